This design comes from an exercise in tuning for small area on the open sky130 flow, not from production work.
The RTL was checked by simulation tests, not by an equivalence proof against the original design.
The runs stand in the order in which they began. Some may have run side by side, so a run need not build on the results above it, and the first need not be the original design.
Some runs may be left out. An edit can pass the tests and still lose a function that they never use.
Power figures rest on the tool's default switching activity, not on a simulated workload.

--- flow/config.mk ---
export PLATFORM = sky130hd
export DESIGN_NAME = vga_stats_display
export DESIGN_NICKNAME = vga_stats_display
export VERILOG_FILES = /design/flow/design.v
export SDC_FILE = /design/flow/constraint.sdc
export NUM_CORES = 4
export LEC_CHECK = 0
export CAP_MARGIN = 20
export CORE_MARGIN = 2
export CORE_UTILIZATION = 40
export CTS_CLUSTER_DIAMETER = 50
export CTS_CLUSTER_SIZE = 10
export SLEW_MARGIN = 30
--- flow/constraint.sdc ---
create_clock -name core_clock -period 40.0 [get_ports {clk}]
set_input_delay 8.0000 -clock core_clock [delete_from_list [all_inputs] [get_ports {clk}]]
set_output_delay 8.0000 -clock core_clock [all_outputs]
set_load 0.01 [all_outputs]
--- flow/design.v ---
module Vga(
	input pixelClock,
	input reset,
	input [23:0] activePixel,
	output reg [7:0]RED,
	output reg [7:0]GREEN,
	output reg [7:0]BLUE,
	output reg HSYNC,
	output reg VSYNC,
	output reg visibleArea,
	output reg [10:0] screenX,
	output reg [10:0] screenY
);
reg [15:0] hPos;
reg [15:0] vPos;
parameter [15:0] hVisiblePixels = 640;
localparam [7:0] hBackPorchPixels = 48;
localparam [7:0] hSyncPixels = 96;
localparam [7:0] hFrontPorchPixels = 16;
localparam [15:0] hTotalPixels = hVisiblePixels + hFrontPorchPixels + hSyncPixels + hBackPorchPixels;
parameter [15:0] vVisibleLines = 480;
localparam [7:0] vBackPorchLines = 33;
localparam [7:0] vSyncLines = 2;
localparam [7:0] vFrontPorchLines = 10;
localparam [15:0] vTotalLines = vVisibleLines + vFrontPorchLines + vSyncLines + vBackPorchLines;
    parameter HA_END = 639;            
    parameter HS_STA = HA_END + 16;    
    parameter HS_END = HS_STA + 96;    
    parameter LINE   = 799;            
    parameter VA_END = 479;            
    parameter VS_STA = VA_END + 10;    
    parameter VS_END = VS_STA + 2;     
    parameter SCREEN = 524;            
always @(posedge pixelClock)
begin
	hPos <= hPos + 1'b1;
	if (hPos >= hTotalPixels)
	begin
		hPos <= 0;
		vPos <= vPos + 1'b1;
		if (vPos >= vTotalLines)
			vPos <= 0;
	end
	if (reset)
	begin
		hPos <= 0;
		vPos <= 0;
	end
	if ((vPos >= vBackPorchLines)
		& (vPos < vBackPorchLines + vVisibleLines)
		& (hPos >= hBackPorchPixels)
		& (hPos < hBackPorchPixels + hVisiblePixels))
		begin
			visibleArea <= 1;
			RED <= activePixel[23:16];
			GREEN <= activePixel[15:8];
			BLUE <= activePixel[7:0];
		end
	else
		begin
			visibleArea <= 0;
			RED <= 8'h00;
			GREEN <= 8'h00;
			BLUE <= 8'h00;
		end
	HSYNC <= ~(hPos >= HS_STA && hPos < HS_END);   
	VSYNC <= ~(vPos >= VS_STA && vPos < VS_END);
	if(hPos<hBackPorchPixels) screenX<=0;
	else screenX <= hPos - hBackPorchPixels;
	if (vPos<vBackPorchLines) screenY<=0;
	else screenY <= vPos - vBackPorchLines;
end
endmodule
module Renderer(
	input pixelClock,
	input visibleArea,
	input [10:0] screenX,
	input [10:0] screenY,
	input [3:0] data_trans,
	input [3:0] data_recev,
	input [15:0] received1,
	input [15:0] received2,
	input [15:0] received3,
	input [15:0] received4,
	input [15:0] transmitted1,
	input [15:0] transmitted2,
	input [15:0] transmitted3,
	input [15:0] transmitted4,
	input [10:0] drop1,
	input [10:0] drop2,
	input [10:0] drop3,
	input [10:0] drop4,
	input [2:0] count1,
	input [2:0] count2,
	input [2:0] count3,
	input [2:0] count4,
	input [11:0] buffer1,
	input [11:0] buffer2,
	input [11:0] buffer3,
	input [11:0] buffer4,
	output reg [23:0] screenPixel
);
localparam
	black = 24'h000000,
	blue = 24'h0000FF,
	green = 24'h00FF00,
	red = 24'hFF0000,
	yellow = 24'hFFFF00,
	white = 24'hFFFFFF;
localparam [799:0] digits = {	
	80'b01111100110001101100011011001110110111101111011011100110110001101100011001111100,
	80'b00011000001110000111100000011000000110000001100000011000000110000001100001111110,
	80'b01111100110001100000011000001100000110000011000001100000110000001100011011111110,
	80'b01111100110001100000011000000110001111000000011000000110000001101100011001111100,
	80'b00001100000111000011110001101100110011001111111000001100000011000000110000011110,
	80'b11111110110000001100000011000000111111000000011000000110000001101100011001111100,
	80'b00111000011000001100000011000000111111001100011011000110110001101100011001111100,
	80'b11111110110001100000011000000110000011000001100000110000001100000011000000110000,
	80'b01111100110001101100011011000110011111001100011011000110110001101100011001111100,
	80'b01111100110001101100011011000110011111100000011000000110000001100000110001111000
};
function digit_bit;
	input [31:0] idx;
	begin
		digit_bit = (idx[9:0] < 800) ? digits[idx[9:0]] : 1'b0;
	end
endfunction
function [15:0] bcd_d0;
	input [15:0] v;
	reg [4:0] r;
	integer i;
	begin
		r = 5'd0;
		for (i = 15; i >= 0; i = i - 1) begin
			r = {r[3:0], v[i]};
			if (r >= 5'd10) r = r - 5'd10;
		end
		bcd_d0 = {11'd0, r};
	end
endfunction
function [15:0] bcd_q1;
	input [15:0] v;
	reg [4:0] r;
	reg [15:0] q;
	integer i;
	begin
		r = 5'd0;
		q = 16'd0;
		for (i = 15; i >= 0; i = i - 1) begin
			r = {r[3:0], v[i]};
			q = {q[14:0], (r >= 5'd10)};
			if (r >= 5'd10) r = r - 5'd10;
		end
		bcd_q1 = q;
	end
endfunction
localparam
	v_box_start=129,
	v_box_end=249,
	h_box_start=53,
	h_box_end=75,
	box_distance=42,
	h_num=8,
	v_num=10;
reg [15:0] transmitted_data; 
reg [15:0] received_data;
reg [15:0] drop_data;
reg [23:0] box_pixel;
reg [23:0] box_pixel1;
reg [23:0] box_pixel2;
reg [23:0] box_pixel3;
reg [23:0] box_pixel4;
reg [23:0] color_box_pixel_1;
reg [23:0] color_box_pixel_2;
reg [23:0] color_box_pixel_3;
reg [23:0] color_box_pixel_4;
reg [23:0] color_box_pixel;
reg [23:0] input_num_pixel_1;
reg [23:0] input_num_pixel_2;
reg [23:0] input_num_pixel_3;
reg [23:0] input_num_pixel_4;
reg [23:0] input_num_pixel;
reg [23:0] output_num_pixel_1;
reg [23:0] output_num_pixel_2;
reg [23:0] output_num_pixel_3;
reg [23:0] output_num_pixel_4;
reg [23:0] output_num_pixel;
reg [23:0] tnum_pixel_1;
reg [23:0] tnum_pixel_2;
reg [23:0] tnum_pixel_3;
reg [23:0] tnum_pixel_4;
reg [23:0] tnum_pixel_5;
reg [23:0] tnum_pixel;
reg [23:0] rnum_pixel_1;
reg [23:0] rnum_pixel_2;
reg [23:0] rnum_pixel_3;
reg [23:0] rnum_pixel_4;
reg [23:0] rnum_pixel_5;
reg [23:0] rnum_pixel;
reg [23:0] num_pixel_1;
reg [23:0] num_pixel_2;
reg [23:0] num_pixel_3;
reg [23:0] num_pixel_4;
reg [23:0] num_pixel_5;
reg [23:0] num_pixel;
reg [23:0] computedPixel;
wire [15:0] bcd_d0_transmitted1 = bcd_d0(transmitted1);
wire [15:0] bcd_q1_transmitted1 = bcd_q1(transmitted1);
wire [15:0] bcd_d1_transmitted1 = bcd_d0(bcd_q1_transmitted1);
wire [15:0] bcd_d2_transmitted1 = bcd_q1(bcd_q1_transmitted1);
wire [15:0] bcd_d0_transmitted2 = bcd_d0(transmitted2);
wire [15:0] bcd_q1_transmitted2 = bcd_q1(transmitted2);
wire [15:0] bcd_d1_transmitted2 = bcd_d0(bcd_q1_transmitted2);
wire [15:0] bcd_d2_transmitted2 = bcd_q1(bcd_q1_transmitted2);
wire [15:0] bcd_d0_transmitted3 = bcd_d0(transmitted3);
wire [15:0] bcd_q1_transmitted3 = bcd_q1(transmitted3);
wire [15:0] bcd_d1_transmitted3 = bcd_d0(bcd_q1_transmitted3);
wire [15:0] bcd_d2_transmitted3 = bcd_q1(bcd_q1_transmitted3);
wire [15:0] bcd_d0_transmitted4 = bcd_d0(transmitted4);
wire [15:0] bcd_q1_transmitted4 = bcd_q1(transmitted4);
wire [15:0] bcd_d1_transmitted4 = bcd_d0(bcd_q1_transmitted4);
wire [15:0] bcd_d2_transmitted4 = bcd_q1(bcd_q1_transmitted4);
wire [15:0] bcd_d0_transmitted_data = bcd_d0(transmitted_data);
wire [15:0] bcd_q1_transmitted_data = bcd_q1(transmitted_data);
wire [15:0] bcd_d1_transmitted_data = bcd_d0(bcd_q1_transmitted_data);
wire [15:0] bcd_d2_transmitted_data = bcd_q1(bcd_q1_transmitted_data);
wire [15:0] bcd_d0_received1 = bcd_d0(received1);
wire [15:0] bcd_q1_received1 = bcd_q1(received1);
wire [15:0] bcd_d1_received1 = bcd_d0(bcd_q1_received1);
wire [15:0] bcd_d2_received1 = bcd_q1(bcd_q1_received1);
wire [15:0] bcd_d0_received2 = bcd_d0(received2);
wire [15:0] bcd_q1_received2 = bcd_q1(received2);
wire [15:0] bcd_d1_received2 = bcd_d0(bcd_q1_received2);
wire [15:0] bcd_d2_received2 = bcd_q1(bcd_q1_received2);
wire [15:0] bcd_d0_received3 = bcd_d0(received3);
wire [15:0] bcd_q1_received3 = bcd_q1(received3);
wire [15:0] bcd_d1_received3 = bcd_d0(bcd_q1_received3);
wire [15:0] bcd_d2_received3 = bcd_q1(bcd_q1_received3);
wire [15:0] bcd_d0_received4 = bcd_d0(received4);
wire [15:0] bcd_q1_received4 = bcd_q1(received4);
wire [15:0] bcd_d1_received4 = bcd_d0(bcd_q1_received4);
wire [15:0] bcd_d2_received4 = bcd_q1(bcd_q1_received4);
wire [15:0] bcd_d0_received_data = bcd_d0(received_data);
wire [15:0] bcd_q1_received_data = bcd_q1(received_data);
wire [15:0] bcd_d1_received_data = bcd_d0(bcd_q1_received_data);
wire [15:0] bcd_d2_received_data = bcd_q1(bcd_q1_received_data);
wire [15:0] bcd_d0_drop1 = bcd_d0(drop1);
wire [15:0] bcd_q1_drop1 = bcd_q1(drop1);
wire [15:0] bcd_d1_drop1 = bcd_d0(bcd_q1_drop1);
wire [15:0] bcd_d2_drop1 = bcd_q1(bcd_q1_drop1);
wire [15:0] bcd_d0_drop2 = bcd_d0(drop2);
wire [15:0] bcd_q1_drop2 = bcd_q1(drop2);
wire [15:0] bcd_d1_drop2 = bcd_d0(bcd_q1_drop2);
wire [15:0] bcd_d2_drop2 = bcd_q1(bcd_q1_drop2);
wire [15:0] bcd_d0_drop3 = bcd_d0(drop3);
wire [15:0] bcd_q1_drop3 = bcd_q1(drop3);
wire [15:0] bcd_d1_drop3 = bcd_d0(bcd_q1_drop3);
wire [15:0] bcd_d2_drop3 = bcd_q1(bcd_q1_drop3);
wire [15:0] bcd_d0_drop4 = bcd_d0(drop4);
wire [15:0] bcd_q1_drop4 = bcd_q1(drop4);
wire [15:0] bcd_d1_drop4 = bcd_d0(bcd_q1_drop4);
wire [15:0] bcd_d2_drop4 = bcd_q1(bcd_q1_drop4);
wire [15:0] bcd_d0_drop_data = bcd_d0(drop_data);
wire [15:0] bcd_q1_drop_data = bcd_q1(drop_data);
wire [15:0] bcd_d1_drop_data = bcd_d0(bcd_q1_drop_data);
wire [15:0] bcd_d2_drop_data = bcd_q1(bcd_q1_drop_data);
always @(posedge pixelClock)
begin
	if (visibleArea)
	begin
		if ((((screenX >= h_box_start & screenX < h_box_start+1)|(screenX >= h_box_end-1 & screenX < h_box_end))
			& screenY >= v_box_start
			& screenY < v_box_end)
			|(screenX>=h_box_start & screenX<h_box_end 
			&((screenY>=v_box_start & screenY<v_box_start+1)|(screenY>=v_box_end-1 & screenY<v_box_end))))
			box_pixel1 <= black;
		else
			box_pixel1 <= white;
		if ((((screenX >= h_box_start+box_distance & screenX < h_box_start+box_distance+1)|(screenX >= h_box_end+box_distance-1 & screenX < h_box_end+box_distance))
			& screenY >= v_box_start
			& screenY <v_box_end)
			|(screenX>=h_box_start+box_distance & screenX<h_box_end+box_distance
			&((screenY>=v_box_start & screenY<v_box_start+1)|(screenY>=v_box_end-1 & screenY<v_box_end))))
			box_pixel2 <= black;
		else
			box_pixel2 <= white;
		if ((((screenX >= h_box_start+2*box_distance & screenX < h_box_start+2*box_distance+1)|(screenX >= h_box_end+2*box_distance-1 & screenX < h_box_end+2*box_distance))
			& screenY >= v_box_start
			& screenY < v_box_end)
			|(screenX>=h_box_start+2*box_distance & screenX<h_box_end+2*box_distance
			&((screenY>=v_box_start & screenY<v_box_start+1)|(screenY>=v_box_end-1 & screenY<v_box_end))))
			box_pixel3 <= black;
		else
			box_pixel3 <= white;
		if ((((screenX >= h_box_start+3*box_distance & screenX < h_box_start+3*box_distance+1)|(screenX >= h_box_end+3*box_distance-1 & screenX < h_box_end+3*box_distance))
			& screenY >= v_box_start
			& screenY < v_box_end)
			|(screenX>=h_box_start+3*box_distance & screenX<h_box_end+3*box_distance
			&((screenY>=v_box_start & screenY<v_box_start+1)|(screenY>=v_box_end-1 & screenY<v_box_end))))
			box_pixel4 <= black;
		else
			box_pixel4 <= white;
		box_pixel<=box_pixel1&box_pixel2&box_pixel3&box_pixel4;
		if (screenX>=h_box_start+7 & screenX<h_box_end-7 & screenY>=v_box_end-v_num-6 & screenY<v_box_end-6 & count1>=1 & digit_bit(799-(screenY-v_box_end+v_num+6+1)*(screenX-h_box_start-7+1)-1-80*buffer1[11:10]))
			color_box_pixel_1<=black;
		else if (screenX>=h_box_start+1 & screenX<h_box_end-1 & screenY>=v_box_end-21 & screenY<v_box_end-1 & count1>=1)
			color_box_pixel_1<=red;
		else if (screenX>=h_box_start+7 & screenX<h_box_end-7 & screenY>=v_box_end-v_num-6-21 & screenY<v_box_end-6-21 & count1>=2 &  digit_bit(799-(screenY-v_box_end+v_num+6+21+1)*(screenX-h_box_start-7+1)-1-80*buffer1[9:8]))
			color_box_pixel_1<=black;
		else if (screenX>=h_box_start+1 & screenX<h_box_end-1 & screenY>=v_box_end-21-21 & screenY<v_box_end-1-21 & count1>=2)
			color_box_pixel_1<=red;
		else if (screenX>=h_box_start+7 & screenX<h_box_end-7 & screenY>=v_box_end-v_num-6-2*21 & screenY<v_box_end-6-2*21 & count1>=3 &  digit_bit(799-(screenY-v_box_end+v_num+6+2*21+1)*(screenX-h_box_start-7+1)-1-80*buffer1[7:6]))
			color_box_pixel_1<=black;
		else if (screenX>=h_box_start+1 & screenX<h_box_end-1 & screenY>=v_box_end-21-2*21 & screenY<v_box_end-1-2*21 & count1>=3)
			color_box_pixel_1<=red;
		else if (screenX>=h_box_start+7 & screenX<h_box_end-7 & screenY>=v_box_end-v_num-6-3*21 & screenY<v_box_end-6-3*21 & count1>=4 &  digit_bit(799-(screenY-v_box_end+v_num+6+3*21+1)*(screenX-h_box_start-7+1)-1-80*buffer1[5:4]))
			color_box_pixel_1<=black;
		else if (screenX>=h_box_start+1 & screenX<h_box_end-1 & screenY>=v_box_end-21-3*21 & screenY<v_box_end-1-3*21 & count1>=4)
			color_box_pixel_1<=red;
		else if (screenX>=h_box_start+7 & screenX<h_box_end-7 & screenY>=v_box_end-v_num-6-4*21 & screenY<v_box_end-6-4*21 & count1>=5 &  digit_bit(799-(screenY-v_box_end+v_num+6+4*21+1)*(screenX-h_box_start-7+1)-1-80*buffer1[3:2]))
			color_box_pixel_1<=black;
		else if (screenX>=h_box_start+1 & screenX<h_box_end-1 & screenY>=v_box_end-21-4*21 & screenY<v_box_end-1-4*21 & count1>=5)
			color_box_pixel_1<=red;
		else if (screenX>=h_box_start+7 & screenX<h_box_end-7 & screenY>=v_box_end-v_num-6-5*21 & screenY<v_box_end-6-5*21 & count1==6 &  digit_bit(799-(screenY-v_box_end+v_num+6+5*21+1)*(screenX-h_box_start-7+1)-1-80*buffer1[1:0]))
			color_box_pixel_1<=black;
		else if (screenX>=h_box_start+1 & screenX<h_box_end-1 & screenY>=v_box_end-21-5*21 & screenY<v_box_end-1-5*21 & count1==6)
			color_box_pixel_1<=red;
		else color_box_pixel_1<=white;
		if (screenX>=h_box_start+7+box_distance & screenX<h_box_end-7+box_distance & screenY>=v_box_end-v_num-6 & screenY<v_box_end-6 & count2>=1 & digit_bit(799-(screenY-v_box_end+v_num+6+1)*(screenX-h_box_start-7-box_distance+1)-1-80*buffer2[11:10]))
			color_box_pixel_2<=black;
		else if (screenX>=h_box_start+1+box_distance & screenX<h_box_end-1+box_distance & screenY>=v_box_end-21 & screenY<v_box_end-1 & count2>=1)
			color_box_pixel_2<=blue;
		else if (screenX>=h_box_start+7+box_distance & screenX<h_box_end-7+box_distance & screenY>=v_box_end-v_num-6-21 & screenY<v_box_end-6-21 & count2>=2 &  digit_bit(799-(screenY-v_box_end+v_num+21+6+1)*(screenX-h_box_start-7-box_distance+1)-1-80*buffer2[9:8]))
			color_box_pixel_2<=black;
		else if (screenX>=h_box_start+1+box_distance & screenX<h_box_end-1+box_distance & screenY>=v_box_end-21-21 & screenY<v_box_end-1-21 & count2>=2)
			color_box_pixel_2<=blue;
		else if (screenX>=h_box_start+7+box_distance & screenX<h_box_end-7+box_distance & screenY>=v_box_end-v_num-6-2*21 & screenY<v_box_end-6-2*21 & count2>=3 &  digit_bit(799-(screenY-v_box_end+v_num+2*21+6+1)*(screenX-h_box_start-7-box_distance+1)-1-80*buffer2[7:6]))
			color_box_pixel_2<=black;
		else if (screenX>=h_box_start+1+box_distance & screenX<h_box_end-1+box_distance & screenY>=v_box_end-21-2*21 & screenY<v_box_end-1-2*21 & count2>=3)
			color_box_pixel_2<=blue;
		else if (screenX>=h_box_start+7+box_distance & screenX<h_box_end-7+box_distance & screenY>=v_box_end-v_num-6-3*21 & screenY<v_box_end-6-3*21 & count2>=4 &  digit_bit(799-(screenY-v_box_end+v_num+3*21+6+1)*(screenX-h_box_start-7-box_distance+1)-1-80*buffer2[5:4]))
			color_box_pixel_2<=black;
		else if (screenX>=h_box_start+1+box_distance & screenX<h_box_end-1+box_distance & screenY>=v_box_end-21-3*21 & screenY<v_box_end-1-3*21 & count2>=4)
			color_box_pixel_2<=blue;
		else if (screenX>=h_box_start+7+box_distance & screenX<h_box_end-7+box_distance & screenY>=v_box_end-v_num-6-4*21 & screenY<v_box_end-6-4*21 & count2>=5 &  digit_bit(799-(screenY-v_box_end+v_num+4*21+6+1)*(screenX-h_box_start-7-box_distance+1)-1-80*buffer2[3:2]))
			color_box_pixel_2<=black;
		else if (screenX>=h_box_start+1+box_distance & screenX<h_box_end-1+box_distance & screenY>=v_box_end-21-4*21 & screenY<v_box_end-1-4*21 & count2>=5)
			color_box_pixel_2<=blue;
		else if (screenX>=h_box_start+7+box_distance & screenX<h_box_end-7+box_distance & screenY>=v_box_end-v_num-6-5*21 & screenY<v_box_end-6-5*21 & count2==6 & digit_bit(799-(screenY-v_box_end+v_num+5*21+6+1)*(screenX-h_box_start-7-box_distance+1)-1-80*buffer2[1:0]))
			color_box_pixel_2<=black;
		else if (screenX>=h_box_start+1+box_distance & screenX<h_box_end-1+box_distance & screenY>=v_box_end-21-5*21 & screenY<v_box_end-1-5*21 & count2==6)
			color_box_pixel_2<=blue;
		else color_box_pixel_2<=white;
		if (screenX>=h_box_start+7+2*box_distance & screenX<h_box_end-7+2*box_distance & screenY>=v_box_end-v_num-6 & screenY<v_box_end-6 & count3>=1 & digit_bit(799-(screenY-v_box_end+v_num+6+1)*(screenX-h_box_start-7-2*box_distance+1)-1-80*buffer3[11:10]))
			color_box_pixel_3<=black;
		else if (screenX>=h_box_start+1+2*box_distance & screenX<h_box_end-1+2*box_distance & screenY>=v_box_end-21 & screenY<v_box_end-1 & count3>=1)
			color_box_pixel_3<=yellow;
		else if (screenX>=h_box_start+7+2*box_distance & screenX<h_box_end-7+2*box_distance & screenY>=v_box_end-v_num-6-21 & screenY<v_box_end-6-21 & count3>=2 & digit_bit(799-(screenY-v_box_end+v_num+21+6+1)*(screenX-h_box_start-7-2*box_distance+1)-1-80*buffer3[9:8]))
			color_box_pixel_3<=black;
		else if (screenX>=h_box_start+1+2*box_distance & screenX<h_box_end-1+2*box_distance & screenY>=v_box_end-21-21 & screenY<v_box_end-1-21 & count3>=2)
			color_box_pixel_3<=yellow;
		else if (screenX>=h_box_start+7+2*box_distance & screenX<h_box_end-7+2*box_distance & screenY>=v_box_end-v_num-6-2*21 & screenY<v_box_end-6-2*21 & count3>=3 &  digit_bit(799-(screenY-v_box_end+v_num+2*21+6+1)*(screenX-h_box_start-7-2*box_distance+1)-1-80*buffer3[7:6]))
			color_box_pixel_3<=black;
		else if (screenX>=h_box_start+1+2*box_distance & screenX<h_box_end-1+2*box_distance & screenY>=v_box_end-21-2*21 & screenY<v_box_end-1-2*21 & count3>=3)
			color_box_pixel_3<=yellow;
		else if (screenX>=h_box_start+7+2*box_distance & screenX<h_box_end-7+2*box_distance & screenY>=v_box_end-v_num-6-3*21 & screenY<v_box_end-6-3*21 & count3>=4 &  digit_bit(799-(screenY-v_box_end+v_num+3*21+6+1)*(screenX-h_box_start-7-2*box_distance+1)-1-80*buffer3[5:4]))
			color_box_pixel_3<=black;
		else if (screenX>=h_box_start+1+2*box_distance & screenX<h_box_end-1+2*box_distance & screenY>=v_box_end-21-2*21 & screenY<v_box_end-1-2*21 & count3>=4)
			color_box_pixel_3<=yellow;
		else if (screenX>=h_box_start+7+2*box_distance & screenX<h_box_end-7+2*box_distance & screenY>=v_box_end-v_num-6-4*21 & screenY<v_box_end-6-4*21 & count3>=5 &  digit_bit(799-(screenY-v_box_end+v_num+4*21+6+1)*(screenX-h_box_start-7-2*box_distance+1)-1-80*buffer3[3:2]))
			color_box_pixel_3<=black;
		else if (screenX>=h_box_start+1+2*box_distance & screenX<h_box_end-1+2*box_distance & screenY>=v_box_end-21-4*21 & screenY<v_box_end-1-4*21 & count3>=5)
			color_box_pixel_3<=yellow;
		else if (screenX>=h_box_start+7+2*box_distance & screenX<h_box_end-7+2*box_distance & screenY>=v_box_end-v_num-6-5*21 & screenY<v_box_end-6-5*21 & count3==6 & digit_bit(799-(screenY-v_box_end+v_num+5*21+6+1)*(screenX-h_box_start-7-2*box_distance+1)-1-80*buffer3[1:0]))
			color_box_pixel_3<=black;
		else if (screenX>=h_box_start+1+2*box_distance & screenX<h_box_end-1+2*box_distance & screenY>=v_box_end-21-5*21 & screenY<v_box_end-1-5*21 & count3==6)
			color_box_pixel_3<=yellow;
		else color_box_pixel_3<=white;
		if (screenX>=h_box_start+7+3*box_distance & screenX<h_box_end-7+3*box_distance & screenY>=v_box_end-v_num-6 & screenY<v_box_end-6 & count4>=1 & digit_bit(799-(screenY-v_box_end+v_num+6+1)*(screenX-h_box_start-7-3*box_distance+1)-1-80*buffer4[11:10]))
			color_box_pixel_4<=black;
		else if (screenX>=h_box_start+1+3*box_distance & screenX<h_box_end-1+3*box_distance & screenY>=v_box_end-21 & screenY<v_box_end-1 & count4>=1)
			color_box_pixel_4<=green;
		else if (screenX>=h_box_start+7+3*box_distance & screenX<h_box_end-7+3*box_distance & screenY>=v_box_end-v_num-6-21 & screenY<v_box_end-6-21 & count4>=2 &  digit_bit(799-(screenY-v_box_end+v_num+21+6+1)*(screenX-h_box_start-7-3*box_distance+1)-1-80*buffer4[9:8]))
			color_box_pixel_4<=black;
		else if (screenX>=h_box_start+1+3*box_distance & screenX<h_box_end-1+3*box_distance & screenY>=v_box_end-21-21 & screenY<v_box_end-1-21 & count4>=2)
			color_box_pixel_4<=green;
		else if (screenX>=h_box_start+7+3*box_distance & screenX<h_box_end-7+3*box_distance & screenY>=v_box_end-v_num-6-2*21 & screenY<v_box_end-6-2*21 & count4>=3 &  digit_bit(799-(screenY-v_box_end+v_num+2*21+6+1)*(screenX-h_box_start-7-3*box_distance+1)-1-80*buffer4[7:6]))
			color_box_pixel_4<=black;
		else if (screenX>=h_box_start+1+3*box_distance & screenX<h_box_end-1+3*box_distance & screenY>=v_box_end-21-2*21 & screenY<v_box_end-1-2*21 & count4>=3)
			color_box_pixel_4<=green;
		else if (screenX>=h_box_start+7+3*box_distance & screenX<h_box_end-7+3*box_distance & screenY>=v_box_end-v_num-6-3*21 & screenY<v_box_end-6-3*21 & count4>=4 &  digit_bit(799-(screenY-v_box_end+v_num+3*21+6+1)*(screenX-h_box_start-7-3*box_distance+1)-1-80*buffer4[5:4]))
			color_box_pixel_4<=black;
		else if (screenX>=h_box_start+1+3*box_distance & screenX<h_box_end-1+3*box_distance & screenY>=v_box_end-21-3*21 & screenY<v_box_end-1-3*21 & count4>=4)
			color_box_pixel_4<=green;
		else if (screenX>=h_box_start+7+3*box_distance & screenX<h_box_end-7+3*box_distance & screenY>=v_box_end-v_num-6-4*21 & screenY<v_box_end-6-4*21 & count4>=5 &  digit_bit(799-(screenY-v_box_end+v_num+4*21+6+1)*(screenX-h_box_start-7-3*box_distance+1)-1-80*buffer4[3:2]))
			color_box_pixel_4<=black;
		else if (screenX>=h_box_start+1+3*box_distance & screenX<h_box_end-1+3*box_distance & screenY>=v_box_end-21-4*21 & screenY<v_box_end-1-4*21 & count4>=5)
			color_box_pixel_4<=green;
		else if (screenX>=h_box_start+7+3*box_distance & screenX<h_box_end-7+3*box_distance & screenY>=v_box_end-v_num-6-5*21 & screenY<v_box_end-6-5*21 & count4==6 &  digit_bit(799-(screenY-v_box_end+v_num+5*21+6+1)*(screenX-h_box_start-7-3*box_distance+1)-1-80*buffer4[1:0]))
			color_box_pixel_4<=black;
		else if (screenX>=h_box_start+1+3*box_distance & screenX<h_box_end-1+3*box_distance & screenY>=v_box_end-21-5*21 & screenY<v_box_end-1-5*21 & count4==6)
			color_box_pixel_4<=green;
		else color_box_pixel_4<=white;
		color_box_pixel<=color_box_pixel_4&color_box_pixel_3&color_box_pixel_2&color_box_pixel_1;
		if (screenX>=106 & screenX<114 & screenY>=389 & screenY<399 & digit_bit(799-(screenX-106)-80*data_trans[3]))
			input_num_pixel_4<=black;
		else
			input_num_pixel_4<=white;
		if (screenX>=114 & screenX<122 & screenY>=389 & screenY<399 & digit_bit(799-(screenX-114)-80*data_trans[2]))
			input_num_pixel_3<=black;
		else
			input_num_pixel_3<=white;
		if (screenX>=122 & screenX<130 & screenY>=389 & screenY<399 & digit_bit(799-(screenX-122)-80*data_trans[1]))
			input_num_pixel_2<=black;
		else
			input_num_pixel_2<=white;
		if (screenX>=130 & screenX<138 & screenY>=389 & screenY<399 & digit_bit(799-(screenX-130)-80*data_trans[0]))
			input_num_pixel_1<=black;
		else
			input_num_pixel_1<=white;
		if (screenX>=106 & screenX<114 & screenY>=99 & screenY<109 & digit_bit(799-(screenX-106)-80*data_recev[3]))
			output_num_pixel_4<=black;
		else
			output_num_pixel_4<=white;
		if (screenX>=114 & screenX<122 & screenY>=99 & screenY<109 & digit_bit(799-(screenX-114)-80*data_recev[2]))
			output_num_pixel_3<=black;
		else
			output_num_pixel_3<=white;
		if (screenX>=122 & screenX<130 & screenY>=99 & screenY<109 & digit_bit(799-(screenX-122)-80*data_recev[1]))
			output_num_pixel_2<=black;
		else
			output_num_pixel_2<=white;
		if (screenX>=130 & screenX<138 & screenY>=99 & screenY<109 & digit_bit(799-(screenX-130)-80*data_recev[0]))
			output_num_pixel_1<=black;
		else
			output_num_pixel_1<=white;
		input_num_pixel<=input_num_pixel_1&input_num_pixel_2&input_num_pixel_3&input_num_pixel_4;
		output_num_pixel<=output_num_pixel_1&output_num_pixel_2&output_num_pixel_3&output_num_pixel_4;
		if (screenX>=281 & screenX<289 & screenY>=139 & screenY<149 & transmitted1<10 & digit_bit(799-(screenX-281+1)*(screenY-139+1)-1-80*transmitted1))
			tnum_pixel_1<=black;
		else if ((screenX>=281 & screenX<289 & screenY>=139 & screenY<149  & digit_bit(799-(screenX-281+1)*(screenY-139+1)-1-80*bcd_d0_transmitted1))
		| (screenX>=273 & screenX<281 & screenY>=139 & screenY<149  & digit_bit(799-(screenX-273+1)*(screenY-139+1)-1-80*bcd_q1_transmitted1))
		& transmitted1<100)
			tnum_pixel_1<=black;
		else if ((screenX>=281 & screenX<289 & screenY>=139 & screenY<149  & digit_bit(799-(screenX-281+1)*(screenY-139+1)-1-80*bcd_d0_transmitted1))
		| (screenX>=273 & screenX<281 & screenY>=139 & screenY<149  & digit_bit(799-(screenX-273+1)*(screenY-139+1)-1-80*bcd_d1_transmitted1))
		| (screenX>=265 & screenX<273 & screenY>=139 & screenY<149  & digit_bit(799-(screenX-265+1)*(screenY-139+1)-1-80*bcd_d2_transmitted1))
		& transmitted1<1000)
			tnum_pixel_1<=black;
		else 
			tnum_pixel_1<=white;
		if (screenX>=361 & screenX<369 & screenY>=139 & screenY<149 & transmitted2<10 & digit_bit(799-(screenX-361+1)*(screenY-139+1)-1-80*transmitted2))
			tnum_pixel_2<=black;
		else if ((screenX>=361 & screenX<369 & screenY>=139 & screenY<149  & digit_bit(799-(screenX-361+1)*(screenY-139+1)-1-80*bcd_d0_transmitted2))
		| (screenX>=353 & screenX<361 & screenY>=139 & screenY<149  & digit_bit(799-(screenX-353+1)*(screenY-139+1)-1-80*bcd_q1_transmitted2))
		& transmitted2<100)
			tnum_pixel_2<=black;
		else if ((screenX>=361 & screenX<369 & screenY>=139 & screenY<149  & digit_bit(799-(screenX-361+1)*(screenY-139+1)-1-80*bcd_d0_transmitted2))
		| (screenX>=353 & screenX<361 & screenY>=139 & screenY<149  & digit_bit(799-(screenX-353+1)*(screenY-139+1)-1-80*bcd_d1_transmitted2))
		| (screenX>=345 & screenX<353 & screenY>=139 & screenY<149  & digit_bit(799-(screenX-345+1)*(screenY-139+1)-1-80*bcd_d2_transmitted2))
		& transmitted2<1000)
			tnum_pixel_2<=black;
		else 
			tnum_pixel_2<=white;
		if (screenX>=441 & screenX<449 & screenY>=139 & screenY<149 & transmitted3<10 & digit_bit(799-(screenX-441+1)*(screenY-139+1)-1-80*transmitted3))
			tnum_pixel_3<=black;
		else if ((screenX>=441 & screenX<449 & screenY>=139 & screenY<149  & digit_bit(799-(screenX-441+1)*(screenY-139+1)-1-80*bcd_d0_transmitted3))
		| (screenX>=433 & screenX<441 & screenY>=139 & screenY<149  & digit_bit(799-(screenX-433+1)*(screenY-139+1)-1-80*bcd_q1_transmitted3))
		& transmitted3<100)
			tnum_pixel_3<=black;
		else if ((screenX>=441 & screenX<449 & screenY>=139 & screenY<149  & digit_bit(799-(screenX-441+1)*(screenY-139+1)-1-80*bcd_d0_transmitted3))
		| (screenX>=433 & screenX<441 & screenY>=139 & screenY<149  & digit_bit(799-(screenX-433+1)*(screenY-139+1)-1-80*bcd_d1_transmitted3))
		| (screenX>=425 & screenX<433 & screenY>=139 & screenY<149  & digit_bit(799-(screenX-425+1)*(screenY-139+1)-1-80*bcd_d2_transmitted3))
		& transmitted3<1000)
			tnum_pixel_3<=black;
		else 
			tnum_pixel_3<=white;
		if (screenX>=521 & screenX<529 & screenY>=139 & screenY<149 & transmitted4<10 & digit_bit(799-(screenX-521+1)*(screenY-139+1)-1-80*transmitted4))
			tnum_pixel_4<=black;
		else if ((screenX>=521 & screenX<529 & screenY>=139 & screenY<149  & digit_bit(799-(screenX-521+1)*(screenY-139+1)-1-80*bcd_d0_transmitted4))
		| (screenX>=513 & screenX<521 & screenY>=139 & screenY<149  & digit_bit(799-(screenX-513+1)*(screenY-139+1)-1-80*bcd_q1_transmitted4))
		& transmitted4<100)
			tnum_pixel_4<=black;
		else if ((screenX>=521 & screenX<529 & screenY>=139 & screenY<149  & digit_bit(799-(screenX-521+1)*(screenY-139+1)-1-80*bcd_d0_transmitted4))
		| (screenX>=513 & screenX<521 & screenY>=139 & screenY<149  & digit_bit(799-(screenX-513+1)*(screenY-139+1)-1-80*bcd_d1_transmitted4))
		| (screenX>=505 & screenX<513 & screenY>=139 & screenY<149  & digit_bit(799-(screenX-505+1)*(screenY-139+1)-1-80*bcd_d2_transmitted4))
		& transmitted4<1000)
			tnum_pixel_4<=black;
		else 
			tnum_pixel_4<=white;
		transmitted_data<=transmitted1+transmitted2+transmitted3+transmitted4;
		if (screenX>=566 & screenX<574 & screenY>=139 & screenY<149 & transmitted_data<10 & digit_bit(799-(screenX-566+1)*(screenY-139+1)-1-80*transmitted_data))
			tnum_pixel_5<=black;
		else if ((screenX>=566 & screenX<574 & screenY>=139 & screenY<149  & digit_bit(799-(screenX-566+1)*(screenY-139+1)-1-80*bcd_d0_transmitted_data))
		| (screenX>=558 & screenX<566 & screenY>=139 & screenY<149  & digit_bit(799-(screenX-558+1)*(screenY-139+1)-1-80*bcd_q1_transmitted_data))
		& transmitted_data<100)
			tnum_pixel_5<=black;
		else if ((screenX>=566 & screenX<574 & screenY>=139 & screenY<149  & digit_bit(799-(screenX-566+1)*(screenY-139+1)-1-80*bcd_d0_transmitted_data))
		| (screenX>=558 & screenX<566 & screenY>=139 & screenY<149  & digit_bit(799-(screenX-558+1)*(screenY-139+1)-1-80*bcd_d1_transmitted_data))
		| (screenX>=550 & screenX<558 & screenY>=139 & screenY<149  & digit_bit(799-(screenX-550+1)*(screenY-139+1)-1-80*bcd_d2_transmitted_data))
		& transmitted_data<1000)
			tnum_pixel_5<=black;
		else 
			tnum_pixel_5<=white;
		if (screenX>=281 & screenX<289 & screenY>=239 & screenY<249 & received1<10 & digit_bit(799-(screenX-281+1)*(screenY-239+1)-1-80*received1))
			rnum_pixel_1<=black;
		else if ((screenX>=281 & screenX<289 & screenY>=239 & screenY<249  & digit_bit(799-(screenX-281+1)*(screenY-239+1)-1-80*bcd_d0_received1))
		| (screenX>=273 & screenX<281 & screenY>=239 & screenY<249  & digit_bit(799-(screenX-273+1)*(screenY-239+1)-1-80*bcd_q1_received1))
		& received1<100)
			rnum_pixel_1<=black;
		else if ((screenX>=281 & screenX<289 & screenY>=239 & screenY<249  & digit_bit(799-(screenX-281+1)*(screenY-239+1)-1-80*bcd_d0_received1))
		| (screenX>=273 & screenX<281 & screenY>=239 & screenY<249  & digit_bit(799-(screenX-273+1)*(screenY-239+1)-1-80*bcd_d1_received1))
		| (screenX>=265 & screenX<273 & screenY>=239 & screenY<249  & digit_bit(799-(screenX-265+1)*(screenY-239+1)-1-80*bcd_d2_received1))
		& received1<1000)
			rnum_pixel_1<=black;
		else 
			rnum_pixel_1<=white;
		if (screenX>=361 & screenX<369 & screenY>=239 & screenY<249 & received2<10 & digit_bit(799-(screenX-361+1)*(screenY-239+1)-1-80*received2))
			rnum_pixel_2<=black;
		else if ((screenX>=361 & screenX<369 & screenY>=239 & screenY<249  & digit_bit(799-(screenX-361+1)*(screenY-239+1)-1-80*bcd_d0_received2))
		| (screenX>=353 & screenX<361 & screenY>=139 & screenY<249  & digit_bit(799-(screenX-353+1)*(screenY-239+1)-1-80*bcd_q1_received2))
		& received2<100)
			rnum_pixel_2<=black;
		else if ((screenX>=361 & screenX<369 & screenY>=239 & screenY<249  & digit_bit(799-(screenX-361+1)*(screenY-239+1)-1-80*bcd_d0_received2))
		| (screenX>=353 & screenX<361 & screenY>=239 & screenY<249  & digit_bit(799-(screenX-353+1)*(screenY-239+1)-1-80*bcd_d1_received2))
		| (screenX>=345 & screenX<353 & screenY>=239 & screenY<249  & digit_bit(799-(screenX-345+1)*(screenY-239+1)-1-80*bcd_d2_received2))
		& received2<1000)
			rnum_pixel_2<=black;
		else 
			rnum_pixel_2<=white;
		if (screenX>=441 & screenX<449 & screenY>=239 & screenY<249 & received3<10 & digit_bit(799-(screenX-441+1)*(screenY-239+1)-1-80*received3))
			rnum_pixel_3<=black;
		else if ((screenX>=441 & screenX<449 & screenY>=239 & screenY<249  & digit_bit(799-(screenX-441+1)*(screenY-239+1)-1-80*bcd_d0_received3))
		| (screenX>=433 & screenX<441 & screenY>=239 & screenY<249  & digit_bit(799-(screenX-433+1)*(screenY-239+1)-1-80*bcd_q1_received3))
		& received3<100)
			rnum_pixel_3<=black;
		else if ((screenX>=441 & screenX<449 & screenY>=239 & screenY<249  & digit_bit(799-(screenX-441+1)*(screenY-239+1)-1-80*bcd_d0_received3))
		| (screenX>=433 & screenX<441 & screenY>=239 & screenY<249  & digit_bit(799-(screenX-433+1)*(screenY-239+1)-1-80*bcd_d1_received3))
		| (screenX>=425 & screenX<433 & screenY>=239 & screenY<249  & digit_bit(799-(screenX-425+1)*(screenY-239+1)-1-80*bcd_d2_received3))
		& received3<1000)
			rnum_pixel_3<=black;
		else 
			rnum_pixel_3<=white;
		if (screenX>=521 & screenX<529 & screenY>=239 & screenY<249 & received4<10 & digit_bit(799-(screenX-521+1)*(screenY-239+1)-1-80*received4))
			rnum_pixel_4<=black;
		else if ((screenX>=521 & screenX<529 & screenY>=239 & screenY<249  & digit_bit(799-(screenX-521+1)*(screenY-239+1)-1-80*bcd_d0_received4))
		| (screenX>=513 & screenX<521 & screenY>=239 & screenY<249  & digit_bit(799-(screenX-513+1)*(screenY-239+1)-1-80*bcd_q1_received4))
		& received4<100)
			rnum_pixel_4<=black;
		else if ((screenX>=521 & screenX<529 & screenY>=239 & screenY<249  & digit_bit(799-(screenX-521+1)*(screenY-239+1)-1-80*bcd_d0_received4))
		| (screenX>=513 & screenX<521 & screenY>=239 & screenY<249  & digit_bit(799-(screenX-513+1)*(screenY-239+1)-1-80*bcd_d1_received4))
		| (screenX>=505 & screenX<513 & screenY>=239 & screenY<249  & digit_bit(799-(screenX-505+1)*(screenY-239+1)-1-80*bcd_d2_received4))
		& received4<1000)
			rnum_pixel_4<=black;
		else 
			rnum_pixel_4<=white;
		received_data<=received1+received2+received3+received4;
		if (screenX>=566 & screenX<574 & screenY>=239 & screenY<249 & received_data<10 & digit_bit(799-(screenX-566+1)*(screenY-239+1)-1-80*received_data))
			rnum_pixel_5<=black;
		else if ((screenX>=566 & screenX<574 & screenY>=239 & screenY<249  & digit_bit(799-(screenX-566+1)*(screenY-239+1)-1-80*bcd_d0_received_data))
		| (screenX>=558 & screenX<566 & screenY>=239 & screenY<249  & digit_bit(799-(screenX-558+1)*(screenY-239+1)-1-80*bcd_q1_received_data))
		& received_data<100)
			rnum_pixel_5<=black;
		else if ((screenX>=566 & screenX<574 & screenY>=239 & screenY<249  & digit_bit(799-(screenX-566+1)*(screenY-239+1)-1-80*bcd_d0_received_data))
		| (screenX>=558 & screenX<566 & screenY>=239 & screenY<249  & digit_bit(799-(screenX-558+1)*(screenY-239+1)-1-80*bcd_d1_received_data))
		| (screenX>=550 & screenX<558 & screenY>=239 & screenY<249  & digit_bit(799-(screenX-550+1)*(screenY-239+1)-1-80*bcd_d2_received_data))
		& received_data<1000)
			rnum_pixel_5<=black;
		else 
			rnum_pixel_5<=white;
		if (screenX>=281 & screenX<289 & screenY>=329 & screenY<339 & drop1<10 & digit_bit(799-(screenX-281+1)*(screenY-329+1)-1-80*drop1))
			num_pixel_1<=black;
		else if ((screenX>=281 & screenX<289 & screenY>=329 & screenY<339  & digit_bit(799-(screenX-281+1)*(screenY-329+1)-1-80*bcd_d0_drop1))
		| (screenX>=273 & screenX<281 & screenY>=329 & screenY<339  & digit_bit(799-(screenX-273+1)*(screenY-329+1)-1-80*bcd_q1_drop1))
		& drop1<100)
			num_pixel_1<=black;
		else if ((screenX>=281 & screenX<289 & screenY>=329 & screenY<339  & digit_bit(799-(screenX-281+1)*(screenY-329+1)-1-80*bcd_d0_drop1))
		| (screenX>=273 & screenX<281 & screenY>=329 & screenY<339  & digit_bit(799-(screenX-273+1)*(screenY-329+1)-1-80*bcd_d1_drop1))
		| (screenX>=265 & screenX<273 & screenY>=329 & screenY<339  & digit_bit(799-(screenX-265+1)*(screenY-329+1)-1-80*bcd_d2_drop1))
		& drop1<1000)
			num_pixel_1<=black;
		else 
			num_pixel_1<=white;
		if (screenX>=361 & screenX<369 & screenY>=329 & screenY<339 & drop2<10 & digit_bit(799-(screenX-361+1)*(screenY-329+1)-1-80*drop2))
			num_pixel_2<=black;
		else if ((screenX>=361 & screenX<369 & screenY>=329 & screenY<339  & digit_bit(799-(screenX-361+1)*(screenY-329+1)-1-80*bcd_d0_drop2))
		| (screenX>=353 & screenX<361 & screenY>=329 & screenY<339  & digit_bit(799-(screenX-353+1)*(screenY-329+1)-1-80*bcd_q1_drop2))
		& drop2<100)
			num_pixel_2<=black;
		else if ((screenX>=361 & screenX<369 & screenY>=329 & screenY<339  & digit_bit(799-(screenX-361+1)*(screenY-329+1)-1-80*bcd_d0_drop2))
		| (screenX>=353 & screenX<361 & screenY>=329 & screenY<339  & digit_bit(799-(screenX-353+1)*(screenY-329+1)-1-80*bcd_d1_drop2))
		| (screenX>=345 & screenX<353 & screenY>=329 & screenY<339  & digit_bit(799-(screenX-345+1)*(screenY-329+1)-1-80*bcd_d2_drop2))
		& drop2<1000)
			num_pixel_2<=black;
		else 
			num_pixel_2<=white;
		if (screenX>=441 & screenX<449 & screenY>=329 & screenY<339 & drop3<10 & digit_bit(799-(screenX-441+1)*(screenY-329+1)-1-80*drop3))
			num_pixel_3<=black;
		else if ((screenX>=441 & screenX<449 & screenY>=329 & screenY<339  & digit_bit(799-(screenX-441+1)*(screenY-329+1)-1-80*bcd_d0_drop3))
		| (screenX>=433 & screenX<441 & screenY>=329 & screenY<339  & digit_bit(799-(screenX-433+1)*(screenY-329+1)-1-80*bcd_q1_drop3))
		& drop3<100)
			num_pixel_3<=black;
		else if ((screenX>=441 & screenX<449 & screenY>=329 & screenY<339  & digit_bit(799-(screenX-441+1)*(screenY-329+1)-1-80*bcd_d0_drop3))
		| (screenX>=433 & screenX<441 & screenY>=329 & screenY<339  & digit_bit(799-(screenX-433+1)*(screenY-329+1)-1-80*bcd_d1_drop3))
		| (screenX>=425 & screenX<433 & screenY>=329 & screenY<339  & digit_bit(799-(screenX-425+1)*(screenY-329+1)-1-80*bcd_d2_drop3))
		& drop3<1000)
			num_pixel_3<=black;
		else 
			num_pixel_3<=white;
		if (screenX>=521 & screenX<529 & screenY>=329 & screenY<339 & drop4<10 & digit_bit(799-(screenX-521+1)*(screenY-329+1)-1-80*drop4))
			num_pixel_4<=black;
		else if ((screenX>=521 & screenX<529 & screenY>=329 & screenY<339  & digit_bit(799-(screenX-521+1)*(screenY-329+1)-1-80*bcd_d0_drop4))
		| (screenX>=513 & screenX<521 & screenY>=329 & screenY<339  & digit_bit(799-(screenX-513+1)*(screenY-329+1)-1-80*bcd_q1_drop4))
		& drop4<100)
			num_pixel_4<=black;
		else if ((screenX>=521 & screenX<529 & screenY>=329 & screenY<339  & digit_bit(799-(screenX-521+1)*(screenY-329+1)-1-80*bcd_d0_drop4))
		| (screenX>=513 & screenX<521 & screenY>=329 & screenY<339  & digit_bit(799-(screenX-513+1)*(screenY-329+1)-1-80*bcd_d1_drop4))
		| (screenX>=505 & screenX<513 & screenY>=329 & screenY<339  & digit_bit(799-(screenX-505+1)*(screenY-329+1)-1-80*bcd_d2_drop4))
		& drop4<1000)
			num_pixel_4<=black;
		else 
			num_pixel_4<=white;
		drop_data<=drop1+drop2+drop3+drop4;
		if (screenX>=566 & screenX<574 & screenY>=329 & screenY<339 & drop_data<10 & digit_bit(799-(screenX-566+1)*(screenY-329+1)-1-80*drop_data))
			num_pixel_5<=black;
		else if ((screenX>=566 & screenX<574 & screenY>=329 & screenY<339  & digit_bit(799-(screenX-566+1)*(screenY-329+1)-1-80*bcd_d0_drop_data))
		| (screenX>=558 & screenX<566 & screenY>=329 & screenY<339  & digit_bit(799-(screenX-558+1)*(screenY-329+1)-1-80*bcd_q1_drop_data))
		& drop_data>=100)
			num_pixel_5<=black;
		else if ((screenX>=566 & screenX<574 & screenY>=329 & screenY<339  & digit_bit(799-(screenX-566+1)*(screenY-329+1)-1-80*bcd_d0_drop_data))
		| (screenX>=558 & screenX<566 & screenY>=329 & screenY<339  & digit_bit(799-(screenX-558+1)*(screenY-329+1)-1-80*bcd_d1_drop_data))
		| (screenX>=550 & screenX<558 & screenY>=329 & screenY<339  & digit_bit(799-(screenX-550+1)*(screenY-329+1)-1-80*bcd_d2_drop_data))
		& drop_data<1000)
			num_pixel_5<=black;
		else 
			num_pixel_5<=white;
		num_pixel<=num_pixel_1&num_pixel_2&num_pixel_3&num_pixel_4&num_pixel_5;
		tnum_pixel<=tnum_pixel_1&tnum_pixel_2&tnum_pixel_3&tnum_pixel_4&tnum_pixel_5;
		rnum_pixel<=rnum_pixel_1&rnum_pixel_2&rnum_pixel_3&rnum_pixel_4&rnum_pixel_5;
		computedPixel <= box_pixel & color_box_pixel & input_num_pixel&num_pixel&output_num_pixel&tnum_pixel&rnum_pixel;
		screenPixel <= computedPixel;
	end
end
endmodule
module vga_stats_display(
	input clk,
	input rst,
	input [3:0] data_trans,
	input [3:0] data_recev,
	input [15:0] received1,
	input [15:0] received2,
	input [15:0] received3,
	input [15:0] received4,
	input [15:0] transmitted1,
	input [15:0] transmitted2,
	input [15:0] transmitted3,
	input [15:0] transmitted4,
	input [10:0] drop1,
	input [10:0] drop2,
	input [10:0] drop3,
	input [10:0] drop4,
	input [2:0] count1,
	input [2:0] count2,
	input [2:0] count3,
	input [2:0] count4,
	input [11:0] buffer1,
	input [11:0] buffer2,
	input [11:0] buffer3,
	input [11:0] buffer4,
	output [7:0] RED,
	output [7:0] GREEN,
	output [7:0] BLUE,
	output HSYNC,
	output VSYNC
);
	wire [10:0] screenx;
	wire [10:0] screeny;
	wire visible;
	wire [23:0] pixel;
	Renderer rend(.pixelClock(clk),.visibleArea(visible),.screenX(screenx),.screenY(screeny),.data_trans(data_trans),.data_recev(data_recev),
	.received1(received1),.received2(received2),.received3(received3),.received4(received4),
	.transmitted1(transmitted1),.transmitted2(transmitted2),.transmitted3(transmitted3),.transmitted4(transmitted4),
	.drop1(drop1),.drop2(drop2),.drop3(drop3),.drop4(drop4),
	.count1(count1),.count2(count2),.count3(count3),.count4(count4),
	.buffer1(buffer1),.buffer2(buffer2),.buffer3(buffer3),.buffer4(buffer4),
	.screenPixel(pixel));
	Vga vg(.pixelClock(clk),.reset(rst),.activePixel(pixel),
	.RED(RED),.GREEN(GREEN),.BLUE(BLUE),.HSYNC(HSYNC),.VSYNC(VSYNC),.visibleArea(visible),.screenX(screenx),.screenY(screeny));
endmodule
--- flow/run.sh ---
#!/bin/bash
# synth_recipe.tcl (not shown) runs the flow's synth.tcl, then flattens the netlist and writes it again
# the make line also repeats each setting of config.mk as NAME=value (left out here)
make -C /OpenROAD-flow-scripts/flow DESIGN_CONFIG=/design/flow/config.mk WORK_HOME=/design/flow/orfs CLKGATE_MAP_FILE= SYNTH_SCRIPT=/design/flow/synth_recipe.tcl finish
==> results by group, run 1 <==
Run status
  – Status: complete, no violations

Yosys
  – Part of the Yosys area used for sequential elements: 1.83%
  – Number of register bits inferred by synthesis: 155
  – Share of the synthesized area in the top cell type: 16.5%
  – Number of enable flip-flop cells after synthesis: 95
  – Netlist Area Pre-Place: 222000 um2
  – Average cell area after synthesis: 7.64 um2
  – Syn Inst Count: 29000
  – Count of warnings emitted by yosys: 2
  – Cell taking the most area after synthesis: sky130_fd_sc_hd__fa_1
  – Cells taking the most area after synthesis: sky130_fd_sc_hd__fa_1, sky130_fd_sc_hd__ha_1, sky130_fd_sc_hd__xnor2_1, sky130_fd_sc_hd__inv_1, sky130_fd_sc_hd__mux4_2
  – Async set-or-reset flop fraction in the synthesized netlist: 0%
  – Ys flop type: sky130_fd_sc_hd__edfxtp_1
  – Count of unique library cells instantiated by Yosys: 162

Clocking
  – Hold buffer count at CTS: 0
  – Number of buffers on the longest clock path: 3
  – Total clock buffers created by CTS: 25
  – TritonCTS clock tree: done
  – Clock sink total: 155
  – Root buffer selected by CTS: sky130_fd_sc_hd__clkbuf_16
  – Clock-pin transition on the worst setup and hold timing paths: 90 ps
  – CTS-repair resized insts: 0
  – Clock Latency Late Sink: 620 ps
  – Setup bufs post-CTS: 0
  – Count of H-tree levels built during CTS: 4

Global route
  – Pin count of the biggest net entering global routing: 80
  – Vias in the first global route: 204000
  – Wire length of the first global-routing pass: 1260 mm
  – GR Util All Layers: 28.7%
  – GRT Residual Overflow: 0
  – Initial antenna violation count: 64

Timing
  – Max-slew violation count: 0
  – Summed negative setup slack over all endpoints: 0 ps
  – Setup Skew: 42.2 ps
  – Max Fclk: 0.0333 GHz
  – Clock period minus worst slack: 30050 ps
  – Setup Viol. Count Final: 0
  – Transition time at the pin with the least slew margin: 1180 ps
  – Remaining max-slew budget at the tightest pin: 21.3%
  – Ratio of final minimum period to clock period: 75.1%
  – Unrepaired setup endpoints after global routing: false
  – Final hold viol count: 0

Setup path
  – Required @ worst endpoint: 40410 ps
  – Critical path's slowest cell: sky130_fd_sc_hd__o21bai_1
  – Largest incremental delay on the critical path: 780 ps
  – Critical path class: input port to flip-flop
  – Critical path's most frequent cell: sky130_fd_sc_hd__xnor2_1
  – Max Fanout on Critical Path: 11
  – Crit path launch type: input port
  – Arrival time reported for the critical path endpoint: 30460 ps
  – Capturing element type of the critical path: flip-flop

Finish
  – Final core utilization: 42.5%
  – Ratio of cells with drive above 1 in the final layout: 7.23%
  – Area added between synthesis and finish: 5.80%
  – Leading cell type in the layout, fill and taps excluded: sky130_fd_sc_hd__inv_1
  – Final nets: 33200
  – Most frequent cells in the layout: sky130_fd_sc_hd__inv_1, sky130_fd_sc_hd__nor2_1, sky130_fd_sc_hd__ha_1, sky130_fd_sc_hd__nand2_1, sky130_fd_sc_hd__a21oi_1

Worst hold path
  – Type of the worst min-delay path: flip-flop to flip-flop

Routing
  – Number of nets with antenna violations after detailed routing: 0
  – First-iteration detailed-routing DRC count: 22500
  – Detail Route met2 WL: 361 mm
  – Vias: 215000
  – Total Routed Length: 836 mm
  – First-pass iteration count of the detailed router: 9
  – Metal3 WL: 77.6 mm
  – Number of remaining DRC errors: 0
  – Total routed wire length on the met1 layer: 356 mm
  – Post-detailed-route wirelength per cell: 23.4 um
  – Detail-routed via count per cell: 6.01
  – Top routing layer used: met5

Place
  – Routability congestion estimate: 1.01
  – Buffers added on ports: 267
  – HPWL reported at the end of detailed placement: 676 mm

Die
  – Count of pins on the block boundary: 268
  – Core footprint: 553000 um2
  – Die Footprint: 560000 um2
  – Die X: 749 um
  – Initial cell density of the core: 40.1%
  – Site Rows: 273
  – Height of the chip: 749 um

Run
  – Max cap viols: 0
-- synth_stat cells, types with 59 or more instances --
cell type                   count
sky130_fd_sc_hd__inv_1       3208
sky130_fd_sc_hd__nor2_1      2895
sky130_fd_sc_hd__ha_1        2755
sky130_fd_sc_hd__nand2_1     2453
sky130_fd_sc_hd__a21oi_1     2261
sky130_fd_sc_hd__xnor2_1     2240
sky130_fd_sc_hd__fa_1        1831
sky130_fd_sc_hd__o21ai_0     1754
sky130_fd_sc_hd__clkbuf_1    1254
sky130_fd_sc_hd__mux2i_1      587
sky130_fd_sc_hd__mux4_2       534
sky130_fd_sc_hd__xor2_1       482
sky130_fd_sc_hd__a211oi_1     460
sky130_fd_sc_hd__a21o_1       446
sky130_fd_sc_hd__nand3_1      405
sky130_fd_sc_hd__o211ai_1     405
sky130_fd_sc_hd__nor3_1       370
sky130_fd_sc_hd__a31oi_1      298
sky130_fd_sc_hd__nand2b_1     269
sky130_fd_sc_hd__o21bai_1     253
sky130_fd_sc_hd__buf_1        203
sky130_fd_sc_hd__nor2b_1      194
sky130_fd_sc_hd__o22ai_1      188
sky130_fd_sc_hd__mux2_2       178
sky130_fd_sc_hd__and2_1       170
sky130_fd_sc_hd__o21a_1       163
sky130_fd_sc_hd__or2_2        144
sky130_fd_sc_hd__nor4_1       122
sky130_fd_sc_hd__o31ai_1      117
sky130_fd_sc_hd__a21boi_0     100
sky130_fd_sc_hd__edfxtp_1      95
sky130_fd_sc_hd__and3_1        92
sky130_fd_sc_hd__or3_1         91
sky130_fd_sc_hd__o21ai_1       87
sky130_fd_sc_hd__a311oi_1      81
sky130_fd_sc_hd__nand4_1       79
sky130_fd_sc_hd__o311ai_0      76
sky130_fd_sc_hd__a211o_1       72
sky130_fd_sc_hd__o221ai_1      62
sky130_fd_sc_hd__dfxtp_1       60
sky130_fd_sc_hd__o2111ai_1     59
-- layer usage --
| metal | up-vias | global-route usage [%] |
|---|---|---|
| li1 | 100000 | - |
| met2 | 9243 | 44.4 |
| met5 | - | 0 |
| met1 | 104000 | 39.3 |
| met4 | 48 | 11.8 |
| met3 | 1448 | 5.33 |
-- sequential cells by signal, indices dropped and copies added, names as in the netlist, 2 cells and up --
register                cells
rend.drop_data             13
rend.transmitted_data      16
rend.color_box_pixel_2      2
vg.screenY                 11
rend.received_data         16
vg.screenX                 11
rend.screenPixel            3
rend.computedPixel          3
vg.hPos                    16
rend.color_box_pixel_4      2
rend.color_box_pixel        3
vg.vPos                    16
rend.color_box_pixel_3      2
rend.color_box_pixel_1      2
-- logic make-up after synthesis --
logic type,synth area share (%)
other cells,0.00169
simple gates,15.3
xor+xnor,10.8
mux,9.10
fa+ha+maj,32.1
buf+inv,8.25
flops,1.83
compound gates,22.6
-- metrics by stage --
step | std cells | cell area [um2] | hold slack, ps | setup slack (ps)
finish | 35800 | 235000 | 425 | 9950
global route | 35700 | 235000 | 444 | 8010
CTS | 35700 | 234000 | 432 | 10280
detailed placement | 35700 | 234000 | 410 | 9810
global placement | 35700 | 233000 | 406 | 9850
floorplan | 29000 | 222000 | 400 | 13320
-- path summary, 6_finish.rpt --
path	slack, ps	end	cells after the start	start
hold reg to reg	430	rend.screenPixel[22]	0	rend.computedPixel[22]
setup reg to reg	15730	rend.tnum_pixel_5[22]	96	rend.transmitted_data[13]
setup / recovery	9950	rend.tnum_pixel_3[22]	95	transmitted3[13]
hold / removal	430	rend.screenPixel[22]	0	rend.computedPixel[22]
-- critical path, delay by kind of cell --
| family | cells | cell delay, ps |
|---|---|---|
| multiplexers | 2 | 670 |
| XOR/XNOR | 18 | 3590 |
| AO/OA/AOI/OAI | 31 | 7700 |
| adder cells (fa/ha/maj) | 21 | 6460 |
| buffers and inverters | 17 | 2690 |
| AND/OR/NAND/NOR | 6 | 1340 |
-- area by class of cell --
type / instances / area [um2]
diodes: 59 / 148
clock buffers: 27 / 654
clock inverters: 5 / 50.0
fillers: 56300 / 318000
inverters: 3299 / 12400
multi-input cells: 24000 / 201000
flip-flops and latches: 155 / 4080
well taps: 7287 / 9120
repair buffers: 892 / 7400
Power of run 1 is not shown: default switching activity piles up to over one toggle a cycle in this logic, so the estimate is an artifact.
==> run 2: changes to the inputs <==
==> flow/design.v (replaced) <==
module Vga(
	input pixelClock,
	input reset,
	output reg HSYNC,
	output reg VSYNC,
	output [9:0] x,
	output [9:0] y,
	output show           
);
function [9:0] inc;
	input [9:0] a;
	reg c;
	integer i;
	begin
		c = 1'b1;
		for (i = 0; i < 10; i = i + 1) begin
			inc[i] = a[i] ^ c;
			c = a[i] & c;
		end
	end
endfunction
function ge;
	input [9:0] a;
	input [9:0] k;
	reg r;
	integer i;
	begin
		r = 1'b1;
		for (i = 0; i < 10; i = i + 1)
			r = k[i] ? (a[i] & r) : (a[i] | r);
		ge = r;
	end
endfunction
reg [9:0] cx;	 
reg [9:0] cy;	 
wire line_end = (cx == 10'd751);	 
wire frame_end = (cy == 10'd492);	 
always @(posedge pixelClock) begin
	if (reset) begin
		cx <= 10'd975;	 
		cy <= 10'd991;	 
	end else if (line_end) begin
		cx <= 10'd975;
		cy <= frame_end ? 10'd991 : inc(cy);
	end else
		cx <= inc(cx);
	HSYNC <= ~(ge(cx, 10'd606) & ~ge(cx, 10'd702));	 
	VSYNC <= ~((cy == 10'd456) | (cy == 10'd457));	 
end
assign x = cx;
assign y = cy;
assign show = (ge(cx, 10'd1019) | ~ge(cx, 10'd635)) & ~ge(cy, 10'd480);
endmodule
module Renderer(
	input clk,
	input [9:0] x,           
	input [9:0] y,           
	input [3:0] data_trans,
	input [3:0] data_recev,
	input [15:0] received1,
	input [15:0] received2,
	input [15:0] received3,
	input [15:0] received4,
	input [15:0] transmitted1,
	input [15:0] transmitted2,
	input [15:0] transmitted3,
	input [15:0] transmitted4,
	input [10:0] drop1,
	input [10:0] drop2,
	input [10:0] drop3,
	input [10:0] drop4,
	input [2:0] count1,
	input [2:0] count2,
	input [2:0] count3,
	input [2:0] count4,
	input [11:0] buffer1,
	input [11:0] buffer2,
	input [11:0] buffer3,
	input [11:0] buffer4,
	output [2:0] pixel       
);
localparam [2:0] BLACK = 3'b000, WHITE = 3'b111, RED = 3'b100, BLUE = 3'b001,
	YELLOW = 3'b110, GREEN = 3'b010;
function [15:0] add;
	input [15:0] a;
	input [15:0] b;
	input ci;
	reg c;
	integer i;
	begin
		c = ci;
		for (i = 0; i < 16; i = i + 1) begin
			add[i] = a[i] ^ b[i] ^ c;
			c = (a[i] & b[i]) | (c & (a[i] ^ b[i]));
		end
	end
endfunction
function ge;
	input [15:0] a;
	input [15:0] k;
	reg r;
	integer i;
	begin
		r = 1'b1;
		for (i = 0; i < 16; i = i + 1)
			r = k[i] ? (a[i] & r) : (a[i] | r);
		ge = r;
	end
endfunction
function in;
	input [15:0] a;
	input [15:0] lo;
	input [15:0] hi;
	begin
		in = ge(a, lo) & ~ge(a, hi);
	end
endfunction
function [0:0] glyph_tab;
	input [10:0] i;
	begin
		case (i)
			11'd0: glyph_tab = 1'd1;
			11'd1: glyph_tab = 1'd1;
			11'd2: glyph_tab = 1'd1;
			11'd3: glyph_tab = 1'd1;
			11'd6: glyph_tab = 1'd1;
			11'd7: glyph_tab = 1'd1;
			11'd16: glyph_tab = 1'd1;
			11'd17: glyph_tab = 1'd1;
			11'd19: glyph_tab = 1'd1;
			11'd21: glyph_tab = 1'd1;
			11'd23: glyph_tab = 1'd1;
			11'd25: glyph_tab = 1'd1;
			11'd32: glyph_tab = 1'd1;
			11'd35: glyph_tab = 1'd1;
			11'd36: glyph_tab = 1'd1;
			11'd38: glyph_tab = 1'd1;
			11'd39: glyph_tab = 1'd1;
			11'd40: glyph_tab = 1'd1;
			11'd48: glyph_tab = 1'd1;
			11'd49: glyph_tab = 1'd1;
			11'd50: glyph_tab = 1'd1;
			11'd51: glyph_tab = 1'd1;
			11'd52: glyph_tab = 1'd1;
			11'd53: glyph_tab = 1'd1;
			11'd54: glyph_tab = 1'd1;
			11'd55: glyph_tab = 1'd1;
			11'd56: glyph_tab = 1'd1;
			11'd57: glyph_tab = 1'd1;
			11'd66: glyph_tab = 1'd1;
			11'd67: glyph_tab = 1'd1;
			11'd70: glyph_tab = 1'd1;
			11'd71: glyph_tab = 1'd1;
			11'd72: glyph_tab = 1'd1;
			11'd81: glyph_tab = 1'd1;
			11'd83: glyph_tab = 1'd1;
			11'd85: glyph_tab = 1'd1;
			11'd86: glyph_tab = 1'd1;
			11'd87: glyph_tab = 1'd1;
			11'd89: glyph_tab = 1'd1;
			11'd96: glyph_tab = 1'd1;
			11'd98: glyph_tab = 1'd1;
			11'd99: glyph_tab = 1'd1;
			11'd100: glyph_tab = 1'd1;
			11'd101: glyph_tab = 1'd1;
			11'd102: glyph_tab = 1'd1;
			11'd103: glyph_tab = 1'd1;
			11'd104: glyph_tab = 1'd1;
			11'd112: glyph_tab = 1'd1;
			11'd113: glyph_tab = 1'd1;
			11'd114: glyph_tab = 1'd1;
			11'd115: glyph_tab = 1'd1;
			11'd116: glyph_tab = 1'd1;
			11'd117: glyph_tab = 1'd1;
			11'd118: glyph_tab = 1'd1;
			11'd119: glyph_tab = 1'd1;
			11'd120: glyph_tab = 1'd1;
			11'd129: glyph_tab = 1'd1;
			11'd130: glyph_tab = 1'd1;
			11'd136: glyph_tab = 1'd1;
			11'd137: glyph_tab = 1'd1;
			11'd144: glyph_tab = 1'd1;
			11'd148: glyph_tab = 1'd1;
			11'd151: glyph_tab = 1'd1;
			11'd152: glyph_tab = 1'd1;
			11'd160: glyph_tab = 1'd1;
			11'd162: glyph_tab = 1'd1;
			11'd165: glyph_tab = 1'd1;
			11'd168: glyph_tab = 1'd1;
			11'd179: glyph_tab = 1'd1;
			11'd193: glyph_tab = 1'd1;
			11'd198: glyph_tab = 1'd1;
			11'd201: glyph_tab = 1'd1;
			11'd210: glyph_tab = 1'd1;
			11'd214: glyph_tab = 1'd1;
			11'd228: glyph_tab = 1'd1;
			11'd229: glyph_tab = 1'd1;
			11'd241: glyph_tab = 1'd1;
			11'd248: glyph_tab = 1'd1;
			11'd249: glyph_tab = 1'd1;
			11'd256: glyph_tab = 1'd1;
			11'd257: glyph_tab = 1'd1;
			11'd258: glyph_tab = 1'd1;
			11'd259: glyph_tab = 1'd1;
			11'd262: glyph_tab = 1'd1;
			11'd263: glyph_tab = 1'd1;
			11'd272: glyph_tab = 1'd1;
			11'd273: glyph_tab = 1'd1;
			11'd275: glyph_tab = 1'd1;
			11'd277: glyph_tab = 1'd1;
			11'd281: glyph_tab = 1'd1;
			11'd288: glyph_tab = 1'd1;
			11'd291: glyph_tab = 1'd1;
			11'd294: glyph_tab = 1'd1;
			11'd296: glyph_tab = 1'd1;
			11'd304: glyph_tab = 1'd1;
			11'd305: glyph_tab = 1'd1;
			11'd306: glyph_tab = 1'd1;
			11'd308: glyph_tab = 1'd1;
			11'd310: glyph_tab = 1'd1;
			11'd323: glyph_tab = 1'd1;
			11'd326: glyph_tab = 1'd1;
			11'd337: glyph_tab = 1'd1;
			11'd342: glyph_tab = 1'd1;
			11'd343: glyph_tab = 1'd1;
			11'd352: glyph_tab = 1'd1;
			11'd354: glyph_tab = 1'd1;
			11'd355: glyph_tab = 1'd1;
			11'd356: glyph_tab = 1'd1;
			11'd357: glyph_tab = 1'd1;
			11'd358: glyph_tab = 1'd1;
			11'd359: glyph_tab = 1'd1;
			11'd360: glyph_tab = 1'd1;
			11'd368: glyph_tab = 1'd1;
			11'd373: glyph_tab = 1'd1;
			11'd374: glyph_tab = 1'd1;
			11'd375: glyph_tab = 1'd1;
			11'd376: glyph_tab = 1'd1;
			11'd377: glyph_tab = 1'd1;
			11'd384: glyph_tab = 1'd1;
			11'd385: glyph_tab = 1'd1;
			11'd386: glyph_tab = 1'd1;
			11'd387: glyph_tab = 1'd1;
			11'd390: glyph_tab = 1'd1;
			11'd391: glyph_tab = 1'd1;
			11'd400: glyph_tab = 1'd1;
			11'd401: glyph_tab = 1'd1;
			11'd403: glyph_tab = 1'd1;
			11'd405: glyph_tab = 1'd1;
			11'd409: glyph_tab = 1'd1;
			11'd416: glyph_tab = 1'd1;
			11'd419: glyph_tab = 1'd1;
			11'd422: glyph_tab = 1'd1;
			11'd432: glyph_tab = 1'd1;
			11'd433: glyph_tab = 1'd1;
			11'd434: glyph_tab = 1'd1;
			11'd436: glyph_tab = 1'd1;
			11'd438: glyph_tab = 1'd1;
			11'd440: glyph_tab = 1'd1;
			11'd451: glyph_tab = 1'd1;
			11'd454: glyph_tab = 1'd1;
			11'd456: glyph_tab = 1'd1;
			11'd465: glyph_tab = 1'd1;
			11'd469: glyph_tab = 1'd1;
			11'd473: glyph_tab = 1'd1;
			11'd480: glyph_tab = 1'd1;
			11'd482: glyph_tab = 1'd1;
			11'd483: glyph_tab = 1'd1;
			11'd484: glyph_tab = 1'd1;
			11'd488: glyph_tab = 1'd1;
			11'd496: glyph_tab = 1'd1;
			11'd503: glyph_tab = 1'd1;
			11'd504: glyph_tab = 1'd1;
			11'd514: glyph_tab = 1'd1;
			11'd515: glyph_tab = 1'd1;
			11'd521: glyph_tab = 1'd1;
			11'd529: glyph_tab = 1'd1;
			11'd532: glyph_tab = 1'd1;
			11'd533: glyph_tab = 1'd1;
			11'd536: glyph_tab = 1'd1;
			11'd537: glyph_tab = 1'd1;
			11'd544: glyph_tab = 1'd1;
			11'd547: glyph_tab = 1'd1;
			11'd549: glyph_tab = 1'd1;
			11'd551: glyph_tab = 1'd1;
			11'd552: glyph_tab = 1'd1;
			11'd560: glyph_tab = 1'd1;
			11'd562: glyph_tab = 1'd1;
			11'd564: glyph_tab = 1'd1;
			11'd565: glyph_tab = 1'd1;
			11'd566: glyph_tab = 1'd1;
			11'd567: glyph_tab = 1'd1;
			11'd568: glyph_tab = 1'd1;
			11'd569: glyph_tab = 1'd1;
			11'd577: glyph_tab = 1'd1;
			11'd579: glyph_tab = 1'd1;
			11'd580: glyph_tab = 1'd1;
			11'd582: glyph_tab = 1'd1;
			11'd583: glyph_tab = 1'd1;
			11'd584: glyph_tab = 1'd1;
			11'd593: glyph_tab = 1'd1;
			11'd594: glyph_tab = 1'd1;
			11'd595: glyph_tab = 1'd1;
			11'd597: glyph_tab = 1'd1;
			11'd598: glyph_tab = 1'd1;
			11'd601: glyph_tab = 1'd1;
			11'd611: glyph_tab = 1'd1;
			11'd612: glyph_tab = 1'd1;
			11'd613: glyph_tab = 1'd1;
			11'd626: glyph_tab = 1'd1;
			11'd627: glyph_tab = 1'd1;
			11'd628: glyph_tab = 1'd1;
			11'd633: glyph_tab = 1'd1;
			11'd640: glyph_tab = 1'd1;
			11'd641: glyph_tab = 1'd1;
			11'd642: glyph_tab = 1'd1;
			11'd643: glyph_tab = 1'd1;
			11'd644: glyph_tab = 1'd1;
			11'd646: glyph_tab = 1'd1;
			11'd647: glyph_tab = 1'd1;
			11'd656: glyph_tab = 1'd1;
			11'd657: glyph_tab = 1'd1;
			11'd659: glyph_tab = 1'd1;
			11'd663: glyph_tab = 1'd1;
			11'd672: glyph_tab = 1'd1;
			11'd676: glyph_tab = 1'd1;
			11'd679: glyph_tab = 1'd1;
			11'd688: glyph_tab = 1'd1;
			11'd689: glyph_tab = 1'd1;
			11'd691: glyph_tab = 1'd1;
			11'd693: glyph_tab = 1'd1;
			11'd695: glyph_tab = 1'd1;
			11'd696: glyph_tab = 1'd1;
			11'd704: glyph_tab = 1'd1;
			11'd706: glyph_tab = 1'd1;
			11'd710: glyph_tab = 1'd1;
			11'd712: glyph_tab = 1'd1;
			11'd723: glyph_tab = 1'd1;
			11'd725: glyph_tab = 1'd1;
			11'd729: glyph_tab = 1'd1;
			11'd736: glyph_tab = 1'd1;
			11'd740: glyph_tab = 1'd1;
			11'd744: glyph_tab = 1'd1;
			11'd752: glyph_tab = 1'd1;
			11'd753: glyph_tab = 1'd1;
			11'd754: glyph_tab = 1'd1;
			11'd755: glyph_tab = 1'd1;
			11'd759: glyph_tab = 1'd1;
			11'd760: glyph_tab = 1'd1;
			11'd768: glyph_tab = 1'd1;
			11'd769: glyph_tab = 1'd1;
			11'd770: glyph_tab = 1'd1;
			11'd775: glyph_tab = 1'd1;
			11'd776: glyph_tab = 1'd1;
			11'd784: glyph_tab = 1'd1;
			11'd787: glyph_tab = 1'd1;
			11'd791: glyph_tab = 1'd1;
			11'd800: glyph_tab = 1'd1;
			11'd802: glyph_tab = 1'd1;
			11'd804: glyph_tab = 1'd1;
			11'd807: glyph_tab = 1'd1;
			11'd817: glyph_tab = 1'd1;
			11'd819: glyph_tab = 1'd1;
			11'd821: glyph_tab = 1'd1;
			11'd823: glyph_tab = 1'd1;
			11'd824: glyph_tab = 1'd1;
			11'd825: glyph_tab = 1'd1;
			11'd834: glyph_tab = 1'd1;
			11'd838: glyph_tab = 1'd1;
			11'd839: glyph_tab = 1'd1;
			11'd840: glyph_tab = 1'd1;
			11'd851: glyph_tab = 1'd1;
			11'd853: glyph_tab = 1'd1;
			11'd855: glyph_tab = 1'd1;
			11'd857: glyph_tab = 1'd1;
			11'd868: glyph_tab = 1'd1;
			11'd871: glyph_tab = 1'd1;
			11'd872: glyph_tab = 1'd1;
			11'd880: glyph_tab = 1'd1;
			11'd881: glyph_tab = 1'd1;
			11'd882: glyph_tab = 1'd1;
			11'd883: glyph_tab = 1'd1;
			11'd884: glyph_tab = 1'd1;
			11'd885: glyph_tab = 1'd1;
			11'd886: glyph_tab = 1'd1;
			11'd887: glyph_tab = 1'd1;
			11'd888: glyph_tab = 1'd1;
			11'd889: glyph_tab = 1'd1;
			11'd896: glyph_tab = 1'd1;
			11'd897: glyph_tab = 1'd1;
			11'd898: glyph_tab = 1'd1;
			11'd899: glyph_tab = 1'd1;
			11'd900: glyph_tab = 1'd1;
			11'd902: glyph_tab = 1'd1;
			11'd903: glyph_tab = 1'd1;
			11'd912: glyph_tab = 1'd1;
			11'd913: glyph_tab = 1'd1;
			11'd915: glyph_tab = 1'd1;
			11'd917: glyph_tab = 1'd1;
			11'd921: glyph_tab = 1'd1;
			11'd928: glyph_tab = 1'd1;
			11'd931: glyph_tab = 1'd1;
			11'd934: glyph_tab = 1'd1;
			11'd944: glyph_tab = 1'd1;
			11'd945: glyph_tab = 1'd1;
			11'd946: glyph_tab = 1'd1;
			11'd948: glyph_tab = 1'd1;
			11'd950: glyph_tab = 1'd1;
			11'd952: glyph_tab = 1'd1;
			11'd960: glyph_tab = 1'd1;
			11'd963: glyph_tab = 1'd1;
			11'd966: glyph_tab = 1'd1;
			11'd969: glyph_tab = 1'd1;
			11'd977: glyph_tab = 1'd1;
			11'd981: glyph_tab = 1'd1;
			11'd982: glyph_tab = 1'd1;
			11'd992: glyph_tab = 1'd1;
			11'd994: glyph_tab = 1'd1;
			11'd995: glyph_tab = 1'd1;
			11'd996: glyph_tab = 1'd1;
			11'd997: glyph_tab = 1'd1;
			11'd998: glyph_tab = 1'd1;
			11'd1008: glyph_tab = 1'd1;
			11'd1017: glyph_tab = 1'd1;
			11'd1024: glyph_tab = 1'd1;
			11'd1025: glyph_tab = 1'd1;
			11'd1026: glyph_tab = 1'd1;
			11'd1027: glyph_tab = 1'd1;
			11'd1030: glyph_tab = 1'd1;
			11'd1031: glyph_tab = 1'd1;
			11'd1040: glyph_tab = 1'd1;
			11'd1041: glyph_tab = 1'd1;
			11'd1043: glyph_tab = 1'd1;
			11'd1045: glyph_tab = 1'd1;
			11'd1047: glyph_tab = 1'd1;
			11'd1049: glyph_tab = 1'd1;
			11'd1056: glyph_tab = 1'd1;
			11'd1059: glyph_tab = 1'd1;
			11'd1060: glyph_tab = 1'd1;
			11'd1062: glyph_tab = 1'd1;
			11'd1063: glyph_tab = 1'd1;
			11'd1072: glyph_tab = 1'd1;
			11'd1073: glyph_tab = 1'd1;
			11'd1074: glyph_tab = 1'd1;
			11'd1075: glyph_tab = 1'd1;
			11'd1076: glyph_tab = 1'd1;
			11'd1077: glyph_tab = 1'd1;
			11'd1078: glyph_tab = 1'd1;
			11'd1079: glyph_tab = 1'd1;
			11'd1080: glyph_tab = 1'd1;
			11'd1081: glyph_tab = 1'd1;
			11'd1090: glyph_tab = 1'd1;
			11'd1091: glyph_tab = 1'd1;
			11'd1094: glyph_tab = 1'd1;
			11'd1095: glyph_tab = 1'd1;
			11'd1096: glyph_tab = 1'd1;
			11'd1105: glyph_tab = 1'd1;
			11'd1107: glyph_tab = 1'd1;
			11'd1109: glyph_tab = 1'd1;
			11'd1111: glyph_tab = 1'd1;
			11'd1113: glyph_tab = 1'd1;
			11'd1120: glyph_tab = 1'd1;
			11'd1122: glyph_tab = 1'd1;
			11'd1123: glyph_tab = 1'd1;
			11'd1124: glyph_tab = 1'd1;
			11'd1127: glyph_tab = 1'd1;
			11'd1128: glyph_tab = 1'd1;
			11'd1136: glyph_tab = 1'd1;
			11'd1137: glyph_tab = 1'd1;
			11'd1138: glyph_tab = 1'd1;
			11'd1139: glyph_tab = 1'd1;
			11'd1140: glyph_tab = 1'd1;
			11'd1141: glyph_tab = 1'd1;
			11'd1142: glyph_tab = 1'd1;
			11'd1143: glyph_tab = 1'd1;
			11'd1144: glyph_tab = 1'd1;
			11'd1145: glyph_tab = 1'd1;
			11'd1152: glyph_tab = 1'd1;
			11'd1153: glyph_tab = 1'd1;
			11'd1154: glyph_tab = 1'd1;
			11'd1155: glyph_tab = 1'd1;
			11'd1158: glyph_tab = 1'd1;
			11'd1159: glyph_tab = 1'd1;
			11'd1168: glyph_tab = 1'd1;
			11'd1169: glyph_tab = 1'd1;
			11'd1171: glyph_tab = 1'd1;
			11'd1173: glyph_tab = 1'd1;
			11'd1175: glyph_tab = 1'd1;
			11'd1177: glyph_tab = 1'd1;
			11'd1184: glyph_tab = 1'd1;
			11'd1187: glyph_tab = 1'd1;
			11'd1188: glyph_tab = 1'd1;
			11'd1190: glyph_tab = 1'd1;
			11'd1191: glyph_tab = 1'd1;
			11'd1200: glyph_tab = 1'd1;
			11'd1201: glyph_tab = 1'd1;
			11'd1202: glyph_tab = 1'd1;
			11'd1203: glyph_tab = 1'd1;
			11'd1204: glyph_tab = 1'd1;
			11'd1205: glyph_tab = 1'd1;
			11'd1206: glyph_tab = 1'd1;
			11'd1207: glyph_tab = 1'd1;
			11'd1208: glyph_tab = 1'd1;
			11'd1218: glyph_tab = 1'd1;
			11'd1219: glyph_tab = 1'd1;
			11'd1222: glyph_tab = 1'd1;
			11'd1224: glyph_tab = 1'd1;
			11'd1233: glyph_tab = 1'd1;
			11'd1235: glyph_tab = 1'd1;
			11'd1237: glyph_tab = 1'd1;
			11'd1241: glyph_tab = 1'd1;
			11'd1248: glyph_tab = 1'd1;
			11'd1250: glyph_tab = 1'd1;
			11'd1251: glyph_tab = 1'd1;
			11'd1252: glyph_tab = 1'd1;
			11'd1264: glyph_tab = 1'd1;
			11'd1265: glyph_tab = 1'd1;
			11'd1266: glyph_tab = 1'd1;
			11'd1267: glyph_tab = 1'd1;
			11'd1272: glyph_tab = 1'd1;
			default: glyph_tab = 1'd0;
		endcase
	end
endfunction
function [0:0] font_rom;
	input [9:0] i;
	begin
		case (i)
			10'd3: font_rom = 1'd1;
			10'd4: font_rom = 1'd1;
			10'd5: font_rom = 1'd1;
			10'd6: font_rom = 1'd1;
			10'd10: font_rom = 1'd1;
			10'd11: font_rom = 1'd1;
			10'd17: font_rom = 1'd1;
			10'd18: font_rom = 1'd1;
			10'd25: font_rom = 1'd1;
			10'd26: font_rom = 1'd1;
			10'd33: font_rom = 1'd1;
			10'd34: font_rom = 1'd1;
			10'd41: font_rom = 1'd1;
			10'd42: font_rom = 1'd1;
			10'd43: font_rom = 1'd1;
			10'd44: font_rom = 1'd1;
			10'd45: font_rom = 1'd1;
			10'd46: font_rom = 1'd1;
			10'd49: font_rom = 1'd1;
			10'd50: font_rom = 1'd1;
			10'd54: font_rom = 1'd1;
			10'd55: font_rom = 1'd1;
			10'd57: font_rom = 1'd1;
			10'd58: font_rom = 1'd1;
			10'd62: font_rom = 1'd1;
			10'd63: font_rom = 1'd1;
			10'd65: font_rom = 1'd1;
			10'd66: font_rom = 1'd1;
			10'd70: font_rom = 1'd1;
			10'd71: font_rom = 1'd1;
			10'd74: font_rom = 1'd1;
			10'd75: font_rom = 1'd1;
			10'd76: font_rom = 1'd1;
			10'd77: font_rom = 1'd1;
			10'd78: font_rom = 1'd1;
			10'd82: font_rom = 1'd1;
			10'd83: font_rom = 1'd1;
			10'd84: font_rom = 1'd1;
			10'd85: font_rom = 1'd1;
			10'd86: font_rom = 1'd1;
			10'd89: font_rom = 1'd1;
			10'd90: font_rom = 1'd1;
			10'd94: font_rom = 1'd1;
			10'd95: font_rom = 1'd1;
			10'd97: font_rom = 1'd1;
			10'd98: font_rom = 1'd1;
			10'd102: font_rom = 1'd1;
			10'd103: font_rom = 1'd1;
			10'd105: font_rom = 1'd1;
			10'd106: font_rom = 1'd1;
			10'd110: font_rom = 1'd1;
			10'd111: font_rom = 1'd1;
			10'd113: font_rom = 1'd1;
			10'd114: font_rom = 1'd1;
			10'd118: font_rom = 1'd1;
			10'd119: font_rom = 1'd1;
			10'd122: font_rom = 1'd1;
			10'd123: font_rom = 1'd1;
			10'd124: font_rom = 1'd1;
			10'd125: font_rom = 1'd1;
			10'd126: font_rom = 1'd1;
			10'd129: font_rom = 1'd1;
			10'd130: font_rom = 1'd1;
			10'd134: font_rom = 1'd1;
			10'd135: font_rom = 1'd1;
			10'd137: font_rom = 1'd1;
			10'd138: font_rom = 1'd1;
			10'd142: font_rom = 1'd1;
			10'd143: font_rom = 1'd1;
			10'd145: font_rom = 1'd1;
			10'd146: font_rom = 1'd1;
			10'd150: font_rom = 1'd1;
			10'd151: font_rom = 1'd1;
			10'd154: font_rom = 1'd1;
			10'd155: font_rom = 1'd1;
			10'd156: font_rom = 1'd1;
			10'd157: font_rom = 1'd1;
			10'd158: font_rom = 1'd1;
			10'd164: font_rom = 1'd1;
			10'd165: font_rom = 1'd1;
			10'd172: font_rom = 1'd1;
			10'd173: font_rom = 1'd1;
			10'd180: font_rom = 1'd1;
			10'd181: font_rom = 1'd1;
			10'd188: font_rom = 1'd1;
			10'd189: font_rom = 1'd1;
			10'd195: font_rom = 1'd1;
			10'd196: font_rom = 1'd1;
			10'd202: font_rom = 1'd1;
			10'd203: font_rom = 1'd1;
			10'd209: font_rom = 1'd1;
			10'd210: font_rom = 1'd1;
			10'd217: font_rom = 1'd1;
			10'd218: font_rom = 1'd1;
			10'd225: font_rom = 1'd1;
			10'd226: font_rom = 1'd1;
			10'd230: font_rom = 1'd1;
			10'd231: font_rom = 1'd1;
			10'd233: font_rom = 1'd1;
			10'd234: font_rom = 1'd1;
			10'd235: font_rom = 1'd1;
			10'd236: font_rom = 1'd1;
			10'd237: font_rom = 1'd1;
			10'd238: font_rom = 1'd1;
			10'd239: font_rom = 1'd1;
			10'd242: font_rom = 1'd1;
			10'd243: font_rom = 1'd1;
			10'd244: font_rom = 1'd1;
			10'd245: font_rom = 1'd1;
			10'd246: font_rom = 1'd1;
			10'd249: font_rom = 1'd1;
			10'd250: font_rom = 1'd1;
			10'd254: font_rom = 1'd1;
			10'd255: font_rom = 1'd1;
			10'd257: font_rom = 1'd1;
			10'd258: font_rom = 1'd1;
			10'd262: font_rom = 1'd1;
			10'd263: font_rom = 1'd1;
			10'd265: font_rom = 1'd1;
			10'd266: font_rom = 1'd1;
			10'd270: font_rom = 1'd1;
			10'd271: font_rom = 1'd1;
			10'd273: font_rom = 1'd1;
			10'd274: font_rom = 1'd1;
			10'd278: font_rom = 1'd1;
			10'd279: font_rom = 1'd1;
			10'd282: font_rom = 1'd1;
			10'd283: font_rom = 1'd1;
			10'd284: font_rom = 1'd1;
			10'd285: font_rom = 1'd1;
			10'd286: font_rom = 1'd1;
			10'd287: font_rom = 1'd1;
			10'd294: font_rom = 1'd1;
			10'd295: font_rom = 1'd1;
			10'd302: font_rom = 1'd1;
			10'd303: font_rom = 1'd1;
			10'd309: font_rom = 1'd1;
			10'd310: font_rom = 1'd1;
			10'd315: font_rom = 1'd1;
			10'd316: font_rom = 1'd1;
			10'd317: font_rom = 1'd1;
			10'd322: font_rom = 1'd1;
			10'd323: font_rom = 1'd1;
			10'd324: font_rom = 1'd1;
			10'd325: font_rom = 1'd1;
			10'd326: font_rom = 1'd1;
			10'd329: font_rom = 1'd1;
			10'd330: font_rom = 1'd1;
			10'd334: font_rom = 1'd1;
			10'd335: font_rom = 1'd1;
			10'd337: font_rom = 1'd1;
			10'd338: font_rom = 1'd1;
			10'd345: font_rom = 1'd1;
			10'd346: font_rom = 1'd1;
			10'd353: font_rom = 1'd1;
			10'd354: font_rom = 1'd1;
			10'd362: font_rom = 1'd1;
			10'd363: font_rom = 1'd1;
			10'd364: font_rom = 1'd1;
			10'd365: font_rom = 1'd1;
			10'd366: font_rom = 1'd1;
			10'd367: font_rom = 1'd1;
			10'd374: font_rom = 1'd1;
			10'd375: font_rom = 1'd1;
			10'd382: font_rom = 1'd1;
			10'd383: font_rom = 1'd1;
			10'd390: font_rom = 1'd1;
			10'd391: font_rom = 1'd1;
			10'd393: font_rom = 1'd1;
			10'd394: font_rom = 1'd1;
			10'd395: font_rom = 1'd1;
			10'd396: font_rom = 1'd1;
			10'd397: font_rom = 1'd1;
			10'd398: font_rom = 1'd1;
			10'd399: font_rom = 1'd1;
			10'd401: font_rom = 1'd1;
			10'd402: font_rom = 1'd1;
			10'd403: font_rom = 1'd1;
			10'd404: font_rom = 1'd1;
			10'd410: font_rom = 1'd1;
			10'd411: font_rom = 1'd1;
			10'd418: font_rom = 1'd1;
			10'd419: font_rom = 1'd1;
			10'd426: font_rom = 1'd1;
			10'd427: font_rom = 1'd1;
			10'd433: font_rom = 1'd1;
			10'd434: font_rom = 1'd1;
			10'd435: font_rom = 1'd1;
			10'd436: font_rom = 1'd1;
			10'd437: font_rom = 1'd1;
			10'd438: font_rom = 1'd1;
			10'd439: font_rom = 1'd1;
			10'd442: font_rom = 1'd1;
			10'd443: font_rom = 1'd1;
			10'd446: font_rom = 1'd1;
			10'd447: font_rom = 1'd1;
			10'd450: font_rom = 1'd1;
			10'd451: font_rom = 1'd1;
			10'd453: font_rom = 1'd1;
			10'd454: font_rom = 1'd1;
			10'd458: font_rom = 1'd1;
			10'd459: font_rom = 1'd1;
			10'd460: font_rom = 1'd1;
			10'd461: font_rom = 1'd1;
			10'd466: font_rom = 1'd1;
			10'd467: font_rom = 1'd1;
			10'd468: font_rom = 1'd1;
			10'd474: font_rom = 1'd1;
			10'd475: font_rom = 1'd1;
			10'd482: font_rom = 1'd1;
			10'd483: font_rom = 1'd1;
			10'd484: font_rom = 1'd1;
			10'd485: font_rom = 1'd1;
			10'd486: font_rom = 1'd1;
			10'd489: font_rom = 1'd1;
			10'd490: font_rom = 1'd1;
			10'd494: font_rom = 1'd1;
			10'd495: font_rom = 1'd1;
			10'd497: font_rom = 1'd1;
			10'd498: font_rom = 1'd1;
			10'd505: font_rom = 1'd1;
			10'd506: font_rom = 1'd1;
			10'd513: font_rom = 1'd1;
			10'd514: font_rom = 1'd1;
			10'd522: font_rom = 1'd1;
			10'd523: font_rom = 1'd1;
			10'd524: font_rom = 1'd1;
			10'd525: font_rom = 1'd1;
			10'd529: font_rom = 1'd1;
			10'd530: font_rom = 1'd1;
			10'd537: font_rom = 1'd1;
			10'd538: font_rom = 1'd1;
			10'd545: font_rom = 1'd1;
			10'd546: font_rom = 1'd1;
			10'd550: font_rom = 1'd1;
			10'd551: font_rom = 1'd1;
			10'd554: font_rom = 1'd1;
			10'd555: font_rom = 1'd1;
			10'd556: font_rom = 1'd1;
			10'd557: font_rom = 1'd1;
			10'd558: font_rom = 1'd1;
			10'd561: font_rom = 1'd1;
			10'd562: font_rom = 1'd1;
			10'd563: font_rom = 1'd1;
			10'd564: font_rom = 1'd1;
			10'd565: font_rom = 1'd1;
			10'd566: font_rom = 1'd1;
			10'd567: font_rom = 1'd1;
			10'd569: font_rom = 1'd1;
			10'd570: font_rom = 1'd1;
			10'd574: font_rom = 1'd1;
			10'd575: font_rom = 1'd1;
			10'd582: font_rom = 1'd1;
			10'd583: font_rom = 1'd1;
			10'd589: font_rom = 1'd1;
			10'd590: font_rom = 1'd1;
			10'd596: font_rom = 1'd1;
			10'd597: font_rom = 1'd1;
			10'd603: font_rom = 1'd1;
			10'd604: font_rom = 1'd1;
			10'd610: font_rom = 1'd1;
			10'd611: font_rom = 1'd1;
			10'd617: font_rom = 1'd1;
			10'd618: font_rom = 1'd1;
			10'd625: font_rom = 1'd1;
			10'd626: font_rom = 1'd1;
			10'd630: font_rom = 1'd1;
			10'd631: font_rom = 1'd1;
			10'd634: font_rom = 1'd1;
			10'd635: font_rom = 1'd1;
			10'd636: font_rom = 1'd1;
			10'd637: font_rom = 1'd1;
			10'd638: font_rom = 1'd1;
			10'd641: font_rom = 1'd1;
			10'd642: font_rom = 1'd1;
			10'd643: font_rom = 1'd1;
			10'd644: font_rom = 1'd1;
			10'd645: font_rom = 1'd1;
			10'd646: font_rom = 1'd1;
			10'd651: font_rom = 1'd1;
			10'd652: font_rom = 1'd1;
			10'd659: font_rom = 1'd1;
			10'd660: font_rom = 1'd1;
			10'd667: font_rom = 1'd1;
			10'd668: font_rom = 1'd1;
			10'd675: font_rom = 1'd1;
			10'd676: font_rom = 1'd1;
			10'd683: font_rom = 1'd1;
			10'd684: font_rom = 1'd1;
			10'd691: font_rom = 1'd1;
			10'd692: font_rom = 1'd1;
			10'd699: font_rom = 1'd1;
			10'd700: font_rom = 1'd1;
			10'd701: font_rom = 1'd1;
			10'd702: font_rom = 1'd1;
			10'd707: font_rom = 1'd1;
			10'd708: font_rom = 1'd1;
			10'd709: font_rom = 1'd1;
			10'd715: font_rom = 1'd1;
			10'd716: font_rom = 1'd1;
			10'd722: font_rom = 1'd1;
			10'd723: font_rom = 1'd1;
			10'd724: font_rom = 1'd1;
			10'd725: font_rom = 1'd1;
			10'd726: font_rom = 1'd1;
			10'd729: font_rom = 1'd1;
			10'd730: font_rom = 1'd1;
			10'd734: font_rom = 1'd1;
			10'd735: font_rom = 1'd1;
			10'd737: font_rom = 1'd1;
			10'd738: font_rom = 1'd1;
			10'd742: font_rom = 1'd1;
			10'd743: font_rom = 1'd1;
			10'd745: font_rom = 1'd1;
			10'd746: font_rom = 1'd1;
			10'd749: font_rom = 1'd1;
			10'd750: font_rom = 1'd1;
			10'd751: font_rom = 1'd1;
			10'd753: font_rom = 1'd1;
			10'd754: font_rom = 1'd1;
			10'd756: font_rom = 1'd1;
			10'd757: font_rom = 1'd1;
			10'd758: font_rom = 1'd1;
			10'd759: font_rom = 1'd1;
			10'd761: font_rom = 1'd1;
			10'd762: font_rom = 1'd1;
			10'd763: font_rom = 1'd1;
			10'd764: font_rom = 1'd1;
			10'd766: font_rom = 1'd1;
			10'd767: font_rom = 1'd1;
			10'd769: font_rom = 1'd1;
			10'd770: font_rom = 1'd1;
			10'd771: font_rom = 1'd1;
			10'd774: font_rom = 1'd1;
			10'd775: font_rom = 1'd1;
			10'd777: font_rom = 1'd1;
			10'd778: font_rom = 1'd1;
			10'd782: font_rom = 1'd1;
			10'd783: font_rom = 1'd1;
			10'd785: font_rom = 1'd1;
			10'd786: font_rom = 1'd1;
			10'd790: font_rom = 1'd1;
			10'd791: font_rom = 1'd1;
			10'd794: font_rom = 1'd1;
			10'd795: font_rom = 1'd1;
			10'd796: font_rom = 1'd1;
			10'd797: font_rom = 1'd1;
			10'd798: font_rom = 1'd1;
			default: font_rom = 1'd0;
		endcase
	end
endfunction
function [7:0] digits_tab;
	input [6:0] i;
	begin
		case (i)
			7'd0: digits_tab = 8'd0;
			7'd1: digits_tab = 8'd1;
			7'd2: digits_tab = 8'd2;
			7'd3: digits_tab = 8'd3;
			7'd4: digits_tab = 8'd4;
			7'd5: digits_tab = 8'd5;
			7'd6: digits_tab = 8'd6;
			7'd7: digits_tab = 8'd7;
			7'd8: digits_tab = 8'd8;
			7'd9: digits_tab = 8'd9;
			7'd10: digits_tab = 8'd16;
			7'd11: digits_tab = 8'd17;
			7'd12: digits_tab = 8'd18;
			7'd13: digits_tab = 8'd19;
			7'd14: digits_tab = 8'd20;
			7'd15: digits_tab = 8'd21;
			7'd16: digits_tab = 8'd22;
			7'd17: digits_tab = 8'd23;
			7'd18: digits_tab = 8'd24;
			7'd19: digits_tab = 8'd25;
			7'd20: digits_tab = 8'd32;
			7'd21: digits_tab = 8'd33;
			7'd22: digits_tab = 8'd34;
			7'd23: digits_tab = 8'd35;
			7'd24: digits_tab = 8'd36;
			7'd25: digits_tab = 8'd37;
			7'd26: digits_tab = 8'd38;
			7'd27: digits_tab = 8'd39;
			7'd28: digits_tab = 8'd40;
			7'd29: digits_tab = 8'd41;
			7'd30: digits_tab = 8'd48;
			7'd31: digits_tab = 8'd49;
			7'd32: digits_tab = 8'd50;
			7'd33: digits_tab = 8'd51;
			7'd34: digits_tab = 8'd52;
			7'd35: digits_tab = 8'd53;
			7'd36: digits_tab = 8'd54;
			7'd37: digits_tab = 8'd55;
			7'd38: digits_tab = 8'd56;
			7'd39: digits_tab = 8'd57;
			7'd40: digits_tab = 8'd64;
			7'd41: digits_tab = 8'd65;
			7'd42: digits_tab = 8'd66;
			7'd43: digits_tab = 8'd67;
			7'd44: digits_tab = 8'd68;
			7'd45: digits_tab = 8'd69;
			7'd46: digits_tab = 8'd70;
			7'd47: digits_tab = 8'd71;
			7'd48: digits_tab = 8'd72;
			7'd49: digits_tab = 8'd73;
			7'd50: digits_tab = 8'd80;
			7'd51: digits_tab = 8'd81;
			7'd52: digits_tab = 8'd82;
			7'd53: digits_tab = 8'd83;
			7'd54: digits_tab = 8'd84;
			7'd55: digits_tab = 8'd85;
			7'd56: digits_tab = 8'd86;
			7'd57: digits_tab = 8'd87;
			7'd58: digits_tab = 8'd88;
			7'd59: digits_tab = 8'd89;
			7'd60: digits_tab = 8'd96;
			7'd61: digits_tab = 8'd97;
			7'd62: digits_tab = 8'd98;
			7'd63: digits_tab = 8'd99;
			7'd64: digits_tab = 8'd100;
			7'd65: digits_tab = 8'd101;
			7'd66: digits_tab = 8'd102;
			7'd67: digits_tab = 8'd103;
			7'd68: digits_tab = 8'd104;
			7'd69: digits_tab = 8'd105;
			7'd70: digits_tab = 8'd112;
			7'd71: digits_tab = 8'd113;
			7'd72: digits_tab = 8'd114;
			7'd73: digits_tab = 8'd115;
			7'd74: digits_tab = 8'd116;
			7'd75: digits_tab = 8'd117;
			7'd76: digits_tab = 8'd118;
			7'd77: digits_tab = 8'd119;
			7'd78: digits_tab = 8'd120;
			7'd79: digits_tab = 8'd121;
			7'd80: digits_tab = 8'd128;
			7'd81: digits_tab = 8'd129;
			7'd82: digits_tab = 8'd130;
			7'd83: digits_tab = 8'd131;
			7'd84: digits_tab = 8'd132;
			7'd85: digits_tab = 8'd133;
			7'd86: digits_tab = 8'd134;
			7'd87: digits_tab = 8'd135;
			7'd88: digits_tab = 8'd136;
			7'd89: digits_tab = 8'd137;
			7'd90: digits_tab = 8'd144;
			7'd91: digits_tab = 8'd145;
			7'd92: digits_tab = 8'd146;
			7'd93: digits_tab = 8'd147;
			7'd94: digits_tab = 8'd148;
			7'd95: digits_tab = 8'd149;
			7'd96: digits_tab = 8'd150;
			7'd97: digits_tab = 8'd151;
			7'd98: digits_tab = 8'd152;
			7'd99: digits_tab = 8'd153;
			default: digits_tab = 8'd0;
		endcase
	end
endfunction
function [7:0] mod25_tab;
	input [7:0] i;
	begin
		case (i)
			8'd0: mod25_tab = 8'd0;
			8'd1: mod25_tab = 8'd1;
			8'd2: mod25_tab = 8'd2;
			8'd3: mod25_tab = 8'd3;
			8'd4: mod25_tab = 8'd4;
			8'd5: mod25_tab = 8'd5;
			8'd6: mod25_tab = 8'd6;
			8'd7: mod25_tab = 8'd7;
			8'd8: mod25_tab = 8'd8;
			8'd9: mod25_tab = 8'd9;
			8'd10: mod25_tab = 8'd10;
			8'd11: mod25_tab = 8'd11;
			8'd12: mod25_tab = 8'd12;
			8'd13: mod25_tab = 8'd13;
			8'd14: mod25_tab = 8'd14;
			8'd15: mod25_tab = 8'd15;
			8'd16: mod25_tab = 8'd16;
			8'd17: mod25_tab = 8'd17;
			8'd18: mod25_tab = 8'd18;
			8'd19: mod25_tab = 8'd19;
			8'd20: mod25_tab = 8'd20;
			8'd21: mod25_tab = 8'd21;
			8'd22: mod25_tab = 8'd22;
			8'd23: mod25_tab = 8'd23;
			8'd24: mod25_tab = 8'd24;
			8'd25: mod25_tab = 8'd32;
			8'd26: mod25_tab = 8'd33;
			8'd27: mod25_tab = 8'd34;
			8'd28: mod25_tab = 8'd35;
			8'd29: mod25_tab = 8'd36;
			8'd30: mod25_tab = 8'd37;
			8'd31: mod25_tab = 8'd38;
			8'd32: mod25_tab = 8'd39;
			8'd33: mod25_tab = 8'd40;
			8'd34: mod25_tab = 8'd41;
			8'd35: mod25_tab = 8'd42;
			8'd36: mod25_tab = 8'd43;
			8'd37: mod25_tab = 8'd44;
			8'd38: mod25_tab = 8'd45;
			8'd39: mod25_tab = 8'd46;
			8'd40: mod25_tab = 8'd47;
			8'd41: mod25_tab = 8'd48;
			8'd42: mod25_tab = 8'd49;
			8'd43: mod25_tab = 8'd50;
			8'd44: mod25_tab = 8'd51;
			8'd45: mod25_tab = 8'd52;
			8'd46: mod25_tab = 8'd53;
			8'd47: mod25_tab = 8'd54;
			8'd48: mod25_tab = 8'd55;
			8'd49: mod25_tab = 8'd56;
			8'd50: mod25_tab = 8'd64;
			8'd51: mod25_tab = 8'd65;
			8'd52: mod25_tab = 8'd66;
			8'd53: mod25_tab = 8'd67;
			8'd54: mod25_tab = 8'd68;
			8'd55: mod25_tab = 8'd69;
			8'd56: mod25_tab = 8'd70;
			8'd57: mod25_tab = 8'd71;
			8'd58: mod25_tab = 8'd72;
			8'd59: mod25_tab = 8'd73;
			8'd60: mod25_tab = 8'd74;
			8'd61: mod25_tab = 8'd75;
			8'd62: mod25_tab = 8'd76;
			8'd63: mod25_tab = 8'd77;
			8'd64: mod25_tab = 8'd78;
			8'd65: mod25_tab = 8'd79;
			8'd66: mod25_tab = 8'd80;
			8'd67: mod25_tab = 8'd81;
			8'd68: mod25_tab = 8'd82;
			8'd69: mod25_tab = 8'd83;
			8'd70: mod25_tab = 8'd84;
			8'd71: mod25_tab = 8'd85;
			8'd72: mod25_tab = 8'd86;
			8'd73: mod25_tab = 8'd87;
			8'd74: mod25_tab = 8'd88;
			8'd75: mod25_tab = 8'd96;
			8'd76: mod25_tab = 8'd97;
			8'd77: mod25_tab = 8'd98;
			8'd78: mod25_tab = 8'd99;
			8'd79: mod25_tab = 8'd100;
			8'd80: mod25_tab = 8'd101;
			8'd81: mod25_tab = 8'd102;
			8'd82: mod25_tab = 8'd103;
			8'd83: mod25_tab = 8'd104;
			8'd84: mod25_tab = 8'd105;
			8'd85: mod25_tab = 8'd106;
			8'd86: mod25_tab = 8'd107;
			8'd87: mod25_tab = 8'd108;
			8'd88: mod25_tab = 8'd109;
			8'd89: mod25_tab = 8'd110;
			8'd90: mod25_tab = 8'd111;
			8'd91: mod25_tab = 8'd112;
			8'd92: mod25_tab = 8'd113;
			8'd93: mod25_tab = 8'd114;
			8'd94: mod25_tab = 8'd115;
			8'd95: mod25_tab = 8'd116;
			8'd96: mod25_tab = 8'd117;
			8'd97: mod25_tab = 8'd118;
			8'd98: mod25_tab = 8'd119;
			8'd99: mod25_tab = 8'd120;
			8'd100: mod25_tab = 8'd128;
			8'd101: mod25_tab = 8'd129;
			8'd102: mod25_tab = 8'd130;
			8'd103: mod25_tab = 8'd131;
			8'd104: mod25_tab = 8'd132;
			8'd105: mod25_tab = 8'd133;
			8'd106: mod25_tab = 8'd134;
			8'd107: mod25_tab = 8'd135;
			8'd108: mod25_tab = 8'd136;
			8'd109: mod25_tab = 8'd137;
			8'd110: mod25_tab = 8'd138;
			8'd111: mod25_tab = 8'd139;
			8'd112: mod25_tab = 8'd140;
			8'd113: mod25_tab = 8'd141;
			8'd114: mod25_tab = 8'd142;
			8'd115: mod25_tab = 8'd143;
			8'd116: mod25_tab = 8'd144;
			8'd117: mod25_tab = 8'd145;
			8'd118: mod25_tab = 8'd146;
			8'd119: mod25_tab = 8'd147;
			8'd120: mod25_tab = 8'd148;
			8'd121: mod25_tab = 8'd149;
			8'd122: mod25_tab = 8'd150;
			8'd123: mod25_tab = 8'd151;
			8'd124: mod25_tab = 8'd152;
			8'd125: mod25_tab = 8'd160;
			8'd126: mod25_tab = 8'd161;
			8'd127: mod25_tab = 8'd162;
			8'd128: mod25_tab = 8'd163;
			8'd129: mod25_tab = 8'd164;
			8'd130: mod25_tab = 8'd165;
			8'd131: mod25_tab = 8'd166;
			8'd132: mod25_tab = 8'd167;
			8'd133: mod25_tab = 8'd168;
			8'd134: mod25_tab = 8'd169;
			8'd135: mod25_tab = 8'd170;
			8'd136: mod25_tab = 8'd171;
			8'd137: mod25_tab = 8'd172;
			8'd138: mod25_tab = 8'd173;
			8'd139: mod25_tab = 8'd174;
			8'd140: mod25_tab = 8'd175;
			8'd141: mod25_tab = 8'd176;
			8'd142: mod25_tab = 8'd177;
			8'd143: mod25_tab = 8'd178;
			8'd144: mod25_tab = 8'd179;
			8'd145: mod25_tab = 8'd180;
			8'd146: mod25_tab = 8'd181;
			8'd147: mod25_tab = 8'd182;
			8'd148: mod25_tab = 8'd183;
			8'd149: mod25_tab = 8'd184;
			8'd150: mod25_tab = 8'd192;
			8'd151: mod25_tab = 8'd193;
			8'd152: mod25_tab = 8'd194;
			8'd153: mod25_tab = 8'd195;
			8'd154: mod25_tab = 8'd196;
			8'd155: mod25_tab = 8'd197;
			8'd156: mod25_tab = 8'd198;
			8'd157: mod25_tab = 8'd199;
			8'd158: mod25_tab = 8'd200;
			default: mod25_tab = 8'd0;
		endcase
	end
endfunction
function [6:0] tens_tab;
	input [6:0] i;
	begin
		case (i)
			7'd0: tens_tab = 7'd0;
			7'd1: tens_tab = 7'd0;
			7'd2: tens_tab = 7'd0;
			7'd3: tens_tab = 7'd0;
			7'd4: tens_tab = 7'd0;
			7'd5: tens_tab = 7'd0;
			7'd6: tens_tab = 7'd0;
			7'd7: tens_tab = 7'd0;
			7'd8: tens_tab = 7'd0;
			7'd9: tens_tab = 7'd0;
			7'd10: tens_tab = 7'd10;
			7'd11: tens_tab = 7'd10;
			7'd12: tens_tab = 7'd10;
			7'd13: tens_tab = 7'd10;
			7'd14: tens_tab = 7'd10;
			7'd15: tens_tab = 7'd10;
			7'd16: tens_tab = 7'd10;
			7'd17: tens_tab = 7'd10;
			7'd18: tens_tab = 7'd10;
			7'd19: tens_tab = 7'd10;
			7'd20: tens_tab = 7'd20;
			7'd21: tens_tab = 7'd20;
			7'd22: tens_tab = 7'd20;
			7'd23: tens_tab = 7'd20;
			7'd24: tens_tab = 7'd20;
			7'd25: tens_tab = 7'd20;
			7'd26: tens_tab = 7'd20;
			7'd27: tens_tab = 7'd20;
			7'd28: tens_tab = 7'd20;
			7'd29: tens_tab = 7'd20;
			7'd30: tens_tab = 7'd30;
			7'd31: tens_tab = 7'd30;
			7'd32: tens_tab = 7'd30;
			7'd33: tens_tab = 7'd30;
			7'd34: tens_tab = 7'd30;
			7'd35: tens_tab = 7'd30;
			7'd36: tens_tab = 7'd30;
			7'd37: tens_tab = 7'd30;
			7'd38: tens_tab = 7'd30;
			7'd39: tens_tab = 7'd30;
			7'd40: tens_tab = 7'd40;
			7'd41: tens_tab = 7'd40;
			7'd42: tens_tab = 7'd40;
			7'd43: tens_tab = 7'd40;
			7'd44: tens_tab = 7'd40;
			7'd45: tens_tab = 7'd40;
			7'd46: tens_tab = 7'd40;
			7'd47: tens_tab = 7'd40;
			7'd48: tens_tab = 7'd40;
			7'd49: tens_tab = 7'd40;
			7'd50: tens_tab = 7'd50;
			7'd51: tens_tab = 7'd50;
			7'd52: tens_tab = 7'd50;
			7'd53: tens_tab = 7'd50;
			7'd54: tens_tab = 7'd50;
			7'd55: tens_tab = 7'd50;
			7'd56: tens_tab = 7'd50;
			7'd57: tens_tab = 7'd50;
			7'd58: tens_tab = 7'd50;
			7'd59: tens_tab = 7'd50;
			7'd60: tens_tab = 7'd60;
			7'd61: tens_tab = 7'd60;
			7'd62: tens_tab = 7'd60;
			7'd63: tens_tab = 7'd60;
			7'd64: tens_tab = 7'd60;
			7'd65: tens_tab = 7'd60;
			7'd66: tens_tab = 7'd60;
			7'd67: tens_tab = 7'd60;
			7'd68: tens_tab = 7'd60;
			7'd69: tens_tab = 7'd60;
			7'd70: tens_tab = 7'd70;
			7'd71: tens_tab = 7'd70;
			7'd72: tens_tab = 7'd70;
			7'd73: tens_tab = 7'd70;
			7'd74: tens_tab = 7'd70;
			7'd75: tens_tab = 7'd70;
			7'd76: tens_tab = 7'd70;
			7'd77: tens_tab = 7'd70;
			7'd78: tens_tab = 7'd70;
			7'd79: tens_tab = 7'd70;
			7'd80: tens_tab = 7'd80;
			7'd81: tens_tab = 7'd80;
			7'd82: tens_tab = 7'd80;
			7'd83: tens_tab = 7'd80;
			7'd84: tens_tab = 7'd80;
			7'd85: tens_tab = 7'd80;
			7'd86: tens_tab = 7'd80;
			7'd87: tens_tab = 7'd80;
			7'd88: tens_tab = 7'd80;
			7'd89: tens_tab = 7'd80;
			7'd90: tens_tab = 7'd90;
			7'd91: tens_tab = 7'd90;
			7'd92: tens_tab = 7'd90;
			7'd93: tens_tab = 7'd90;
			7'd94: tens_tab = 7'd90;
			7'd95: tens_tab = 7'd90;
			7'd96: tens_tab = 7'd90;
			7'd97: tens_tab = 7'd90;
			7'd98: tens_tab = 7'd90;
			7'd99: tens_tab = 7'd90;
			default: tens_tab = 7'd0;
		endcase
	end
endfunction
wire [15:0] X = {6'd0, x};
wire [15:0] Y = {6'd0, y};
wire row_t = in(Y, 139, 149);
wire row_r = in(Y, 239, 249);
wire row_d = in(Y, 329, 339);
wire row_any = row_t | row_r | row_d;
wire [3:0] cb_k;
assign cb_k[0] = in(X, 265, 289);
assign cb_k[1] = in(X, 345, 369);
assign cb_k[2] = in(X, 425, 449);
assign cb_k[3] = in(X, 505, 529);
wire cb_in = |cb_k;
wire cb_h = in(X, 265, 273) | in(X, 345, 353) | in(X, 425, 433) | in(X, 505, 513);
wire cb_t = in(X, 273, 281) | in(X, 353, 361) | in(X, 433, 441) | in(X, 513, 521);
wire tot_in = in(X, 549, 573);
wire tot_h = in(X, 549, 557);
wire tot_t = in(X, 557, 565);
wire pos_h = tot_in ? tot_h : cb_h;	 
wire pos_t = tot_in ? tot_t : cb_t;	 
wire [3:0] en = cb_k | {4{tot_in}};
wire [15:0] a1 = ({16{row_t}} & transmitted1 | {16{row_r}} & received1 | {16{row_d}} & {5'd0, drop1}) & {16{en[0]}};
wire [15:0] a2 = ({16{row_t}} & transmitted2 | {16{row_r}} & received2 | {16{row_d}} & {5'd0, drop2}) & {16{en[1]}};
wire [15:0] a3 = ({16{row_t}} & transmitted3 | {16{row_r}} & received3 | {16{row_d}} & {5'd0, drop3}) & {16{en[2]}};
wire [15:0] a4 = ({16{row_t}} & transmitted4 | {16{row_r}} & received4 | {16{row_d}} & {5'd0, drop4}) & {16{en[3]}};
wire [15:0] s1 = a1 ^ a2 ^ a3;
wire [15:0] c1 = {(a1[14:0] & a2[14:0]) | (a1[14:0] & a3[14:0]) | (a2[14:0] & a3[14:0]), 1'b0};
wire [15:0] s2 = s1 ^ c1 ^ a4;
wire [15:0] c2 = {(s1[14:0] & c1[14:0]) | (s1[14:0] & a4[14:0]) | (c1[14:0] & a4[14:0]), 1'b0};
wire [15:0] V = add(s2, c2, 1'b0);
wire [15:0] r25_0 = add({11'd0, V[6:2]}, {8'd0, V[7] ? 8'd7 : 8'd0}, 1'b0);
wire [15:0] r25_1 = add({8'd0, V[8] ? 8'd14 : 8'd0}, {8'd0, V[9] ? 8'd3 : 8'd0}, 1'b0);
wire [15:0] r25_2 = add({8'd0, V[10] ? 8'd6 : 8'd0}, {8'd0, V[11] ? 8'd12 : 8'd0}, 1'b0);
wire [15:0] r25_3 = add({8'd0, V[12] ? 8'd24 : 8'd0}, {8'd0, V[13] ? 8'd23 : 8'd0}, 1'b0);
wire [15:0] r25_4 = add({8'd0, V[14] ? 8'd21 : 8'd0}, {8'd0, V[15] ? 8'd17 : 8'd0}, 1'b0);
wire [15:0] S25 = add(add(add(r25_0, r25_1, 1'b0), add(r25_2, r25_3, 1'b0), 1'b0), r25_4, 1'b0);
wire [7:0] m25 = mod25_tab(S25[7:0]);	 
wire [7:0] dd = digits_tab({m25[4:0], V[1:0]});
wire [3:0] d1 = dd[7:4];
wire [3:0] d0 = dd[3:0];
wire [15:0] d2w = add(add({15'd0, V[7]}, {14'd0, V[8], 1'b0}, 1'b0), {13'd0, V[9], 1'b0, V[9]}, 1'b0);
wire [15:0] d2x = add(d2w, {13'd0, m25[7:5]}, 1'b0);
wire [3:0] d2 = d2x[3:0];
wire lt1000 = ~ge(V, 1000);
wire ge100 = ge(V, 100);
wire [3:0] cdigit = pos_h ? d2 : pos_t ? d1 : d0;
wire cnt_show = ~pos_h | lt1000;
wire [3:0] bcol, dcol, bside, bspan;
genvar gb, gj;
generate
	for (gb = 0; gb < 4; gb = gb + 1) begin : g_box
		assign bcol[gb] = in(X, 54 + 42*gb, 74 + 42*gb);
		assign dcol[gb] = in(X, 60 + 42*gb, 68 + 42*gb);
		assign bside[gb] = (x == 53 + 42*gb) | (x == 74 + 42*gb);
		assign bspan[gb] = in(X, 53 + 42*gb, 75 + 42*gb);
	end
endgenerate
wire [5:0] brow, drow;
generate
	for (gj = 0; gj < 6; gj = gj + 1) begin : g_row
		assign brow[gj] = in(Y, 228 - 21*gj, 248 - 21*gj);
		assign drow[gj] = in(Y, 233 - 21*gj, 243 - 21*gj);
	end
endgenerate
wire box_line = (|bside & in(Y, 129, 249)) | (|bspan & ((y == 129) | (y == 248)));
wire [2:0] cnt = ({3{bcol[0]}} & count1) | ({3{bcol[1]}} & count2) | ({3{bcol[2]}} & count3) | ({3{bcol[3]}} & count4);
wire [11:0] bw = ({12{bcol[0]}} & buffer1) | ({12{bcol[1]}} & buffer2) | ({12{bcol[2]}} & buffer3) | ({12{bcol[3]}} & buffer4);
wire [5:0] filled = {cnt == 3'd6, cnt >= 3'd5, cnt >= 3'd4, cnt >= 3'd3, cnt >= 3'd2, cnt >= 3'd1};
wire cell_on = |(brow & filled);
wire cell_in = |bcol & |brow & ~(bcol[2] & brow[3]);
wire [2:0] cell_col = bcol[0] ? RED : bcol[1] ? BLUE : bcol[2] ? YELLOW : GREEN;
wire dig_in = |dcol & |drow;
wire [1:0] dig_w = ({2{drow[0]}} & bw[11:10]) | ({2{drow[1]}} & bw[9:8]) | ({2{drow[2]}} & bw[7:6])
	| ({2{drow[3]}} & bw[5:4]) | ({2{drow[4]}} & bw[3:2]) | ({2{drow[5]}} & bw[1:0]);
wire [2:0] xo = dig_in ? (dcol[0] ? 3'd4 : dcol[1] ? 3'd2 : dcol[2] ? 3'd0 : 3'd6)
	: tot_in ? 3'd3 : 3'd7;
wire [3:0] yo = dig_in ? (drow[0] ? 4'd7 : drow[1] ? 4'd12 : drow[2] ? 4'd1 : drow[3] ? 4'd6
		: drow[4] ? 4'd11 : 4'd0)
	: row_t ? 4'd5 : row_r ? 4'd1 : 4'd7;
wire [15:0] g_dx = add({13'd0, x[2:0]}, {13'd0, xo}, 1'b0);
wire [15:0] g_dy = add({12'd0, y[3:0]}, {12'd0, yo}, 1'b0);
wire [3:0] g_d = dig_in ? {2'b00, dig_w} : cdigit;
wire gbit = glyph_tab({g_d, g_dx[2:0], g_dy[3:0]});
wire r2_rows = in(Y, 139, 239);
wire r2_in = in(X, 353, 361) & r2_rows & ~ge(received2, 100);
wire dq_in = tot_t & row_d & ge100;
wire [15:0] n = add(r2_rows ? 16'd239 : 16'd329, ~Y, 1'b0);	 
reg [9:0] w;
wire [15:0] w_next = add(((x == 10'd352) || (x == 10'd556)) ? 16'd798 : {6'd0, w}, n, 1'b0);
always @(posedge clk)
	w <= w_next[9:0];
wire [15:0] vq = add({9'd0, V[6:0]}, ~{12'd0, d0}, 1'b1);
wire [6:0] m10 = r2_rows ? tens_tab(received2[6:0]) : vq[6:0];
wire [15:0] q_hi = add({9'd0, w[9:3]}, ~{9'd0, m10}, 1'b1);
wire qbit = font_rom({q_hi[6:0], w[2:0]});
wire bin_t = in(Y, 389, 399);
wire bin_r = in(Y, 99, 109);
wire [3:0] bword = bin_t ? data_trans : data_recev;
wire bbit = (in(X, 106, 114) & bword[3]) | (in(X, 114, 122) & bword[2])
	| (in(X, 122, 130) & bword[1]) | (in(X, 130, 138) & bword[0]);
wire bblack = (bin_t | bin_r) & in(X, 106, 138) & (bbit ? (x[2:0] == 3'd5 || x[2:0] == 3'd6)
	: (x[2:0] == 3'd3 || x[2:0] == 3'd4 || x[2:0] == 3'd5 || x[2:0] == 3'd6 || x[2:0] == 3'd7));
wire cnt_black = row_any & cb_in & cnt_show & gbit;
wire dig_black = dig_in & cell_on & gbit;
reg tot_black;
always @(posedge clk)
	tot_black <= row_any & tot_in & ((cnt_show & gbit) | (dq_in & qbit));
wire black = box_line | dig_black | cnt_black | bblack | (r2_in & qbit)
	| (in(X, 550, 574) & tot_black);
assign pixel = black ? BLACK : (cell_in & cell_on) ? cell_col : WHITE;
endmodule
module vga_stats_display(
	input clk,
	input rst,
	input [3:0] data_trans,
	input [3:0] data_recev,
	input [15:0] received1,
	input [15:0] received2,
	input [15:0] received3,
	input [15:0] received4,
	input [15:0] transmitted1,
	input [15:0] transmitted2,
	input [15:0] transmitted3,
	input [15:0] transmitted4,
	input [10:0] drop1,
	input [10:0] drop2,
	input [10:0] drop3,
	input [10:0] drop4,
	input [2:0] count1,
	input [2:0] count2,
	input [2:0] count3,
	input [2:0] count4,
	input [11:0] buffer1,
	input [11:0] buffer2,
	input [11:0] buffer3,
	input [11:0] buffer4,
	output [7:0] RED,
	output [7:0] GREEN,
	output [7:0] BLUE,
	output HSYNC,
	output VSYNC
);
	wire [9:0] x, y;
	wire show;
	wire [2:0] pixel;
	Vga vg(.pixelClock(clk), .reset(rst), .HSYNC(HSYNC), .VSYNC(VSYNC),
		.x(x), .y(y), .show(show));
	Renderer rend(.clk(clk), .x(x), .y(y), .data_trans(data_trans), .data_recev(data_recev),
		.received1(received1), .received2(received2), .received3(received3), .received4(received4),
		.transmitted1(transmitted1), .transmitted2(transmitted2), .transmitted3(transmitted3), .transmitted4(transmitted4),
		.drop1(drop1), .drop2(drop2), .drop3(drop3), .drop4(drop4),
		.count1(count1), .count2(count2), .count3(count3), .count4(count4),
		.buffer1(buffer1), .buffer2(buffer2), .buffer3(buffer3), .buffer4(buffer4),
		.pixel(pixel));
	reg [2:0] p1, p2, p3, p4, rgb;
	always @(posedge clk) begin
		p1 <= show ? pixel : 3'b000;
		p2 <= p1;
		p3 <= p2;
		p4 <= p3;
		rgb <= p4;
	end
	assign RED = {8{rgb[2]}};
	assign GREEN = {8{rgb[1]}};
	assign BLUE = {8{rgb[0]}};
endmodule
--- a/flow/config.mk
+++ b/flow/config.mk
@@ -7,2 +7,3 @@
 export LEC_CHECK = 0
+export ABC_AREA = 1
 export CAP_MARGIN = 20
==> results by group, run 2 <==
Run status
  – Status: complete, no violations

Yosys
  – Average cell area after synthesis: 5.97 um2
  – Count of warnings emitted by yosys: 3
  – Number of enable flip-flop cells after synthesis: 0
  – Ys flop type: sky130_fd_sc_hd__dfxtp_1
  – Library cell with the highest instance count after synthesis: sky130_fd_sc_hd__nand2_1
  – Cells taking the most area after synthesis: sky130_fd_sc_hd__nand2_1, sky130_fd_sc_hd__fa_1, sky130_fd_sc_hd__inv_1, sky130_fd_sc_hd__ha_1, sky130_fd_sc_hd__dfxtp_1
  – Share of the synthesized area in the top cell type: 18.6%
  – Syn Inst Count: 2158
  – Leading cell types by count after synthesis: sky130_fd_sc_hd__nand2_1, sky130_fd_sc_hd__inv_1, sky130_fd_sc_hd__nor2_1
  – Netlist Area Pre-Place: 12900 um2
  – Number of register bits inferred by synthesis: 48
  – Count of unique library cells instantiated by Yosys: 67
  – Cell taking the most area after synthesis: sky130_fd_sc_hd__nand2_1
  – Part of the Yosys area used for sequential elements: 7.45%
  – Async set-or-reset flop fraction in the synthesized netlist: 0%

Setup path
  – Capturing element type of the critical path: flip-flop
  – Critical path's most frequent cell: sky130_fd_sc_hd__fa_1
  – Critical path class: input port to flip-flop
  – Cell count along the critical path: 66
  – Max Fanout on Critical Path: 12
  – Crit path buffers/inverters: 14
  – Required @ worst endpoint: 40180 ps
  – Largest incremental delay on the critical path: 810 ps
  – R2r startpoint: vg.cy[0]
  – Beginning of the critical path: received2[1]
  – Endpoint of the lowest-slack register-to-register path: p1[2]
  – Critical path's slowest cell: sky130_fd_sc_hd__fa_1
  – Crit path launch type: input port
  – Reg-to-reg setup timing slack: 20780 ps
  – Arrival time reported for the critical path endpoint: 24790 ps
  – Worst reg-to-reg path cell count: 74
  – Family of cells with the greatest summed delay on the critical path: adder cells

Routing
  – Total Routed Length: 49.3 mm
  – Number of remaining DRC errors: 0
  – First-iteration detailed-routing DRC count: 1436
  – Post-detailed-route wirelength per cell: 18.0 um
  – Number of nets with antenna violations after detailed routing: 0
  – Vias: 15400
  – First-pass iteration count of the detailed router: 6
  – Detail-routed via count per cell: 5.60

Global route
  – Wire length of the first global-routing pass: 78.5 mm
  – GR Util All Layers: 28.8%
  – Fraction of met2 tracks used by global routing: 50.7%
  – Vias in the first global route: 14600
  – Global routing usage on met1: 38.1%
  – Layer carrying the most global-route usage: met2
  – Pin count of the biggest net entering global routing: 67
  – GRT Residual Overflow: 0
  – M3 GR Usage: 3.27%
  – Initial antenna violation count: 0

Finish
  – Fillers: 3317
  – Total inserted antenna cells: 0
  – Area added between synthesis and finish: 22.0%
  – Largest registers in the final layout: rend.w: 10 flops, vg.cx: 10 flops, vg.cy: 10 flops
  – Ratio of cells with drive above 1 in the final layout: 4.70%
  – Post-route standard cell area excluding fillers: 15700 um2
  – Most frequent cells in the layout: sky130_fd_sc_hd__nand2_1, sky130_fd_sc_hd__inv_1, sky130_fd_sc_hd__clkdlybuf4s50_1, sky130_fd_sc_hd__nor2_1, sky130_fd_sc_hd__nand3_1
  – Final nets: 2750
  – Leading cell type in the layout, fill and taps excluded: sky130_fd_sc_hd__nand2_1

Timing
  – Setup Viol. Count Final: 0
  – Max-slew violation count: 0
  – Unrepaired setup endpoints after global routing: false
  – Final hold viol count: 0
  – Summed negative setup slack over all endpoints: 0 ps
  – Clock period minus worst slack: 24610 ps
  – Final hold slack: 325 ps
  – Setup Skew: 7.26 ps
  – Ratio of final minimum period to clock period: 61.5%
  – Transition time at the pin with the least slew margin: 736 ps
  – Max Fclk: 0.0406 GHz
  – Remaining max-slew budget at the tightest pin: 50.7%

Clocking
  – Clock sink total: 48
  – TritonCTS clock tree: done
  – Hold buffer count at CTS: 0
  – Number of buffers on the longest clock path: 2
  – CTS-repair resized insts: 0
  – Clock-pin transition on the worst setup and hold timing paths: 80 ps
  – Count of H-tree levels built during CTS: 2
  – Setup bufs post-CTS: 0
  – Clock Latency Late Sink: 300 ps
  – Total clock buffers created by CTS: 5
  – Root buffer selected by CTS: sky130_fd_sc_hd__clkbuf_16

Die
  – Count of pins on the block boundary: 268
  – Die Footprint: 33700 um2
  – Die X: 184 um
  – Site Rows: 65
  – Height of the chip: 184 um
  – Core footprint: 31600 um2
  – Initial cell density of the core: 40.8%

Power and ir drop
  – Power after layout: 279 uW
  – Power Dens Cells: 17.8 nW/um2
  – Maximum ir drop on the vdd rail: 0.0000217 V
  – Static Leakage: 0.00750 uW

Worst hold path
  – Min-Delay Path Depth: 0
  – Type of the worst min-delay path: flip-flop to flip-flop
  – Startpoint of the tightest hold check path: p3[2]
  – Sink of the worst hold path: p4[2]

Place
  – Cell Area, Placed: 15500 um2
  – HPWL reported at the end of detailed placement: 40.6 mm
  – Buffers added on ports: 267
  – Routability congestion estimate: 0.983

Run
  – Max cap viols: 0
run 2: cell count changes in the layout (fill, tap and decap cells not counted), moves of 617 or more:
cell and delta:
sky130_fd_sc_hd__inv_1 -2921, sky130_fd_sc_hd__nand2_1 -1809, sky130_fd_sc_hd__nor2_1 -2666, sky130_fd_sc_hd__fa_1 -1736, sky130_fd_sc_hd__a21oi_1 -2175, sky130_fd_sc_hd__xnor2_1 -2132
sky130_fd_sc_hd__buf_4 -617, sky130_fd_sc_hd__ha_1 -2661, sky130_fd_sc_hd__o21ai_0 -1678
run 2: per-stage QoR:
step | worst slack (ps) | util, % | std cells
after floorplan | 17270 | - | 2158
after global placement | 15460 | 49.1 | 2734
after detailed placement | 15190 | 49.1 | 2734
after CTS | 15480 | 49.7 | 2742
after global routing | 14340 | 49.7 | 2742
final | 15390 | 49.7 | 2742
run 2: worst max path at each step:
stage	endpoint	slack [ps]
3_3_place_gp	p1[2]	15460
4_1_cts	p1[2]	15480
3_5_place_dp	p1[2]	15190
2_1_floorplan	p1[0]	17270
6_report	p1[2]	15390
5_1_grt	p1[0]	14340
run 2: metal layers:
metal	up-vias	part of all wire (%)
li1	7363	-
met1	7163	43
met2	755	48
met3	83	7.0
met4	0	2.0
met5	-	0
run 2: layout make-up:
cell class | count | area (um2) | share of cell area, %
well taps | 402 | 503 | 3.20
clock buffers | 5 | 125 | 0.796
inverters | 323 | 1220 | 7.74
multi-input cells | 1688 | 10100 | 64.4
clock inverters | 3 | 68.8 | 0.438
repair buffers | 273 | 2720 | 17.3
flip-flops and latches | 48 | 961 | 6.11
run 2: kinds of logic after synthesis:
family	share of synthesized area [%]
flip-flops	7.45
adder cells (fa/ha/maj)	21.5
AO/OA/AOI/OAI	15.1
XOR/XNOR	1.23
buffers and inverters	14.1
AND/OR/NAND/NOR	40.7
run 2: power breakdown:
part / total [uW] / internal (uW) / switching [uW]
Combinational: 161 / 62.6 / 97.9
Clock: 57.8 / 36.1 / 21.7
Sequential: 61.1 / 53.7 / 7.38
==> run 3: changes to the inputs <==
--- a/flow/design.v
+++ b/flow/design.v
@@ -988,166 +988,146 @@
 endfunction
-function [7:0] mod25_tab;
-	input [7:0] i;
+function [6:0] mod25_tab;
+	input [6:0] i;
+	begin
+		case (i)
+			7'd0: mod25_tab = 7'd0;
+			7'd1: mod25_tab = 7'd1;
+			7'd2: mod25_tab = 7'd2;
+			7'd3: mod25_tab = 7'd3;
+			7'd4: mod25_tab = 7'd4;
+			7'd5: mod25_tab = 7'd5;
+			7'd6: mod25_tab = 7'd6;
+			7'd7: mod25_tab = 7'd7;
+			7'd8: mod25_tab = 7'd8;
+			7'd9: mod25_tab = 7'd9;
+			7'd10: mod25_tab = 7'd10;
+			7'd11: mod25_tab = 7'd11;
+			7'd12: mod25_tab = 7'd12;
+			7'd13: mod25_tab = 7'd13;
+			7'd14: mod25_tab = 7'd14;
+			7'd15: mod25_tab = 7'd15;
+			7'd16: mod25_tab = 7'd16;
+			7'd17: mod25_tab = 7'd17;
+			7'd18: mod25_tab = 7'd18;
+			7'd19: mod25_tab = 7'd19;
+			7'd20: mod25_tab = 7'd20;
+			7'd21: mod25_tab = 7'd21;
+			7'd22: mod25_tab = 7'd22;
+			7'd23: mod25_tab = 7'd23;
+			7'd24: mod25_tab = 7'd24;
+			7'd25: mod25_tab = 7'd32;
+			7'd26: mod25_tab = 7'd33;
+			7'd27: mod25_tab = 7'd34;
+			7'd28: mod25_tab = 7'd35;
+			7'd29: mod25_tab = 7'd36;
+			7'd30: mod25_tab = 7'd37;
+			7'd31: mod25_tab = 7'd38;
+			7'd32: mod25_tab = 7'd39;
+			7'd33: mod25_tab = 7'd40;
+			7'd34: mod25_tab = 7'd41;
+			7'd35: mod25_tab = 7'd42;
+			7'd36: mod25_tab = 7'd43;
+			7'd37: mod25_tab = 7'd44;
+			7'd38: mod25_tab = 7'd45;
+			7'd39: mod25_tab = 7'd46;
+			7'd40: mod25_tab = 7'd47;
+			7'd41: mod25_tab = 7'd48;
+			7'd42: mod25_tab = 7'd49;
+			7'd43: mod25_tab = 7'd50;
+			7'd44: mod25_tab = 7'd51;
+			7'd45: mod25_tab = 7'd52;
+			7'd46: mod25_tab = 7'd53;
+			7'd47: mod25_tab = 7'd54;
+			7'd48: mod25_tab = 7'd55;
+			7'd49: mod25_tab = 7'd56;
+			7'd50: mod25_tab = 7'd64;
+			7'd51: mod25_tab = 7'd65;
+			7'd52: mod25_tab = 7'd66;
+			7'd53: mod25_tab = 7'd67;
+			7'd54: mod25_tab = 7'd68;
+			7'd55: mod25_tab = 7'd69;
+			7'd56: mod25_tab = 7'd70;
+			7'd57: mod25_tab = 7'd71;
+			7'd58: mod25_tab = 7'd72;
+			7'd59: mod25_tab = 7'd73;
+			7'd60: mod25_tab = 7'd74;
+			7'd61: mod25_tab = 7'd75;
+			7'd62: mod25_tab = 7'd76;
+			7'd63: mod25_tab = 7'd77;
+			7'd64: mod25_tab = 7'd78;
+			7'd65: mod25_tab = 7'd79;
+			7'd66: mod25_tab = 7'd80;
+			7'd67: mod25_tab = 7'd81;
+			7'd68: mod25_tab = 7'd82;
+			7'd69: mod25_tab = 7'd83;
+			7'd70: mod25_tab = 7'd84;
+			7'd71: mod25_tab = 7'd85;
+			7'd72: mod25_tab = 7'd86;
+			7'd73: mod25_tab = 7'd87;
+			7'd74: mod25_tab = 7'd88;
+			7'd75: mod25_tab = 7'd96;
+			7'd76: mod25_tab = 7'd97;
+			7'd77: mod25_tab = 7'd98;
+			7'd78: mod25_tab = 7'd99;
+			7'd79: mod25_tab = 7'd100;
+			7'd80: mod25_tab = 7'd101;
+			7'd81: mod25_tab = 7'd102;
+			7'd82: mod25_tab = 7'd103;
+			7'd83: mod25_tab = 7'd104;
+			7'd84: mod25_tab = 7'd105;
+			7'd85: mod25_tab = 7'd106;
+			7'd86: mod25_tab = 7'd107;
+			7'd87: mod25_tab = 7'd108;
+			7'd88: mod25_tab = 7'd109;
+			7'd89: mod25_tab = 7'd110;
+			7'd90: mod25_tab = 7'd111;
+			7'd91: mod25_tab = 7'd112;
+			7'd92: mod25_tab = 7'd113;
+			7'd93: mod25_tab = 7'd114;
+			7'd94: mod25_tab = 7'd115;
+			7'd95: mod25_tab = 7'd116;
+			7'd96: mod25_tab = 7'd117;
+			7'd97: mod25_tab = 7'd118;
+			7'd98: mod25_tab = 7'd119;
+			7'd99: mod25_tab = 7'd120;
+			default: mod25_tab = 7'd0;
+		endcase
+	end
+endfunction
+function [3:0] hund_tab;
+	input [4:0] i;
 	begin
 		case (i)
-			8'd0: mod25_tab = 8'd0;
-			8'd1: mod25_tab = 8'd1;
-			8'd2: mod25_tab = 8'd2;
-			8'd3: mod25_tab = 8'd3;
-			8'd4: mod25_tab = 8'd4;
-			8'd5: mod25_tab = 8'd5;
-			8'd6: mod25_tab = 8'd6;
-			8'd7: mod25_tab = 8'd7;
-			8'd8: mod25_tab = 8'd8;
-			8'd9: mod25_tab = 8'd9;
-			8'd10: mod25_tab = 8'd10;
-			8'd11: mod25_tab = 8'd11;
-			8'd12: mod25_tab = 8'd12;
-			8'd13: mod25_tab = 8'd13;
-			8'd14: mod25_tab = 8'd14;
-			8'd15: mod25_tab = 8'd15;
-			8'd16: mod25_tab = 8'd16;
-			8'd17: mod25_tab = 8'd17;
-			8'd18: mod25_tab = 8'd18;
-			8'd19: mod25_tab = 8'd19;
-			8'd20: mod25_tab = 8'd20;
-			8'd21: mod25_tab = 8'd21;
-			8'd22: mod25_tab = 8'd22;
-			8'd23: mod25_tab = 8'd23;
-			8'd24: mod25_tab = 8'd24;
-			8'd25: mod25_tab = 8'd32;
-			8'd26: mod25_tab = 8'd33;
-			8'd27: mod25_tab = 8'd34;
-			8'd28: mod25_tab = 8'd35;
-			8'd29: mod25_tab = 8'd36;
-			8'd30: mod25_tab = 8'd37;
-			8'd31: mod25_tab = 8'd38;
-			8'd32: mod25_tab = 8'd39;
-			8'd33: mod25_tab = 8'd40;
-			8'd34: mod25_tab = 8'd41;
-			8'd35: mod25_tab = 8'd42;
-			8'd36: mod25_tab = 8'd43;
-			8'd37: mod25_tab = 8'd44;
-			8'd38: mod25_tab = 8'd45;
-			8'd39: mod25_tab = 8'd46;
-			8'd40: mod25_tab = 8'd47;
-			8'd41: mod25_tab = 8'd48;
-			8'd42: mod25_tab = 8'd49;
-			8'd43: mod25_tab = 8'd50;
-			8'd44: mod25_tab = 8'd51;
-			8'd45: mod25_tab = 8'd52;
-			8'd46: mod25_tab = 8'd53;
-			8'd47: mod25_tab = 8'd54;
-			8'd48: mod25_tab = 8'd55;
-			8'd49: mod25_tab = 8'd56;
-			8'd50: mod25_tab = 8'd64;
-			8'd51: mod25_tab = 8'd65;
-			8'd52: mod25_tab = 8'd66;
-			8'd53: mod25_tab = 8'd67;
-			8'd54: mod25_tab = 8'd68;
-			8'd55: mod25_tab = 8'd69;
-			8'd56: mod25_tab = 8'd70;
-			8'd57: mod25_tab = 8'd71;
-			8'd58: mod25_tab = 8'd72;
-			8'd59: mod25_tab = 8'd73;
-			8'd60: mod25_tab = 8'd74;
-			8'd61: mod25_tab = 8'd75;
-			8'd62: mod25_tab = 8'd76;
-			8'd63: mod25_tab = 8'd77;
-			8'd64: mod25_tab = 8'd78;
-			8'd65: mod25_tab = 8'd79;
-			8'd66: mod25_tab = 8'd80;
-			8'd67: mod25_tab = 8'd81;
-			8'd68: mod25_tab = 8'd82;
-			8'd69: mod25_tab = 8'd83;
-			8'd70: mod25_tab = 8'd84;
-			8'd71: mod25_tab = 8'd85;
-			8'd72: mod25_tab = 8'd86;
-			8'd73: mod25_tab = 8'd87;
-			8'd74: mod25_tab = 8'd88;
-			8'd75: mod25_tab = 8'd96;
-			8'd76: mod25_tab = 8'd97;
-			8'd77: mod25_tab = 8'd98;
-			8'd78: mod25_tab = 8'd99;
-			8'd79: mod25_tab = 8'd100;
-			8'd80: mod25_tab = 8'd101;
-			8'd81: mod25_tab = 8'd102;
-			8'd82: mod25_tab = 8'd103;
-			8'd83: mod25_tab = 8'd104;
-			8'd84: mod25_tab = 8'd105;
-			8'd85: mod25_tab = 8'd106;
-			8'd86: mod25_tab = 8'd107;
-			8'd87: mod25_tab = 8'd108;
-			8'd88: mod25_tab = 8'd109;
-			8'd89: mod25_tab = 8'd110;
-			8'd90: mod25_tab = 8'd111;
-			8'd91: mod25_tab = 8'd112;
-			8'd92: mod25_tab = 8'd113;
-			8'd93: mod25_tab = 8'd114;
-			8'd94: mod25_tab = 8'd115;
-			8'd95: mod25_tab = 8'd116;
-			8'd96: mod25_tab = 8'd117;
-			8'd97: mod25_tab = 8'd118;
-			8'd98: mod25_tab = 8'd119;
-			8'd99: mod25_tab = 8'd120;
-			8'd100: mod25_tab = 8'd128;
-			8'd101: mod25_tab = 8'd129;
-			8'd102: mod25_tab = 8'd130;
-			8'd103: mod25_tab = 8'd131;
-			8'd104: mod25_tab = 8'd132;
-			8'd105: mod25_tab = 8'd133;
-			8'd106: mod25_tab = 8'd134;
-			8'd107: mod25_tab = 8'd135;
-			8'd108: mod25_tab = 8'd136;
-			8'd109: mod25_tab = 8'd137;
-			8'd110: mod25_tab = 8'd138;
-			8'd111: mod25_tab = 8'd139;
-			8'd112: mod25_tab = 8'd140;
-			8'd113: mod25_tab = 8'd141;
-			8'd114: mod25_tab = 8'd142;
-			8'd115: mod25_tab = 8'd143;
-			8'd116: mod25_tab = 8'd144;
-			8'd117: mod25_tab = 8'd145;
-			8'd118: mod25_tab = 8'd146;
-			8'd119: mod25_tab = 8'd147;
-			8'd120: mod25_tab = 8'd148;
-			8'd121: mod25_tab = 8'd149;
-			8'd122: mod25_tab = 8'd150;
-			8'd123: mod25_tab = 8'd151;
-			8'd124: mod25_tab = 8'd152;
-			8'd125: mod25_tab = 8'd160;
-			8'd126: mod25_tab = 8'd161;
-			8'd127: mod25_tab = 8'd162;
-			8'd128: mod25_tab = 8'd163;
-			8'd129: mod25_tab = 8'd164;
-			8'd130: mod25_tab = 8'd165;
-			8'd131: mod25_tab = 8'd166;
-			8'd132: mod25_tab = 8'd167;
-			8'd133: mod25_tab = 8'd168;
-			8'd134: mod25_tab = 8'd169;
-			8'd135: mod25_tab = 8'd170;
-			8'd136: mod25_tab = 8'd171;
-			8'd137: mod25_tab = 8'd172;
-			8'd138: mod25_tab = 8'd173;
-			8'd139: mod25_tab = 8'd174;
-			8'd140: mod25_tab = 8'd175;
-			8'd141: mod25_tab = 8'd176;
-			8'd142: mod25_tab = 8'd177;
-			8'd143: mod25_tab = 8'd178;
-			8'd144: mod25_tab = 8'd179;
-			8'd145: mod25_tab = 8'd180;
-			8'd146: mod25_tab = 8'd181;
-			8'd147: mod25_tab = 8'd182;
-			8'd148: mod25_tab = 8'd183;
-			8'd149: mod25_tab = 8'd184;
-			8'd150: mod25_tab = 8'd192;
-			8'd151: mod25_tab = 8'd193;
-			8'd152: mod25_tab = 8'd194;
-			8'd153: mod25_tab = 8'd195;
-			8'd154: mod25_tab = 8'd196;
-			8'd155: mod25_tab = 8'd197;
-			8'd156: mod25_tab = 8'd198;
-			8'd157: mod25_tab = 8'd199;
-			8'd158: mod25_tab = 8'd200;
-			default: mod25_tab = 8'd0;
+			5'd1: hund_tab = 4'd0;
+			5'd2: hund_tab = 4'd1;
+			5'd3: hund_tab = 4'd2;
+			5'd4: hund_tab = 4'd0;
+			5'd5: hund_tab = 4'd1;
+			5'd6: hund_tab = 4'd2;
+			5'd7: hund_tab = 4'd3;
+			5'd8: hund_tab = 4'd1;
+			5'd9: hund_tab = 4'd2;
+			5'd10: hund_tab = 4'd3;
+			5'd11: hund_tab = 4'd4;
+			5'd12: hund_tab = 4'd2;
+			5'd13: hund_tab = 4'd3;
+			5'd14: hund_tab = 4'd4;
+			5'd15: hund_tab = 4'd5;
+			5'd16: hund_tab = 4'd4;
+			5'd17: hund_tab = 4'd5;
+			5'd18: hund_tab = 4'd6;
+			5'd19: hund_tab = 4'd7;
+			5'd20: hund_tab = 4'd5;
+			5'd21: hund_tab = 4'd6;
+			5'd22: hund_tab = 4'd7;
+			5'd23: hund_tab = 4'd8;
+			5'd24: hund_tab = 4'd6;
+			5'd25: hund_tab = 4'd7;
+			5'd26: hund_tab = 4'd8;
+			5'd27: hund_tab = 4'd9;
+			5'd28: hund_tab = 4'd7;
+			5'd29: hund_tab = 4'd8;
+			5'd30: hund_tab = 4'd9;
+			5'd31: hund_tab = 4'd10;
+			default: hund_tab = 4'd0;
 		endcase
@@ -1292,9 +1272,8 @@
 wire [15:0] V = add(s2, c2, 1'b0);
-wire [15:0] r25_0 = add({11'd0, V[6:2]}, {8'd0, V[7] ? 8'd7 : 8'd0}, 1'b0);
-wire [15:0] r25_1 = add({8'd0, V[8] ? 8'd14 : 8'd0}, {8'd0, V[9] ? 8'd3 : 8'd0}, 1'b0);
-wire [15:0] r25_2 = add({8'd0, V[10] ? 8'd6 : 8'd0}, {8'd0, V[11] ? 8'd12 : 8'd0}, 1'b0);
-wire [15:0] r25_3 = add({8'd0, V[12] ? 8'd24 : 8'd0}, {8'd0, V[13] ? 8'd23 : 8'd0}, 1'b0);
-wire [15:0] r25_4 = add({8'd0, V[14] ? 8'd21 : 8'd0}, {8'd0, V[15] ? 8'd17 : 8'd0}, 1'b0);
-wire [15:0] S25 = add(add(add(r25_0, r25_1, 1'b0), add(r25_2, r25_3, 1'b0), 1'b0), r25_4, 1'b0);
-wire [7:0] m25 = mod25_tab(S25[7:0]);	 
+wire [15:0] ra = add({11'd0, V[6:2]}, {13'd0, {3{V[7]}}}, 1'b0);			 
+wire [15:0] rb = add({12'd0, {3{V[8]}}, 1'b0}, {14'd0, {2{V[9]}}}, 1'b0);		 
+wire [15:0] rc = add({13'd0, {2{V[10]}}, 1'b0}, {12'd0, {2{V[11]}}, 2'b0}, 1'b0);	 
+wire [15:0] rd = add({12'd0, ~V[15:12]}, 16'd10, 1'b0);				 
+wire [15:0] sp = add(add(ra, rb, 1'b0), add(rc, rd, 1'b0), 1'b0);
+wire [6:0] m25 = mod25_tab(sp[6:0]);	 
 wire [7:0] dd = digits_tab({m25[4:0], V[1:0]});
@@ -1302,5 +1281,3 @@
 wire [3:0] d0 = dd[3:0];
-wire [15:0] d2w = add(add({15'd0, V[7]}, {14'd0, V[8], 1'b0}, 1'b0), {13'd0, V[9], 1'b0, V[9]}, 1'b0);
-wire [15:0] d2x = add(d2w, {13'd0, m25[7:5]}, 1'b0);
-wire [3:0] d2 = d2x[3:0];
+wire [3:0] d2 = hund_tab({V[9:7], m25[6:5]});
 wire lt1000 = ~ge(V, 1000);
@@ -1329,3 +1306,4 @@
 wire [11:0] bw = ({12{bcol[0]}} & buffer1) | ({12{bcol[1]}} & buffer2) | ({12{bcol[2]}} & buffer3) | ({12{bcol[3]}} & buffer4);
-wire [5:0] filled = {cnt == 3'd6, cnt >= 3'd5, cnt >= 3'd4, cnt >= 3'd3, cnt >= 3'd2, cnt >= 3'd1};
+wire [5:0] filled = {cnt == 3'd6, cnt[2] & (cnt[1] | cnt[0]), cnt[2], cnt[2] | (cnt[1] & cnt[0]),
+	cnt[2] | cnt[1], |cnt};
 wire cell_on = |(brow & filled);
==> flow/flow/run.sh (new file) <==
#!/bin/bash
# Own layout flow: the standard flow, except that
#  - the combinational logic of the standard synthesis is re-optimised by ABC
#    (flow/reopt.tcl); the flip-flops keep their cells and names;
#  - the port buffers are sky130_fd_sc_hd__buf_1 (every port still gets one).
# Each tool's output goes to a log file of its own in this folder.
set -euo pipefail
W=$(pwd)
R=$W/orfs/results/$FLOW_PLATFORM/vga_stats_display/base

bash standard.sh synth > $W/flow_synth.log 2>&1
cp $R/1_2_yosys.v $W/standard_netlist.v

IN=$W/standard_netlist.v OUT=$W/reopt_netlist.v ABC_T=${ABC_T:-120} \
LIB=$FLOW_HOME/platforms/$FLOW_PLATFORM/lib/sky130_fd_sc_hd__tt_025C_1v80.lib \
	yosys -c $W/flow/reopt.tcl > $W/reopt.log 2>&1

# the flip-flops must come through unchanged
diff <(grep -o 'sky130_fd_sc_hd__df[a-z0-9_]* [^ ]*' $W/standard_netlist.v | sort) \
     <(grep -o 'sky130_fd_sc_hd__df[a-z0-9_]* [^ ]*' $W/reopt_netlist.v | sort) > $W/flops_diff.log

cp $W/reopt_netlist.v $R/1_2_yosys.v
rm -f $R/1_synth.odb
bash standard.sh "BUFFER_PORTS_ARGS=-buffer_cell sky130_fd_sc_hd__buf_1" finish > $W/flow_finish.log 2>&1
==> flow/flow/reopt.tcl (new file) <==
# Re-optimises the combinational logic of the standard synthesis's netlist
# with ABC. The flip-flops stay as they are (same cells, same names: they are
# black boxes here); every other cell is read as its logic function from the liberty file and mapped
# again. Environment: IN (netlist), OUT (netlist written), LIB (liberty),
# ABC_T (seconds for ABC's deepsyn).
yosys read_liberty -ignore_miss_func $::env(LIB)
yosys read_verilog $::env(IN)
yosys hierarchy -top vga_stats_display
yosys setattr -mod -set blackbox 1 sky130_fd_sc_hd__df*
yosys stat -liberty $::env(LIB)
yosys flatten
yosys opt -purge
yosys abc -liberty $::env(LIB) -dont_use sky130_fd_sc_hd__probe_p_8 -dont_use sky130_fd_sc_hd__probec_p_8 -dont_use sky130_fd_sc_hd__lpflow_bleeder_1 -dont_use sky130_fd_sc_hd__lpflow_clkbufkapwr_1 -dont_use sky130_fd_sc_hd__lpflow_clkbufkapwr_16 -dont_use sky130_fd_sc_hd__lpflow_clkbufkapwr_2 -dont_use sky130_fd_sc_hd__lpflow_clkbufkapwr_4 -dont_use sky130_fd_sc_hd__lpflow_clkbufkapwr_8 -dont_use sky130_fd_sc_hd__lpflow_clkinvkapwr_1 -dont_use sky130_fd_sc_hd__lpflow_clkinvkapwr_16 -dont_use sky130_fd_sc_hd__lpflow_clkinvkapwr_2 -dont_use sky130_fd_sc_hd__lpflow_clkinvkapwr_4 -dont_use sky130_fd_sc_hd__lpflow_clkinvkapwr_8 -dont_use sky130_fd_sc_hd__lpflow_decapkapwr_12 -dont_use sky130_fd_sc_hd__lpflow_decapkapwr_3 -dont_use sky130_fd_sc_hd__lpflow_decapkapwr_4 -dont_use sky130_fd_sc_hd__lpflow_decapkapwr_6 -dont_use sky130_fd_sc_hd__lpflow_decapkapwr_8 -dont_use sky130_fd_sc_hd__lpflow_inputiso0n_1 -dont_use sky130_fd_sc_hd__lpflow_inputiso0p_1 -dont_use sky130_fd_sc_hd__lpflow_inputiso1n_1 -dont_use sky130_fd_sc_hd__lpflow_inputiso1p_1 -dont_use sky130_fd_sc_hd__lpflow_inputisolatch_1 -dont_use sky130_fd_sc_hd__lpflow_isobufsrc_1 -dont_use sky130_fd_sc_hd__lpflow_isobufsrc_16 -dont_use sky130_fd_sc_hd__lpflow_isobufsrc_2 -dont_use sky130_fd_sc_hd__lpflow_isobufsrc_4 -dont_use sky130_fd_sc_hd__lpflow_isobufsrc_8 -dont_use sky130_fd_sc_hd__lpflow_isobufsrckapwr_16 -dont_use sky130_fd_sc_hd__lpflow_lsbuf_lh_hl_isowell_tap_1 -dont_use sky130_fd_sc_hd__lpflow_lsbuf_lh_hl_isowell_tap_2 -dont_use sky130_fd_sc_hd__lpflow_lsbuf_lh_hl_isowell_tap_4 -dont_use sky130_fd_sc_hd__lpflow_lsbuf_lh_isowell_4 -dont_use sky130_fd_sc_hd__lpflow_lsbuf_lh_isowell_tap_1 -dont_use sky130_fd_sc_hd__lpflow_lsbuf_lh_isowell_tap_2 -dont_use sky130_fd_sc_hd__lpflow_lsbuf_lh_isowell_tap_4  -script "+strash;&get,-n;&deepsyn,-T,$::env(ABC_T);&put;strash;&get,-n;&dch,-f;&nf,-a;&put"
yosys opt_clean -purge
# the mapped cells' port directions, for the checks below
yosys read_liberty -lib -nooverwrite $::env(LIB)
yosys hilomap -singleton -hicell sky130_fd_sc_hd__conb_1 HI -locell sky130_fd_sc_hd__conb_1 LO
yosys insbuf -buf sky130_fd_sc_hd__buf_1 A X
yosys splitnets
yosys opt_clean -purge
yosys check -assert
yosys stat -liberty $::env(LIB)
yosys write_verilog -noattr -nohex -nodec $::env(OUT)
==> flow/standard.sh (new file) <==
#!/bin/bash
# synth_recipe.tcl (not shown) runs the flow's synth.tcl, then flattens the netlist and writes it again
# the make line also repeats each setting of config.mk as NAME=value (left out here)
make -C /OpenROAD-flow-scripts/flow DESIGN_CONFIG=/design/flow/config.mk WORK_HOME=/design/flow/orfs CLKGATE_MAP_FILE= SYNTH_SCRIPT=/design/flow/synth_recipe.tcl "${@:-finish}"
removed: flow/run.sh
==> results by group, run 3 <==
Die
  – Site Rows: 59
  – Die Footprint: 27700 um2
  – Height of the chip: 166 um
  – Die X: 166 um
  – Initial cell density of the core: 40.6%
  – Count of pins on the block boundary: 268
  – Core footprint: 26000 um2

Finish
  – Total inserted antenna cells: 0
  – Final nets: 2127
  – Largest registers in the final layout: rend.w: 10 flops, vg.cx: 10 flops, vg.cy: 10 flops
  – Leading cell type in the layout, fill and taps excluded: sky130_fd_sc_hd__buf_1
  – Register area: 961 um2
  – Most frequent cells in the layout: sky130_fd_sc_hd__buf_1, sky130_fd_sc_hd__nand2_1, sky130_fd_sc_hd__nor2_1, sky130_fd_sc_hd__xnor2_1, sky130_fd_sc_hd__o21ai_0
  – Post-route standard cell area excluding fillers: 12300 um2
  – Fillers: 2783
  – Final core utilization: 47.4%
  – Area added between synthesis and finish: 16.6%
  – Ratio of cells with drive above 1 in the final layout: 2.28%
  – Area taken by multi-input logic gates: 9430 um2

Timing
  – Setup Viol. Count Final: 0
  – Summed negative setup slack over all endpoints: 0 ps
  – Max-slew violation count: 0
  – Clock period minus worst slack: 20710 ps
  – Setup Skew: 7.23 ps
  – Transition time at the pin with the least slew margin: 893 ps
  – Ratio of final minimum period to clock period: 51.8%
  – Max Fclk: 0.0483 GHz
  – Unrepaired setup endpoints after global routing: false
  – Remaining max-slew budget at the tightest pin: 40.0%
  – Final hold viol count: 0

Worst hold path
  – Sink of the worst hold path: p4[1]
  – Type of the worst min-delay path: flip-flop to flip-flop
  – Startpoint of the tightest hold check path: p3[1]
  – Min-Delay Path Depth: 0

Setup path
  – Crit path launch type: input port
  – Arrival time reported for the critical path endpoint: 20940 ps
  – Largest incremental delay on the critical path: 630 ps
  – Endpoint of the lowest-slack register-to-register path: p1[0]
  – Required @ worst endpoint: 40230 ps
  – R2r startpoint: vg.cx[2]
  – Crit path buffers/inverters: 1
  – Critical path's most frequent cell: sky130_fd_sc_hd__maj3_1
  – Capturing element type of the critical path: flip-flop
  – Family of cells with the greatest summed delay on the critical path: compound AO/OA/AOI/OAI gates
  – Critical path's slowest cell: sky130_fd_sc_hd__xnor2_1
  – Worst reg-to-reg path cell count: 46
  – Reg-to-reg setup timing slack: 24140 ps
  – Max Fanout on Critical Path: 12
  – Critical path class: input port to flip-flop

Clocking
  – Number of buffers on the longest clock path: 2
  – TritonCTS clock tree: done
  – Hold buffer count at CTS: 0
  – Clock Latency Late Sink: 300 ps
  – Count of H-tree levels built during CTS: 2
  – Setup bufs post-CTS: 0
  – Clock sink total: 48
  – Root buffer selected by CTS: sky130_fd_sc_hd__clkbuf_16
  – Clock-pin transition on the worst setup and hold timing paths: 70 ps
  – Total clock buffers created by CTS: 5
  – CTS-repair resized insts: 0

Routing
  – Number of nets with antenna violations after detailed routing: 0
  – Detail-routed via count per cell: 6.11
  – First-pass iteration count of the detailed router: 9
  – Number of remaining DRC errors: 0
  – Total Routed Length: 41.6 mm
  – Vias: 13600
  – Post-detailed-route wirelength per cell: 18.7 um
  – First-iteration detailed-routing DRC count: 1403

Run status
  – Status: complete, no violations

Power and ir drop
  – Maximum ir drop on the vdd rail: 0.0000212 V
  – Static Leakage: 0.00453 uW
  – Power Dens Cells: 22.0 nW/um2

Yosys
  – Netlist Area Pre-Place: 10600 um2
  – Syn Inst Count: 1615
  – Average cell area after synthesis: 6.54 um2
  – Count of warnings emitted by yosys: 3

Run
  – Max cap viols: 0

Global route
  – Wire length of the first global-routing pass: 65.1 mm
  – GRT Residual Overflow: 0
  – Initial antenna violation count: 0
  – GR Util All Layers: 28.3%
  – Vias in the first global route: 12400
  – Pin count of the biggest net entering global routing: 23

Place
  – HPWL reported at the end of detailed placement: 34.1 mm
  – Routability congestion estimate: 0.977
  – Buffers added on ports: 267
  – Cell Area, Placed: 12100 um2
## run 3: power by group
group	total (uW)	switching [uW]	internal [uW]
sequential	68.4	14.0	54.4
clock	50.5	20.7	29.8
combinational	151	89.3	61.9
## run 3: worst max-delay path by stage
stage | slack (ps) | cells after the start | to | startpoint
2_1_floorplan | 20840 | 42 | rend.tot_black | received3[1]
3_3_place_gp | 19490 | 43 | p1[0] | received2[1]
3_5_place_dp | 19080 | 43 | p1[0] | received2[1]
4_1_cts | 19370 | 43 | p1[0] | received2[1]
5_1_grt | 18060 | 43 | p1[1] | received2[1]
6_report | 19290 | 43 | p1[0] | received2[1]
## run 3: metal layers
| layer | global-route usage (%) | share of wire, % | vias up | wire length, um |
|---|---|---|---|---|
| met2 | 45.5 | 44 | 726 | 18500 |
| met1 | 39.6 | 44 | 6211 | 18400 |
| met5 | 0 | 0 | - | 0 |
| met4 | 6.75 | 2.5 | 0 | 1040 |
| li1 | - | - | 6532 | - |
| met3 | 4.59 | 8.8 | 103 | 3670 |
## run 3: through the flow
stage / cells / hold slack (ps) / setup slack (ps) / power (uW)
after floorplan: 1615 / 310 / 20840 / 171
after global placement: 2213 / 311 / 19490 / 218
after detailed placement: 2213 / 312 / 19080 / 215
after CTS: 2221 / 329 / 19370 / 266
after global routing: 2221 / 338 / 18060 / 287
final: 2221 / 330 / 19290 / 270
## run 3: layout make-up
type,instances,area share (%)
clock buffers,5,1.02
clock inverters,3,0.376
inverters,46,1.40
multi-input cells,1497,76.6
flip-flops and latches,48,7.81
well taps,335,3.41
repair buffers,287,9.37
==> run 4: changes to the inputs <==
--- a/flow/flow/run.sh
+++ b/flow/flow/run.sh
@@ -13,3 +13,3 @@
 
-IN=$W/standard_netlist.v OUT=$W/reopt_netlist.v ABC_T=${ABC_T:-120} \
+IN=$W/standard_netlist.v OUT=$W/reopt_netlist.v ABC_T=${ABC_T:-180} \
 LIB=$FLOW_HOME/platforms/$FLOW_PLATFORM/lib/sky130_fd_sc_hd__tt_025C_1v80.lib \
@@ -21,2 +21,5 @@
 
+# and every cell must be mapped (no logic left as expressions)
+if grep -q "assign" $W/reopt_netlist.v; then echo "unmapped logic" >&2; exit 1; fi
+
 cp $W/reopt_netlist.v $R/1_2_yosys.v
==> flow/flow/reopt.tcl (replaced) <==
# Re-optimises the combinational logic of the standard synthesis's netlist
# with ABC. The flip-flops stay as they are (same cells, same names: they are
# black boxes here); every other cell is read as its logic function from the liberty file and mapped
# again. Environment: IN (netlist), OUT (netlist written), LIB (liberty),
# ABC_T (seconds for ABC's deepsyn).
yosys read_liberty -ignore_miss_func $::env(LIB)
yosys read_verilog $::env(IN)
yosys hierarchy -top vga_stats_display
yosys setattr -mod -set blackbox 1 sky130_fd_sc_hd__df*
yosys stat -liberty $::env(LIB)
yosys flatten
yosys opt -purge
yosys abc -liberty $::env(LIB) -dont_use sky130_fd_sc_hd__probe_p_8 -dont_use sky130_fd_sc_hd__probec_p_8 -dont_use sky130_fd_sc_hd__lpflow_bleeder_1 -dont_use sky130_fd_sc_hd__lpflow_clkbufkapwr_1 -dont_use sky130_fd_sc_hd__lpflow_clkbufkapwr_16 -dont_use sky130_fd_sc_hd__lpflow_clkbufkapwr_2 -dont_use sky130_fd_sc_hd__lpflow_clkbufkapwr_4 -dont_use sky130_fd_sc_hd__lpflow_clkbufkapwr_8 -dont_use sky130_fd_sc_hd__lpflow_clkinvkapwr_1 -dont_use sky130_fd_sc_hd__lpflow_clkinvkapwr_16 -dont_use sky130_fd_sc_hd__lpflow_clkinvkapwr_2 -dont_use sky130_fd_sc_hd__lpflow_clkinvkapwr_4 -dont_use sky130_fd_sc_hd__lpflow_clkinvkapwr_8 -dont_use sky130_fd_sc_hd__lpflow_decapkapwr_12 -dont_use sky130_fd_sc_hd__lpflow_decapkapwr_3 -dont_use sky130_fd_sc_hd__lpflow_decapkapwr_4 -dont_use sky130_fd_sc_hd__lpflow_decapkapwr_6 -dont_use sky130_fd_sc_hd__lpflow_decapkapwr_8 -dont_use sky130_fd_sc_hd__lpflow_inputiso0n_1 -dont_use sky130_fd_sc_hd__lpflow_inputiso0p_1 -dont_use sky130_fd_sc_hd__lpflow_inputiso1n_1 -dont_use sky130_fd_sc_hd__lpflow_inputiso1p_1 -dont_use sky130_fd_sc_hd__lpflow_inputisolatch_1 -dont_use sky130_fd_sc_hd__lpflow_isobufsrc_1 -dont_use sky130_fd_sc_hd__lpflow_isobufsrc_16 -dont_use sky130_fd_sc_hd__lpflow_isobufsrc_2 -dont_use sky130_fd_sc_hd__lpflow_isobufsrc_4 -dont_use sky130_fd_sc_hd__lpflow_isobufsrc_8 -dont_use sky130_fd_sc_hd__lpflow_isobufsrckapwr_16 -dont_use sky130_fd_sc_hd__lpflow_lsbuf_lh_hl_isowell_tap_1 -dont_use sky130_fd_sc_hd__lpflow_lsbuf_lh_hl_isowell_tap_2 -dont_use sky130_fd_sc_hd__lpflow_lsbuf_lh_hl_isowell_tap_4 -dont_use sky130_fd_sc_hd__lpflow_lsbuf_lh_isowell_4 -dont_use sky130_fd_sc_hd__lpflow_lsbuf_lh_isowell_tap_1 -dont_use sky130_fd_sc_hd__lpflow_lsbuf_lh_isowell_tap_2 -dont_use sky130_fd_sc_hd__lpflow_lsbuf_lh_isowell_tap_4  -script "+strash;&get,-n;&deepsyn,-T,$::env(ABC_T);&put;strash;amap"
yosys opt_clean -purge
# the mapped cells' port directions, for the checks below
yosys read_liberty -lib -nooverwrite $::env(LIB)
yosys hilomap -singleton -hicell sky130_fd_sc_hd__conb_1 HI -locell sky130_fd_sc_hd__conb_1 LO
yosys insbuf -buf sky130_fd_sc_hd__buf_1 A X
yosys splitnets
yosys opt_clean -purge
yosys check -assert
yosys stat -liberty $::env(LIB)
yosys write_verilog -noattr -nohex -nodec $::env(OUT)
==> results by group, run 4 <==
Clocking
  – Total clock buffers created by CTS: 5
  – Count of H-tree levels built during CTS: 2
  – Clock sink total: 48
  – Hold buffer count at CTS: 0
  – Setup bufs post-CTS: 0
  – Clock Latency Late Sink: 300 ps
  – TritonCTS clock tree: done
  – Number of buffers on the longest clock path: 2
  – Root buffer selected by CTS: sky130_fd_sc_hd__clkbuf_16
  – Clock-pin transition on the worst setup and hold timing paths: 70 ps
  – CTS-repair resized insts: 0

Routing
  – Number of nets with antenna violations after detailed routing: 0
  – Post-detailed-route wirelength per cell: 18.6 um
  – First-iteration detailed-routing DRC count: 1931
  – Vias: 12400
  – Total Routed Length: 37.3 mm
  – Detail-routed via count per cell: 6.16
  – First-pass iteration count of the detailed router: 11
  – Number of remaining DRC errors: 0

Place
  – Routability congestion estimate: 1.03
  – Buffers added on ports: 267
  – Dpl ws: 18590 ps
  – HPWL reported at the end of detailed placement: 31.2 mm

Timing
  – Final hold slack: 326 ps
  – Unrepaired setup endpoints after global routing: false
  – Max-slew violation count: 0
  – Transition time at the pin with the least slew margin: 1000 ps
  – Max Fclk: 0.0468 GHz
  – Final hold viol count: 0
  – Setup Skew: 5.63 ps
  – Remaining max-slew budget at the tightest pin: 33.0%
  – Summed negative setup slack over all endpoints: 0 ps
  – Ratio of final minimum period to clock period: 53.4%
  – Final worst-path setup slack: 18630 ps
  – Clock period minus worst slack: 21370 ps
  – Setup Viol. Count Final: 0

Yosys
  – Syn Inst Count: 1470
  – Average cell area after synthesis: 5.65 um2
  – Netlist Area Pre-Place: 8300 um2
  – Count of warnings emitted by yosys: 3

Setup path
  – Critical path class: input port to flip-flop
  – Crit path launch type: input port
  – Endpoint of the lowest-slack register-to-register path: p1[2]
  – Capturing element type of the critical path: flip-flop
  – Required @ worst endpoint: 40220 ps
  – Arrival time reported for the critical path endpoint: 21590 ps
  – Crit path buffers/inverters: 7
  – Critical path's slowest cell: sky130_fd_sc_hd__or4_1
  – Beginning of the critical path: transmitted3[1]
  – Reg-to-reg setup timing slack: 23000 ps
  – Worst reg-to-reg path cell count: 90
  – Critical path capture point: p1[2]
  – Cell count along the critical path: 75
  – Max Fanout on Critical Path: 8
  – Largest incremental delay on the critical path: 520 ps
  – Critical path's most frequent cell: sky130_fd_sc_hd__nor2_1
  – Family of cells with the greatest summed delay on the critical path: simple AND/OR/NAND/NOR gates
  – R2r startpoint: vg.cy[0]

Power and ir drop
  – Maximum ir drop on the vdd rail: 0.0000160 V
  – Power Dens Cells: 26.6 nW/um2
  – Static Leakage: 0.00320 uW
  – Power Internal: 138 uW
  – Sequential Power Share: 23.8%
  – Clock network fraction of design power: 19.1%
  – Switching part of the total power: 47.3%
  – Switching Power: 124 uW
  – Gate power share: 57.2%

Global route
  – GRT Residual Overflow: 0
  – GR Util All Layers: 32.5%
  – Initial antenna violation count: 0
  – Vias in the first global route: 10800
  – Pin count of the biggest net entering global routing: 18
  – Wire length of the first global-routing pass: 57.9 mm

Run status
  – Status: complete, no violations

Die
  – Site Rows: 52
  – Die X: 148 um
  – Die Footprint: 21900 um2
  – Core footprint: 20300 um2
  – Height of the chip: 148 um
  – Initial cell density of the core: 40.9%
  – Count of pins on the block boundary: 268

Finish
  – Leading cell type in the layout, fill and taps excluded: sky130_fd_sc_hd__nor2_1
  – Most frequent cells in the layout: sky130_fd_sc_hd__nor2_1, sky130_fd_sc_hd__buf_1, sky130_fd_sc_hd__clkinv_1, sky130_fd_sc_hd__nand2_1, sky130_fd_sc_hd__o21ai_0
  – Total inserted antenna cells: 0
  – Largest registers in the final layout: rend.w: 10 flops, vg.cx: 10 flops, vg.cy: 10 flops
  – Ratio of cells with drive above 1 in the final layout: 1.67%
  – Final nets: 1982
  – Area added between synthesis and finish: 19.0%

Run
  – Max cap viols: 0

Worst hold path
  – Type of the worst min-delay path: flip-flop to flip-flop
run 4: metrics by stage:
step	total power (uW)	utilization (%)	std cells	instance area, um2
6_report	263	48.7	2011	9880
5_1_grt	284	48.7	2011	9880
4_1_cts	258	48.7	2011	9880
3_5_place_dp	208	47.8	2003	9710
3_3_place_gp	212	47.8	2003	9710
2_1_floorplan	168	-	1470	8300
run 4: worst min path at each step:
stage / start / endpoint / depth (start not counted)
final: p4[0] / rgb[0] / 0
after global routing: p3[0] / p4[0] / 0
after CTS: p3[0] / p4[0] / 0
after detailed placement: p3[0] / p4[0] / 0
after global placement: p4[1] / rgb[1] / 0
after floorplan: p1[0] / p2[0] / 0
run 4: final cells by class:
type	count	area (um2)
timing repair buffer	287	1150
sequential	48	961
tap	270	338
multi-input combinational	1237	6650
inverter	161	604
clock buffer	5	125
fill	2215	10400
clock inverter	3	47.5
run 4: layer usage:
metal / vias to the layer above / GRT usage [%] / wire (um)
li1: 6020 / - / -
met1: 5473 / 47.5 / 16300
met2: 794 / 49.7 / 15800
met3: 99 / 5.00 / 4170
met4: 0 / 8.95 / 1080
met5: - / 0 / 0
run 4: power groups by stage:
stage	Sequential [uW]	Combinational, uW	Clock, uW
floorplan	60.8	107	0
global placement	63.7	148	0
detailed placement	63.3	145	0
CTS	62.3	146	50.1
global route	63.6	168	52.4
finish	62.4	150	50.0
==> run 5: changes to the inputs <==
==> flow/flow/run.sh (replaced) <==
#!/bin/bash
# Own layout flow: the standard flow, except that
#  - the combinational logic of the standard synthesis is re-optimised by ABC
#    (flow/reopt.tcl), with a few random seeds in parallel, keeping the
#    smallest result; the flip-flops keep their cells and names;
#  - the port buffers are sky130_fd_sc_hd__buf_1 (every port still gets one).
# Each tool's output goes to a log file of its own in this folder.
set -euo pipefail
W=$(pwd)
R=$W/orfs/results/$FLOW_PLATFORM/vga_stats_display/base
LIB=$FLOW_HOME/platforms/$FLOW_PLATFORM/lib/sky130_fd_sc_hd__tt_025C_1v80.lib

bash standard.sh synth > $W/flow_synth.log 2>&1
cp $R/1_2_yosys.v $W/standard_netlist.v

SEEDS="1 2 3 4"
for s in $SEEDS; do
	IN=$W/standard_netlist.v OUT=$W/reopt_netlist_$s.v ABC_T=${ABC_T:-300} ABC_S=$s LIB=$LIB \
		yosys -c $W/flow/reopt.tcl > $W/reopt_$s.log 2>&1 &
done
wait

# keep the smallest netlist that passed its checks: the flip-flops must come
# through unchanged, and every cell must be mapped (no logic left as expressions)
flops() { grep -o 'sky130_fd_sc_hd__df[a-z0-9_]* [^ ]*' "$1" | sort; }
flops $W/standard_netlist.v > $W/flops_standard.txt
best=""; best_area=""
for s in $SEEDS; do
	f=$W/reopt_netlist_$s.v
	[[ -f $f ]] || continue
	grep -q "End of script" $W/reopt_$s.log || continue
	flops $f | cmp -s - $W/flops_standard.txt || continue
	if grep -q "assign" $f; then continue; fi
	area=$(grep -i "chip area" $W/reopt_$s.log | tail -1 | awk '{print $NF}')
	echo "seed $s: area $area" >> $W/reopt_choice.log
	if [[ -z $best_area ]] || awk -v a=$area -v b=$best_area 'BEGIN{exit !(a<b)}'; then
		best=$f; best_area=$area
	fi
done
[[ -n $best ]] || { echo "no usable re-optimised netlist" >&2; exit 1; }
echo "chosen: $best ($best_area)" >> $W/reopt_choice.log

cp $best $R/1_2_yosys.v
rm -f $R/1_synth.odb
bash standard.sh "BUFFER_PORTS_ARGS=-buffer_cell sky130_fd_sc_hd__buf_1" finish > $W/flow_finish.log 2>&1
==> flow/flow/reopt.tcl (replaced) <==
# Re-optimises the combinational logic of the standard synthesis's netlist
# with ABC. The flip-flops stay as they are (same cells, same names: they are
# black boxes here); every other cell is read as its logic function from the liberty file and mapped
# again. Environment: IN (netlist), OUT (netlist written), LIB (liberty),
# ABC_T (seconds for ABC's deepsyn), ABC_S (its random seed).
yosys read_liberty -ignore_miss_func $::env(LIB)
yosys read_verilog $::env(IN)
yosys hierarchy -top vga_stats_display
yosys setattr -mod -set blackbox 1 sky130_fd_sc_hd__df*
yosys stat -liberty $::env(LIB)
yosys flatten
yosys opt -purge
yosys abc -liberty $::env(LIB) -dont_use sky130_fd_sc_hd__probe_p_8 -dont_use sky130_fd_sc_hd__probec_p_8 -dont_use sky130_fd_sc_hd__lpflow_bleeder_1 -dont_use sky130_fd_sc_hd__lpflow_clkbufkapwr_1 -dont_use sky130_fd_sc_hd__lpflow_clkbufkapwr_16 -dont_use sky130_fd_sc_hd__lpflow_clkbufkapwr_2 -dont_use sky130_fd_sc_hd__lpflow_clkbufkapwr_4 -dont_use sky130_fd_sc_hd__lpflow_clkbufkapwr_8 -dont_use sky130_fd_sc_hd__lpflow_clkinvkapwr_1 -dont_use sky130_fd_sc_hd__lpflow_clkinvkapwr_16 -dont_use sky130_fd_sc_hd__lpflow_clkinvkapwr_2 -dont_use sky130_fd_sc_hd__lpflow_clkinvkapwr_4 -dont_use sky130_fd_sc_hd__lpflow_clkinvkapwr_8 -dont_use sky130_fd_sc_hd__lpflow_decapkapwr_12 -dont_use sky130_fd_sc_hd__lpflow_decapkapwr_3 -dont_use sky130_fd_sc_hd__lpflow_decapkapwr_4 -dont_use sky130_fd_sc_hd__lpflow_decapkapwr_6 -dont_use sky130_fd_sc_hd__lpflow_decapkapwr_8 -dont_use sky130_fd_sc_hd__lpflow_inputiso0n_1 -dont_use sky130_fd_sc_hd__lpflow_inputiso0p_1 -dont_use sky130_fd_sc_hd__lpflow_inputiso1n_1 -dont_use sky130_fd_sc_hd__lpflow_inputiso1p_1 -dont_use sky130_fd_sc_hd__lpflow_inputisolatch_1 -dont_use sky130_fd_sc_hd__lpflow_isobufsrc_1 -dont_use sky130_fd_sc_hd__lpflow_isobufsrc_16 -dont_use sky130_fd_sc_hd__lpflow_isobufsrc_2 -dont_use sky130_fd_sc_hd__lpflow_isobufsrc_4 -dont_use sky130_fd_sc_hd__lpflow_isobufsrc_8 -dont_use sky130_fd_sc_hd__lpflow_isobufsrckapwr_16 -dont_use sky130_fd_sc_hd__lpflow_lsbuf_lh_hl_isowell_tap_1 -dont_use sky130_fd_sc_hd__lpflow_lsbuf_lh_hl_isowell_tap_2 -dont_use sky130_fd_sc_hd__lpflow_lsbuf_lh_hl_isowell_tap_4 -dont_use sky130_fd_sc_hd__lpflow_lsbuf_lh_isowell_4 -dont_use sky130_fd_sc_hd__lpflow_lsbuf_lh_isowell_tap_1 -dont_use sky130_fd_sc_hd__lpflow_lsbuf_lh_isowell_tap_2 -dont_use sky130_fd_sc_hd__lpflow_lsbuf_lh_isowell_tap_4  -script "+strash;&get,-n;&deepsyn,-T,$::env(ABC_T),-S,$::env(ABC_S);&put;strash;amap"
yosys opt_clean -purge
# the mapped cells' port directions, for the checks below
yosys read_liberty -lib -nooverwrite $::env(LIB)
yosys hilomap -singleton -hicell sky130_fd_sc_hd__conb_1 HI -locell sky130_fd_sc_hd__conb_1 LO
yosys insbuf -buf sky130_fd_sc_hd__buf_1 A X
yosys splitnets
yosys opt_clean -purge
yosys check -assert
yosys stat -liberty $::env(LIB)
yosys write_verilog -noattr -nohex -nodec $::env(OUT)
==> results by group, run 5 <==
Run status
  – Status: complete, no violations

Die
  – Count of pins on the block boundary: 268
  – Initial cell density of the core: 40.7%
  – Die X: 147 um
  – Core footprint: 20200 um2
  – Height of the chip: 147 um
  – Die Footprint: 21700 um2
  – Site Rows: 52

Finish
  – Final core utilization: 48.5%
  – Largest registers in the final layout: rend.w: 10 flops, vg.cx: 10 flops, vg.cy: 10 flops
  – Final nets: 1955
  – Post-route standard cell area excluding fillers: 9790 um2
  – Fillers: 2205
  – Ratio of cells with drive above 1 in the final layout: 1.46%
  – Most frequent cells in the layout: sky130_fd_sc_hd__nor2_1, sky130_fd_sc_hd__buf_1, sky130_fd_sc_hd__clkinv_1, sky130_fd_sc_hd__o21ai_0, sky130_fd_sc_hd__nand2_1
  – Leading cell type in the layout, fill and taps excluded: sky130_fd_sc_hd__nor2_1
  – Area added between synthesis and finish: 19.1%
  – Total inserted antenna cells: 0

Timing
  – Max Fclk: 0.0444 GHz
  – Transition time at the pin with the least slew margin: 1010 ps
  – Unrepaired setup endpoints after global routing: false
  – Max-slew violation count: 0
  – Summed negative setup slack over all endpoints: 0 ps
  – Setup Viol. Count Final: 0
  – Setup Skew: 8.66 ps
  – Ratio of final minimum period to clock period: 56.3%
  – Clock period minus worst slack: 22530 ps
  – Remaining max-slew budget at the tightest pin: 32.3%
  – Final hold viol count: 0

Routing
  – Number of nets with antenna violations after detailed routing: 0
  – Number of remaining DRC errors: 0
  – Detail-routed via count per cell: 6.16
  – Total Routed Length: 36.8 mm
  – First-iteration detailed-routing DRC count: 1627
  – First-pass iteration count of the detailed router: 14
  – Vias: 12200
  – Post-detailed-route wirelength per cell: 18.6 um

Global route
  – Wire length of the first global-routing pass: 56.8 mm
  – GRT Residual Overflow: 0
  – GR Util All Layers: 32.4%
  – Pin count of the biggest net entering global routing: 17
  – Initial antenna violation count: 0
  – Vias in the first global route: 10700

Worst hold path
  – Min-Delay Path Depth: 0
  – Type of the worst min-delay path: flip-flop to flip-flop
  – Startpoint of the tightest hold check path: p3[0]

Place
  – HPWL reported at the end of detailed placement: 30.4 mm
  – Routability congestion estimate: 1.05
  – Buffers added on ports: 267
  – Cell Area, Placed: 9590 um2

Power and ir drop
  – Power Dens Cells: 26.2 nW/um2
  – Maximum ir drop on the vdd rail: 0.0000219 V
  – Static Leakage: 0.00316 uW

Setup path
  – Beginning of the critical path: received2[1]
  – Arrival time reported for the critical path endpoint: 22750 ps
  – Worst reg-to-reg path cell count: 102
  – Critical path's most frequent cell: sky130_fd_sc_hd__nor2_1
  – R2r startpoint: vg.cy[0]
  – Required @ worst endpoint: 40220 ps
  – Critical path's slowest cell: sky130_fd_sc_hd__o21ai_0
  – Capturing element type of the critical path: flip-flop
  – Crit path launch type: input port
  – Max Fanout on Critical Path: 10
  – Critical path class: input port to flip-flop
  – Largest incremental delay on the critical path: 750 ps

Clocking
  – TritonCTS clock tree: done
  – Clock-pin transition on the worst setup and hold timing paths: 70 ps
  – Total clock buffers created by CTS: 5
  – CTS-repair resized insts: 0
  – Clock sink total: 48
  – Hold buffer count at CTS: 0
  – Setup bufs post-CTS: 0
  – Clock Latency Late Sink: 300 ps
  – Number of buffers on the longest clock path: 2
  – Count of H-tree levels built during CTS: 2
  – Root buffer selected by CTS: sky130_fd_sc_hd__clkbuf_16

Yosys
  – Netlist Area Pre-Place: 8220 um2
  – Syn Inst Count: 1446
  – Count of warnings emitted by yosys: 3
  – Average cell area after synthesis: 5.68 um2

Run
  – Max cap viols: 0
==> run 5: routing by layer <==
metal,up-vias,share of wire (%),track usage (%),wire length [um]
met4,0,2.3,6.97,852
met3,91,12,6.24,4240
met5,-,0,0,0
met1,5417,44,46.4,16000
li1,5931,-,-,-
met2,779,43,50.5,15700
==> run 5: power breakdown <==
group	switching, uW	total [uW]	internal [uW]
registers	5.84	59.2	53.3
logic	90.3	140	49.8
clock network	21.1	57.2	36.1
==> run 5: final timing paths <==
| path | endpoint | slack [ps] |
|---|---|---|
| setup / recovery | p1[2] | 17470 |
| hold reg to reg | p4[0] | 330 |
| hold / removal | p4[0] | 330 |
| setup reg to reg | p1[2] | 21630 |
==> run 5: final cells by class <==
cell class,count,area (um2),area share (%)
multi-input cells,1199,6510,66.5
repair buffers,284,1130,11.5
flip-flops and latches,48,961,9.82
inverters,175,657,6.71
well taps,270,338,3.45
clock buffers,5,125,1.28
clock inverters,3,68.8,0.703
==> run 5: metrics by stage <==
step                instances  power, uW  setup slack (ps)  hold slack, ps
global route             1984        274             15690             335
detailed placement       1976        195             17450             315
finish                   1984        256             17470             329
global placement         1976        198             18200             312
CTS                      1984        252             17680             332
floorplan                1446        156             19840             310
==> run 5: critical path: cells and delay by family <==
family          cells  cell delay [ps]
compound gates     35             8210
xor+xnor            1              100
buf+inv             3              680
simple gates       49             5750
==> run 6: changes to the inputs <==
==> flow/flow/run.sh (replaced) <==
#!/bin/bash
# Own layout flow: the standard flow, except that
#  - the port buffers are sky130_fd_sc_hd__buf_1 (every port still gets one).
# Each tool's output goes to a log file of its own in this folder.
set -euo pipefail
W=$(pwd)
R=$W/orfs/results/$FLOW_PLATFORM/vga_stats_display/base
LIB=$FLOW_HOME/platforms/$FLOW_PLATFORM/lib/sky130_fd_sc_hd__tt_025C_1v80.lib

bash standard.sh synth > $W/flow_synth.log 2>&1
cp $R/1_2_yosys.v $W/standard_netlist.v

flops() { grep -o 'sky130_fd_sc_hd__df[a-z0-9_]* [^ ]*' "$1" | sort; }
flops $W/standard_netlist.v > $W/flops_standard.txt
best=""; best_area=""

# one round: re-optimise netlist $1 with seeds $3.. for $2 seconds each, in
# parallel; then keep the smallest netlist that passed its checks (the
# flip-flops come through unchanged, every cell is mapped)
round() {
	local in=$1 t=$2; shift 2
	local s f area
	for s in "$@"; do
		IN=$in OUT=$W/reopt_netlist_$s.v ABC_T=$t ABC_S=$s LIB=$LIB \
			yosys -c $W/flow/reopt.tcl > $W/reopt_$s.log 2>&1 &
	done
	wait
	for s in "$@"; do
		f=$W/reopt_netlist_$s.v
		[[ -f $f ]] || continue
		grep -q "End of script" $W/reopt_$s.log || continue
		flops $f | cmp -s - $W/flops_standard.txt || continue
		if grep -q "assign" $f; then continue; fi
		area=$(grep -i "chip area" $W/reopt_$s.log | tail -1 | awk '{print $NF}')
		echo "seed $s from $(basename $in): area $area" >> $W/reopt_choice.log
		if [[ -z $best_area ]] || awk -v a=$area -v b=$best_area 'BEGIN{exit !(a<b)}'; then
			best=$f; best_area=$area
		fi
	done
}

round $W/standard_netlist.v ${T1:-300} 1 2 3 4
round $W/standard_netlist.v ${T1:-300} 5 6 7 8
[[ -n $best ]] || { echo "no usable re-optimised netlist" >&2; exit 1; }
cp $best $W/round1_best.v
round $W/round1_best.v ${T2:-180} 11 12 13 14
echo "chosen: $best ($best_area)" >> $W/reopt_choice.log

cp $best $R/1_2_yosys.v
rm -f $R/1_synth.odb
bash standard.sh "BUFFER_PORTS_ARGS=-buffer_cell sky130_fd_sc_hd__buf_1" finish > $W/flow_finish.log 2>&1
==> results by group, run 6 <==
Run status
  – Status: complete, no violations

Die
  – Core footprint: 20200 um2
  – Site Rows: 52
  – Initial cell density of the core: 40.6%
  – Count of pins on the block boundary: 268
  – Die X: 147 um
  – Die Footprint: 21600 um2
  – Height of the chip: 147 um

Place
  – Cell Area, Placed: 9580 um2
  – Buffers added on ports: 267
  – HPWL reported at the end of detailed placement: 30.9 mm
  – Routability congestion estimate: 1.01

Routing
  – Total routed wire length on the met1 layer: 14.9 mm
  – Total Routed Length: 37.7 mm
  – Detail Route met2 WL: 16.6 mm
  – Post-detailed-route wirelength per cell: 19.0 um
  – Metal3 WL: 4.48 mm
  – Detail-routed via count per cell: 6.11
  – First-pass iteration count of the detailed router: 6
  – Number of nets with antenna violations after detailed routing: 0
  – First-iteration detailed-routing DRC count: 1321
  – Top routing layer used: met4
  – Vias: 12100
  – Number of remaining DRC errors: 0

Setup path
  – Required @ worst endpoint: 40240 ps
  – Largest incremental delay on the critical path: 480 ps
  – Critical path's most frequent cell: sky130_fd_sc_hd__nor2_1
  – Reg-to-reg setup timing slack: 21780 ps
  – R2r startpoint: vg.cy[0]
  – Crit path launch type: input port
  – Critical path class: input port to flip-flop
  – Arrival time reported for the critical path endpoint: 22170 ps
  – Capturing element type of the critical path: flip-flop
  – Worst reg-to-reg path cell count: 96
  – Max Fanout on Critical Path: 7
  – Endpoint of the lowest-slack register-to-register path: p1[2]
  – Critical path's slowest cell: sky130_fd_sc_hd__or4_1

Finish
  – Fillers: 2197
  – Largest registers in the final layout: rend.w: 10 flops, vg.cx: 10 flops, vg.cy: 10 flops
  – Leading cell type in the layout, fill and taps excluded: sky130_fd_sc_hd__nor2_1
  – Ratio of cells with drive above 1 in the final layout: 1.64%
  – Post-route standard cell area excluding fillers: 9760 um2
  – Most frequent cells in the layout: sky130_fd_sc_hd__nor2_1, sky130_fd_sc_hd__buf_1, sky130_fd_sc_hd__clkinv_1, sky130_fd_sc_hd__o21ai_0, sky130_fd_sc_hd__nand2_1
  – Final nets: 1951
  – Area added between synthesis and finish: 19.3%

Timing
  – Transition time at the pin with the least slew margin: 940 ps
  – Final hold viol count: 0
  – Summed negative setup slack over all endpoints: 0 ps
  – Remaining max-slew budget at the tightest pin: 37.3%
  – Ratio of final minimum period to clock period: 54.8%
  – Setup Viol. Count Final: 0
  – Clock period minus worst slack: 21930 ps
  – Max Fclk: 0.0456 GHz
  – Unrepaired setup endpoints after global routing: false
  – Max-slew violation count: 0
  – Setup Skew: 12.3 ps

Clocking
  – Count of H-tree levels built during CTS: 2
  – Setup bufs post-CTS: 0
  – TritonCTS clock tree: done
  – CTS-repair resized insts: 0
  – Clock sink total: 48
  – Number of buffers on the longest clock path: 2
  – Root buffer selected by CTS: sky130_fd_sc_hd__clkbuf_16
  – Total clock buffers created by CTS: 5
  – Clock Latency Late Sink: 300 ps
  – Hold buffer count at CTS: 0
  – Clock-pin transition on the worst setup and hold timing paths: 80 ps

Run
  – Max cap viols: 0

Power and ir drop
  – Static Leakage: 0.00309 uW
  – Power Dens Cells: 25.6 nW/um2
  – Maximum ir drop on the vdd rail: 0.0000208 V

Yosys
  – Average cell area after synthesis: 5.68 um2
  – Count of warnings emitted by yosys: 3
  – Netlist Area Pre-Place: 8180 um2
  – Syn Inst Count: 1440

Worst hold path
  – Startpoint of the tightest hold check path: p1[1]
  – Type of the worst min-delay path: flip-flop to flip-flop
  – Min-Delay Path Depth: 0
  – Sink of the worst hold path: p2[1]

Global route
  – Vias in the first global route: 10900
  – GR Util All Layers: 33.3%
  – Pin count of the biggest net entering global routing: 18
  – GRT Residual Overflow: 0
  – Wire length of the first global-routing pass: 57.5 mm
  – Initial antenna violation count: 5
[run 6: critical path: cells and delay by family]
kind	cells	cell delay, ps
AOI/OAI and AO/OA	36	7540
xor gates and xnor gates	1	280
buffers and inverters	6	800
and+or+nand+nor	38	5540
[run 6: report_power, final]
part           internal (uW)  total (uW)  switching (uW)
clock                   29.5        49.3            19.8
sequential              54.1        60.7            6.59
combinational           48.3         140            91.9
total                    132         250             118
[run 6: metal layers]
layer	GRT usage (%)	vias up
li1	-	5898
met1	41.8	5347
met2	55.4	755
met3	7.76	119
met4	13.1	0
met5	0	-
[run 6: stage by stage]
stage	total power [uW]	worst slack, ps	hold WS [ps]	util, %	cells
3_3_place_gp	200	18580	312	47.5	1972
2_1_floorplan	157	19960	310	-	1440
5_1_grt	269	16300	339	48.4	1984
6_report	250	18070	329	48.4	1984
4_1_cts	247	18460	330	48.3	1980
3_5_place_dp	198	18220	314	47.5	1972
[run 6: how the worst max path moves through the flow]
| stage | slack [ps] | end | cells past startpoint | from |
|---|---|---|---|---|
| floorplan | 19960 | p1[2] | 79 | transmitted1[0] |
| global placement | 18580 | p1[2] | 81 | transmitted1[0] |
| detailed placement | 18220 | p1[2] | 81 | transmitted1[0] |
| CTS | 18460 | p1[2] | 81 | transmitted1[0] |
| global route | 16300 | p1[2] | 81 | transmitted1[0] |
| finish | 18070 | p1[2] | 81 | transmitted1[0] |
[run 6: final cells by class]
type | count | area (um2) | share of cell area, %
multi-input cells | 1200 | 6510 | 66.7
repair buffers | 286 | 1140 | 11.7
flip-flops and latches | 48 | 961 | 9.85
inverters | 168 | 631 | 6.46
well taps | 270 | 338 | 3.46
clock buffers | 6 | 129 | 1.32
clock inverters | 2 | 35.0 | 0.359
diodes | 4 | 10.0 | 0.103
==> run 7: changes to the inputs <==
--- a/flow/config.mk
+++ b/flow/config.mk
@@ -11,4 +11,6 @@
 export CORE_UTILIZATION = 40
+export CTS_BUF_LIST = sky130_fd_sc_hd__clkbuf_8
 export CTS_CLUSTER_DIAMETER = 50
 export CTS_CLUSTER_SIZE = 10
+export GPL_TIMING_DRIVEN = 0
 export SLEW_MARGIN = 30
==> results by group, run 7 <==
Place
  – Buffers added on ports: 267
  – Routability congestion estimate: 0.969
  – HPWL reported at the end of detailed placement: 30.4 mm
  – Cell Area, Placed: 9630 um2

Routing
  – Post-detailed-route wirelength per cell: 18.5 um
  – First-pass iteration count of the detailed router: 7
  – Number of remaining DRC errors: 0
  – Vias: 12000
  – First-iteration detailed-routing DRC count: 1277
  – Total Routed Length: 37.0 mm
  – Detail-routed via count per cell: 6.02
  – Number of nets with antenna violations after detailed routing: 0

Global route
  – GR Util All Layers: 32.4%
  – Initial antenna violation count: 5
  – Vias in the first global route: 10400
  – Wire length of the first global-routing pass: 56.2 mm
  – Pin count of the biggest net entering global routing: 18
  – GRT Residual Overflow: 0

Die
  – Count of pins on the block boundary: 268
  – Initial cell density of the core: 40.6%
  – Height of the chip: 147 um
  – Site Rows: 52
  – Die X: 147 um
  – Die Footprint: 21600 um2
  – Core footprint: 20200 um2

Run status
  – Status: complete, no violations

Setup path
  – Critical path class: input port to flip-flop
  – Critical path's slowest cell: sky130_fd_sc_hd__nor4_2
  – Required @ worst endpoint: 40180 ps
  – Max Fanout on Critical Path: 7
  – Worst reg-to-reg path cell count: 94
  – Critical path's most frequent cell: sky130_fd_sc_hd__nor2_1
  – Reg-to-reg setup timing slack: 20070 ps
  – Crit path launch type: input port
  – Arrival time reported for the critical path endpoint: 23180 ps
  – Capturing element type of the critical path: flip-flop
  – Largest incremental delay on the critical path: 580 ps

Clocking
  – Clock-pin transition on the worst setup and hold timing paths: 80 ps
  – Setup bufs post-CTS: 0
  – Hold buffer count at CTS: 0
  – Count of H-tree levels built during CTS: 2
  – Number of buffers on the longest clock path: 2
  – Clock sink total: 48
  – Clock Latency Late Sink: 330 ps
  – CTS-repair resized insts: 0
  – Total clock buffers created by CTS: 5
  – TritonCTS clock tree: done
  – Root buffer selected by CTS: sky130_fd_sc_hd__clkbuf_8

Finish
  – Area added between synthesis and finish: 19.4%
  – Fillers: 2232
  – Leading cell type in the layout, fill and taps excluded: sky130_fd_sc_hd__nor2_1
  – Final nets: 1962
  – Most frequent cells in the layout: sky130_fd_sc_hd__nor2_1, sky130_fd_sc_hd__buf_1, sky130_fd_sc_hd__clkinv_1, sky130_fd_sc_hd__o21ai_0, sky130_fd_sc_hd__nand2_1
  – Post-route standard cell area excluding fillers: 9770 um2
  – Largest registers in the final layout: rend.w: 10 flops, vg.cx: 10 flops, vg.cy: 10 flops
  – Ratio of cells with drive above 1 in the final layout: 1.80%

Yosys
  – Average cell area after synthesis: 5.68 um2
  – Netlist Area Pre-Place: 8180 um2
  – Syn Inst Count: 1440
  – Count of warnings emitted by yosys: 3

Timing
  – Unrepaired setup endpoints after global routing: false
  – Clock period minus worst slack: 22990 ps
  – Max-slew violation count: 0
  – Setup Viol. Count Final: 0
  – Remaining max-slew budget at the tightest pin: 35.2%
  – Final hold viol count: 0
  – Transition time at the pin with the least slew margin: 970 ps
  – Ratio of final minimum period to clock period: 57.5%
  – Setup Skew: 20.7 ps
  – Max Fclk: 0.0435 GHz
  – Summed negative setup slack over all endpoints: 0 ps

Power and ir drop
  – Maximum ir drop on the vdd rail: 0.0000157 V
  – Static Leakage: 0.00304 uW
  – Power Dens Cells: 24.5 nW/um2

Worst hold path
  – Type of the worst min-delay path: flip-flop to flip-flop
  – Min-Delay Path Depth: 0

Run
  – Max cap viols: 0
## run 7: final timing paths
path                                       from    end
worst max-delay path            transmitted2[0]  p1[2]
worst min-delay path                      p3[2]  p4[2]
worst max register to register         vg.cy[0]  p1[2]
worst min register to register            p3[2]  p4[2]
## run 7: report_power, final
group / leakage, uW / internal (uW) / total, uW / switching [uW]
Sequential: 0.000393 / 54.0 / 60.6 / 6.55
Combinational: 0.00258 / 47.7 / 140 / 92.7
Clock: 0.0000614 / 20.5 / 38.5 / 18.0
## run 7: critical path, delay by kind of cell
kind	cells	cell delay (ps)
xor+xnor	1	250
buf+inv	5	750
simple gates	38	6060
compound gates	36	8080
## run 7: area by class of cell
cell class | count | area, um2 | share of cell area [%]
Multi-Input combinational cell | 1200 | 6560 | 67.1
Clock inverter | 2 | 38.8 | 0.397
Antenna cell | 5 | 12.5 | 0.128
Inverter | 168 | 631 | 6.45
Clock buffer | 6 | 82.6 | 0.845
Timing Repair Buffer | 273 | 1060 | 10.8
Buffer | 24 | 90.1 | 0.922
Tap cell | 270 | 338 | 3.46
Sequential cell | 48 | 961 | 9.83
## run 7: through the flow
| step | hold WS (ps) | cells | power, uW | util [%] | worst slack, ps |
|---|---|---|---|---|---|
| finish | 331 | 1996 | 239 | 48.4 | 17010 |
| global route | 338 | 1996 | 260 | 48.4 | 15390 |
| CTS | 333 | 1991 | 235 | 48.4 | 17340 |
| detailed placement | 312 | 1983 | 197 | 47.8 | 17040 |
| global placement | 312 | 1977 | 199 | 47.2 | 16810 |
| floorplan | 310 | 1440 | 157 | - | 19960 |
## run 7: metal layers
layer | global-route usage, % | share of wire [%] | routed length, um
met1 | 42.2 | 41 | 15100
met2 | 52.9 | 44 | 16300
met3 | 6.93 | 11 | 4040
met4 | 12.0 | 4.2 | 1540
met5 | 0 | 0 | 0
==> run 8: changes to the inputs <==
--- a/flow/design.v
+++ b/flow/design.v
@@ -79,6 +79,4 @@
 	input [11:0] buffer4,
-	output [2:0] pixel       
+	output [1:0] pixel       
 );
-localparam [2:0] BLACK = 3'b000, WHITE = 3'b111, RED = 3'b100, BLUE = 3'b001,
-	YELLOW = 3'b110, GREEN = 3'b010;
 function [15:0] add;
@@ -1310,3 +1308,2 @@
 wire cell_in = |bcol & |brow & ~(bcol[2] & brow[3]);
-wire [2:0] cell_col = bcol[0] ? RED : bcol[1] ? BLUE : bcol[2] ? YELLOW : GREEN;
 wire dig_in = |dcol & |drow;
@@ -1349,3 +1346,3 @@
 	| (in(X, 550, 574) & tot_black);
-assign pixel = black ? BLACK : (cell_in & cell_on) ? cell_col : WHITE;
+assign pixel = black ? 2'b00 : (cell_in & cell_on) ? 2'b10 : 2'b11;
 endmodule
@@ -1384,3 +1381,3 @@
 	wire show;
-	wire [2:0] pixel;
+	wire [1:0] pixel;
 	Vga vg(.pixelClock(clk), .reset(rst), .HSYNC(HSYNC), .VSYNC(VSYNC),
@@ -1394,5 +1391,15 @@
 		.pixel(pixel));
-	reg [2:0] p1, p2, p3, p4, rgb;
+	reg [2:0] box_col;
+	always @* begin
+		case (x[7:4])
+			4'd3, 4'd4: box_col = 3'b100;		 
+			4'd6, 4'd7: box_col = 3'b001;		 
+			4'd8, 4'd9, 4'd10: box_col = 3'b110;	 
+			default: box_col = 3'b010;		 
+		endcase
+	end
+	reg [1:0] p1, p2, p3, p4;
+	reg [2:0] rgb;
 	always @(posedge clk) begin
-		p1 <= show ? pixel : 3'b000;
+		p1 <= show ? pixel : 2'b00;
 		p2 <= p1;
@@ -1400,3 +1407,3 @@
 		p4 <= p3;
-		rgb <= p4;
+		rgb <= (p4 == 2'b11) ? 3'b111 : (p4 == 2'b00) ? 3'b000 : box_col;
 	end
==> results by group, run 8 <==
Setup path
  – Critical path class: input port to flip-flop
  – Critical path's most frequent cell: sky130_fd_sc_hd__nor2_1
  – Max Fanout on Critical Path: 11
  – Crit path launch type: input port
  – Required @ worst endpoint: 40240 ps
  – Worst reg-to-reg path cell count: 95
  – Critical path's slowest cell: sky130_fd_sc_hd__a222oi_1
  – Capturing element type of the critical path: flip-flop
  – Largest incremental delay on the critical path: 620 ps
  – Arrival time reported for the critical path endpoint: 23370 ps

Global route
  – Initial antenna violation count: 2
  – Vias in the first global route: 11200
  – Pin count of the biggest net entering global routing: 17
  – Wire length of the first global-routing pass: 58.4 mm
  – GRT Residual Overflow: 0
  – GR Util All Layers: 33.5%

Worst hold path
  – Min-Delay Path Depth: 0
  – Type of the worst min-delay path: flip-flop to flip-flop

Place
  – Cell Area, Placed: 9570 um2
  – Buffers added on ports: 267
  – Routability congestion estimate: 0.983
  – HPWL reported at the end of detailed placement: 31.4 mm
  – Placed Instances: 2011

Routing
  – Number of nets with antenna violations after detailed routing: 0
  – First-iteration detailed-routing DRC count: 1220
  – Total Routed Length: 37.8 mm
  – Detail-routed via count per cell: 6.14
  – Post-detailed-route wirelength per cell: 18.7 um
  – Vias: 12400
  – First-pass iteration count of the detailed router: 8
  – Number of remaining DRC errors: 0

Timing
  – Clock period minus worst slack: 23130 ps
  – Setup Viol. Count Final: 0
  – Remaining max-slew budget at the tightest pin: 29.7%
  – Final hold viol count: 0
  – Summed negative setup slack over all endpoints: 0 ps
  – Max-slew violation count: 0
  – Ratio of final minimum period to clock period: 57.8%
  – Transition time at the pin with the least slew margin: 1050 ps
  – Unrepaired setup endpoints after global routing: false
  – Max Fclk: 0.0432 GHz
  – Final hold slack: 334 ps
  – Setup Skew: 9.10 ps

Clocking
  – CTS-repair resized insts: 0
  – Clock sink total: 44
  – Setup bufs post-CTS: 0
  – Root buffer selected by CTS: sky130_fd_sc_hd__clkbuf_8
  – Count of H-tree levels built during CTS: 2
  – Number of buffers on the longest clock path: 2
  – Total clock buffers created by CTS: 5
  – Hold buffer count at CTS: 0
  – Clock Latency Late Sink: 310 ps
  – Clock-pin transition on the worst setup and hold timing paths: 100 ps
  – TritonCTS clock tree: done

Finish
  – Most frequent cells in the layout: sky130_fd_sc_hd__nor2_1, sky130_fd_sc_hd__buf_1, sky130_fd_sc_hd__clkinv_1, sky130_fd_sc_hd__nand2_1, sky130_fd_sc_hd__o21ai_0
  – Area added between synthesis and finish: 18.6%
  – Largest registers in the final layout: rend.w: 10 flops, vg.cx: 10 flops, vg.cy: 10 flops
  – Post-route standard cell area excluding fillers: 9690 um2
  – Ratio of cells with drive above 1 in the final layout: 1.72%
  – Final nets: 1990
  – Fillers: 2226
  – Post-Layout Cell Count: 2021
  – Leading cell type in the layout, fill and taps excluded: sky130_fd_sc_hd__nor2_1

Die
  – Core footprint: 20100 um2
  – Die X: 147 um
  – Initial cell density of the core: 40.6%
  – Die Footprint: 21600 um2
  – Site Rows: 52
  – Count of pins on the block boundary: 268
  – Height of the chip: 147 um

Run
  – Max cap viols: 0

Run status
  – Status: complete, no violations

Power and ir drop
  – Power Dens Cells: 25.1 nW/um2
  – Power after layout: 243 uW
  – Static Leakage: 0.00313 uW
  – Maximum ir drop on the vdd rail: 0.0000140 V

Yosys
  – Netlist Area Pre-Place: 8170 um2
  – Syn Inst Count: 1470
  – Average cell area after synthesis: 5.56 um2
  – Count of warnings emitted by yosys: 3
## run 8: per-layer routing
layer  share of wire [%]  global-route usage, %
met1                  38                   39.4
met2                  48                   60.0
met3                 8.7                   4.38
met4                 5.5                   16.5
met5                   0                      0
## run 8: worst paths after layout
check / start / end / slack (ps)
hold reg to reg: p1[0] / p2[0] / 330
hold / removal: p1[0] / p2[0] / 330
setup reg to reg: vg.cy[1] / p1[0] / 20480
setup / recovery: transmitted1[3] / p1[0] / 16870
## run 8: cell type report
class | instances | area, um2 | area share [%]
clock inverter | 2 | 15.0 | 0.155
inverter | 174 | 653 | 6.74
sequential | 44 | 881 | 9.09
timing repair buffer | 271 | 1020 | 10.6
multi-input combinational | 1228 | 6600 | 68.1
clock buffer | 6 | 82.6 | 0.852
antenna | 2 | 5.00 | 0.0517
buffer | 24 | 90.1 | 0.930
tap | 270 | 338 | 3.49
## run 8: where the power goes
group | internal, uW | leakage [uW] | total, uW | switching [uW]
clock network | 14.0 | 0.0000434 | 32.2 | 18.1
logic | 53.1 | 0.00272 | 153 | 99.8
registers | 49.7 | 0.000361 | 57.8 | 8.17
total | 117 | 0.00313 | 243 | 126
## run 8: stage by stage
stage	setup WS, ps	utilization, %
after global placement	14790	47.3
after global routing	14910	48.2
final	16870	48.2
after CTS	17200	48.1
after floorplan	19330	-
after detailed placement	16900	47.6
## run 8: critical path, delay by kind of cell
| family | cells | cell delay, ps |
|---|---|---|
| AOI/OAI and AO/OA | 46 | 10770 |
| and+or+nand+nor | 27 | 3400 |
| buffers and inverters | 7 | 1200 |
==> run 9: changes to the inputs <==
--- a/flow/flow/run.sh
+++ b/flow/flow/run.sh
@@ -41,7 +41,9 @@
 
-round $W/standard_netlist.v ${T1:-300} 1 2 3 4
-round $W/standard_netlist.v ${T1:-300} 5 6 7 8
+round $W/standard_netlist.v ${T1:-200} 1 2 3 4
+round $W/standard_netlist.v ${T1:-200} 5 6 7 8
 [[ -n $best ]] || { echo "no usable re-optimised netlist" >&2; exit 1; }
 cp $best $W/round1_best.v
-round $W/round1_best.v ${T2:-180} 11 12 13 14
+round $W/round1_best.v ${T2:-150} 11 12 13 14
+cp $best $W/round2_best.v
+round $W/round2_best.v ${T2:-120} 21 22 23 24
 echo "chosen: $best ($best_area)" >> $W/reopt_choice.log
==> results by group, run 9 <==
Routing
  – Total Routed Length: 36.7 mm
  – Number of remaining DRC errors: 0
  – Top routing layer used: met4
  – Detail Route met2 WL: 16.3 mm
  – Total routed wire length on the met1 layer: 15.1 mm
  – Post-detailed-route wirelength per cell: 18.5 um
  – Vias: 12100
  – First-iteration detailed-routing DRC count: 1560
  – Metal3 WL: 3.79 mm
  – Detail-routed via count per cell: 6.12
  – Number of nets with antenna violations after detailed routing: 0
  – First-pass iteration count of the detailed router: 7

Setup path
  – Required @ worst endpoint: 40190 ps
  – Worst reg-to-reg path cell count: 99
  – Largest incremental delay on the critical path: 520 ps
  – Critical path's most frequent cell: sky130_fd_sc_hd__nor2_1
  – Arrival time reported for the critical path endpoint: 22940 ps
  – Crit path launch type: input port
  – Capturing element type of the critical path: flip-flop
  – R2r startpoint: vg.cy[0]
  – Beginning of the critical path: transmitted2[1]
  – Critical path class: input port to flip-flop
  – Max Fanout on Critical Path: 9
  – Critical path's slowest cell: sky130_fd_sc_hd__o21ai_0

Place
  – Buffers added on ports: 267
  – Dpl ws: 17310 ps
  – HPWL reported at the end of detailed placement: 29.6 mm
  – Routability congestion estimate: 0.945

Global route
  – Wire length of the first global-routing pass: 55.3 mm
  – Vias in the first global route: 10400
  – GR Util All Layers: 32.0%
  – GRT Residual Overflow: 0
  – Pin count of the biggest net entering global routing: 17
  – Initial antenna violation count: 0

Timing
  – Final hold viol count: 0
  – Final worst-path setup slack: 17260 ps
  – Setup Skew: 9.03 ps
  – Transition time at the pin with the least slew margin: 984 ps
  – Summed negative setup slack over all endpoints: 0 ps
  – Final hold slack: 335 ps
  – Ratio of final minimum period to clock period: 56.9%
  – Max Fclk: 0.0440 GHz
  – Remaining max-slew budget at the tightest pin: 34.3%
  – Clock period minus worst slack: 22740 ps
  – Max-slew violation count: 0
  – Unrepaired setup endpoints after global routing: false
  – Setup Viol. Count Final: 0

Die
  – Core footprint: 19700 um2
  – Die Footprint: 21300 um2
  – Initial cell density of the core: 41.1%
  – Die X: 146 um
  – Height of the chip: 146 um
  – Site Rows: 51
  – Count of pins on the block boundary: 268

Finish
  – Final core utilization: 49.1%
  – Ratio of cells with drive above 1 in the final layout: 2.09%
  – Final nets: 1960
  – Leading cell type in the layout, fill and taps excluded: sky130_fd_sc_hd__nor2_1
  – Area added between synthesis and finish: 19.6%
  – Largest registers in the final layout: rend.w: 10 flops, vg.cx: 10 flops, vg.cy: 10 flops
  – Total inserted antenna cells: 0
  – Most frequent cells in the layout: sky130_fd_sc_hd__nor2_1, sky130_fd_sc_hd__buf_1, sky130_fd_sc_hd__o21ai_0, sky130_fd_sc_hd__clkinv_1, sky130_fd_sc_hd__nand2_1

Clocking
  – Clock sink total: 44
  – Number of buffers on the longest clock path: 2
  – CTS-repair resized insts: 0
  – Count of H-tree levels built during CTS: 2
  – Hold buffer count at CTS: 0
  – Root buffer selected by CTS: sky130_fd_sc_hd__clkbuf_8
  – Setup bufs post-CTS: 0
  – Total clock buffers created by CTS: 5
  – TritonCTS clock tree: done
  – Clock-pin transition on the worst setup and hold timing paths: 90 ps
  – Clock Latency Late Sink: 320 ps

Yosys
  – Netlist Area Pre-Place: 8080 um2
  – Average cell area after synthesis: 5.63 um2
  – Count of warnings emitted by yosys: 3
  – Syn Inst Count: 1435

Power and ir drop
  – Static Leakage: 0.00295 uW
  – Power Dens Cells: 26.4 nW/um2
  – Maximum ir drop on the vdd rail: 0.0000427 V
  – Power after layout: 255 uW

Run
  – Max cap viols: 0

Run status
  – Status: complete, no violations

Worst hold path
  – Min-Delay Path Depth: 0
  – Startpoint of the tightest hold check path: p3[0]
  – Type of the worst min-delay path: flip-flop to flip-flop
-- run 9: cell count changes in the layout (fill, tap and decap cells not counted), moves of 8 or more --
cell / before / now
sky130_fd_sc_hd__a21o_1: 12 / 37
sky130_fd_sc_hd__a21oi_1: 112 / 120
sky130_fd_sc_hd__clkinv_1: 174 / 160
sky130_fd_sc_hd__nand2_1: 172 / 137
sky130_fd_sc_hd__nor3_1: 25 / 39
sky130_fd_sc_hd__o211ai_1: 14 / 6
sky130_fd_sc_hd__o21ai_0: 170 / 178
sky130_fd_sc_hd__o221ai_1: 10 / 19
sky130_fd_sc_hd__o22ai_1: 54 / 36
-- run 9: worst max-delay path: cells and delay by family --
family,cells,cell delay [ps]
simple gates,34,4730
compound gates,45,9240
buf+inv,5,960
-- run 9: area by class of cell --
| type | instances | area (um2) |
|---|---|---|
| well taps | 265 | 332 |
| flip-flops and latches | 44 | 881 |
| clock buffers | 5 | 68.8 |
| multi-input cells | 1207 | 6570 |
| clock inverters | 3 | 26.3 |
| inverters | 160 | 601 |
| plain buffers | 24 | 90.1 |
| fillers | 2163 | 9990 |
| repair buffers | 276 | 1090 |
-- run 9: final timing paths --
kind | endpoint | slack, ps
worst max-delay path | p1[1] | 17260
worst min-delay path | p4[0] | 330
worst max register to register | p1[1] | 20800
worst min register to register | p4[0] | 330
-- run 9: metrics by stage --
step,cell area [um2],std cells
finish,9660,1984
global route,9660,1984
CTS,9650,1984
detailed placement,9550,1976
global placement,9410,1967
floorplan,8080,1435
-- run 9: power by group --
part           switching (uW)  internal [uW]
Sequential               8.37           50.4
Combinational             107           59.1
Clock                    17.7           12.9
Total                     133            122
-- run 9: metal layers --
| layer | vias to the layer above | GRT usage [%] |
|---|---|---|
| li1 | 5946 | - |
| met3 | 106 | 5.31 |
| met2 | 744 | 53.5 |
| met4 | 0 | 12.2 |
| met1 | 5337 | 41.3 |
| met5 | - | 0 |

-- separate check: timing with driven ports --
In the flow no input, the clock included, has a driving cell. The finished layouts below were timed again as built, in two steps. Step 1: set_driving_cell puts a clkbuf_16 on clk and a buf_2 on each other input, an assumption about the parent block. Step 2 also shifts input and output timing later by t, the mid clock arrival at the registers, as if the neighbouring blocks saw the same clock. Three values: ideal ports, drivers, drivers and shift; two values: the first two.
run	shift t [ns]	slack for setup (ns)	clock arrival spread, ns	slew at the worst register clock pin (ns)	pins driven straight from the clock port
run 1	0.716	9.949 / 10.033 / 9.317	0.044 / 0.045	0.11 / 0.11	1
run 2	0.344	15.389 / 15.376 / 15.033	0.008 / 0.007	0.08 / 0.08	1
run 3	0.331	19.291 / 19.301 / 18.970	0.008 / 0.007	0.07 / 0.07	1
run 4	0.327	18.627 / 18.640 / 18.313	0.005 / 0.006	0.07 / 0.07	1
run 5	0.337	17.471 / 17.491 / 17.155	0.009 / 0.009	0.08 / 0.08	1
run 6	0.336	18.067 / 18.085 / 17.749	0.013 / 0.012	0.08 / 0.08	1
run 7	0.352	17.008 / 17.015 / 16.663	0.021 / 0.021	0.11 / 0.11	1
run 8	0.350	16.867 / 16.877 / 16.526	0.009 / 0.009	0.10 / 0.10	1
run 9	0.342	17.256 / 17.254 / 16.913	0.009 / 0.009	0.10 / 0.10	1
After both steps setup and hold are still met in every run listed. For run 1, which loses most, drivers alone change the setup slack by +0.084 ns; drivers and shift together by -0.632 ns.
